This design comes from an exercise in tuning for small area on the open sky130 flow, not from production work. At most, simulation tests tie the RTL to the original design; equivalence was not proved. Order is by start time. A run may have started before the one above it ended, and the first run may already hold edits. Not every run is shown, and edits may drop behaviour that the tests do not exercise. The RTL of runs 1, 4 and 5 was laid out without a check of its function. The clock port is modelled as an ideal driver; clocking choices that lean on that would not hold on a real chip. No activity file was given, so power comes from the tool's default toggle rates.

## design.v

```verilog
module alu(
    input clk,
    input [2:0] aluControl,
    input [17:0] a,
    input [17:0] b,
    output reg [17:0] result,
    output zero,
    output negative,
    output reg carry_out,
    output reg cf_out,
    output reg zf_out
);
    localparam ALU_ADD  = 3'b000;
    localparam ALU_AND  = 3'b001;
    localparam ALU_NAND = 3'b010;
    localparam ALU_NOR  = 3'b011;
    localparam ALU_SUB  = 3'b100;  
    localparam ALU_ADDI = 3'b101;
    localparam ALU_ANDI = 3'b110;
    always @(*) begin
        zf_out = a == b ? 1'b1 : 1'b0;
        cf_out = b > a ? 1'b1 : 1'b0;
        case (aluControl)
            ALU_ADD: {carry_out, result} = a + b;  
	    ALU_ADDI: {carry_out, result} = a + b;  
            ALU_AND: begin
                result = a & b;  
                carry_out = 0;
            end
	    ALU_ANDI: begin
                result = a & b;  
                carry_out = 0;
            end
            ALU_NAND: begin
                result = ~(a & b);  
                carry_out = 0;
            end
            ALU_NOR: begin
                result = ~(a | b);  
                carry_out = 0;
            end
            default: begin
                result = 0;
                carry_out = 0;
            end
        endcase
    end
    assign zero = (result == 0);
    assign negative = result[17];
endmodule
module control_unit(
    input clk,
    input reset,
    input [17:14] opcode,  
    input ZF,  
    input CF,  
    output reg branch,  
    output reg pc_write,  
    output reg mem_read,  
    output reg mem_to_reg,  
    output reg mem_write,  
    output reg alu_src,  
    output reg reg_write,  
    output reg [2:0] alu_op,  
    output reg is_cmp_op  
);
    parameter ADD  = 4'b0001;
    parameter AND  = 4'b0011;
    parameter NAND = 4'b0101;
    parameter NOR  = 4'b0110;
    parameter ADDI = 4'b0010;
    parameter ANDI = 4'b0100;
    parameter LD   = 4'b1000;
    parameter ST   = 4'b1001;
    parameter CMP  = 4'b1010;
    parameter JUMP = 4'b0111;
    parameter JE   = 4'b1011;
    parameter JA   = 4'b1100;
    parameter JB   = 4'b1101;
    parameter JAE  = 4'b1110;
    parameter JBE  = 4'b1111;
    parameter ALU_ADD  = 3'b000;
    parameter ALU_AND  = 3'b001;
    parameter ALU_NAND = 3'b010;
    parameter ALU_NOR  = 3'b011;
    parameter ALU_SUB  = 3'b100;  
    parameter ALU_ADDI = 3'b101;
    parameter ALU_ANDI = 3'b110;
    always @(*) begin
        pc_write = 0;
        mem_read = 0;
        mem_to_reg = 0;
        mem_write = 0;
        alu_src = 0;
        reg_write = 0;
        alu_op = ALU_ADD;
        branch = 0;  
        case (opcode)
            ADD: begin
                alu_op = ALU_ADD;
                reg_write = 1;
            end
            AND: begin
                alu_op = ALU_AND;
                reg_write = 1;
            end
            NAND: begin
                alu_op = ALU_NAND;
                reg_write = 1;
            end
            NOR: begin
                alu_op = ALU_NOR;
                reg_write = 1;
            end
            ADDI: begin
                alu_op = ALU_ADDI;
                alu_src = 1;
                reg_write = 1;
            end
            ANDI: begin
                alu_op = ALU_ANDI;
                alu_src = 1;
                reg_write = 1;
            end
            LD: begin
                mem_read = 1;
                mem_to_reg = 1;
                reg_write = 1;
            end
            ST: begin
                mem_write = 1;
            end
            CMP: begin
                alu_op = ALU_SUB;  
            end
            JUMP: begin
                pc_write = 1;
            end
            JE: begin
                if (ZF) begin
                    pc_write = 1;  
                    branch = 1;  
                end
            end
            JA: begin
                if (!ZF && !CF) begin
                    pc_write = 1;
                    branch = 1;
                end
            end
	    JB: begin
                if (!ZF && CF) begin
                    pc_write = 1;
                    branch = 1;
                end
            end
	    JAE: begin
                if (!CF) begin
                    pc_write = 1;
                    branch = 1;
                end
            end
	    JBE: begin
                if (ZF || CF) begin
                    pc_write = 1;
                    branch = 1;
                end
            end
            default: begin
            end
        endcase
    end
endmodule
module register_file(
    input clk,
    input reset,
    input reg_write_en,
    input [3:0] read_sel1,
    input [3:0] read_sel2,
    input [3:0] read_sel3,
    input [3:0] write_sel,
    input [17:0] write_data,
    output [17:0] read_data1,
    output [17:0] read_data2,
    output [17:0] read_data3
);
    reg [17:0] registers[15:0];
    integer i;
    always @(posedge clk or posedge reset) begin
        if (reset) begin
            for (i = 0; i < 16; i = i + 1)
                registers[i] <= 18'd0;
        end else if (reg_write_en) begin
            registers[write_sel] <= write_data;
        end
    end
    assign read_data1 = registers[read_sel1];
    assign read_data2 = registers[read_sel2];
    assign read_data3 = registers[read_sel3];
endmodule
module cpu(
    input clk,
    input reset,
    output wire [9:0] imem_addr,
    input wire [17:0] imem_data,
    output wire [9:0] dmem_addr,
    output wire dmem_we,
    output wire [17:0] dmem_wdata,
    input wire [17:0] dmem_rdata,
    output wire [3:0] debug_opcode,  
    output wire debug_pc_write,  
    output wire debug_branch  
);
    parameter ALU_SUB  = 3'b100;  
    reg [9:0] program_counter;
    reg CF_bit, ZF_bit;
    wire [2:0] alu_op;
    wire alu_src, reg_write, mem_read, mem_to_reg, mem_write, pc_write, branch, CF_in, ZF_in;
    wire [17:0] write_data, alu_operand2, read_data1, read_data2, data_mem_in;
    wire [17:0] current_instr;
    wire [3:0] opcode;   
    wire [3:0] reg_dst, reg_src1, reg_src2;
    wire [5:0] imm;
    wire [9:0] addr;
    wire [17:0] alu_result;
    wire alu_zero, alu_carry, alu_negative;
    wire [17:0] data_mem_out;
    alu my_alu(
        .clk(clk),
        .aluControl(alu_op),
        .a(read_data1),
        .b(alu_operand2),
        .result(alu_result),
        .zero(alu_zero),
        .negative(alu_negative),
        .carry_out(alu_carry),
	.cf_out(CF_in),
	.zf_out(ZF_in)
    );
    control_unit my_cu(
	.clk(clk),
	.reset(reset),
	.ZF(ZF_bit),
	.CF(CF_bit),
        .opcode(opcode),
        .pc_write(pc_write),
        .mem_read(mem_read),
        .mem_to_reg(mem_to_reg),
        .mem_write(mem_write),
        .alu_src(alu_src),
        .reg_write(reg_write),
        .alu_op(alu_op),
        .branch(branch)
    );
    register_file my_reg_file(
        .clk(clk),
        .reset(reset),
        .reg_write_en(reg_write),
        .read_sel1(reg_src1),
        .read_sel2(reg_src2),
        .read_sel3(reg_dst),
        .write_sel(reg_dst),
        .write_data(write_data),
        .read_data1(read_data1),
        .read_data2(read_data2),
        .read_data3(data_mem_in)
    );
    assign dmem_addr = addr;
    assign dmem_we = mem_write;
    assign dmem_wdata = data_mem_in;
    assign data_mem_out = dmem_rdata;
    assign imem_addr = program_counter;
    assign current_instr = imem_data;
    assign opcode = current_instr[17:14]; 
    assign reg_dst = current_instr[13:10];
    assign reg_src1 = alu_op == ALU_SUB ? current_instr[13:10] : current_instr[9:6];
    assign reg_src2 = current_instr[3:0];
    assign addr = current_instr[9:0];
    assign imm = current_instr[5:0];  
assign debug_opcode = opcode;
assign debug_pc_write = pc_write;
assign debug_branch = branch;
    assign alu_operand2 = alu_src ? {imm[5:5] ? 12'hFFF : 12'h000, imm} : read_data2;  
    assign write_data = mem_to_reg ? data_mem_out : alu_result;
always @(posedge clk or posedge reset) begin
    	if (reset) begin
	    program_counter <= 1023;
	    ZF_bit <= 1'b0;
	    CF_bit <= 1'b0;
        end else begin
	ZF_bit <= alu_op == ALU_SUB ? ZF_in : ZF_bit;
    	CF_bit <= alu_op == ALU_SUB ? CF_in : CF_bit;
	if (pc_write) begin
	program_counter <= program_counter + addr;
	end
	else begin
        program_counter <= program_counter + 1;
	end
	end
end
endmodule
```

## run.sh

```bash
#!/bin/bash
# synth_recipe.tcl (not shown) runs the flow's synth.tcl, then flattens the netlist and writes it again
# the make line also repeats each setting of config.mk as NAME=value (left out here)
make -C /OpenROAD-flow-scripts/flow DESIGN_CONFIG=/design/flow/config.mk WORK_HOME=/design/flow/orfs CLKGATE_MAP_FILE= SYNTH_SCRIPT=/design/flow/synth_recipe.tcl finish
```

## config.mk

```make
export PLATFORM = sky130hd
export DESIGN_NAME = cpu
export DESIGN_NICKNAME = cpu
export VERILOG_FILES = /design/flow/design.v
export SDC_FILE = /design/flow/constraint.sdc
export NUM_CORES = 4
export LEC_CHECK = 0
export CAP_MARGIN = 20
export CORE_MARGIN = 2
export CORE_UTILIZATION = 30
export SLEW_MARGIN = 20
```

## constraint.sdc

```tcl
create_clock -name core_clock -period 7.0 [get_ports {clk}]
set_input_delay 1.4000 -clock core_clock [delete_from_list [all_inputs] [get_ports {clk}]]
set_output_delay 1.4000 -clock core_clock [all_outputs]
set_load 0.01 [all_outputs]
```

==> impl_metrics.tcl, run 1 <==
set metrics [dict create \
    outcome "finished clean" \
    p_seq_share_pct 39.7 \
    overflow 0 \
    whs_path_depth 2 \
    clock_path_buffers 3 \
    yosys.area.top_type "dfrtp_1" \
    hold_violations 0 \
    dieArea_sq_mm 0.0730 \
    ant_nets 0 \
    pwr-share-comb_pct 37.4 \
    start_util_pct 30.3 \
    crit_start "imem_data[15]" \
    clock_sinks 300 \
    grt_max_degree 154 \
    routed-via-count 23100 \
    synthFlopType "dfrtp_1" \
    r2r-end "my_reg_file.registers[7][15]" \
    min_to "my_reg_file.registers[1][7]" \
    core-area_sq_mm 0.0701 \
    synth_fa_ha_area_share_pct 3.95 \
    hp-class "flop to flop" \
    period_needed_ns 6.07 \
    rows 97 \
    post_drt_wl_per_cell_um 33.8 \
    rrSetupSlack_ns 2.43 \
    vias_per_cell 6.57 \
    maxCapViolCount 0 \
    synth.distinct_cells 93 \
    io_pins 83 \
    final_common_cell "nand2_1" \
    antenna_found_initial 7 \
    track_usage_pct 31.6 \
    rr_worst_depth 14 \
    synth_mux_area_share_pct 4.90 \
    final_cells 3520 \
    finClkSkew_ns 0.0255 \
    firstDrtPassIters 10 \
    worstPathRequired_ns 7.39 \
    hold_buffers 0 \
    postSynthAreaPerCell_sq_um 8.52 \
    finalWorstSetupSlack_ns 0.933 \
    worst_slew_pin_slew_ns 1.17 \
    postCtsSetupRepairBufs 0 \
    synth_top_area_share_pct 34.1 \
    finish.instance_area_sq_mm 0.0250 \
    timing.rr.start "my_reg_file.registers[1][4]" \
    gp_congestion 1.07 \
    drv_slew 0 \
    ctsResizeCount 0 \
    worst_ir_drop_vdd_mv 0.211 \
    dp_slack_ns 0.414 \
    dp_hpwl_um 83300 \
    wirelength_um 119000 \
    dieHeight_um 270 \
    synth_xor_xnor_area_share_pct 0.535 \
    fin_crit_sh_pct 86.7 \
    drive_above_1_share_pct 13.2 \
    pwr_density_cell_mw_per_mm2 363 \
    switchingPower_mw 4.02 \
    p_int_mw 5.07 \
    crit_arrival_ns 6.45 \
    synth_top_family_by_area "compound AO/OA/AOI/OAI gates" \
    ys_warn_count 5 \
    area_delta_synth_final_pct 17.6 \
    holdWs_ns 0.542 \
    total_power_mw 9.09 \
    syn_area_sq_mm 0.0213 \
    synth_compound_area_share_pct 32.6 \
    synth_edf_count 0 \
    ys_seq_area_share_pct 35.4 \
    netlist_instances 2495 \
    leakage_nw 10.1 \
    multi_input_area_sq_mm 0.0127 \
    setup_tns_ns 0 \
    grt_pass1_vias 22400 \
    regArea_sq_mm 0.00752 \
    route.detailed.drc 0 \
    insertion_delay_ns 0.58 \
    synth_seq_cells 300 \
    synth_area_leaders "dfrtp_1, a22oi_1, o21ai_0" \
    hold_start "my_reg_file.registers[1][7]" \
    setup_viol 0 \
    cp_max_fo 37 \
    grt_pass1_wl_um 168000 \
    rsz0062_at_grt "false" \
    placed_area_sq_mm 0.0237 \
    cp-end-kind "flop" \
    drt_iter0_drc 4126 \
    async_flop_share_pct 100 \
    cp-start-kind "primary input" \
    max_freq_mhz 165 \
    port_buffers 82 \
    fill_cells 7323 \
    path_class "primary input to flop" \
    final_core_util_pct 35.7 \
    p_sw_share_pct 44.2 \
    cts_tree "yes" \
    nets 2654 \
    htree_num_levels 2 \
    numCtsBuffers 37 \
    clock_tree.root_cell "clkbuf_16" \
    pwr-share-clk_pct 22.9 \
    clk_pin_slew_ns 0.06 \
    fp.dieW_um 270 \
    relSlewSlack_pct 22.0 \
    synthSimpleGateAreaFrac_pct 16.9 \
    most-common-layout-cells "nand2_1, dfrtp_1, o21ai_0" \
    place_inst 3450 \
]
[synthesized netlist by cell type, types with 7 or more instances]
cell type and number:
o32ai_1 18, nor3_1 16, buf_4 19, nand3_1 50, nand4_1 30, o32a_1 16, and2_1 23, o221ai_1 11
ha_1 64, o22ai_1 15, nand2_1 349, o22a_1 20, xnor2_1 11, a211oi_1 7, o31a_1 8, inv_1 36
a32oi_1 23, o31ai_1 9, a31oi_1 57, and3_1 9, nand2b_1 27, dfstp_2 10, a221oi_1 30, a21oi_1 83
buf_2 65, buf_1 16, a22o_1 20, nor2_1 166, o21ai_0 288, nand3b_1 7, nor4_1 9, o21a_1 12
a22oi_1 230, mux2i_1 67, clkbuf_1 126, a21o_1 8, nor2b_1 39, dfrtp_1 290, mux2_2 28, a222oi_1 31
[routing by layer]
| metal | track usage [%] | part of all wire (%) | vias up |
|---|---|---|---|
| li1 | - | - | 9554 |
| met4 | 21.3 | 8.7 | 12 |
| met1 | 39.0 | 38 | 11000 |
| met5 | 1.38 | 0.24 | - |
| met2 | 44.9 | 40 | 1820 |
| met3 | 12.9 | 14 | 685 |
[critical path: stages]
cell	delay, ns
clkdlybuf4s50_1	0.51
and4bb_2	0.47
buf_12	0.29
nor2_1	0.15
a21o_1	0.35
buf_4	0.32
a21oi_1	0.15
nand4_1	0.13
o32a_1	0.48
ha_1	0.52
nand2_1	0.13
nor2_1	0.15
and3_1	0.18
a21o_1	0.19
a311o_1	0.77
a31oi_1	0.18
[sequential cells by signal, summed over array words and instances, names as in the netlist]
signal and cells:
program_counter 10, my_reg_file.registers 288, CF_bit 1, ZF_bit 1
[kinds of logic (layout without fill, tap and decap cells)]
kind of cell / Yosys count / after routing
DFF: 300 / 300
AOI/OAI and AO/OA: 975 / 975
buffers and inverters: 271 / 354
other: 0 / 2
muxes: 98 / 98
and+or+nand+nor: 772 / 772
adders and majority gates: 66 / 66
xor gates and xnor gates: 13 / 13
[layout make-up]
class,count,area share [%]
clock buffer,51,4.28
multi-input combinational,1924,50.8
sequential,300,30.1
clock inverter,16,0.845
timing repair buffer,250,8.71
tap,940,4.70
antenna,2,0.0200
inverter,37,0.570
[worst max-delay path by stage]
stage,end,slack [ns],cells after the start
2_1_floorplan,my_reg_file.registers[11][12],1.55,21
3_3_place_gp,my_reg_file.registers[3][9],0.47,16
3_5_place_dp,my_reg_file.registers[9][9],0.41,17
4_1_cts,my_reg_file.registers[6][9],1.05,17
5_1_grt,CF_bit,0.81,16
6_report,my_reg_file.registers[7][15],0.93,16
[power groups by stage]
stage	logic [mW]	registers, mW	clock network, mW
floorplan	2.10	3.04	0
global placement	3.27	3.58	0
detailed placement	3.31	3.55	0
CTS	3.32	3.53	2.10
global route	3.69	3.63	2.16
finish	3.40	3.61	2.08
==> run 2: changes to the inputs <==
==> design.v (replaced) <==
module alu(
    input [3:0] op,
    input [17:0] a,
    input [17:0] b,
    output reg [17:0] result,
    output zf,
    output cf
);
    wire sub = op[3];
    wire [18:0] sum = {1'b0, a} + {1'b0, b ^ {18{sub}}} + {18'd0, sub};
    assign zf = sum[17:0] == 18'd0;
    assign cf = ~sum[18];
    always @(*) begin
        case (op[2:0])
            3'd3, 3'd4: result = a & b;
            3'd5: result = ~(a & b);
            3'd6: result = ~(a | b);
            default: result = sum[17:0];
        endcase
    end
endmodule
module control_unit(
    input [3:0] opcode,
    input ZF,
    input CF,
    output reg branch,
    output pc_write
);
    always @(*) begin
        case (opcode)
            4'd11: branch = ZF;
            4'd12: branch = !ZF && !CF;
            4'd13: branch = !ZF && CF;
            4'd14: branch = !CF;
            4'd15: branch = ZF || CF;
            default: branch = 1'b0;
        endcase
    end
    assign pc_write = branch | (opcode == 4'd7);
endmodule
module rf_aoi222(input a0, input b0, input a1, input b1, input a2, input b2, output y);
    assign y = ~((a0 & b0) | (a1 & b1) | (a2 & b2));
endmodule
module rf_nand2(input a, input b, output y);
    assign y = ~(a & b);
endmodule
module rf_nand6(input [5:0] g, output y);
    assign y = ~&g;
endmodule
module rf_read_bit(input [15:0] sel, input [15:0] d, output y);
    wire [5:0] g;
    rf_aoi222 u0(.a0(sel[0]),  .b0(d[0]),  .a1(sel[1]),  .b1(d[1]),  .a2(sel[2]),  .b2(d[2]),  .y(g[0]));
    rf_aoi222 u1(.a0(sel[3]),  .b0(d[3]),  .a1(sel[4]),  .b1(d[4]),  .a2(sel[5]),  .b2(d[5]),  .y(g[1]));
    rf_aoi222 u2(.a0(sel[6]),  .b0(d[6]),  .a1(sel[7]),  .b1(d[7]),  .a2(sel[8]),  .b2(d[8]),  .y(g[2]));
    rf_aoi222 u3(.a0(sel[9]),  .b0(d[9]),  .a1(sel[10]), .b1(d[10]), .a2(sel[11]), .b2(d[11]), .y(g[3]));
    rf_aoi222 u4(.a0(sel[12]), .b0(d[12]), .a1(sel[13]), .b1(d[13]), .a2(sel[14]), .b2(d[14]), .y(g[4]));
    rf_nand2  u5(.a(sel[15]), .b(d[15]), .y(g[5]));
    rf_nand6  u6(.g(g), .y(y));
endmodule
module register_file(input [15:0] sel, input [287:0] regs, output [17:0] rdata);
    genvar b, i;
    generate
        for (b = 0; b < 18; b = b + 1) begin : bits
            wire [15:0] d;
            for (i = 0; i < 16; i = i + 1) begin : regs_i
                assign d[i] = regs[18*i + b];
            end
            rf_read_bit u(.sel(sel), .d(d), .y(rdata[b]));
        end
    endgenerate
endmodule
module cpu(
    input clk,
    input reset,
    output wire [9:0] imem_addr,
    input wire [17:0] imem_data,
    output wire [9:0] dmem_addr,
    output wire dmem_we,
    output wire [17:0] dmem_wdata,
    input wire [17:0] dmem_rdata,
    output wire [3:0] debug_opcode,
    output wire debug_pc_write,
    output wire debug_branch
);
    reg [9:0] program_counter;
    reg ZF_bit, CF_bit;
    reg [17:0] regs [0:15];
    reg [15:0] valid;
    wire [3:0] opcode = imem_data[17:14];
    wire [3:0] rd  = imem_data[13:10];
    wire [3:0] rs1 = imem_data[9:6];
    wire [3:0] rs2 = imem_data[3:0];
    wire [9:0] addr = imem_data[9:0];
    wire [17:0] simm = {{12{imem_data[5]}}, imem_data[5:0]};
    wire is_st  = opcode == 4'd9;
    wire is_cmp = opcode == 4'd10;
    wire is_ld  = opcode == 4'd8;
    wire reg_write = (opcode != 4'd0) && (opcode[3] == 1'b0 ? opcode != 4'd7 : is_ld);
    wire [3:0] sel_a = (is_cmp | is_st) ? rd : rs1;
    wire [15:0] oh_a = (16'd1 << sel_a) & valid;
    wire [15:0] oh_b = (16'd1 << rs2) & valid;
    wire [287:0] regs_flat;
    genvar gi;
    generate
        for (gi = 0; gi < 16; gi = gi + 1) begin : flat
            assign regs_flat[18*gi +: 18] = regs[gi];
        end
    endgenerate
    wire [17:0] rdata_a, rdata_b;
    register_file port_a(.sel(oh_a), .regs(regs_flat), .rdata(rdata_a));
    register_file port_b(.sel(oh_b), .regs(regs_flat), .rdata(rdata_b));
    wire use_imm = (opcode == 4'd2) | (opcode == 4'd4);
    wire [17:0] opb = use_imm ? simm : rdata_b;
    wire [17:0] alu_result;
    wire zf_in, cf_in;
    alu my_alu(.op(opcode), .a(rdata_a), .b(opb), .result(alu_result), .zf(zf_in), .cf(cf_in));
    wire [17:0] write_data = is_ld ? dmem_rdata : alu_result;
    wire branch, pc_write;
    control_unit cu(.opcode(opcode), .ZF(ZF_bit), .CF(CF_bit), .branch(branch), .pc_write(pc_write));
    always @(posedge clk) begin
        if (reg_write) regs[rd] <= write_data;
    end
    always @(posedge clk or posedge reset) begin
        if (reset) begin
            valid <= 16'd0;
            program_counter <= 10'd1023;
            ZF_bit <= 1'b0;
            CF_bit <= 1'b0;
        end else begin
            if (reg_write) valid[rd] <= 1'b1;
            if (is_cmp) begin
                ZF_bit <= zf_in;
                CF_bit <= cf_in;
            end
            program_counter <= program_counter + (pc_write ? addr : 10'd1);
        end
    end
    assign imem_addr = program_counter;
    assign dmem_addr = addr;
    assign dmem_we = is_st;
    assign dmem_wdata = rdata_a;
    assign debug_opcode = opcode;
    assign debug_pc_write = pc_write;
    assign debug_branch = branch;
endmodule
--- a/config.mk
+++ b/config.mk
@@ -11 +11,3 @@
 export SLEW_MARGIN = 20
+export SYNTH_HIERARCHICAL = 1
+export SYNTH_MINIMUM_KEEP_SIZE = 0
==> impl_metrics.tcl, run 2 <==
set metrics [dict create \
    critical_path.slowest_cell "clkdlybuf4s50_1" \
    path_class "primary input to flop" \
    hold_buffers 0 \
    syn_area_sq_mm 0.0157 \
    track_usage_pct 18.6 \
    netlist_instances 1164 \
    cp-start-kind "primary input" \
    clock_path_buffers 3 \
    synth.most_common_cell "edfxtp_1" \
    gp_congestion 0.931 \
    relSlewSlack_pct 37.3 \
    top_register "regs" \
    grt_pass1_vias 12200 \
    synth_seq_cells 316 \
    most-common-layout-cells "edfxtp_1, a222oi_1, buf_4" \
    firstDrtPassIters 11 \
    route.detailed.drc 0 \
    overflow 0 \
    whs_path_depth 1 \
    dieHeight_um 233 \
    postSynthAreaPerCell_sq_um 13.5 \
    grtUsageMet2_pct 31.8 \
    drt_iter0_drc 1990 \
    cp_max_fo 16 \
    postCtsSetupRepairBufs 0 \
    async_flop_share_pct 8.86 \
    io_pins 83 \
    worst_ir_drop_vdd_mv 0.157 \
    cp-end-kind "flop" \
    clk_pin_slew_ns 0.06 \
    dieArea_sq_mm 0.0541 \
    ys_top_cells_by_count "edfxtp_1, a222oi_1, nand2_1" \
    synth_top_area_share_pct 55.1 \
    post_drt_wl_per_cell_um 25.0 \
    total_power_mw 5.60 \
    largestRegisters "regs x288, valid x16, program_counter x10" \
    pwr-share-comb_pct 29.1 \
    slowest_delay_ns 0.55 \
    start_util_pct 30.5 \
    core-area_sq_mm 0.0515 \
    drv_slew 0 \
    period_needed_ns 6.47 \
    finish.instance_area_sq_mm 0.0191 \
    port_buffers 82 \
    placed_area_sq_mm 0.0181 \
    nets 1423 \
    p_sw_share_pct 30.6 \
    crit_chain "clkdlybuf4s50_1 > nand2b_4 > nand2b_1 > buf_12 > nand3b_1 > o31ai_2 > and3_1 > buf_4 > a222oi_1 > and4_1 > nand3_1 > ha_1 > o21a_1 > o31a_1 > o311ai_1 > nor3b_2 > o21bai_1 > a21oi_1 > xor2_1 > a2111oi_0 > or3_1 > mux2_2" \
    antenna_cells 0 \
    synth_area_leaders "edfxtp_1, a222oi_1, dfrtp_1" \
    vias_per_cell 6.02 \
    wirelength_um 51400 \
    synth_edf_count 288 \
    fp.dieW_um 233 \
    synth.distinct_cells 72 \
    fin_crit_sh_pct 92.5 \
    p_seq_share_pct 43.3 \
    finClkSkew_ns 0.0270 \
    rr_worst_depth 17 \
    synthFlopType "edfxtp_1" \
    largest_register_ffs 288 \
    maxCapViolCount 0 \
    grt_max_degree 49 \
    setup_viol 0 \
    grt_pass1_wl_um 76300 \
    crit_arrival_ns 6.73 \
    busiest_layer "met2" \
    rows 83 \
    clock_tree.root_cell "clkbuf_16" \
    worst_slew_pin_slew_ns 0.941 \
    final_common_cell "edfxtp_1" \
    cts_tree "yes" \
    pwr_density_cell_mw_per_mm2 294 \
    rsz0062_at_grt "false" \
    fill_cells 4917 \
    outcome "finished clean" \
    numCtsBuffers 28 \
    globalRouteMet1Util_pct 23.8 \
    worstPathRequired_ns 7.26 \
    htree_num_levels 1 \
    hp-class "flop to flop" \
    holdWs_ns 0.475 \
    area_delta_synth_final_pct 21.5 \
    hold_violations 0 \
    routed-via-count 12400 \
    drive_above_1_share_pct 16.1 \
    yosys.area.top_type "edfxtp_1" \
    insertion_delay_ns 0.57 \
    dp_hpwl_um 35200 \
    ys_seq_area_share_pct 59.7 \
    use_met3_pct 2.90 \
    p_int_mw 3.89 \
    antenna_found_initial 0 \
    setup_tns_ns 0 \
    ctsResizeCount 0 \
    switchingPower_mw 1.71 \
    pwr-share-clk_pct 27.6 \
    leakage_nw 6.54 \
    clock_sinks 316 \
    ys_warn_count 9 \
    max_freq_mhz 154 \
    ant_nets 0 \
]
## run 2: changes by cell type after synthesis, moves of 64 or more
| cell | delta |
|---|---|
| o21ai_0 | -259 |
| a22oi_1 | -227 |
| edfxtp_1 | +288 |
| a222oi_1 | +149 |
| nand2_1 | -268 |
| mux2i_1 | -64 |
| clkbuf_1 | -114 |
| dfrtp_1 | -272 |
| nor2_1 | -112 |
| buf_2 | -64 |
## run 2: kinds of logic after synthesis
group	count (synthesis)	synth area share [%]
mux	28	1.99
buf+inv	56	2.04
compound gates	348	19.1
fa+ha+maj	34	2.81
flops	316	59.7
simple gates	338	11.9
xor+xnor	44	2.46
## run 2: final timing paths
| kind | startpoint | end | slack, ns |
|---|---|---|---|
| min | valid[12] | valid[12] | 0.47 |
| max reg2reg | valid[9] | regs[14][16] | 1.85 |
| min in group asynchronous | reset | valid[5] | 1.20 |
| max in group asynchronous | reset | program_counter[2] | 5.49 |
| min reg2reg | valid[12] | valid[12] | 0.47 |
| max | imem_data[17] | regs[7][14] | 0.53 |
## run 2: cell type report
| cell class | count | area, sq um | area share (%) |
|---|---|---|---|
| Clock inverter | 16 | 158 | 0.827 |
| Clock buffer | 35 | 748 | 3.93 |
| Sequential cell | 316 | 9360 | 49.1 |
| Tap cell | 680 | 851 | 4.46 |
| Timing Repair Buffer | 194 | 1810 | 9.47 |
| Multi-Input combinational cell | 792 | 6060 | 31.8 |
| Inverter | 19 | 71.3 | 0.374 |
## run 2: worst max-delay path, delay by kind of cell
| kind | cells | cell delay, ns |
|---|---|---|
| AND/OR/NAND/NOR | 8 | 1.81 |
| AO/OA/AOI/OAI | 8 | 1.49 |
| buffers and inverters | 3 | 0.94 |
| adder cells (fa/ha/maj) | 1 | 0.40 |
| multiplexers | 1 | 0.40 |
| XOR/XNOR | 1 | 0.26 |
## run 2: stage by stage
stage	setup slack, ns	utilization [%]	instances
floorplan	0.873	-	1164
global placement	0.0325	35.2	1999
detailed placement	0.0574	35.2	1999
CTS	0.621	37.0	2050
global route	0.201	37.0	2052
finish	0.525	37.0	2052
## run 2: modules after synthesis, one instance, submodules excluded, excerpt
module	cells	cell area, sq um	flip-flops and latches
rf_nand6	2	13.8	0
alu	285	1840	0
rf_aoi222	1	10.0	0
control_unit	14	93.8	0
cpu	577	11300	316
rf_nand2	1	3.75	0
## run 2: power by group through the flow
| stage | logic, mW | registers (mW) | clock network (mW) |
|---|---|---|---|
| finish | 1.63 | 2.42 | 1.54 |
| global route | 1.77 | 2.43 | 1.64 |
| CTS | 1.61 | 2.42 | 1.57 |
| detailed placement | 1.60 | 2.46 | 0 |
| global placement | 1.57 | 2.46 | 0 |
| floorplan | 0.931 | 2.45 | 0 |
## run 2: layer usage
metal / vias up / wire length [um]
met5: - / 0
li1: 5384 / -
met1: 6083 / 19800
met3: 109 / 5310
met4: 0 / 1430
met2: 780 / 24800
==> run 3: changes to the inputs <==
==> flow/run.sh (new file) <==
#!/bin/bash
set -euo pipefail
export BUFFER_PORTS_ARGS="-buffer_cell sky130_fd_sc_hd__buf_1"
bash standard.sh > flow.log 2>&1
==> standard.sh (new file) <==
#!/bin/bash
# synth_recipe.tcl (not shown) runs the flow's synth.tcl, then flattens the netlist and writes it again
# the make line also repeats each setting of config.mk as NAME=value (left out here)
make -C /OpenROAD-flow-scripts/flow DESIGN_CONFIG=/design/flow/config.mk WORK_HOME=/design/flow/orfs CLKGATE_MAP_FILE= SYNTH_SCRIPT=/design/flow/synth_recipe.tcl "${@:-finish}"
--- a/config.mk
+++ b/config.mk
@@ -9,3 +9,6 @@
 export CORE_MARGIN = 2
-export CORE_UTILIZATION = 30
+export CORE_UTILIZATION = 50
+export CTS_BUF_LIST = sky130_fd_sc_hd__clkbuf_8
+export CTS_CLUSTER_DIAMETER = 50
+export CTS_CLUSTER_SIZE = 15
 export SLEW_MARGIN = 20
removed: run.sh
==> impl_metrics.tcl, run 3 <==
set metrics [dict create \
    clock_path_buffers 3 \
    max_freq_mhz 157 \
    pwr-share-clk_pct 22.9 \
    pwr_density_cell_mw_per_mm2 286 \
    worst_ir_drop_vdd_mv 0.147 \
    pwr-share-comb_pct 28.8 \
    worstPathRequired_ns 7.32 \
    grt_pass1_wl_um 75100 \
    fill_cells 2549 \
    dieArea_sq_mm 0.0328 \
    crit_arrival_ns 6.68 \
    routed-via-count 12300 \
    overflow 0 \
    dp_hpwl_um 34100 \
    gp_congestion 0.931 \
    hold_buffers 0 \
    largestRegisters "regs x288, valid x16, program_counter x10" \
    ys_seq_area_share_pct 59.7 \
    firstDrtPassIters 9 \
    setup_viol 0 \
    syn_area_sq_mm 0.0157 \
    hold_start "valid[11]" \
    placed_area_sq_mm 0.0169 \
    finish.instance_area_sq_mm 0.0175 \
    antenna_found_initial 0 \
    netlist_instances 1164 \
    synth_edf_count 288 \
    clock_sinks 316 \
    htree_num_levels 1 \
    synth.distinct_cells 72 \
    synthFlopType "edfxtp_1" \
    hold_violations 0 \
    final_common_cell "edfxtp_1" \
    crit_start "imem_data[1]" \
    worst_slew_pin_slew_ns 1.06 \
    antenna_cells 0 \
    clk_pin_slew_ns 0.09 \
    cts_tree "yes" \
    ys_top_cells_by_count "edfxtp_1, a222oi_1, nand2_1" \
    start_util_pct 51.0 \
    period_needed_ns 6.36 \
    most-common-layout-cells "edfxtp_1, a222oi_1, nand2_1" \
    ant_nets 0 \
    fp.dieW_um 181 \
    top_register "regs" \
    maxCapViolCount 0 \
    area_delta_synth_final_pct 11.8 \
    total_power_mw 5.02 \
    drt_iter0_drc 2348 \
    vias_per_cell 7.11 \
    grt_max_degree 49 \
    outcome "finished clean" \
    cp-start-kind "primary input" \
    final_core_util_pct 57.0 \
    dieHeight_um 181 \
    cp-end-kind "flop" \
    place_inst 1679 \
    insertion_delay_ns 0.63 \
    path_class "primary input to flop" \
    largest_register_ffs 288 \
    numCtsBuffers 31 \
    nets 1389 \
    postCtsSetupRepairBufs 0 \
    p_sw_share_pct 33.9 \
    rsz0062_at_grt "false" \
    hp-class "flop to flop" \
    clock_tree.root_cell "clkbuf_8" \
    drive_above_1_share_pct 14.2 \
    relSlewSlack_pct 29.1 \
    track_usage_pct 30.6 \
    fin_crit_sh_pct 90.9 \
    cp_max_fo 16 \
    synth.most_common_cell "edfxtp_1" \
    drv_slew 0 \
    final_cells 1731 \
    wirelength_um 51200 \
    core-area_sq_mm 0.0307 \
    synth_seq_cells 316 \
    ys_warn_count 9 \
    finClkSkew_ns 0.0315 \
    p_int_mw 3.32 \
    leakage_nw 6.01 \
    timing.rr.start "valid[12]" \
    async_flop_share_pct 8.86 \
    grt_pass1_vias 11700 \
    io_pins 83 \
    route.detailed.drc 0 \
    postSynthAreaPerCell_sq_um 13.5 \
    p_seq_share_pct 48.2 \
    switchingPower_mw 1.70 \
    port_buffers 82 \
    synth_area_leaders "edfxtp_1, a222oi_1, dfrtp_1" \
    yosys.area.top_type "edfxtp_1" \
    setup_tns_ns 0 \
    ctsResizeCount 0 \
    post_drt_wl_per_cell_um 29.6 \
    rows 64 \
    synth_top_area_share_pct 55.1 \
]
## run 3: metal layers
layer / wire length [um] / GRT usage [%]
met2: 23200 / 48.3
met4: 1230 / 8.78
met3: 6040 / 6.25
met1: 20700 / 43.3
met5: 0 / 0
## run 3: stage by stage
step                      worst slack [ns]  hold slack [ns]
after floorplan                      0.873            0.433
after CTS                            0.735            0.493
final                                0.637            0.494
after global placement               0.141            0.471
after global routing                 0.400            0.520
after detailed placement             0.101            0.472
## run 3: power groups by stage
stage          registers, mW  clock network (mW)  logic [mW]
3_3_place_gp            2.46                   0        1.39
4_1_cts                 2.42                1.17        1.41
2_1_floorplan           2.45                   0       0.931
5_1_grt                 2.43                1.24        1.56
6_report                2.42                1.15        1.45
3_5_place_dp            2.46                   0        1.41
## run 3: worst paths after layout
| path | to | slack [ns] | depth (start not counted) |
|---|---|---|---|
| max | regs[4][14] | 0.64 | 20 |
| min | valid[11] | 0.49 | 1 |
| max in group asynchronous | program_counter[9] | 5.77 | 3 |
| min reg2reg | valid[11] | 0.49 | 1 |
| min in group asynchronous | CF_bit | 0.62 | 2 |
| max reg2reg | regs[4][14] | 1.64 | 18 |
## run 3: layout make-up
type,count,area [sq um],area share [%]
repair buffers,157,956,5.45
inverters,19,71.3,0.407
clock buffers,31,427,2.43
clock inverters,20,178,1.01
well taps,396,495,2.83
flip-flops and latches,316,9360,53.4
multi-input cells,792,6050,34.5
## run 3: kinds of logic (layout without fill, tap and decap cells)
logic type	Yosys count	count (layout)	share of synthesized area [%]
AOI/OAI and AO/OA	348	348	19.1
muxes	28	28	1.99
buffers and inverters	56	227	2.04
DFF	316	316	59.7
and+or+nand+nor	338	338	11.9
adders and majority gates	34	34	2.81
xor gates and xnor gates	44	44	2.46
## run 3: critical path, stage by stage
cell,delay (ns)
buf_1,0.36
nor2_1,0.20
and3_1,0.29
buf_4,0.25
a222oi_1,0.42
and4_1,0.35
nand3_1,0.09
mux2_2,0.33
xor2_1,0.17
ha_1,0.35
nor2b_1,0.16
o31a_1,0.29
o311ai_1,0.26
nor3b_2,0.31
o21bai_1,0.09
a21oi_1,0.19
xor2_1,0.27
a2111oi_0,0.14
or3_1,0.37
mux2_2,0.39
## run 3: Yosys stat by module (local to each module, per instance), a selection
| module | cells inside | cell area (sq um) |
|---|---|---|
| rf_nand6 | 2 | 13.8 |
| rf_nand2 | 1 | 3.75 |
| rf_aoi222 | 1 | 10.0 |
| cpu | 577 | 11300 |
| control_unit | 14 | 93.8 |
| alu | 285 | 1840 |
==> run 4: changes to the inputs <==
--- a/design.v
+++ b/design.v
@@ -1,6 +1,8 @@
 module alu(
-    input [3:0] op,
     input [17:0] a,
     input [17:0] b,
-    output reg [17:0] result,
+    input [17:0] m,
+    input sub,
+    input k_ld, input k_add, input k_and, input k_nand, input k_nor,
+    output [17:0] wd,
     output zf,
@@ -8,14 +10,220 @@
 );
-    wire sub = op[3];
-    wire [18:0] sum = {1'b0, a} + {1'b0, b ^ {18{sub}}} + {18'd0, sub};
-    assign zf = sum[17:0] == 18'd0;
-    assign cf = ~sum[18];
-    always @(*) begin
-        case (op[2:0])
-            3'd3, 3'd4: result = a & b;
-            3'd5: result = ~(a & b);
-            3'd6: result = ~(a | b);
-            default: result = sum[17:0];
-        endcase
-    end
+    wire [17:0] bx, gn, pn, s;
+    wire g0_1;
+    wire g_10;
+    wire g_12;
+    wire g_14;
+    wire g_16;
+    wire g_18;
+    wire g_20;
+    wire g_21;
+    wire g_23;
+    wire g_25;
+    wire g_27;
+    wire g_28;
+    wire g_3;
+    wire g_30;
+    wire g_32;
+    wire g_34;
+    wire g_35;
+    wire g_36;
+    wire g_38;
+    wire g_4;
+    wire g_40;
+    wire g_41;
+    wire g_42;
+    wire g_43;
+    wire g_44;
+    wire g_46;
+    wire g_47;
+    wire g_48;
+    wire g_6;
+    wire g_8;
+    wire i_2;
+    wire i_31;
+    wire i_33;
+    wire i_37;
+    wire i_39;
+    wire i_45;
+    wire p_11;
+    wire p_13;
+    wire p_15;
+    wire p_17;
+    wire p_19;
+    wire p_22;
+    wire p_24;
+    wire p_26;
+    wire p_29;
+    wire p_5;
+    wire p_7;
+    wire p_9;
+    alu_xor2 u0(.a(b[0]), .b(sub), .y(bx[0]));
+    alu_nand2 u1(.a(a[0]), .b(bx[0]), .y(gn[0]));
+    alu_xnor2 u2(.a(a[0]), .b(bx[0]), .y(pn[0]));
+    alu_xor2 u3(.a(b[1]), .b(sub), .y(bx[1]));
+    alu_nand2 u4(.a(a[1]), .b(bx[1]), .y(gn[1]));
+    alu_xnor2 u5(.a(a[1]), .b(bx[1]), .y(pn[1]));
+    alu_xor2 u6(.a(b[2]), .b(sub), .y(bx[2]));
+    alu_nand2 u7(.a(a[2]), .b(bx[2]), .y(gn[2]));
+    alu_xnor2 u8(.a(a[2]), .b(bx[2]), .y(pn[2]));
+    alu_xor2 u9(.a(b[3]), .b(sub), .y(bx[3]));
+    alu_nand2 u10(.a(a[3]), .b(bx[3]), .y(gn[3]));
+    alu_xnor2 u11(.a(a[3]), .b(bx[3]), .y(pn[3]));
+    alu_xor2 u12(.a(b[4]), .b(sub), .y(bx[4]));
+    alu_nand2 u13(.a(a[4]), .b(bx[4]), .y(gn[4]));
+    alu_xnor2 u14(.a(a[4]), .b(bx[4]), .y(pn[4]));
+    alu_xor2 u15(.a(b[5]), .b(sub), .y(bx[5]));
+    alu_nand2 u16(.a(a[5]), .b(bx[5]), .y(gn[5]));
+    alu_xnor2 u17(.a(a[5]), .b(bx[5]), .y(pn[5]));
+    alu_xor2 u18(.a(b[6]), .b(sub), .y(bx[6]));
+    alu_nand2 u19(.a(a[6]), .b(bx[6]), .y(gn[6]));
+    alu_xnor2 u20(.a(a[6]), .b(bx[6]), .y(pn[6]));
+    alu_xor2 u21(.a(b[7]), .b(sub), .y(bx[7]));
+    alu_nand2 u22(.a(a[7]), .b(bx[7]), .y(gn[7]));
+    alu_xnor2 u23(.a(a[7]), .b(bx[7]), .y(pn[7]));
+    alu_xor2 u24(.a(b[8]), .b(sub), .y(bx[8]));
+    alu_nand2 u25(.a(a[8]), .b(bx[8]), .y(gn[8]));
+    alu_xnor2 u26(.a(a[8]), .b(bx[8]), .y(pn[8]));
+    alu_xor2 u27(.a(b[9]), .b(sub), .y(bx[9]));
+    alu_nand2 u28(.a(a[9]), .b(bx[9]), .y(gn[9]));
+    alu_xnor2 u29(.a(a[9]), .b(bx[9]), .y(pn[9]));
+    alu_xor2 u30(.a(b[10]), .b(sub), .y(bx[10]));
+    alu_nand2 u31(.a(a[10]), .b(bx[10]), .y(gn[10]));
+    alu_xnor2 u32(.a(a[10]), .b(bx[10]), .y(pn[10]));
+    alu_xor2 u33(.a(b[11]), .b(sub), .y(bx[11]));
+    alu_nand2 u34(.a(a[11]), .b(bx[11]), .y(gn[11]));
+    alu_xnor2 u35(.a(a[11]), .b(bx[11]), .y(pn[11]));
+    alu_xor2 u36(.a(b[12]), .b(sub), .y(bx[12]));
+    alu_nand2 u37(.a(a[12]), .b(bx[12]), .y(gn[12]));
+    alu_xnor2 u38(.a(a[12]), .b(bx[12]), .y(pn[12]));
+    alu_xor2 u39(.a(b[13]), .b(sub), .y(bx[13]));
+    alu_nand2 u40(.a(a[13]), .b(bx[13]), .y(gn[13]));
+    alu_xnor2 u41(.a(a[13]), .b(bx[13]), .y(pn[13]));
+    alu_xor2 u42(.a(b[14]), .b(sub), .y(bx[14]));
+    alu_nand2 u43(.a(a[14]), .b(bx[14]), .y(gn[14]));
+    alu_xnor2 u44(.a(a[14]), .b(bx[14]), .y(pn[14]));
+    alu_xor2 u45(.a(b[15]), .b(sub), .y(bx[15]));
+    alu_nand2 u46(.a(a[15]), .b(bx[15]), .y(gn[15]));
+    alu_xnor2 u47(.a(a[15]), .b(bx[15]), .y(pn[15]));
+    alu_xor2 u48(.a(b[16]), .b(sub), .y(bx[16]));
+    alu_nand2 u49(.a(a[16]), .b(bx[16]), .y(gn[16]));
+    alu_xnor2 u50(.a(a[16]), .b(bx[16]), .y(pn[16]));
+    alu_xor2 u51(.a(b[17]), .b(sub), .y(bx[17]));
+    alu_nand2 u52(.a(a[17]), .b(bx[17]), .y(gn[17]));
+    alu_xnor2 u53(.a(a[17]), .b(bx[17]), .y(pn[17]));
+    alu_maj3 u54(.a(a[0]), .b(bx[0]), .c(sub), .y(g0_1));
+    alu_inv u55(.a(g0_1), .y(i_2));
+    alu_o21ai u56(.a1(pn[1]), .a2(i_2), .b1(gn[1]), .y(g_3));
+    alu_o21ai u57(.a1(pn[3]), .a2(gn[2]), .b1(gn[3]), .y(g_4));
+    alu_nor2 u58(.a(pn[3]), .b(pn[2]), .y(p_5));
+    alu_o21ai u59(.a1(pn[5]), .a2(gn[4]), .b1(gn[5]), .y(g_6));
+    alu_nor2 u60(.a(pn[5]), .b(pn[4]), .y(p_7));
+    alu_o21ai u61(.a1(pn[7]), .a2(gn[6]), .b1(gn[7]), .y(g_8));
+    alu_nor2 u62(.a(pn[7]), .b(pn[6]), .y(p_9));
+    alu_o21ai u63(.a1(pn[9]), .a2(gn[8]), .b1(gn[9]), .y(g_10));
+    alu_nor2 u64(.a(pn[9]), .b(pn[8]), .y(p_11));
+    alu_o21ai u65(.a1(pn[11]), .a2(gn[10]), .b1(gn[11]), .y(g_12));
+    alu_nor2 u66(.a(pn[11]), .b(pn[10]), .y(p_13));
+    alu_o21ai u67(.a1(pn[13]), .a2(gn[12]), .b1(gn[13]), .y(g_14));
+    alu_nor2 u68(.a(pn[13]), .b(pn[12]), .y(p_15));
+    alu_o21ai u69(.a1(pn[15]), .a2(gn[14]), .b1(gn[15]), .y(g_16));
+    alu_nor2 u70(.a(pn[15]), .b(pn[14]), .y(p_17));
+    alu_o21ai u71(.a1(pn[17]), .a2(gn[16]), .b1(gn[17]), .y(g_18));
+    alu_nor2 u72(.a(pn[17]), .b(pn[16]), .y(p_19));
+    alu_a21oi u73(.a1(p_5), .a2(g_3), .b1(g_4), .y(g_20));
+    alu_a21oi u74(.a1(p_9), .a2(g_6), .b1(g_8), .y(g_21));
+    alu_nand2 u75(.a(p_9), .b(p_7), .y(p_22));
+    alu_a21oi u76(.a1(p_13), .a2(g_10), .b1(g_12), .y(g_23));
+    alu_nand2 u77(.a(p_13), .b(p_11), .y(p_24));
+    alu_a21oi u78(.a1(p_17), .a2(g_14), .b1(g_16), .y(g_25));
+    alu_nand2 u79(.a(p_17), .b(p_15), .y(p_26));
+    alu_o21ai u80(.a1(p_22), .a2(g_20), .b1(g_21), .y(g_27));
+    alu_o21ai u81(.a1(p_26), .a2(g_23), .b1(g_25), .y(g_28));
+    alu_nor2 u82(.a(p_26), .b(p_24), .y(p_29));
+    alu_a21oi u83(.a1(p_29), .a2(g_27), .b1(g_28), .y(g_30));
+    alu_inv u84(.a(g_27), .y(i_31));
+    alu_o21ai u85(.a1(p_24), .a2(i_31), .b1(g_23), .y(g_32));
+    alu_inv u86(.a(g_20), .y(i_33));
+    alu_a21oi u87(.a1(p_7), .a2(i_33), .b1(g_6), .y(g_34));
+    alu_a21oi u88(.a1(p_11), .a2(g_27), .b1(g_10), .y(g_35));
+    alu_a21oi u89(.a1(p_15), .a2(g_32), .b1(g_14), .y(g_36));
+    alu_inv u90(.a(g_30), .y(i_37));
+    alu_a21oi u91(.a1(p_19), .a2(i_37), .b1(g_18), .y(g_38));
+    alu_inv u92(.a(g_3), .y(i_39));
+    alu_o21ai u93(.a1(pn[2]), .a2(i_39), .b1(gn[2]), .y(g_40));
+    alu_o21ai u94(.a1(pn[4]), .a2(g_20), .b1(gn[4]), .y(g_41));
+    alu_o21ai u95(.a1(pn[6]), .a2(g_34), .b1(gn[6]), .y(g_42));
+    alu_o21ai u96(.a1(pn[8]), .a2(i_31), .b1(gn[8]), .y(g_43));
+    alu_o21ai u97(.a1(pn[10]), .a2(g_35), .b1(gn[10]), .y(g_44));
+    alu_inv u98(.a(g_32), .y(i_45));
+    alu_o21ai u99(.a1(pn[12]), .a2(i_45), .b1(gn[12]), .y(g_46));
+    alu_o21ai u100(.a1(pn[14]), .a2(g_36), .b1(gn[14]), .y(g_47));
+    alu_o21ai u101(.a1(pn[16]), .a2(g_30), .b1(gn[16]), .y(g_48));
+    alu_xnor2 u102(.a(pn[0]), .b(sub), .y(s[0]));
+    alu_xnor2 u103(.a(pn[1]), .b(g0_1), .y(s[1]));
+    alu_xnor2 u104(.a(pn[2]), .b(g_3), .y(s[2]));
+    alu_xnor2 u105(.a(pn[3]), .b(g_40), .y(s[3]));
+    alu_xor2 u106(.a(pn[4]), .b(g_20), .y(s[4]));
+    alu_xnor2 u107(.a(pn[5]), .b(g_41), .y(s[5]));
+    alu_xor2 u108(.a(pn[6]), .b(g_34), .y(s[6]));
+    alu_xnor2 u109(.a(pn[7]), .b(g_42), .y(s[7]));
+    alu_xnor2 u110(.a(pn[8]), .b(g_27), .y(s[8]));
+    alu_xnor2 u111(.a(pn[9]), .b(g_43), .y(s[9]));
+    alu_xor2 u112(.a(pn[10]), .b(g_35), .y(s[10]));
+    alu_xnor2 u113(.a(pn[11]), .b(g_44), .y(s[11]));
+    alu_xnor2 u114(.a(pn[12]), .b(g_32), .y(s[12]));
+    alu_xnor2 u115(.a(pn[13]), .b(g_46), .y(s[13]));
+    alu_xor2 u116(.a(pn[14]), .b(g_36), .y(s[14]));
+    alu_xnor2 u117(.a(pn[15]), .b(g_47), .y(s[15]));
+    alu_xor2 u118(.a(pn[16]), .b(g_30), .y(s[16]));
+    alu_xnor2 u119(.a(pn[17]), .b(g_48), .y(s[17]));
+    alu_rbit u120(.s(s[0]), .m(m[0]), .gn(gn[0]), .pn(pn[0]), .k_ld(k_ld), .k_add(k_add), .k_and(k_and), .k_nand(k_nand), .k_nor(k_nor), .y(wd[0]));
+    alu_rbit u121(.s(s[1]), .m(m[1]), .gn(gn[1]), .pn(pn[1]), .k_ld(k_ld), .k_add(k_add), .k_and(k_and), .k_nand(k_nand), .k_nor(k_nor), .y(wd[1]));
+    alu_rbit u122(.s(s[2]), .m(m[2]), .gn(gn[2]), .pn(pn[2]), .k_ld(k_ld), .k_add(k_add), .k_and(k_and), .k_nand(k_nand), .k_nor(k_nor), .y(wd[2]));
+    alu_rbit u123(.s(s[3]), .m(m[3]), .gn(gn[3]), .pn(pn[3]), .k_ld(k_ld), .k_add(k_add), .k_and(k_and), .k_nand(k_nand), .k_nor(k_nor), .y(wd[3]));
+    alu_rbit u124(.s(s[4]), .m(m[4]), .gn(gn[4]), .pn(pn[4]), .k_ld(k_ld), .k_add(k_add), .k_and(k_and), .k_nand(k_nand), .k_nor(k_nor), .y(wd[4]));
+    alu_rbit u125(.s(s[5]), .m(m[5]), .gn(gn[5]), .pn(pn[5]), .k_ld(k_ld), .k_add(k_add), .k_and(k_and), .k_nand(k_nand), .k_nor(k_nor), .y(wd[5]));
+    alu_rbit u126(.s(s[6]), .m(m[6]), .gn(gn[6]), .pn(pn[6]), .k_ld(k_ld), .k_add(k_add), .k_and(k_and), .k_nand(k_nand), .k_nor(k_nor), .y(wd[6]));
+    alu_rbit u127(.s(s[7]), .m(m[7]), .gn(gn[7]), .pn(pn[7]), .k_ld(k_ld), .k_add(k_add), .k_and(k_and), .k_nand(k_nand), .k_nor(k_nor), .y(wd[7]));
+    alu_rbit u128(.s(s[8]), .m(m[8]), .gn(gn[8]), .pn(pn[8]), .k_ld(k_ld), .k_add(k_add), .k_and(k_and), .k_nand(k_nand), .k_nor(k_nor), .y(wd[8]));
+    alu_rbit u129(.s(s[9]), .m(m[9]), .gn(gn[9]), .pn(pn[9]), .k_ld(k_ld), .k_add(k_add), .k_and(k_and), .k_nand(k_nand), .k_nor(k_nor), .y(wd[9]));
+    alu_rbit u130(.s(s[10]), .m(m[10]), .gn(gn[10]), .pn(pn[10]), .k_ld(k_ld), .k_add(k_add), .k_and(k_and), .k_nand(k_nand), .k_nor(k_nor), .y(wd[10]));
+    alu_rbit u131(.s(s[11]), .m(m[11]), .gn(gn[11]), .pn(pn[11]), .k_ld(k_ld), .k_add(k_add), .k_and(k_and), .k_nand(k_nand), .k_nor(k_nor), .y(wd[11]));
+    alu_rbit u132(.s(s[12]), .m(m[12]), .gn(gn[12]), .pn(pn[12]), .k_ld(k_ld), .k_add(k_add), .k_and(k_and), .k_nand(k_nand), .k_nor(k_nor), .y(wd[12]));
+    alu_rbit u133(.s(s[13]), .m(m[13]), .gn(gn[13]), .pn(pn[13]), .k_ld(k_ld), .k_add(k_add), .k_and(k_and), .k_nand(k_nand), .k_nor(k_nor), .y(wd[13]));
+    alu_rbit u134(.s(s[14]), .m(m[14]), .gn(gn[14]), .pn(pn[14]), .k_ld(k_ld), .k_add(k_add), .k_and(k_and), .k_nand(k_nand), .k_nor(k_nor), .y(wd[14]));
+    alu_rbit u135(.s(s[15]), .m(m[15]), .gn(gn[15]), .pn(pn[15]), .k_ld(k_ld), .k_add(k_add), .k_and(k_and), .k_nand(k_nand), .k_nor(k_nor), .y(wd[15]));
+    alu_rbit u136(.s(s[16]), .m(m[16]), .gn(gn[16]), .pn(pn[16]), .k_ld(k_ld), .k_add(k_add), .k_and(k_and), .k_nand(k_nand), .k_nor(k_nor), .y(wd[16]));
+    alu_rbit u137(.s(s[17]), .m(m[17]), .gn(gn[17]), .pn(pn[17]), .k_ld(k_ld), .k_add(k_add), .k_and(k_and), .k_nand(k_nand), .k_nor(k_nor), .y(wd[17]));
+    assign cf = g_38;
+    assign zf = ~|pn;
+endmodule
+module alu_xor2(input a, input b, output y);
+    assign y = a ^ b;
+endmodule
+module alu_xnor2(input a, input b, output y);
+    assign y = ~(a ^ b);
+endmodule
+module alu_nand2(input a, input b, output y);
+    assign y = ~(a & b);
+endmodule
+module alu_nor2(input a, input b, output y);
+    assign y = ~(a | b);
+endmodule
+module alu_inv(input a, output y);
+    assign y = ~a;
+endmodule
+module alu_maj3(input a, input b, input c, output y);
+    assign y = (a & b) | (a & c) | (b & c);
+endmodule
+module alu_o21ai(input a1, input a2, input b1, output y);
+    assign y = ~((a1 | a2) & b1);
+endmodule
+module alu_a21oi(input a1, input a2, input b1, output y);
+    assign y = ~((a1 & a2) | b1);
+endmodule
+module alu_rbit(input s, input m, input gn, input pn,
+                input k_ld, input k_add, input k_and, input k_nand, input k_nor,
+                output y);
+    assign y = (k_ld & m) | (k_add & s) | (k_and & ~gn) | (k_nand & gn) | (k_nor & gn & pn);
 endmodule
@@ -43,4 +251,4 @@
 endmodule
-module rf_nand2(input a, input b, output y);
-    assign y = ~(a & b);
+module rf_aoi22(input a0, input b0, input a1, input b1, output y);
+    assign y = ~((a0 & b0) | (a1 & b1));
 endmodule
@@ -49,3 +257,3 @@
 endmodule
-module rf_read_bit(input [15:0] sel, input [15:0] d, output y);
+module rf_read_bit(input [15:0] sel, input [15:0] d, input xs, input x, output y);
     wire [5:0] g;
@@ -56,6 +264,6 @@
     rf_aoi222 u4(.a0(sel[12]), .b0(d[12]), .a1(sel[13]), .b1(d[13]), .a2(sel[14]), .b2(d[14]), .y(g[4]));
-    rf_nand2  u5(.a(sel[15]), .b(d[15]), .y(g[5]));
+    rf_aoi22  u5(.a0(sel[15]), .b0(d[15]), .a1(xs), .b1(x), .y(g[5]));
     rf_nand6  u6(.g(g), .y(y));
 endmodule
-module register_file(input [15:0] sel, input [287:0] regs, output [17:0] rdata);
+module register_file(input [15:0] sel, input [287:0] regs, input xs, input [17:0] x, output [17:0] rdata);
     genvar b, i;
@@ -67,3 +275,3 @@
             end
-            rf_read_bit u(.sel(sel), .d(d), .y(rdata[b]));
+            rf_read_bit u(.sel(sel), .d(d), .xs(xs), .x(x[b]), .y(rdata[b]));
         end
@@ -98,5 +306,9 @@
     wire reg_write = (opcode != 4'd0) && (opcode[3] == 1'b0 ? opcode != 4'd7 : is_ld);
-    wire [3:0] sel_a = (is_cmp | is_st) ? rd : rs1;
-    wire [15:0] oh_a = (16'd1 << sel_a) & valid;
-    wire [15:0] oh_b = (16'd1 << rs2) & valid;
+    wire use_rd = is_cmp | is_st;
+    wire use_imm = (opcode == 4'd2) | (opcode == 4'd4);
+    wire [15:0] rd_oh  = 16'd1 << rd;
+    wire [15:0] rs1_oh = 16'd1 << rs1;
+    wire [15:0] rs2_oh = 16'd1 << rs2;
+    wire [15:0] oh_a = (use_rd ? rd_oh : rs1_oh) & valid;
+    wire [15:0] oh_b = use_imm ? 16'd0 : rs2_oh & valid;
     wire [287:0] regs_flat;
@@ -108,11 +320,14 @@
     endgenerate
-    wire [17:0] rdata_a, rdata_b;
-    register_file port_a(.sel(oh_a), .regs(regs_flat), .rdata(rdata_a));
-    register_file port_b(.sel(oh_b), .regs(regs_flat), .rdata(rdata_b));
-    wire use_imm = (opcode == 4'd2) | (opcode == 4'd4);
-    wire [17:0] opb = use_imm ? simm : rdata_b;
-    wire [17:0] alu_result;
+    wire [17:0] rdata_a, opb;
+    register_file port_a(.sel(oh_a), .regs(regs_flat), .xs(1'b0), .x(18'd0), .rdata(rdata_a));
+    register_file port_b(.sel(oh_b), .regs(regs_flat), .xs(use_imm), .x(simm), .rdata(opb));
+    wire [17:0] write_data;
     wire zf_in, cf_in;
-    alu my_alu(.op(opcode), .a(rdata_a), .b(opb), .result(alu_result), .zf(zf_in), .cf(cf_in));
-    wire [17:0] write_data = is_ld ? dmem_rdata : alu_result;
+    wire k_add = (opcode == 4'd1) | (opcode == 4'd2);
+    wire k_and = (opcode == 4'd3) | (opcode == 4'd4);
+    wire k_nand = opcode == 4'd5;
+    wire k_nor = opcode == 4'd6;
+    alu my_alu(.a(rdata_a), .b(opb), .m(dmem_rdata), .sub(is_cmp),
+               .k_ld(is_ld), .k_add(k_add), .k_and(k_and), .k_nand(k_nand), .k_nor(k_nor),
+               .wd(write_data), .zf(zf_in), .cf(cf_in));
     wire branch, pc_write;
==> flow/run.sh (replaced) <==
#!/bin/bash
set -euo pipefail
export BUFFER_PORTS_ARGS="-buffer_cell sky130_fd_sc_hd__buf_1"
export CTS_ARGS="-sink_clustering_enable -repair_clock_nets -dont_use_dummy_load -buf_list sky130_fd_sc_hd__clkbuf_4 -sink_clustering_size 8 -sink_clustering_max_diameter 40"
bash standard.sh > flow.log 2>&1
--- a/config.mk
+++ b/config.mk
@@ -10,5 +10,2 @@
 export CORE_UTILIZATION = 50
-export CTS_BUF_LIST = sky130_fd_sc_hd__clkbuf_8
-export CTS_CLUSTER_DIAMETER = 50
-export CTS_CLUSTER_SIZE = 15
 export SLEW_MARGIN = 20
==> impl_metrics.tcl, run 4 <==
set metrics [dict create \
    outcome "finished clean" \
    ys_top_cells_by_count "edfxtp_1, a222oi_1, nor2_1" \
    track_usage_pct 32.2 \
    grt_max_degree 29 \
    firstDrtPassIters 9 \
    rr_worst_depth 15 \
    async_flop_share_pct 8.86 \
    place_inst 1602 \
    setup_viol 0 \
    cp_max_fo 16 \
    antenna_found_initial 1 \
    ant_nets 0 \
    max_freq_mhz 156 \
    grt_pass1_vias 11400 \
    synth_edf_count 288 \
    numCtsBuffers 52 \
    finish.instance_area_sq_mm 0.0168 \
    syn_area_sq_mm 0.0151 \
    synth.distinct_cells 56 \
    leakage_nw 5.56 \
    rows 63 \
    clock_sinks 316 \
    overflow 0 \
    worst_slew_pin_slew_ns 0.952 \
    cp-end-kind "flop" \
    fin_crit_sh_pct 91.4 \
    top_register "regs" \
    dieHeight_um 178 \
    fp.dieW_um 178 \
    ctsResizeCount 0 \
    synth_area_leaders "edfxtp_1, a222oi_1, a22oi_2" \
    finalWorstSetupSlack_ns 0.604 \
    yosys.area.top_type "edfxtp_1" \
    maxCapViolCount 0 \
    final_cells 1656 \
    cp-start-kind "primary input" \
    synth_seq_cells 316 \
    clock_tree.root_cell "clkbuf_4" \
    final_core_util_pct 56.8 \
    relSlewSlack_pct 36.6 \
    io_pins 83 \
    post_drt_wl_per_cell_um 30.5 \
    most-common-layout-cells "edfxtp_1, a222oi_1, buf_1" \
    wirelength_um 50400 \
    critical_path.slowest_cell "a221o_1" \
    vias_per_cell 7.13 \
    dieArea_sq_mm 0.0315 \
    area_delta_synth_final_pct 11.6 \
    dp_slack_ns 0.161 \
    insertion_delay_ns 0.72 \
    rsz0062_at_grt "false" \
    cts_tree "yes" \
    start_util_pct 50.9 \
    total_power_mw 4.39 \
    postSynthAreaPerCell_sq_um 14.4 \
    worstPathRequired_ns 7.33 \
    netlist_instances 1049 \
    ys_seq_area_share_pct 62.1 \
    placed_area_sq_mm 0.0164 \
    period_needed_ns 6.40 \
    postCtsSetupRepairBufs 0 \
    clk_pin_slew_ns 0.06 \
    routed-via-count 11800 \
    slowest_delay_ns 0.65 \
    hold_violations 0 \
    path_class "primary input to flop" \
    core-area_sq_mm 0.0296 \
    nets 1319 \
    pwr_density_cell_mw_per_mm2 261 \
    dp_hpwl_um 34100 \
    finClkSkew_ns 0.0918 \
    hp-class "flop to flop" \
    largestRegisters "regs x288, valid x16, program_counter x10" \
    htree_num_levels 2 \
    grt_pass1_wl_um 73700 \
    largest_register_ffs 288 \
    port_buffers 82 \
    synth.most_common_cell "edfxtp_1" \
    holdWs_ns 0.509 \
    whs_path_depth 1 \
    synthFlopType "edfxtp_1" \
    drt_iter0_drc 2540 \
    crit_chain "buf_1 > xor2_1 > nand2b_1 > nand3b_1 > o31ai_2 > and3_1 > buf_4 > a222oi_1 > and4_1 > nand3_1 > xnor2_1 > nor2_1 > a21oi_2 > o21ai_1 > buf_4 > a21oi_2 > o21ai_1 > xnor2_1 > a221o_1" \
    worst_ir_drop_vdd_mv 0.119 \
    ys_warn_count 8 \
    setup_tns_ns 0 \
    clock_path_buffers 3 \
    route.detailed.drc 0 \
    drive_above_1_share_pct 16.6 \
    final_common_cell "edfxtp_1" \
    drv_slew 0 \
    crit_arrival_ns 6.73 \
    synth_top_area_share_pct 57.4 \
    hold_buffers 0 \
    gp_congestion 0.943 \
]
run 4: cell count changes after synthesis, moves of 9 or more:
cell,delta
nand2_1,-42
a22oi_2,+36
a21o_1,-31
o21ai_0,-26
xnor2_1,+26
mux2_2,-23
o21ai_1,+20
a221o_1,+18
ha_1,-18
a21oi_2,+10
clkbuf_1,-10
o21bai_1,+10
nand3_1,-9
run 4: final cells by class:
cell class                 count  area [sq um]
clock buffer                  52           390
antenna                        2          5.00
sequential                   316          9360
inverter                      16          60.1
timing repair buffer         152           833
multi-input combinational    728          5680
tap                          390           488
fill                        2515         12800
run 4: final timing paths:
path	from	endpoint	slack [ns]
hold / removal	valid[2]	valid[2]	0.51
min in group asynchronous	reset	CF_bit	0.74
hold reg to reg	valid[2]	valid[2]	0.51
setup / recovery	imem_data[15]	regs[9][11]	0.60
setup reg to reg	valid[12]	regs[9][11]	2.29
max in group asynchronous	reset	program_counter[1]	5.90
run 4: kinds of logic (layout without fill, tap and decap cells):
family | Yosys count | in the layout | synth area share (%)
AOI/OAI and AO/OA | 346 | 346 | 20.9
DFF | 316 | 316 | 62.1
and+or+nand+nor | 261 | 261 | 9.90
xor gates and xnor gates | 66 | 66 | 3.84
buffers and inverters | 40 | 220 | 1.63
adders and majority gates | 16 | 16 | 1.37
muxes | 3 | 3 | 0.216
other | 1 | 38 | 0.0249
run 4: worst max-delay path: cells and delay by family:
kind | cells | cell delay (ns)
AND/OR/NAND/NOR | 6 | 1.83
AO/OA/AOI/OAI | 7 | 1.83
XOR/XNOR | 3 | 0.82
buffers and inverters | 3 | 0.80
run 4: layer usage:
metal  global-route usage, %  vias up  wire (um)
li1                        -     5030          -
met1                    44.9     5763      19700
met2                    49.5      888      22500
met3                    7.82      129       6700
met4                    10.9        0       1510
met5                       0        -          0
run 4: report_power, final:
group,switching (mW),internal [mW],total [mW]
Clock,0.601,0.338,0.938
Combinational,0.733,0.366,1.10
Sequential,0.0602,2.29,2.35
Total,1.39,3.00,4.39
run 4: modules after synthesis (local to each module, per instance), excerpt:
module,flops+latches,times used
alu_xnor2,0,31
control_unit,0,1
cpu,316,1
alu_o21ai,0,20
alu_maj3,0,1
alu_rbit,0,18
rf_aoi222,0,180
alu_a21oi,0,9
alu_xor2,0,23
rf_nand6,0,36
==> run 5: changes to the inputs <==
--- a/design.v
+++ b/design.v
@@ -251,4 +251,4 @@
 endmodule
-module rf_aoi22(input a0, input b0, input a1, input b1, output y);
-    assign y = ~((a0 & b0) | (a1 & b1));
+module rf_nand2(input a, input b, output y);
+    assign y = ~(a & b);
 endmodule
@@ -257,4 +257,6 @@
 endmodule
-module rf_read_bit(input [15:0] sel, input [15:0] d, input xs, input x, output y);
-    wire [5:0] g;
+module rf_nand6_or(input [5:0] g, input xs, input x, output y);
+    assign y = ~&g | (xs & x);
+endmodule
+module rf_groups(input [15:0] sel, input [15:0] d, output [5:0] g);
     rf_aoi222 u0(.a0(sel[0]),  .b0(d[0]),  .a1(sel[1]),  .b1(d[1]),  .a2(sel[2]),  .b2(d[2]),  .y(g[0]));
@@ -264,6 +266,19 @@
     rf_aoi222 u4(.a0(sel[12]), .b0(d[12]), .a1(sel[13]), .b1(d[13]), .a2(sel[14]), .b2(d[14]), .y(g[4]));
-    rf_aoi22  u5(.a0(sel[15]), .b0(d[15]), .a1(xs), .b1(x), .y(g[5]));
-    rf_nand6  u6(.g(g), .y(y));
+    rf_nand2  u5(.a(sel[15]), .b(d[15]), .y(g[5]));
+endmodule
+module register_file(input [15:0] sel, input [287:0] regs, output [17:0] rdata);
+    genvar b, i;
+    generate
+        for (b = 0; b < 18; b = b + 1) begin : bits
+            wire [15:0] d;
+            wire [5:0] g;
+            for (i = 0; i < 16; i = i + 1) begin : regs_i
+                assign d[i] = regs[18*i + b];
+            end
+            rf_groups u(.sel(sel), .d(d), .g(g));
+            rf_nand6 o(.g(g), .y(rdata[b]));
+        end
+    endgenerate
 endmodule
-module register_file(input [15:0] sel, input [287:0] regs, input xs, input [17:0] x, output [17:0] rdata);
+module register_file_x(input [15:0] sel, input [287:0] regs, input xs, input [17:0] x, output [17:0] rdata);
     genvar b, i;
@@ -272,2 +287,3 @@
             wire [15:0] d;
+            wire [5:0] g;
             for (i = 0; i < 16; i = i + 1) begin : regs_i
@@ -275,3 +291,4 @@
             end
-            rf_read_bit u(.sel(sel), .d(d), .xs(xs), .x(x[b]), .y(rdata[b]));
+            rf_groups u(.sel(sel), .d(d), .g(g));
+            rf_nand6_or o(.g(g), .xs(xs), .x(x[b]), .y(rdata[b]));
         end
@@ -321,4 +338,4 @@
     wire [17:0] rdata_a, opb;
-    register_file port_a(.sel(oh_a), .regs(regs_flat), .xs(1'b0), .x(18'd0), .rdata(rdata_a));
-    register_file port_b(.sel(oh_b), .regs(regs_flat), .xs(use_imm), .x(simm), .rdata(opb));
+    register_file port_a(.sel(oh_a), .regs(regs_flat), .rdata(rdata_a));
+    register_file_x port_b(.sel(oh_b), .regs(regs_flat), .xs(use_imm), .x(simm), .rdata(opb));
     wire [17:0] write_data;
--- a/flow/run.sh
+++ b/flow/run.sh
@@ -4,2 +4,7 @@
 export CTS_ARGS="-sink_clustering_enable -repair_clock_nets -dont_use_dummy_load -buf_list sky130_fd_sc_hd__clkbuf_4 -sink_clustering_size 8 -sink_clustering_max_diameter 40"
+bash standard.sh cts > flow_cts.log 2>&1
+R=orfs/results/sky130hd/cpu/base
+DS_IN=$R/4_cts.odb DS_OUT=$R/4_cts_ds.odb DS_SDC=$R/4_cts.sdc DS_MARGIN=0.35 \
+  openroad -no_init -exit flow/downsize.tcl > downsize.log 2>&1
+mv -f $R/4_cts_ds.odb $R/4_cts.odb
 bash standard.sh > flow.log 2>&1
==> flow/downsize.tcl (new file) <==
# Post-CTS area recovery: each combinational cell is tried at the smaller
# drive strengths of its own family (same function and pins), smallest first;
# a change is kept only if the worst setup slack stays at least DS_MARGIN ns
# and the worst hold slack non-negative (placement-estimated parasitics).
# Flip-flops and clock cells are left alone. Then the usual design and timing
# repair, and detailed placement to legalize.
# Environment: DS_IN, DS_OUT (odb), DS_SDC, DS_MARGIN (ns), FLOW_HOME.
set platform $::env(FLOW_HOME)/platforms/sky130hd
read_liberty $platform/lib/sky130_fd_sc_hd__tt_025C_1v80.lib
read_db $::env(DS_IN)
read_sdc $::env(DS_SDC)
source $platform/setRC.tcl
estimate_parasitics -placement
set margin [expr {$::env(DS_MARGIN) * 1e-9}]
set block [ord::get_db_block]
set db [ord::get_db]

proc core_area {} {
  set a 0
  foreach inst [[ord::get_db_block] getInsts] {
    set m [$inst getMaster]
    if {[$m getType] eq "CORE"} { set a [expr {$a + [$m getWidth] * [$m getHeight]}] }
  }
  return [expr {$a / 1e6}]
}
puts "start area [format %.1f [core_area]] wns [sta::worst_slack_cmd max]"

# cell families: sky130_fd_sc_hd__<function>_<drive>
array set fam {}
foreach lib [$db getLibs] {
  foreach m [$lib getMasters] {
    set n [$m getName]
    if {[regexp {^(sky130_fd_sc_hd__[a-z0-9]+)_([0-9]+)$} $n -> base drv]} {
      lappend fam($base) [list [$m getWidth] $n]
    }
  }
}
set tried 0
set kept 0
foreach inst [$block getInsts] {
  set m [$inst getMaster]
  if {[$m getType] ne "CORE"} continue
  set n [$m getName]
  if {![regexp {^(sky130_fd_sc_hd__[a-z0-9]+)_([0-9]+)$} $n -> base drv]} continue
  if {[string match "*df*" $base] || [string match "*clk*" $base] || [string match "*dl*" $base]} continue
  set w [$m getWidth]
  foreach c [lsort -integer -index 0 $fam($base)] {
    set cw [lindex $c 0]
    set cn [lindex $c 1]
    if {$cw >= $w} break
    incr tried
    set iname [$inst getName]
    replace_cell [get_cells $iname] [get_lib_cells */$cn]
    estimate_parasitics -placement
    if {[sta::worst_slack_cmd max] < $margin || [sta::worst_slack_cmd min] < 0} {
      replace_cell [get_cells $iname] [get_lib_cells */$n]
      estimate_parasitics -placement
    } else {
      incr kept
      break
    }
  }
}
puts "tried $tried kept $kept"
estimate_parasitics -placement
repair_design
repair_timing -setup_margin [expr {$::env(DS_MARGIN) / 2.0}]
detailed_placement
check_placement
estimate_parasitics -placement
puts "end area [format %.1f [core_area]] wns [sta::worst_slack_cmd max] whs [sta::worst_slack_cmd min]"
write_db $::env(DS_OUT)
==> impl_metrics.tcl, run 5 <==
set metrics [dict create \
    async_flop_share_pct 8.86 \
    grt_max_degree 29 \
    insertion_delay_ns 0.74 \
    final_core_util_pct 54.6 \
    wirelength_um 48700 \
    maxCapViolCount 0 \
    syn_area_sq_mm 0.0148 \
    route.detailed.drc 0 \
    cp_max_fo 17 \
    finClkSkew_ns 0.0923 \
    fin_crit_sh_pct 94.6 \
    drive_above_1_share_pct 7.11 \
    synth_edf_count 288 \
    ys_seq_area_share_pct 63.1 \
    dieHeight_um 176 \
    clock_path_buffers 3 \
    vias_per_cell 7.15 \
    port_buffers 82 \
    holdWs_ns 0.519 \
    slowest_delay_ns 0.83 \
    relSlewSlack_pct 21.5 \
    largest_register_ffs 288 \
    dieArea_sq_mm 0.0311 \
    worst_slew_pin_slew_ns 1.18 \
    synth_top_area_share_pct 58.3 \
    pwr_density_cell_mw_per_mm2 266 \
    dp_hpwl_um 33100 \
    postCtsSetupRepairBufs 0 \
    largestRegisters "regs x288, valid x16, program_counter x10" \
    synth.distinct_cells 54 \
    hold_violations 0 \
    track_usage_pct 30.6 \
    crit_chain "buf_1 > buf_1 > xnor2_1 > nor3_2 > nor3b_1 > and3_1 > buf_1 > a222oi_1 > and4_1 > nand4_1 > xor2_1 > xnor2_1 > o21ai_1 > a21oi_1 > o21ai_1 > inv_1 > o21ai_1 > a21oi_1 > o21ai_1 > xnor2_1 > a221o_1" \
    grt_pass1_vias 10800 \
    path_class "primary input to flop" \
    gp_congestion 0.938 \
    nets 1307 \
    postSynthAreaPerCell_sq_um 13.9 \
    dp_slack_ns 0.199 \
    most-common-layout-cells "edfxtp_1, a222oi_1, buf_1" \
    worstPathRequired_ns 7.35 \
    drt_iter0_drc 2695 \
    rsz0062_at_grt "false" \
    cts_tree "yes" \
    post_drt_wl_per_cell_um 29.6 \
    crit_arrival_ns 6.98 \
    top_register "regs" \
    yosys.area.top_type "edfxtp_1" \
    leakage_nw 5.14 \
    critical_path.slowest_cell "buf_1" \
    clock_tree.root_cell "clkbuf_4" \
    synth_area_leaders "edfxtp_1, a222oi_1, dfrtp_1" \
    outcome "finished clean" \
    ant_nets 0 \
    firstDrtPassIters 14 \
    hold_start "valid[3]" \
    hold_buffers 0 \
    routed-via-count 11800 \
    period_needed_ns 6.63 \
    start_util_pct 50.5 \
    rows 63 \
    finalWorstSetupSlack_ns 0.375 \
    clock_sinks 316 \
    setup_tns_ns 0 \
    overflow 0 \
    area_delta_synth_final_pct 8.18 \
    numCtsBuffers 50 \
    grt_pass1_wl_um 70100 \
    cp_common_cell "o21ai_1" \
    io_pins 83 \
    hp-class "flop to flop" \
    core-area_sq_mm 0.0294 \
    synth.most_common_cell "edfxtp_1" \
    final_common_cell "edfxtp_1" \
    total_power_mw 4.28 \
    crit_start "imem_data[15]" \
    rr_worst_depth 16 \
    antenna_found_initial 2 \
    setup_viol 0 \
    cp-start-kind "primary input" \
    fp.dieW_um 176 \
    ys_warn_count 8 \
    worst_ir_drop_vdd_mv 0.132 \
    max_freq_mhz 151 \
    synthFlopType "edfxtp_1" \
    synth_seq_cells 316 \
    clk_pin_slew_ns 0.08 \
    timing.rr.start "valid[9]" \
    cp-end-kind "flop" \
    whs_path_depth 1 \
    ys_top_cells_by_count "edfxtp_1, a222oi_1, nand2_1" \
    drv_slew 0 \
    netlist_instances 1066 \
    htree_num_levels 2 \
]
[run 5: area by class of cell]
class	count	area, sq um
diodes	2	5.00
well taps	390	488
inverters	16	60.1
multi-input cells	710	5140
clock buffers	50	375
flip-flops and latches	316	9360
fillers	2544	13300
repair buffers	160	629
[run 5: per-stage QoR]
stage | cell area (sq um) | cells
after floorplan | 14800 | 1066
after global placement | 16100 | 1592
after detailed placement | 16100 | 1592
after CTS | 16500 | 1642
after global routing | 16100 | 1643
final | 16100 | 1644
[run 5: timing repair]
item | 4_1_cts | 5_1_grt
endpoints found under the setup margin | 0 | 16
endpoints found under the hold margin | 0 | 0
gates resized for setup | 0 | 6
[run 5: worst max-delay path, delay by kind of cell]
| family | cells | cell delay (ns) |
|---|---|---|
| AOI/OAI and AO/OA | 8 | 2.16 |
| and+or+nand+nor | 5 | 1.44 |
| buffers and inverters | 4 | 1.34 |
| xor gates and xnor gates | 4 | 0.62 |
[run 5: final timing paths]
path | slack [ns] | end
min in group asynchronous | 0.90 | ZF_bit
hold reg to reg | 0.52 | valid[3]
setup reg to reg | 1.88 | regs[7][15]
hold / removal | 0.52 | valid[3]
max in group asynchronous | 5.61 | CF_bit
setup / recovery | 0.37 | regs[7][15]
[run 5: per-layer routing]
layer / global-route usage [%] / vias up / share of wire [%]
met5: 0 / - / 0
met4: 7.13 / 0 / 1.7
met2: 45.2 / 940 / 43
met1: 44.6 / 5731 / 40
li1: - / 5000 / -
met3: 9.45 / 89 / 15
[run 5: kinds of logic (layout without fill, tap and decap cells)]
family	after synthesis	count (layout)	synth area share [%]
flip-flops	316	316	63.1
AND/OR/NAND/NOR	315	315	11.6
AO/OA/AOI/OAI	310	310	18.2
XOR/XNOR	66	66	3.89
buffers and inverters	40	226	1.65
adder cells (fa/ha/maj)	16	16	1.39
multiplexers	3	3	0.219
other	0	2	0
[run 5: power breakdown]
group | internal, mW | switching (mW)
sequential | 2.28 | 0.0606
combinational | 0.332 | 0.682
clock | 0.325 | 0.599
[run 5: modules after synthesis, one instance, submodules excluded, a selection]
| module | flops+latches | cells inside | area, sq um | copies in the design |
|---|---|---|---|---|
| rf_nand6 | 0 | 2 | 13.8 | 18 |
| cpu | 316 | 548 | 11000 | 1 |
| alu_o21ai | 0 | 1 | 5.00 | 20 |
| alu_xor2 | 0 | 1 | 8.76 | 23 |
| rf_nand2 | 0 | 1 | 3.75 | 36 |
| control_unit | 0 | 14 | 93.8 | 1 |
| alu_rbit | 0 | 4 | 23.8 | 18 |
| alu_inv | 0 | 1 | 3.75 | 6 |
==> run 6: changes to the inputs <==
--- a/design.v
+++ b/design.v
@@ -248,2 +248,39 @@
 endmodule
+module pc_fa(input a, input b, input c, output s, output co);
+    assign s = a ^ b ^ c;
+    assign co = (a & b) | (a & c) | (b & c);
+endmodule
+module pc_ha(input a, input b, output s, output co);
+    assign s = a ^ b;
+    assign co = a & b;
+endmodule
+module pc_xor2(input a, input b, output y);
+    assign y = a ^ b;
+endmodule
+module pc_and2(input a, input b, output y);
+    assign y = a & b;
+endmodule
+module pc_or2b(input a, input bn, output y);
+    assign y = a | ~bn;
+endmodule
+module pc_adder(input [9:0] pc, input pcw, input [9:0] addr, output [9:0] nxt);
+    wire [9:0] b;
+    wire [9:0] c;
+    wire t9;
+    pc_or2b b0(.a(addr[0]), .bn(pcw), .y(b[0]));
+    genvar i;
+    generate
+        for (i = 1; i < 10; i = i + 1) begin : bsel
+            pc_and2 u(.a(addr[i]), .b(pcw), .y(b[i]));
+        end
+    endgenerate
+    pc_ha h0(.a(pc[0]), .b(b[0]), .s(nxt[0]), .co(c[1]));
+    generate
+        for (i = 1; i < 9; i = i + 1) begin : add
+            pc_fa u(.a(pc[i]), .b(b[i]), .c(c[i]), .s(nxt[i]), .co(c[i+1]));
+        end
+    endgenerate
+    pc_xor2 x9a(.a(pc[9]), .b(b[9]), .y(t9));
+    pc_xor2 x9b(.a(t9), .b(c[9]), .y(nxt[9]));
+endmodule
 module rf_aoi222(input a0, input b0, input a1, input b1, input a2, input b2, output y);
@@ -351,2 +388,4 @@
     control_unit cu(.opcode(opcode), .ZF(ZF_bit), .CF(CF_bit), .branch(branch), .pc_write(pc_write));
+    wire [9:0] pc_next;
+    pc_adder pc_add(.pc(program_counter), .pcw(pc_write), .addr(addr), .nxt(pc_next));
     always @(posedge clk) begin
@@ -366,3 +405,3 @@
             end
-            program_counter <= program_counter + (pc_write ? addr : 10'd1);
+            program_counter <= pc_next;
         end
==> impl_metrics.tcl, run 6 <==
set metrics [dict create \
    crit_cells 19 \
    crit_arrival_ns 7.17 \
    ant_nets 0 \
    insertion_delay_ns 0.71 \
    fin_crit_sh_pct 97.1 \
    overflow 0 \
    worst_ir_drop_vdd_mv 0.130 \
    crit_buf_inv 3 \
    path_class "primary input to flop" \
    dieHeight_um 176 \
    clock_path_buffers 3 \
    post_drt_wl_per_cell_um 28.0 \
    drt_iter0_drc 2333 \
    setup_tns_ns 0 \
    cts_tree "yes" \
    clk_pin_slew_ns 0.08 \
    crit_start "imem_data[16]" \
    final_common_cell "edfxtp_1" \
    cp-end-kind "flop" \
    yosys.area.top_type "edfxtp_1" \
    regArea_sq_mm 0.00936 \
    ys_warn_count 8 \
    outcome "finished clean" \
    grt_pass1_wl_um 67200 \
    r2r-end "regs[12][17]" \
    synth_area_leaders "edfxtp_1, a222oi_1, dfrtp_1" \
    crit_chain "buf_1 > buf_1 > xnor2_1 > nor3_1 > nor3_1 > and3_1 > buf_1 > a222oi_1 > and4_1 > nand4_1 > xor2_1 > xnor2_1 > o21ai_1 > a21oi_1 > o21ai_1 > a21oi_1 > o21ai_1 > xnor2_1 > a221o_1" \
    maxCapViolCount 0 \
    syn_area_sq_mm 0.0147 \
    worst_slew_pin_slew_ns 1.13 \
    route.detailed.drc 0 \
    nets 1284 \
    async_flop_share_pct 8.86 \
    antenna_found_initial 3 \
    pwr_density_cell_mw_per_mm2 262 \
    fp.dieW_um 176 \
    area_delta_synth_final_pct 8.57 \
    ys_seq_area_share_pct 63.6 \
    largestRegisters "regs x288, valid x16, program_counter x10" \
    netlist_instances 1041 \
    dp_slack_ns 0.164 \
    clock_sinks 316 \
    hold_start "valid[9]" \
    leakage_nw 5.00 \
    rows 62 \
    finalWorstSetupSlack_ns 0.205 \
    largest_register_ffs 288 \
    core-area_sq_mm 0.0289 \
    dieArea_sq_mm 0.0308 \
    max_freq_mhz 147 \
    relSlewSlack_pct 24.6 \
    rr_worst_depth 14 \
    routed-via-count 11400 \
    hp-class "flop to flop" \
    rrSetupSlack_ns 1.96 \
    synth.most_common_cell "edfxtp_1" \
    final_core_util_pct 55.4 \
    htree_num_levels 2 \
    synthFlopType "edfxtp_1" \
    cpLargestDelayFamily "compound AO/OA/AOI/OAI gates" \
    start_util_pct 51.0 \
    rsz0062_at_grt "false" \
    place_inst 1565 \
    io_pins 83 \
    finish.instance_area_sq_mm 0.0160 \
    cp-start-kind "primary input" \
    timing.rr.start "valid[2]" \
    period_needed_ns 6.80 \
    most-common-layout-cells "edfxtp_1, a222oi_1, buf_1" \
    slowest_delay_ns 0.64 \
    firstDrtPassIters 13 \
    worstPathRequired_ns 7.37 \
    critical_path.slowest_cell "a222oi_1" \
    setup_viol 0 \
    dp_hpwl_um 33000 \
    port_buffers 82 \
    fill_cells 2480 \
    ys_top_cells_by_count "edfxtp_1, a222oi_1, nand2_1" \
    finClkSkew_ns 0.102 \
    vias_per_cell 7.08 \
    wirelength_um 45300 \
    drive_above_1_share_pct 6.82 \
    grt_pass1_vias 10700 \
    grt_max_degree 29 \
    multi_input_area_sq_mm 0.00507 \
    synth_edf_count 288 \
    synth_seq_cells 316 \
    gp_congestion 0.946 \
    top_register "regs" \
    endpoint "regs[14][17]" \
    postSynthAreaPerCell_sq_um 14.1 \
    placed_area_sq_mm 0.0161 \
    synth.distinct_cells 57 \
    hold_violations 0 \
    numCtsBuffers 50 \
    track_usage_pct 29.0 \
    final_cells 1616 \
    drv_slew 0 \
    cp_max_fo 16 \
    synth_top_area_share_pct 58.8 \
    clock_tree.root_cell "clkbuf_4" \
]
==> run 6: changes by cell type after synthesis, moves of 4 or more <==
cell      before  now
nand3_1       25   32
and3_1        34   16
a21boi_0       0    6
nand3b_1       7    2
nand2_1       93   87
xnor2_1       42   34
ha_1          14    5
nand4_1       19   23
fa_1           1    8
a31o_1         4    0
nor4bb_1       0    4
==> run 6: stage by stage <==
step                      power (mW)  hold WS [ns]
after floorplan                 2.97         0.440
after global placement          3.33         0.483
after detailed placement        3.35         0.482
after CTS                       4.25         0.507
after global routing            4.38         0.521
final                           4.18         0.506
==> run 6: how the worst min path moves through the flow <==
| stage | slack (ns) | cells past startpoint | end |
|---|---|---|---|
| detailed placement | 0.48 | 2 | valid[0] |
| global placement | 0.48 | 2 | valid[0] |
| floorplan | 0.44 | 2 | valid[0] |
| CTS | 0.51 | 2 | valid[0] |
| finish | 0.51 | 1 | valid[9] |
| global route | 0.52 | 1 | valid[13] |
==> run 6: power breakdown <==
group	internal, mW	total [mW]	switching (mW)
logic	0.299	0.931	0.632
clock network	0.326	0.909	0.583
registers	2.28	2.34	0.0616
total	2.91	4.18	1.28
==> run 6: cell type report <==
| type | count | share of cell area, % |
|---|---|---|
| sequential | 316 | 58.6 |
| multi-input combinational | 688 | 31.7 |
| timing repair buffer | 164 | 3.99 |
| tap | 384 | 3.01 |
| clock buffer | 50 | 2.35 |
| inverter | 13 | 0.305 |
| antenna | 1 | 0.0157 |
==> run 6: cell families (layout without fill, tap and decap cells) <==
kind of cell | after synthesis | in the layout | synth area share, %
xor gates and xnor gates | 60 | 60 | 3.57
adders and majority gates | 14 | 14 | 1.59
muxes | 7 | 7 | 0.595
buffers and inverters | 37 | 227 | 1.47
other | 0 | 1 | 0
AOI/OAI and AO/OA | 299 | 299 | 17.8
and+or+nand+nor | 308 | 308 | 11.4
DFF | 316 | 316 | 63.6
==> run 6: what timing repair did <==
| action | 4_1_cts | 5_1_grt |
|---|---|---|
| hold buffers | 0 | 0 |
| setup endpoints to repair | 0 | 50 |
| buffers inserted | 0 | 0 |
| gates resized for setup | 0 | 3 |
==> run 6: per-layer routing <==
metal,part of all wire [%],GRT usage (%),vias to the layer above
met5,0,0,-
met4,1.4,5.85,0
met3,14,8.44,59
met2,43,42.2,808
met1,42,43.7,5659
li1,-,-,4909
==> run 6: modules after synthesis, one instance, submodules excluded, a selection <==
module | cells inside | flip-flops and latches | cell area (sq um)
alu_a21oi | 1 | 0 | 8.76
alu_xnor2 | 1 | 0 | 8.76
alu_inv | 1 | 0 | 3.75
rf_nand2 | 1 | 0 | 3.75
pc_fa | 1 | 0 | 20.0
alu_nand2 | 1 | 0 | 3.75
pc_and2 | 1 | 0 | 6.26
alu_xor2 | 1 | 0 | 8.76
alu | 6 | 0 | 43.8
rf_nand6_or | 3 | 0 | 18.8
alu_maj3 | 1 | 0 | 11.3
control_unit | 14 | 0 | 93.8
==> run 7: changes to the inputs <==
--- a/design.v
+++ b/design.v
@@ -291,4 +291,7 @@
 endmodule
-module rf_nand6(input [5:0] g, output y);
-    assign y = ~&g;
+module rf_nand5_or(input [4:0] g, input a, input b, output y);
+    assign y = ~&g | (a & b);
+endmodule
+module rf_nand7(input [5:0] g, input t, output y);
+    assign y = ~(&g & t);
 endmodule
@@ -297,3 +300,3 @@
 endmodule
-module rf_groups(input [15:0] sel, input [15:0] d, output [5:0] g);
+module rf_groups(input [14:0] sel, input [14:0] d, output [4:0] g);
     rf_aoi222 u0(.a0(sel[0]),  .b0(d[0]),  .a1(sel[1]),  .b1(d[1]),  .a2(sel[2]),  .b2(d[2]),  .y(g[0]));
@@ -303,3 +306,2 @@
     rf_aoi222 u4(.a0(sel[12]), .b0(d[12]), .a1(sel[13]), .b1(d[13]), .a2(sel[14]), .b2(d[14]), .y(g[4]));
-    rf_nand2  u5(.a(sel[15]), .b(d[15]), .y(g[5]));
 endmodule
@@ -310,3 +312,3 @@
             wire [15:0] d;
-            wire [5:0] g;
+            wire [4:0] g;
             for (i = 0; i < 16; i = i + 1) begin : regs_i
@@ -314,4 +316,4 @@
             end
-            rf_groups u(.sel(sel), .d(d), .g(g));
-            rf_nand6 o(.g(g), .y(rdata[b]));
+            rf_groups u(.sel(sel[14:0]), .d(d[14:0]), .g(g));
+            rf_nand5_or o(.g(g), .a(sel[15]), .b(d[15]), .y(rdata[b]));
         end
@@ -319,3 +321,5 @@
 endmodule
-module register_file_x(input [15:0] sel, input [287:0] regs, input xs, input [17:0] x, output [17:0] rdata);
+module register_file_x(input [15:0] sel, input [287:0] regs, input xs, input [5:0] imm, output [17:0] rdata);
+    wire sign_n;
+    rf_nand2 sg(.a(xs), .b(imm[5]), .y(sign_n));
     genvar b, i;
@@ -328,4 +332,9 @@
             end
-            rf_groups u(.sel(sel), .d(d), .g(g));
-            rf_nand6_or o(.g(g), .xs(xs), .x(x[b]), .y(rdata[b]));
+            rf_groups u(.sel(sel[14:0]), .d(d[14:0]), .g(g[4:0]));
+            rf_nand2 u15(.a(sel[15]), .b(d[15]), .y(g[5]));
+            if (b < 6) begin : low
+                rf_nand6_or o(.g(g), .xs(xs), .x(imm[b]), .y(rdata[b]));
+            end else begin : high
+                rf_nand7 o(.g(g), .t(sign_n), .y(rdata[b]));
+            end
         end
@@ -355,3 +364,2 @@
     wire [9:0] addr = imem_data[9:0];
-    wire [17:0] simm = {{12{imem_data[5]}}, imem_data[5:0]};
     wire is_st  = opcode == 4'd9;
@@ -376,3 +384,3 @@
     register_file port_a(.sel(oh_a), .regs(regs_flat), .rdata(rdata_a));
-    register_file_x port_b(.sel(oh_b), .regs(regs_flat), .xs(use_imm), .x(simm), .rdata(opb));
+    register_file_x port_b(.sel(oh_b), .regs(regs_flat), .xs(use_imm), .imm(imem_data[5:0]), .rdata(opb));
     wire [17:0] write_data;
--- a/flow/run.sh
+++ b/flow/run.sh
@@ -6,3 +6,3 @@
 R=orfs/results/sky130hd/cpu/base
-DS_IN=$R/4_cts.odb DS_OUT=$R/4_cts_ds.odb DS_SDC=$R/4_cts.sdc DS_MARGIN=0.35 \
+DS_IN=$R/4_cts.odb DS_OUT=$R/4_cts_ds.odb DS_SDC=$R/4_cts.sdc DS_MARGIN=0.7 \
   openroad -no_init -exit flow/downsize.tcl > downsize.log 2>&1
==> impl_metrics.tcl, run 7 <==
set metrics [dict create \
    start_util_pct 50.9 \
    postSynthAreaPerCell_sq_um 14.2 \
    vias_per_cell 7.05 \
    worstPathRequired_ns 7.32 \
    overflow 0 \
    synth_area_leaders "edfxtp_1, a222oi_1, dfrtp_1" \
    antenna_found_initial 1 \
    crit_chain "buf_1 > xnor2_1 > or2_1 > buf_1 > nand4_1 > a21boi_1 > buf_1 > a222oi_1 > and3_1 > nand4_1 > xnor2_1 > nor2_1 > a21oi_1 > o21ai_1 > inv_1 > o21ai_1 > a21oi_1 > o21ai_1 > xnor2_1 > a221o_1" \
    top_register "regs" \
    port_buffers 82 \
    drv_slew 0 \
    numCtsBuffers 51 \
    dieArea_sq_mm 0.0307 \
    async_flop_share_pct 8.86 \
    busiest_layer "met1" \
    netlist_instances 1030 \
    fin_crit_sh_pct 92.3 \
    cp-start-kind "primary input" \
    yosys.area.top_type "edfxtp_1" \
    hp-class "flop to flop" \
    final_common_cell "edfxtp_1" \
    track_usage_pct 27.7 \
    htree_num_levels 2 \
    routed-via-count 11200 \
    synth_seq_cells 316 \
    synth_mux_area_share_pct 0.598 \
    crit_buf_inv 4 \
    synth_fa_ha_area_share_pct 1.60 \
    ys_top_cells_by_count "edfxtp_1, a222oi_1, nand2_1" \
    route.detailed.drc 0 \
    synth_xor_xnor_area_share_pct 3.59 \
    hold_buffers 0 \
    firstDrtPassIters 10 \
    cp-end-kind "flop" \
    grt_max_degree 29 \
    ys_seq_area_share_pct 63.9 \
    rrSetupSlack_ns 1.99 \
    fp.dieW_um 175 \
    worst_slew_pin_slew_ns 1.19 \
    area_delta_synth_final_pct 8.79 \
    synth_edf_count 288 \
    postCtsSetupRepairBufs 0 \
    io_pins 83 \
    gp_congestion 0.919 \
    clock_sinks 316 \
    post_drt_wl_per_cell_um 27.1 \
    cpLargestDelayFamily "compound AO/OA/AOI/OAI gates" \
    synthSimpleGateAreaFrac_pct 11.0 \
    syn_area_sq_mm 0.0147 \
    grtUsageMet2_pct 37.7 \
    finClkSkew_ns 0.0920 \
    synth.distinct_cells 57 \
    clock_tree.root_cell "clkbuf_4" \
    clock_path_buffers 3 \
    largest_register_ffs 288 \
    drt_iter0_drc 2097 \
    insertion_delay_ns 0.70 \
    rows 62 \
    cts_tree "yes" \
    globalRouteMet1Util_pct 45.2 \
    hold_violations 0 \
    crit_arrival_ns 6.78 \
    clk_pin_slew_ns 0.06 \
    wirelength_um 43100 \
    core-area_sq_mm 0.0288 \
    slowest_delay_ns 0.67 \
    cp_max_fo 16 \
    holdWs_ns 0.495 \
    total_power_mw 4.19 \
    worst_ir_drop_vdd_mv 0.0950 \
    path_class "primary input to flop" \
    largestRegisters "regs x288, valid x16, program_counter x10" \
    period_needed_ns 6.46 \
    leakage_nw 5.03 \
    ant_nets 0 \
    setup_tns_ns 0 \
    ctsResizeCount 0 \
    grt_pass1_vias 10500 \
    critical_path.slowest_cell "buf_1" \
    synthFlopType "edfxtp_1" \
    dp_hpwl_um 30900 \
    dieHeight_um 175 \
    maxCapViolCount 0 \
    ys_warn_count 8 \
    drive_above_1_share_pct 7.79 \
    synth_top_area_share_pct 59.0 \
    outcome "finished clean" \
    synth.most_common_cell "edfxtp_1" \
    max_freq_mhz 155 \
    pwr_density_cell_mw_per_mm2 263 \
    grt_pass1_wl_um 64900 \
    synth_top_family_by_area "compound AO/OA/AOI/OAI gates" \
    nets 1259 \
    use_met3_pct 5.68 \
    rsz0062_at_grt "false" \
    synth_compound_area_share_pct 17.9 \
    most-common-layout-cells "edfxtp_1, a222oi_1, buf_1" \
    relSlewSlack_pct 19.9 \
    setup_viol 0 \
    fill_cells 2507 \
]
-- run 7: cell types whose count changed after synthesis, sizes merged --
cell / previous run / this run
nand3: 32 / 14
and4: 36 / 18
and3: 16 / 34
nand2: 87 / 76
nand4: 23 / 41
-- run 7: layout make-up --
type	instances	area [sq um]	area share, %
multi-input cells	677	5040	31.6
repair buffers	149	629	3.95
flip-flops and latches	316	9360	58.7
diodes	1	2.50	0.0157
well taps	384	480	3.01
clock buffers	51	383	2.40
inverters	13	48.8	0.306
-- run 7: kinds of logic (layout without fill, tap and decap cells) --
logic type,count (synthesis),after routing
AOI/OAI and AO/OA,299,299
xor gates and xnor gates,60,60
adders and majority gates,14,14
buffers and inverters,37,213
DFF,316,316
muxes,7,7
other,0,1
and+or+nand+nor,297,297
-- run 7: per-module statistics from Yosys (local to each module, per instance), excerpt --
module,copies in the design,cells,flip-flops and latches
cpu,1,502,316
control_unit,1,14,0
alu,1,6,0
rf_nand5_or,18,3,0
rf_nand7,12,2,0
alu_maj3,1,1,0
alu_xnor2,31,1,0
alu_nand2,21,1,0
rf_nand2,19,1,0
-- run 7: metrics by stage --
step                      util [%]  setup WS [ns]  cells  instance area [sq um]
after global routing          55.4         0.0737   1591                  15900
after CTS                     56.4          0.880   1585                  16200
final                         55.4          0.537   1591                  15900
after global placement        55.0          0.354   1534                  15800
after floorplan                  -          0.291   1030                  14700
after detailed placement      55.1          0.229   1534                  15900
-- run 7: routing by layer --
layer | wire [um] | vias up
li1 | - | 4849
met1 | 19100 | 5511
met2 | 17600 | 810
met3 | 5630 | 50
met4 | 732 | 0
met5 | 0 | -
-- run 7: worst min-delay path: stages (launching register included) --
cell and delay (ns):
dfrtp_1 0.35, inv_1 0.06, o31ai_1 0.06
-- run 7: where the power goes --
part	total [mW]	internal [mW]	leakage (nW)	switching [mW]
clock network	0.929	0.332	0.235	0.597
registers	2.34	2.28	2.94	0.0626
logic	0.912	0.297	1.86	0.616
-- run 7: worst paths after layout --
kind / startpoint / endpoint / depth (start not counted)
max: imem_data[15] / regs[3][15] / 20
min: valid[0] / valid[0] / 2
max reg2reg: ZF_bit / program_counter[9] / 14
min reg2reg: valid[0] / valid[0] / 2
max in group asynchronous: reset / valid[7] / 3
min in group asynchronous: reset / valid[8] / 3
==> run 8: changes to the inputs <==
--- a/design.v
+++ b/design.v
@@ -288,2 +288,8 @@
 endmodule
+module rf_hold(input we, input we_n, input d, input q, output y);
+    assign y = (we & d) | (we_n & q);
+endmodule
+module rf_and2(input a, input b, output y);
+    assign y = a & b;
+endmodule
 module rf_nand2(input a, input b, output y);
@@ -357,3 +363,3 @@
     reg ZF_bit, CF_bit;
-    reg [17:0] regs [0:15];
+    reg [287:0] regs;
     reg [15:0] valid;
@@ -375,9 +381,3 @@
     wire [15:0] oh_b = use_imm ? 16'd0 : rs2_oh & valid;
-    wire [287:0] regs_flat;
-    genvar gi;
-    generate
-        for (gi = 0; gi < 16; gi = gi + 1) begin : flat
-            assign regs_flat[18*gi +: 18] = regs[gi];
-        end
-    endgenerate
+    wire [287:0] regs_flat = regs;
     wire [17:0] rdata_a, opb;
@@ -398,4 +398,24 @@
     pc_adder pc_add(.pc(program_counter), .pcw(pc_write), .addr(addr), .nxt(pc_next));
+    wire [3:0] rd_lo = 4'd1 << rd[1:0];
+    wire [3:0] rd_hi = reg_write ? (4'd1 << rd[3:2]) : 4'd0;
+    wire [15:0] we_oh, we_n;
+    genvar gw;
+    generate
+        for (gw = 0; gw < 16; gw = gw + 1) begin : wdec
+            rf_and2  a(.a(rd_hi[gw / 4]), .b(rd_lo[gw % 4]), .y(we_oh[gw]));
+            rf_nand2 n(.a(rd_hi[gw / 4]), .b(rd_lo[gw % 4]), .y(we_n[gw]));
+        end
+    endgenerate
+    wire [287:0] regs_next;
+    genvar gi, gb;
+    generate
+        for (gi = 0; gi < 16; gi = gi + 1) begin : wr
+            for (gb = 0; gb < 18; gb = gb + 1) begin : b
+                rf_hold h(.we(we_oh[gi]), .we_n(we_n[gi]), .d(write_data[gb]),
+                          .q(regs[18*gi + gb]), .y(regs_next[18*gi + gb]));
+            end
+        end
+    endgenerate
     always @(posedge clk) begin
-        if (reg_write) regs[rd] <= write_data;
+        regs <= regs_next;
     end
@@ -408,3 +428,3 @@
         end else begin
-            if (reg_write) valid[rd] <= 1'b1;
+            valid <= valid | we_oh;
             if (is_cmp) begin
==> impl_metrics.tcl, run 8 <==
set metrics [dict create \
    vias_per_cell 7.46 \
    synth_edf_count 0 \
    synth_fa_ha_area_share_pct 1.28 \
    maxCapViolCount 0 \
    synth_xor_xnor_area_share_pct 3.77 \
    synth_compound_area_share_pct 34.7 \
    gp_congestion 0.898 \
    pwr-share-clk_pct 22.4 \
    outcome "finished clean" \
    most-common-layout-cells "a22o_1, dfxtp_1, a222oi_1" \
    dp_hpwl_um 36600 \
    drive_above_1_share_pct 6.77 \
    slowest_delay_ns 0.72 \
    grt_pass1_wl_um 81300 \
    rr_worst_depth 17 \
    synthSimpleGateAreaFrac_pct 13.3 \
    route.detailed.drc 0 \
    rsz0062_at_grt "false" \
    setup_viol 0 \
    crit_cells 21 \
    cpLargestDelayFamily "compound AO/OA/AOI/OAI gates" \
    grt_pass1_vias 12800 \
    insertion_delay_ns 0.75 \
    switchingPower_mw 1.44 \
    crit_arrival_ns 7.02 \
    dieHeight_um 174 \
    finalWorstSetupSlack_ns 0.559 \
    ant_nets 0 \
    nets 1555 \
    fp.dieW_um 174 \
    pwr-share-comb_pct 21.2 \
    area_delta_synth_final_pct 8.10 \
    critical_path.slowest_cell "nor2_1" \
    ys_warn_count 8 \
    p_seq_share_pct 56.5 \
    overflow 0 \
    rows 62 \
    cts_tree "yes" \
    whs_path_depth 1 \
    placed_area_sq_mm 0.0155 \
    p_int_mw 2.90 \
    finClkSkew_ns 0.106 \
    antenna_found_initial 3 \
    netlist_instances 1341 \
    hold_violations 0 \
    io_pins 83 \
    synth_top_family_by_area "compound AO/OA/AOI/OAI gates" \
    start_util_pct 50.5 \
    clk_pin_slew_ns 0.08 \
    clock_sinks 316 \
    dieArea_sq_mm 0.0302 \
    htree_num_levels 2 \
    yosys.area.top_type "dfxtp_1" \
    dp_slack_ns 0.637 \
    grt_max_degree 29 \
    pwr_density_cell_mw_per_mm2 279 \
    cp-end-kind "flop" \
    drt_iter0_drc 3040 \
    top_register "regs" \
    p_sw_share_pct 33.2 \
    crit_buf_inv 6 \
    postSynthAreaPerCell_sq_um 10.7 \
    finish.instance_area_sq_mm 0.0156 \
    crit_chain "buf_1 > buf_2 > nand2b_1 > nor2_1 > buf_2 > o21ai_1 > buf_2 > a222oi_1 > and3_1 > nand4_1 > maj3_1 > inv_1 > o21ai_1 > a21oi_1 > o21ai_1 > buf_1 > a21oi_1 > o21ai_1 > xnor2_1 > a221o_1 > a22o_1" \
    synth_top_area_share_pct 40.0 \
    leakage_nw 5.61 \
    routed-via-count 14100 \
    clock_tree.root_cell "clkbuf_4" \
    ys_top_cells_by_count "a22o_1, dfxtp_1, a222oi_1" \
    clock_path_buffers 3 \
    drv_slew 0 \
    max_freq_mhz 155 \
    core-area_sq_mm 0.0285 \
    worstPathRequired_ns 7.57 \
    firstDrtPassIters 11 \
    worst_slew_pin_slew_ns 1.29 \
    post_drt_wl_per_cell_um 28.9 \
    postCtsSetupRepairBufs 0 \
    syn_area_sq_mm 0.0144 \
    final_core_util_pct 54.6 \
    synth.distinct_cells 54 \
    worst_ir_drop_vdd_mv 0.166 \
    cp-start-kind "primary input" \
    cp_common_cell "o21ai_1" \
    synthFlopType "dfxtp_1" \
    largest_register_ffs 288 \
    largestRegisters "regs x288, valid x16, program_counter x10" \
    path_class "primary input to flop" \
    hold_buffers 0 \
    synth_area_leaders "dfxtp_1, a22o_1, a222oi_1" \
    ys_seq_area_share_pct 45.0 \
    period_needed_ns 6.44 \
    synth_mux_area_share_pct 0.573 \
    numCtsBuffers 52 \
    relSlewSlack_pct 13.7 \
    wirelength_um 54600 \
    port_buffers 82 \
    cp_max_fo 18 \
    setup_tns_ns 0 \
    hp-class "flop to flop" \
    async_flop_share_pct 8.86 \
    synth_seq_cells 316 \
    ctsResizeCount 0 \
    fin_crit_sh_pct 92.0 \
    track_usage_pct 34.8 \
]
run 8: cell count changes in the layout (fill, tap and decap cells not counted), sizes merged, moves of 8 or more:
| cell | change |
|---|---|
| o21ai | +10 |
| dfxtp | +288 |
| nand4 | +17 |
| nor2 | -13 |
| and2 | +18 |
| a22o | +288 |
| edfxtp | -288 |
| o21bai | -14 |
| clkbuf | -14 |
| or2 | +15 |
| and3 | -8 |
run 8: kinds of logic (layout without fill, tap and decap cells):
kind of cell	Yosys count	count (layout)
xor gates and xnor gates	59	59
AOI/OAI and AO/OA	571	571
and+or+nand+nor	341	341
adders and majority gates	10	10
DFF	316	316
buffers and inverters	36	201
other	0	1
muxes	8	8
run 8: final timing paths:
path / end / slack (ns) / start
min: regs[192] / 0.50 / regs[192]
max in group asynchronous: valid[6] / 5.55 / reset
max: regs[143] / 0.56 / imem_data[17]
min in group asynchronous: valid[12] / 0.88 / reset
max reg2reg: regs[143] / 1.82 / valid[10]
min reg2reg: regs[192] / 0.50 / regs[192]
run 8: per-module statistics from Yosys, one instance, submodules excluded, excerpt:
module     cells inside  area [sq um]
rf_hold               1          8.76
alu_xnor2             1          8.76
pc_ha                 1          12.5
cpu                 493          7650
alu_rbit              4          23.8
rf_aoi222             1          10.0
run 8: metal layers:
metal  track usage, %  wire [um]
met1             51.0      22900
met2             49.9      22900
met3             8.82       7180
met4             11.1       1670
met5                0          0
run 8: power groups by stage:
stage,combinational (mW),sequential (mW),clock [mW]
detailed placement,0.926,2.47,0
global placement,0.901,2.47,0
CTS,0.928,2.44,0.984
finish,0.918,2.45,0.971
global route,0.995,2.49,1.05
floorplan,0.633,2.41,0
run 8: layout make-up:
cell class	instances	area, sq um
Fill cell	2698	13000
Multi-Input combinational cell	989	7640
Sequential cell	316	6480
Timing Repair Buffer	139	549
Tap cell	384	480
Clock buffer	52	390
Inverter	10	37.5
Antenna cell	1	2.50
run 8: stage by stage:
step	power (mW)	hold WS, ns	instances
after floorplan	3.05	0.460	1341
after detailed placement	3.40	0.475	1838
final	4.34	0.501	1891
after CTS	4.35	0.498	1890
after global placement	3.37	0.472	1838
after global routing	4.54	0.519	1891
run 8: worst reg2reg max path: stages, from the launching register on:
cell      delay [ns]
dfrtp_1         0.41
nand3_1         0.10
nor3_2          0.71
buf_1           0.54
a222oi_1        0.15
and4_1          0.36
nand4_1         0.15
xor2_1          0.11
xnor2_1         0.37
o21ai_1         0.11
a21oi_1         0.21
o21ai_1         0.16
buf_1           0.16
a21oi_1         0.34
o21ai_1         0.14
xnor2_1         0.14
a221o_1         0.57
a22o_1          0.31
==> run 9: changes to the inputs <==
--- a/design.v
+++ b/design.v
@@ -291,2 +291,5 @@
 endmodule
+module rf_and3(input a, input b, input c, output y);
+    assign y = a & b & c;
+endmodule
 module rf_and2(input a, input b, output y);
@@ -376,7 +379,15 @@
     wire use_imm = (opcode == 4'd2) | (opcode == 4'd4);
-    wire [15:0] rd_oh  = 16'd1 << rd;
-    wire [15:0] rs1_oh = 16'd1 << rs1;
-    wire [15:0] rs2_oh = 16'd1 << rs2;
-    wire [15:0] oh_a = (use_rd ? rd_oh : rs1_oh) & valid;
-    wire [15:0] oh_b = use_imm ? 16'd0 : rs2_oh & valid;
+    wire [3:0] sel_a = use_rd ? rd : rs1;
+    wire [3:0] a_lo = 4'd1 << sel_a[1:0];
+    wire [3:0] a_hi = 4'd1 << sel_a[3:2];
+    wire [3:0] b_lo = 4'd1 << rs2[1:0];
+    wire [3:0] b_hi = use_imm ? 4'd0 : (4'd1 << rs2[3:2]);
+    wire [15:0] oh_a, oh_b;
+    genvar gs;
+    generate
+        for (gs = 0; gs < 16; gs = gs + 1) begin : rsel
+            rf_and3 a(.a(valid[gs]), .b(a_hi[gs / 4]), .c(a_lo[gs % 4]), .y(oh_a[gs]));
+            rf_and3 b(.a(valid[gs]), .b(b_hi[gs / 4]), .c(b_lo[gs % 4]), .y(oh_b[gs]));
+        end
+    endgenerate
     wire [287:0] regs_flat = regs;
==> impl_metrics.tcl, run 9 <==
set metrics [dict create \
    dieArea_sq_mm 0.0296 \
    timing.rr.start "valid[9]" \
    outcome "finished clean" \
    min_to "valid[8]" \
    fp.dieW_um 172 \
    globalRouteMet1Util_pct 49.6 \
    relSlewSlack_pct 23.2 \
    io_pins 83 \
    hold_buffers 0 \
    grt_pass1_wl_um 78800 \
    hold_violations 0 \
    regArea_sq_mm 0.00648 \
    clock_path_buffers 3 \
    synth.distinct_cells 47 \
    drt_iter0_drc 2493 \
    clock_sinks 316 \
    hold_start "valid[8]" \
    drv_slew 0 \
    synth_xor_xnor_area_share_pct 3.60 \
    setup_viol 0 \
    use_met3_pct 10.3 \
    synth_top_area_share_pct 40.9 \
    postCtsSetupRepairBufs 0 \
    cts_tree "yes" \
    yosys.area.top_type "dfxtp_1" \
    synth_mux_area_share_pct 0.869 \
    ant_nets 0 \
    rrSetupSlack_ns 1.98 \
    clock_tree.root_cell "clkbuf_4" \
    start_util_pct 50.8 \
    max_freq_mhz 153 \
    postSynthAreaPerCell_sq_um 10.9 \
    synth_seq_cells 316 \
    synth_edf_count 0 \
    post_drt_wl_per_cell_um 28.9 \
    hp-class "flop to flop" \
    top_register "regs" \
    setup_tns_ns 0 \
    finalWorstSetupSlack_ns 0.482 \
    largest_register_ffs 288 \
    busiest_layer "met2" \
    largestRegisters "regs x288, valid x16, program_counter x10" \
    grt_pass1_vias 12400 \
    dp_hpwl_um 36400 \
    worst_ir_drop_vdd_mv 0.164 \
    htree_num_levels 2 \
    worstPathRequired_ns 7.54 \
    route.detailed.drc 0 \
    synthSimpleGateAreaFrac_pct 12.2 \
    ctsResizeCount 0 \
    port_buffers 82 \
    fin_crit_sh_pct 93.1 \
    insertion_delay_ns 0.74 \
    cp_max_fo 16 \
    synthFlopType "dfxtp_1" \
    netlist_instances 1292 \
    synth_compound_area_share_pct 34.8 \
    ys_top_cells_by_count "a22o_1, dfxtp_1, a222oi_1" \
    fill_cells 2620 \
    syn_area_sq_mm 0.0141 \
    dieHeight_um 172 \
    pwr_density_cell_mw_per_mm2 287 \
    nets 1521 \
    slowest_delay_ns 0.68 \
    overflow 0 \
    crit_arrival_ns 7.06 \
    rsz0062_at_grt "false" \
    critical_path.slowest_cell "a222oi_1" \
    crit_chain "buf_1 > buf_2 > xnor2_1 > nor3_1 > buf_2 > nor3_1 > and3_1 > buf_1 > a222oi_1 > nand4_1 > xor2_1 > xnor2_1 > nor2_1 > a21oi_1 > o21ai_1 > buf_1 > a21oi_1 > o21ai_1 > xnor2_1 > a221o_1 > a22o_1" \
    numCtsBuffers 51 \
    firstDrtPassIters 10 \
    grt_max_degree 29 \
    synth_fa_ha_area_share_pct 1.30 \
    ys_seq_area_share_pct 45.9 \
    r2r-end "regs[107]" \
    whs_path_depth 1 \
    vias_per_cell 7.33 \
    synth_top_family_by_area "compound AO/OA/AOI/OAI gates" \
    worst_slew_pin_slew_ns 1.15 \
    wirelength_um 53600 \
    cp-end-kind "flop" \
    track_usage_pct 35.3 \
    rr_worst_depth 16 \
    path_class "primary input to flop" \
    most-common-layout-cells "a22o_1, dfxtp_1, a222oi_1" \
    finClkSkew_ns 0.108 \
    rows 61 \
    multi_input_area_sq_mm 0.00737 \
    async_flop_share_pct 8.86 \
    cp-start-kind "primary input" \
    routed-via-count 13600 \
    grtUsageMet2_pct 52.1 \
    synth_area_leaders "dfxtp_1, a22o_1, a222oi_1" \
    crit_buf_inv 5 \
    cpLargestDelayFamily "compound AO/OA/AOI/OAI gates" \
    ys_warn_count 8 \
    area_delta_synth_final_pct 8.51 \
    leakage_nw 5.67 \
    maxCapViolCount 0 \
    gp_congestion 0.926 \
    period_needed_ns 6.52 \
    antenna_found_initial 2 \
    holdWs_ns 0.488 \
    drive_above_1_share_pct 6.05 \
    clk_pin_slew_ns 0.08 \
    dp_slack_ns 0.319 \
    core-area_sq_mm 0.0278 \
]
==> run 9: worst max path at each step <==
stage	start	endpoint	slack, ns	cells past startpoint
2_1_floorplan	imem_data[15]	regs[15]	1.11	21
3_3_place_gp	imem_data[16]	regs[49]	0.38	20
3_5_place_dp	imem_data[16]	regs[15]	0.32	20
4_1_cts	imem_data[16]	regs[285]	1.01	20
5_1_grt	imem_data[16]	regs[285]	0.34	23
6_report	imem_data[16]	regs[107]	0.48	21
==> run 9: kinds of logic after synthesis <==
family | count (synthesis)
simple gates | 311
buf+inv | 29
fa+ha+maj | 10
compound gates | 558
xor+xnor | 58
mux | 10
flops | 316
==> run 9: metal layers <==
layer | vias up | wire (um)
met3 | 128 | 6490
met2 | 901 | 22800
met5 | - | 10
met4 | 2 | 1580
met1 | 6625 | 22700
li1 | 5912 | -
==> run 9: per-module statistics from Yosys (local to each module, per instance), excerpt <==
module        cells  copies in the design  area (sq um)
alu_maj3          1                     1          11.3
alu_nand2         1                    21          3.75
pc_xor2           1                     2          8.76
control_unit     14                     1          93.8
pc_fa             1                     8          20.0
pc_ha             1                     1          12.5
alu               6                     1          43.8
alu_rbit          4                    18          23.8
rf_hold           1                   288          8.76
rf_aoi222         1                   180          10.0
alu_a21oi         1                     9          8.76
rf_nand6_or       3                     6          18.8
alu_inv           1                     6          3.75
cpu             412                     1          7160
==> run 9: per-stage QoR <==
| step | std cells | utilization, % | power, mW | instance area [sq um] |
|---|---|---|---|---|
| 3_3_place_gp | 1799 | 55.0 | 3.44 | 15300 |
| 2_1_floorplan | 1292 | - | 3.09 | 14100 |
| 4_1_cts | 1850 | 56.3 | 4.40 | 15700 |
| 6_report | 1851 | 55.1 | 4.40 | 15300 |
| 3_5_place_dp | 1799 | 55.0 | 3.46 | 15300 |
| 5_1_grt | 1851 | 55.1 | 4.60 | 15300 |
==> run 9: area by class of cell <==
cell class	instances	area share, %
clock buffers	51	2.50
flip-flops and latches	316	42.3
diodes	1	0.0163
well taps	378	3.09
multi-input cells	947	48.1
inverters	10	0.245
repair buffers	148	3.72
==> run 9: worst register-to-register path, delay by kind of cell, from the launching register on <==
family	cells	cell delay, ns
XOR/XNOR	3	0.81
AND/OR/NAND/NOR	4	0.96
flip-flops	1	0.40
buffers and inverters	2	0.50
AO/OA/AOI/OAI	7	2.18
==> run 9: where the power goes <==
group          switching (mW)  leakage [nW]  internal [mW]
Clock                   0.632         0.235          0.332
Combinational           0.558          2.77          0.414
Sequential              0.285          2.66           2.17
Total                    1.48          5.67           2.92
==> run 10: changes to the inputs <==
--- a/flow/run.sh
+++ b/flow/run.sh
@@ -8,3 +8,5 @@
   openroad -no_init -exit flow/downsize.tcl > downsize.log 2>&1
-mv -f $R/4_cts_ds.odb $R/4_cts.odb
+UB_IN=$R/4_cts_ds.odb UB_OUT=$R/4_cts_ub.odb UB_SDC=$R/4_cts.sdc UB_MARGIN=0.6 \
+  openroad -no_init -exit flow/unbuf.tcl > unbuf.log 2>&1
+mv -f $R/4_cts_ub.odb $R/4_cts.odb
 bash standard.sh > flow.log 2>&1
==> flow/unbuf.tcl (new file) <==
# Greedy buffer removal: each buffer that drives no port, is driven by no
# port and is not in the clock network is removed (its loads moved to its
# input net); the removal is kept only if the worst setup slack stays at
# least UB_MARGIN ns, hold slack non-negative and no max slew/capacitance
# violation appears; otherwise the buffer is put back as it was.
# Environment: UB_IN, UB_OUT (odb), UB_SDC, UB_MARGIN (ns), FLOW_HOME.
set platform $::env(FLOW_HOME)/platforms/sky130hd
read_liberty $platform/lib/sky130_fd_sc_hd__tt_025C_1v80.lib
read_db $::env(UB_IN)
read_sdc $::env(UB_SDC)
source $platform/setRC.tcl
estimate_parasitics -placement
set margin [expr {$::env(UB_MARGIN) * 1e-9}]
set block [ord::get_db_block]
set db [ord::get_db]
proc core_area {} {
  set a 0
  foreach inst [[ord::get_db_block] getInsts] {
    set m [$inst getMaster]
    if {[$m getType] eq "CORE"} { set a [expr {$a + [$m getWidth] * [$m getHeight]}] }
  }
  return [expr {$a / 1e6}]
}
puts "start area [format %.1f [core_area]] wns [sta::worst_slack_cmd max]"
set nslew [sta::max_slew_violation_count]
set ncap [sta::max_capacitance_violation_count]
set cands {}
foreach inst [$block getInsts] {
  set n [[$inst getMaster] getName]
  if {![regexp {^sky130_fd_sc_hd__(buf|clkbuf)_[0-9]+$} $n]} continue
  set ok 1
  foreach it [$inst getITerms] {
    if {![$it isInputSignal] && ![$it isOutputSignal]} continue
    set net [$it getNet]
    if {$net eq "NULL" || [llength [$net getBTerms]] > 0 || [$net getSigType] eq "CLOCK"} { set ok 0; break }
  }
  if {$ok} { lappend cands [$inst getName] }
}
puts "candidates [llength $cands]"
set removed 0
foreach name $cands {
  set inst [$block findInst $name]
  set master [$inst getMaster]
  set loc [$inst getLocation]
  set orient [$inst getOrient]
  set in_net NULL; set out_net NULL; set in_term ""; set out_term ""
  foreach it [$inst getITerms] {
    if {[$it isInputSignal]} { set in_net [$it getNet]; set in_term [[$it getMTerm] getName] } elseif {[$it isOutputSignal]} { set out_net [$it getNet]; set out_term [[$it getMTerm] getName] }
  }
  set out_name [$out_net getName]
  set loads {}
  foreach it [$out_net getITerms] {
    if {[$it getInst] eq $inst} continue
    lappend loads [list [[$it getInst] getName] [[$it getMTerm] getName]]
  }
  # remove
  foreach l $loads {
    set it [[$block findInst [lindex $l 0]] findITerm [lindex $l 1]]
    $it disconnect
    $it connect $in_net
  }
  foreach it [$inst getITerms] { if {[$it isInputSignal] || [$it isOutputSignal]} { $it disconnect } }
  odb::dbInst_destroy $inst
  odb::dbNet_destroy $out_net
  estimate_parasitics -placement
  if {[sta::worst_slack_cmd max] < $margin || [sta::worst_slack_cmd min] < 0
      || [sta::max_slew_violation_count] > $nslew || [sta::max_capacitance_violation_count] > $ncap} {
    # put it back
    set inst [odb::dbInst_create $block $master $name]
    $inst setOrient $orient
    $inst setLocation [lindex $loc 0] [lindex $loc 1]
    $inst setPlacementStatus PLACED
    set out_net [odb::dbNet_create $block $out_name]
    [$inst findITerm $in_term] connect $in_net
    [$inst findITerm $out_term] connect $out_net
    foreach l $loads {
      set it [[$block findInst [lindex $l 0]] findITerm [lindex $l 1]]
      $it disconnect
      $it connect $out_net
    }
    estimate_parasitics -placement
  } else {
    incr removed
  }
}
puts "removed $removed"
detailed_placement
check_placement
estimate_parasitics -placement
puts "end area [format %.1f [core_area]] wns [sta::worst_slack_cmd max] whs [sta::worst_slack_cmd min]"
write_db $::env(UB_OUT)
==> impl_metrics.tcl, run 10 <==
set metrics [dict create \
    outcome "finished clean" \
    routed-via-count 13400 \
    placed_area_sq_mm 0.0153 \
    synth_area_leaders "dfxtp_1, a22o_1, a222oi_1" \
    netlist_instances 1292 \
    finClkSkew_ns 0.107 \
    ys_warn_count 8 \
    clock_sinks 316 \
    max_freq_mhz 150 \
    vias_per_cell 7.41 \
    synth_seq_cells 316 \
    clock_tree.root_cell "clkbuf_4" \
    route.detailed.drc 0 \
    worst_slew_pin_slew_ns 1.20 \
    ys_seq_area_share_pct 45.9 \
    most-common-layout-cells "a22o_1, dfxtp_1, a222oi_1" \
    cp_max_fo 18 \
    crit_arrival_ns 7.22 \
    synth.distinct_cells 47 \
    hp-class "flop to flop" \
    grt_pass1_vias 12200 \
    ys_top_cells_by_count "a22o_1, dfxtp_1, a222oi_1" \
    synth_top_area_share_pct 40.9 \
    wirelength_um 53200 \
    whs_path_depth 1 \
    nets 1479 \
    top_register "regs" \
    overflow 0 \
    ctsResizeCount 0 \
    setup_viol 0 \
    firstDrtPassIters 11 \
    port_buffers 82 \
    grt_max_degree 29 \
    finish.instance_area_sq_mm 0.0152 \
    hold_buffers 0 \
    drive_above_1_share_pct 6.22 \
    gp_congestion 0.926 \
    async_flop_share_pct 8.86 \
    postCtsSetupRepairBufs 0 \
    cp-start-kind "primary input" \
    dieArea_sq_mm 0.0296 \
    fill_cells 2597 \
    grt_pass1_wl_um 78000 \
    largestRegisters "regs x288, valid x16, program_counter x10" \
    worst_ir_drop_vdd_mv 0.164 \
    io_pins 83 \
    clock_path_buffers 3 \
    maxCapViolCount 0 \
    path_class "primary input to flop" \
    post_drt_wl_per_cell_um 29.4 \
    synthFlopType "dfxtp_1" \
    syn_area_sq_mm 0.0141 \
    final_core_util_pct 54.6 \
    yosys.area.top_type "dfxtp_1" \
    dieHeight_um 172 \
    clk_pin_slew_ns 0.09 \
    rows 61 \
    rr_worst_depth 15 \
    period_needed_ns 6.67 \
    rsz0062_at_grt "false" \
    track_usage_pct 35.0 \
    dp_hpwl_um 36400 \
    setup_tns_ns 0 \
    final_cells 1809 \
    numCtsBuffers 51 \
    place_inst 1799 \
    start_util_pct 50.8 \
    cp-end-kind "flop" \
    fp.dieW_um 172 \
    htree_num_levels 2 \
    worstPathRequired_ns 7.55 \
    cts_tree "yes" \
    leakage_nw 5.61 \
    drv_slew 0 \
    drt_iter0_drc 2415 \
    largest_register_ffs 288 \
    postSynthAreaPerCell_sq_um 10.9 \
    core-area_sq_mm 0.0278 \
    ant_nets 0 \
    synth_edf_count 0 \
    pwr_density_cell_mw_per_mm2 289 \
    relSlewSlack_pct 20.1 \
    area_delta_synth_final_pct 7.38 \
    fin_crit_sh_pct 95.3 \
    antenna_found_initial 2 \
    insertion_delay_ns 0.73 \
    hold_violations 0 \
]
## run 10: cell counts after synthesis
No cell type changed its count.
## run 10: cells by family after synthesis
| group | synth area share (%) |
|---|---|
| AOI/OAI and AO/OA | 34.8 |
| xor gates and xnor gates | 3.60 |
| adders and majority gates | 1.30 |
| buffers and inverters | 1.32 |
| DFF | 45.9 |
| muxes | 0.869 |
| and+or+nand+nor | 12.2 |
## run 10: critical path: stages
cell and delay [ns]:
buf_1 0.11, buf_2 0.29, nor3_1 0.18, nor3b_1 0.56
and3_1 0.96, a222oi_1 0.27, and4_1 0.34, nand4_1 0.15
xor2_1 0.10, xnor2_1 0.42, o21ai_1 0.20, a21oi_1 0.38
o21ai_1 0.20, buf_1 0.17, a21oi_1 0.30, o21ai_1 0.13
xnor2_1 0.14, a221o_1 0.58, a22o_1 0.31
## run 10: area by class of cell
type	instances	area, sq um	share of cell area (%)
clock buffers	51	383	2.53
well taps	378	473	3.12
flip-flops and latches	316	6480	42.7
multi-input cells	947	7370	48.6
inverters	10	37.5	0.248
diodes	1	2.50	0.0165
plain buffers	24	101	0.669
repair buffers	82	308	2.03
## run 10: metrics by stage
step	hold WS, ns	setup slack, ns	total power, mW
after floorplan	0.444	1.11	3.09
after global placement	0.465	0.381	3.44
after detailed placement	0.470	0.319	3.46
after CTS	0.487	1.01	4.40
after global routing	0.519	0.154	4.59
final	0.488	0.326	4.38
## run 10: routing by layer
| metal | vias up | GRT usage, % | share of wire [%] |
|---|---|---|---|
| met2 | 918 | 51.8 | 42 |
| met3 | 117 | 9.54 | 12 |
| met1 | 6540 | 49.4 | 43 |
| met5 | - | 0 | 0 |
| met4 | 0 | 11.5 | 3.0 |
| li1 | 5822 | - | - |
## run 10: worst paths after layout
kind / start / endpoint / slack, ns
worst max register to register: valid[9] / regs[125] / 1.79
worst min register to register: valid[8] / valid[8] / 0.49
worst max-delay path: imem_data[14] / regs[125] / 0.33
worst min-delay path: valid[8] / valid[8] / 0.49
min in group asynchronous: reset / valid[14] / 0.77
max in group asynchronous: reset / ZF_bit / 5.71
## run 10: power by group
group / switching [mW] / internal [mW]
Sequential: 0.285 / 2.17
Combinational: 0.552 / 0.406
Clock: 0.630 / 0.332
Total: 1.47 / 2.91
## run 10: modules after synthesis (local to each module, per instance), excerpt
module	cells inside	flip-flops and latches
alu	6	0
rf_and2	1	0
rf_nand2	1	0
pc_and2	1	0
pc_fa	1	0
cpu	412	316
pc_xor2	1	0
alu_nor2	1	0
control_unit	14	0
alu_inv	1	0
rf_hold	1	0
alu_maj3	1	0
pc_or2b	1	0
rf_aoi222	1	0
alu_nand2	1	0
==> run 11: changes to the inputs <==
--- a/design.v
+++ b/design.v
@@ -288,4 +288,7 @@
 endmodule
-module rf_hold(input we, input we_n, input d, input q, output y);
-    assign y = (we & d) | (we_n & q);
+module rf_hold(input we, input keep, input d, input q, output y);
+    assign y = (we & d) | (keep & q);
+endmodule
+module rf_a21oi(input a1, input a2, input b1, output y);
+    assign y = ~((a1 & a2) | b1);
 endmodule
@@ -367,3 +370,3 @@
     reg [287:0] regs;
-    reg [15:0] valid;
+    reg valid;
     wire [3:0] opcode = imem_data[17:14];
@@ -381,5 +384,5 @@
     wire [3:0] a_lo = 4'd1 << sel_a[1:0];
-    wire [3:0] a_hi = 4'd1 << sel_a[3:2];
+    wire [3:0] a_hi = valid ? (4'd1 << sel_a[3:2]) : 4'd0;
     wire [3:0] b_lo = 4'd1 << rs2[1:0];
-    wire [3:0] b_hi = use_imm ? 4'd0 : (4'd1 << rs2[3:2]);
+    wire [3:0] b_hi = (valid & ~use_imm) ? (4'd1 << rs2[3:2]) : 4'd0;
     wire [15:0] oh_a, oh_b;
@@ -388,4 +391,4 @@
         for (gs = 0; gs < 16; gs = gs + 1) begin : rsel
-            rf_and3 a(.a(valid[gs]), .b(a_hi[gs / 4]), .c(a_lo[gs % 4]), .y(oh_a[gs]));
-            rf_and3 b(.a(valid[gs]), .b(b_hi[gs / 4]), .c(b_lo[gs % 4]), .y(oh_b[gs]));
+            rf_and2 a(.a(a_hi[gs / 4]), .b(a_lo[gs % 4]), .y(oh_a[gs]));
+            rf_and2 b(.a(b_hi[gs / 4]), .b(b_lo[gs % 4]), .y(oh_b[gs]));
         end
@@ -411,3 +414,4 @@
     wire [3:0] rd_hi = reg_write ? (4'd1 << rd[3:2]) : 4'd0;
-    wire [15:0] we_oh, we_n;
+    wire valid_n = ~valid;
+    wire [15:0] we_oh, keep;
     genvar gw;
@@ -416,3 +420,3 @@
             rf_and2  a(.a(rd_hi[gw / 4]), .b(rd_lo[gw % 4]), .y(we_oh[gw]));
-            rf_nand2 n(.a(rd_hi[gw / 4]), .b(rd_lo[gw % 4]), .y(we_n[gw]));
+            rf_a21oi k(.a1(rd_hi[gw / 4]), .a2(rd_lo[gw % 4]), .b1(valid_n), .y(keep[gw]));
         end
@@ -424,3 +428,3 @@
             for (gb = 0; gb < 18; gb = gb + 1) begin : b
-                rf_hold h(.we(we_oh[gi]), .we_n(we_n[gi]), .d(write_data[gb]),
+                rf_hold h(.we(we_oh[gi]), .keep(keep[gi]), .d(write_data[gb]),
                           .q(regs[18*gi + gb]), .y(regs_next[18*gi + gb]));
@@ -434,3 +438,3 @@
         if (reset) begin
-            valid <= 16'd0;
+            valid <= 1'b0;
             program_counter <= 10'd1023;
@@ -439,3 +443,3 @@
         end else begin
-            valid <= valid | we_oh;
+            valid <= 1'b1;
             if (is_cmp) begin
==> impl_metrics.tcl, run 11 <==
set metrics [dict create \
    outcome "aborted with a tool error" \
    flow.stopped_at "6_report" \
    tool.error "[ERROR PSM-0069] Check connectivity failed on VDD." \
    grt_max_degree 21 \
    netlist_instances 1268 \
    antenna_found_initial 1 \
    dieHeight_um 170 \
    synth_top_family_by_area "compound AO/OA/AOI/OAI gates" \
    synth.distinct_cells 52 \
    clock_tree.root_cell "clkbuf_4" \
    hold_buffers 0 \
    port_buffers 82 \
    htree_num_levels 2 \
    yosys.area.top_type "dfxtp_1" \
    clock_sinks 301 \
    synth_area_leaders "dfxtp_1, a22o_1, a222oi_1" \
    ant_nets 0 \
    grt_pass1_vias 12200 \
    synth_compound_area_share_pct 37.3 \
    gp_congestion 0.916 \
    routed-via-count 13400 \
    synth_mux_area_share_pct 0.237 \
    synth_edf_count 0 \
    firstDrtPassIters 52 \
    synth_top_area_share_pct 42.0 \
    wirelength_um 52200 \
    ys_seq_area_share_pct 44.4 \
    ys_warn_count 8 \
    track_usage_pct 35.3 \
    rows 60 \
    synthSimpleGateAreaFrac_pct 11.6 \
    fp.dieW_um 170 \
    async_flop_share_pct 4.32 \
    drt_iter0_drc 3020 \
    ctsResizeCount 0 \
    synth_xor_xnor_area_share_pct 3.82 \
    postSynthAreaPerCell_sq_um 10.8 \
    synth_seq_cells 301 \
    postCtsSetupRepairBufs 0 \
    clock_path_buffers 3 \
    dp_hpwl_um 35700 \
    overflow 0 \
    io_pins 83 \
    syn_area_sq_mm 0.0137 \
    synth_fa_ha_area_share_pct 1.34 \
    ys_top_cells_by_count "a22o_1, dfxtp_1, a222oi_1" \
    start_util_pct 51.0 \
    synthFlopType "dfxtp_1" \
    grt_pass1_wl_um 77700 \
    numCtsBuffers 48 \
]
==> run 11: cell types whose count changed after synthesis, sizes merged, moves of 4 or more <==
cell	previous run	this run
and3	50	20
mux2	6	2
a21oi	47	63
or2	16	0
dfrtp	18	3
nand2	87	70
nand3	2	6
and2	26	59
==> run 11: power groups by stage <==
stage	Combinational, mW	Sequential (mW)	Clock [mW]
floorplan	0.210	1.87	0
global placement	0.367	1.86	0
detailed placement	0.378	1.86	0
CTS	0.379	1.82	0.922
global route	0.404	1.83	0.996
==> run 11: kinds of logic after synthesis <==
group | Yosys count
AO/OA/AOI/OAI | 583
flip-flops | 301
AND/OR/NAND/NOR | 282
XOR/XNOR | 59
buffers and inverters | 29
adder cells (fa/ha/maj) | 10
multiplexers | 3
other | 1
==> run 11: per-stage QoR <==
stage          instance area, sq um  hold slack (ns)  instances  total power [mW]  setup WS [ns]
3_5_place_dp                  14700            0.478       1716              2.24          0.264
3_3_place_gp                  14700            0.473       1716              2.23          0.374
5_1_grt                       14800            0.519       1748              3.23         0.0507
4_1_cts                       15000            0.499       1764              3.12          0.968
2_1_floorplan                 13700            0.460       1268              2.08           1.17
==> run 11: modules after synthesis (local to each module, per instance), excerpt <==
module | times used | area, sq um
rf_and2 | 48 | 6.26
cpu | 1 | 6700
alu_rbit | 18 | 23.8
pc_or2b | 1 | 6.26
rf_nand6_or | 6 | 18.8
alu_maj3 | 1 | 11.3
alu_xnor2 | 31 | 8.76
alu_xor2 | 23 | 8.76
alu_a21oi | 9 | 8.76
alu | 1 | 43.8
alu_nand2 | 21 | 3.75
pc_fa | 8 | 20.0
==> run 11: worst max path at each step <==
stage                       start   endpoint  depth (start not counted)
floorplan           imem_data[16]  regs[159]                         20
global route        imem_data[15]  regs[267]                         21
detailed placement  imem_data[15]   regs[69]                         21
CTS                 imem_data[15]  regs[141]                         21
global placement    imem_data[15]   regs[32]                         20
==> run 11: metal layers <==
layer  up-vias  GRT usage, %  share of wire, %
met4         1          9.61               2.6
met5         -             0             0.048
met1      6542          52.7                43
met3       127          8.08                13
li1       5748             -                 -
met2       968          50.8                41
==> run 12: changes to the inputs <==
--- a/flow/downsize.tcl
+++ b/flow/downsize.tcl
@@ -9,2 +9,4 @@
 read_liberty $platform/lib/sky130_fd_sc_hd__tt_025C_1v80.lib
+# the platform's don't-use cells (probe and low-power cells), as in ORFS
+set_dont_use [get_lib_cells {*/sky130_fd_sc_hd__probe* */sky130_fd_sc_hd__lpflow_*}]
 read_db $::env(DS_IN)
--- a/flow/unbuf.tcl
+++ b/flow/unbuf.tcl
@@ -8,2 +8,4 @@
 read_liberty $platform/lib/sky130_fd_sc_hd__tt_025C_1v80.lib
+# the platform's don't-use cells (probe and low-power cells), as in ORFS
+set_dont_use [get_lib_cells {*/sky130_fd_sc_hd__probe* */sky130_fd_sc_hd__lpflow_*}]
 read_db $::env(UB_IN)
==> impl_metrics.tcl, run 12 <==
set metrics [dict create \
    cp_common_cell "buf_1" \
    vias_per_cell 7.70 \
    grt_pass1_vias 12200 \
    async_flop_share_pct 4.32 \
    switchingPower_mw 0.899 \
    cp-start-kind "primary input" \
    endpoint "regs[287]" \
    start_util_pct 51.0 \
    firstDrtPassIters 10 \
    grt_pass1_wl_um 77700 \
    ctsResizeCount 0 \
    top_register "regs" \
    hp-class "flop to flop" \
    io_pins 83 \
    most-common-layout-cells "a22o_1, dfxtp_1, a222oi_1" \
    leakage_nw 5.04 \
    dieArea_sq_mm 0.0288 \
    maxCapViolCount 0 \
    clock_sinks 301 \
    routed-via-count 13400 \
    final_core_util_pct 54.5 \
    wirelength_um 52000 \
    finClkSkew_ns 0.0888 \
    rsz0062_at_grt "false" \
    route.detailed.drc 0 \
    crit_buf_inv 3 \
    postCtsSetupRepairBufs 0 \
    cp_max_fo 18 \
    crit_cells 19 \
    insertion_delay_ns 0.71 \
    path_class "primary input to flop" \
    p_sw_share_pct 29.0 \
    ys_seq_area_share_pct 44.4 \
    crit_chain "buf_1 > buf_1 > xor2_1 > nand3_1 > o21ai_0 > and2_1 > a222oi_1 > and3_1 > nand4_1 > xnor2_1 > nor2_1 > a21oi_1 > o21ai_1 > buf_1 > a21oi_1 > o21ai_1 > xnor2_1 > a221o_1 > a22o_1" \
    pwr-share-clk_pct 29.3 \
    p_int_mw 2.20 \
    p_seq_share_pct 58.8 \
    relSlewSlack_pct 18.2 \
    setup_tns_ns 0 \
    area_delta_synth_final_pct 7.01 \
    worstPathRequired_ns 7.52 \
    r2r-end "regs[195]" \
    pwr-share-comb_pct 12.0 \
    rrSetupSlack_ns 0.65 \
    fill_cells 2527 \
    clock_path_buffers 3 \
    numCtsBuffers 48 \
    drive_above_1_share_pct 5.56 \
    synth_top_area_share_pct 42.0 \
    period_needed_ns 6.67 \
    outcome "finished clean" \
    nets 1451 \
    dp_hpwl_um 35700 \
    ant_nets 0 \
    synthFlopType "dfxtp_1" \
    cts_tree "yes" \
    worst_slew_pin_slew_ns 1.23 \
    holdWs_ns 0.503 \
    yosys.area.top_type "dfxtp_1" \
    worst_ir_drop_vdd_mv 0.151 \
    crit_arrival_ns 7.20 \
    post_drt_wl_per_cell_um 29.8 \
    clk_pin_slew_ns 0.07 \
    port_buffers 82 \
    antenna_found_initial 1 \
    setup_viol 0 \
    hold_violations 0 \
    crit_start "imem_data[15]" \
    synth_area_leaders "dfxtp_1, a22o_1, a222oi_1" \
    largestRegisters "regs x288, program_counter x10" \
    grt_max_degree 21 \
    synth_edf_count 0 \
    synth.distinct_cells 52 \
    core-area_sq_mm 0.0270 \
    largest_register_ffs 288 \
    cp-end-kind "flop" \
    clock_tree.root_cell "clkbuf_4" \
    timing.rr.start "valid" \
    pwr_density_cell_mw_per_mm2 211 \
    htree_num_levels 2 \
    track_usage_pct 35.2 \
    max_freq_mhz 150 \
    slowest_delay_ns 0.91 \
    critical_path.slowest_cell "and2_1" \
    rr_worst_depth 20 \
    netlist_instances 1268 \
    syn_area_sq_mm 0.0137 \
    fin_crit_sh_pct 95.3 \
    drt_iter0_drc 3057 \
    ys_top_cells_by_count "a22o_1, dfxtp_1, a222oi_1" \
    postSynthAreaPerCell_sq_um 10.8 \
    synth_seq_cells 301 \
    drv_slew 0 \
    gp_congestion 0.916 \
    overflow 0 \
    cpLargestDelayFamily "compound AO/OA/AOI/OAI gates" \
    dieHeight_um 170 \
    hold_buffers 0 \
    fp.dieW_um 170 \
    rows 60 \
    ys_warn_count 8 \
]
==> run 12: cell counts after synthesis <==
No cell type changed its count.
==> run 12: power groups by stage <==
stage	Clock (mW)	Combinational, mW	Sequential [mW]
3_5_place_dp	0	0.378	1.86
3_3_place_gp	0	0.367	1.86
6_report	0.907	0.370	1.82
4_1_cts	0.922	0.379	1.82
2_1_floorplan	0	0.210	1.87
5_1_grt	0.996	0.399	1.83
==> run 12: how the worst min path moves through the flow <==
stage	cells past startpoint	slack [ns]	endpoint	startpoint
detailed placement	1	0.48	regs[62]	regs[62]
global route	1	0.52	regs[0]	regs[0]
CTS	1	0.50	regs[62]	regs[62]
floorplan	1	0.46	regs[0]	regs[0]
finish	1	0.50	regs[109]	regs[109]
global placement	1	0.47	regs[9]	regs[9]
==> run 12: area by class of cell <==
type / instances / area [sq um] / share of cell area, %
repair buffers: 82 / 308 / 2.09
clock buffers: 48 / 360 / 2.45
inverters: 11 / 41.3 / 0.281
multi-input cells: 938 / 7360 / 50.1
diodes: 1 / 2.50 / 0.0170
plain buffers: 22 / 91.3 / 0.621
flip-flops and latches: 301 / 6100 / 41.5
well taps: 341 / 427 / 2.90
==> run 12: modules after synthesis (local to each module, per instance), excerpt <==
module	cell area [sq um]	flip-flops and latches
alu	43.8	0
alu_inv	3.75	0
alu_maj3	11.3	0
alu_xnor2	8.76	0
pc_ha	12.5	0
rf_aoi222	10.0	0
==> run 12: cell families after synthesis <==
logic type / share of synthesized area [%]
AND/OR/NAND/NOR: 11.6
AO/OA/AOI/OAI: 37.3
flip-flops: 44.4
adder cells (fa/ha/maj): 1.34
XOR/XNOR: 3.82
multiplexers: 0.237
other: 0.0273
buffers and inverters: 1.28
==> run 12: metrics by stage <==
stage | instances | instance area (sq um) | power (mW) | worst slack (ns)
global placement | 1716 | 14700 | 2.23 | 0.374
finish | 1744 | 14700 | 3.10 | 0.328
detailed placement | 1716 | 14700 | 2.24 | 0.264
CTS | 1764 | 15000 | 3.12 | 0.968
global route | 1744 | 14700 | 3.22 | 0.0429
floorplan | 1268 | 13700 | 2.08 | 1.17
==> run 12: metal layers <==
layer	share of wire, %	wire, um	global-route usage (%)
met1	43	22600	52.8
met3	12	6490	7.86
met5	0	0	0
met4	2.5	1320	9.36
met2	42	21600	50.7
==> run 12: worst reg2reg max path, cell delays in order (launching register included) <==
cell and delay, ns:
dfrtp_1 0.52, inv_1 0.46, a2111oi_0 0.48, buf_1 0.24, and2_1 0.85, a222oi_1 0.30, and4_1 0.25, nand4_1 0.11
xor2_1 0.26, maj3_1 0.28, inv_1 0.05, o21ai_1 0.27, a21oi_1 0.21, o21ai_1 0.29, inv_1 0.09, o21ai_1 0.29
a21oi_1 0.15, o21ai_1 0.19, xnor2_1 0.10, a221o_1 0.57, a22o_1 0.32
==> run 13: changes to the inputs <==
--- a/flow/run.sh
+++ b/flow/run.sh
@@ -8,5 +8,3 @@
   openroad -no_init -exit flow/downsize.tcl > downsize.log 2>&1
-UB_IN=$R/4_cts_ds.odb UB_OUT=$R/4_cts_ub.odb UB_SDC=$R/4_cts.sdc UB_MARGIN=0.6 \
-  openroad -no_init -exit flow/unbuf.tcl > unbuf.log 2>&1
-mv -f $R/4_cts_ub.odb $R/4_cts.odb
+mv -f $R/4_cts_ds.odb $R/4_cts.odb
 bash standard.sh > flow.log 2>&1
removed: flow/unbuf.tcl
==> impl_metrics.tcl, run 13 <==
set metrics [dict create \
    synthFlopType "dfxtp_1" \
    drive_above_1_share_pct 6.01 \
    syn_area_sq_mm 0.0137 \
    route.detailed.drc 0 \
    grt_pass1_vias 12300 \
    place_inst 1716 \
    drt_iter0_drc 2928 \
    ys_warn_count 8 \
    finClkSkew_ns 0.0675 \
    rsz0062_at_grt "false" \
    crit_chain "buf_1 > buf_1 > xor2_1 > nand3_1 > o21ai_0 > and2_1 > a222oi_1 > and3_1 > nand4_1 > maj3_1 > inv_1 > o21ai_1 > a21oi_1 > o21ai_1 > inv_1 > o21ai_1 > a21oi_1 > o21ai_1 > xnor2_1 > a221o_1 > a22o_1" \
    crit_buf_inv 4 \
    wirelength_um 52300 \
    clock_path_buffers 3 \
    holdWs_ns 0.499 \
    dp_slack_ns 0.264 \
    dieHeight_um 170 \
    pwr_density_cell_mw_per_mm2 209 \
    most-common-layout-cells "a22o_1, dfxtp_1, a222oi_1" \
    grtUsageMet2_pct 51.4 \
    fin_crit_sh_pct 92.9 \
    final_cells 1773 \
    r2r-end "regs[33]" \
    synth_seq_cells 301 \
    leakage_nw 5.12 \
    area_delta_synth_final_pct 8.43 \
    yosys.area.top_type "dfxtp_1" \
    outcome "finished clean" \
    grt_max_degree 21 \
    maxCapViolCount 0 \
    setup_tns_ns 0 \
    numCtsBuffers 48 \
    largestRegisters "regs x288, program_counter x10" \
    track_usage_pct 35.4 \
    postSynthAreaPerCell_sq_um 10.8 \
    globalRouteMet1Util_pct 53.1 \
    critical_path.slowest_cell "and2_1" \
    port_buffers 82 \
    finalWorstSetupSlack_ns 0.494 \
    postCtsSetupRepairBufs 0 \
    cp_max_fo 18 \
    vias_per_cell 7.61 \
    nets 1480 \
    ctsResizeCount 0 \
    rrSetupSlack_ns 0.86 \
    clk_pin_slew_ns 0.09 \
    htree_num_levels 2 \
    cp-end-kind "flop" \
    rows 60 \
    netlist_instances 1268 \
    use_met3_pct 7.70 \
    cts_tree "yes" \
    cp_common_cell "o21ai_1" \
    synth_top_area_share_pct 42.0 \
    synth_area_leaders "dfxtp_1, a22o_1, a222oi_1" \
    worst_slew_pin_slew_ns 1.23 \
    hold_violations 0 \
    ys_seq_area_share_pct 44.4 \
    antenna_found_initial 1 \
    cpLargestDelayFamily "compound AO/OA/AOI/OAI gates" \
    dieArea_sq_mm 0.0288 \
    async_flop_share_pct 4.32 \
    slowest_delay_ns 0.79 \
    worstPathRequired_ns 7.57 \
    min_to "regs[62]" \
    clock_sinks 301 \
    overflow 0 \
    clock_tree.root_cell "clkbuf_4" \
    fp.dieW_um 170 \
    hp-class "flop to flop" \
    io_pins 83 \
    crit_start "imem_data[15]" \
    busiest_layer "met1" \
    ant_nets 0 \
    insertion_delay_ns 0.71 \
    final_core_util_pct 55.3 \
    setup_viol 0 \
    gp_congestion 0.916 \
    synth.distinct_cells 52 \
    whs_path_depth 1 \
    dp_hpwl_um 35700 \
    period_needed_ns 6.51 \
    grt_pass1_wl_um 78200 \
    post_drt_wl_per_cell_um 29.5 \
    worst_ir_drop_vdd_mv 0.153 \
    drv_slew 0 \
    hold_buffers 0 \
    relSlewSlack_pct 17.9 \
    cp-start-kind "primary input" \
    max_freq_mhz 154 \
    start_util_pct 51.0 \
    routed-via-count 13500 \
    core-area_sq_mm 0.0270 \
    top_register "regs" \
    ys_top_cells_by_count "a22o_1, dfxtp_1, a222oi_1" \
    hold_start "regs[62]" \
    rr_worst_depth 20 \
    timing.rr.start "valid" \
    crit_arrival_ns 7.08 \
    largest_register_ffs 288 \
    path_class "primary input to flop" \
    synth_edf_count 0 \
    firstDrtPassIters 11 \
]
[run 13: cell counts after synthesis]
Identical to the previous run, type by type.
[run 13: cells by family after synthesis]
| kind of cell | share of synthesized area [%] |
|---|---|
| buffers and inverters | 1.28 |
| other | 0.0273 |
| adder cells (fa/ha/maj) | 1.34 |
| multiplexers | 0.237 |
| flip-flops | 44.4 |
| XOR/XNOR | 3.82 |
| AO/OA/AOI/OAI | 37.3 |
| AND/OR/NAND/NOR | 11.6 |
[run 13: how the worst max path moves through the flow]
| stage | endpoint | slack, ns | depth (start not counted) |
|---|---|---|---|
| 6_report | regs[33] | 0.49 | 21 |
| 5_1_grt | regs[267] | 0.16 | 21 |
| 4_1_cts | regs[141] | 0.97 | 21 |
| 3_5_place_dp | regs[69] | 0.26 | 21 |
| 3_3_place_gp | regs[32] | 0.37 | 20 |
| 2_1_floorplan | regs[159] | 1.17 | 20 |
[run 13: power breakdown]
group / internal, mW / switching [mW]
logic: 0.111 / 0.270
registers: 1.78 / 0.0390
clock network: 0.313 / 0.594
total: 2.21 / 0.903
[run 13: per-stage QoR]
step                      power (mW)  area [sq um]
after floorplan                 2.08         13700
after global placement          2.23         14700
after detailed placement        2.24         14700
after CTS                       3.12         15000
after global routing            3.23         14900
final                           3.11         14900
[run 13: final cells by class]
cell class              instances  area [sq um]
fillers                      2531         12100
diodes                          1          2.50
multi-input cells             938          7360
inverters                      11          41.3
flip-flops and latches        301          6100
well taps                     341           427
repair buffers                133           594
clock buffers                  48           360
[run 13: per-layer routing]
layer,up-vias,routed length (um)
li1,5805,-
met4,0,1310
met1,6605,22800
met3,113,6190
met5,-,0
met2,974,21900
[run 13: per-module statistics from Yosys, one instance, submodules excluded, a selection]
module       flip-flops and latches  cells inside
alu_o21ai                         0             1
pc_fa                             0             1
rf_nand2                          0             1
rf_a21oi                          0             1
cpu                             301           388
rf_nand5_or                       0             3
alu_nand2                         0             1
alu_maj3                          0             1
alu                               0             6
[run 13: worst reg2reg max path, stage by stage, from the launching register on]
cell and delay (ns):
dfrtp_1 0.51, inv_1 0.45, a2111oi_0 0.46, buf_1 0.25
and2_1 0.67, a222oi_1 0.29, and4_1 0.25, nand4_1 0.11
xor2_1 0.27, maj3_1 0.29, inv_1 0.05, o21ai_1 0.27
a21oi_1 0.21, o21ai_1 0.28, inv_1 0.09, o21ai_1 0.29
a21oi_1 0.15, o21ai_1 0.19, xnor2_1 0.10, a221o_1 0.58
a22o_1 0.31

re-timing with driven ports:
How much do the figures lean on ideal ports? The routed layouts below were timed once more, with nothing changed but the port constraints.
Step 1 (the two cells are an assumption about what drives the block):
set clk [get_ports {clk}]
set_driving_cell -lib_cell sky130_fd_sc_hd__clkbuf_16 $clk
set_driving_cell -lib_cell sky130_fd_sc_hd__buf_2 [delete_from_list [all_inputs] $clk]
Step 2 adds t to the input delays and takes it off the output delays; t is the mean of the earliest and latest rising clock arrival at the registers after step 1. Input paths then give back, and output paths get back, about the clock's delay inside the block.
Slacks: no drivers / after step 1 / after step 2; pairs: no drivers / after step 1.
| run | t (ns) | setup WS [ns] | slew at the worst register clock pin (ns) | worst slew at a driven data input, ns | cell pins on the clock port's net |
|---|---|---|---|---|---|
| run 1 | 0.626 | 0.933 / 0.960 / 0.334 | 0.07 / 0.07 | 0.07 | 1 |
| run 2 | 0.621 | 0.525 / 0.546 / -0.075 | 0.07 / 0.07 | 0.04 | 1 |
| run 3 | 0.659 | 0.637 / 0.660 / 0.001 | 0.10 / 0.10 | 0.05 | 1 |
| run 4 | 0.715 | 0.604 / 0.622 / -0.093 | 0.10 / 0.10 | 0.04 | 1 |
| run 5 | 0.745 | 0.375 / 0.400 / -0.345 | 0.10 / 0.10 | 0.05 | 1 |
| run 6 | 0.709 | 0.205 / 0.228 / -0.481 | 0.10 / 0.10 | 0.05 | 1 |
| run 7 | 0.698 | 0.537 / 0.554 / -0.144 | 0.09 / 0.09 | 0.03 | 1 |
| run 8 | 0.742 | 0.559 / 0.579 / -0.163 | 0.10 / 0.10 | 0.03 | 1 |
| run 9 | 0.725 | 0.482 / 0.498 / -0.227 | 0.10 / 0.10 | 0.03 | 1 |
| run 10 | 0.719 | 0.326 / 0.343 / -0.376 | 0.10 / 0.10 | 0.03 | 1 |
| run 12 | 0.695 | 0.328 / 0.340 / -0.354 | 0.10 / 0.10 | 0.03 | 1 |
| run 13 | 0.703 | 0.494 / 0.508 / -0.195 | 0.10 / 0.10 | 0.03 | 1 |
With both steps, setup timing fails in 10 of these runs, where it was met with ideal ports. The setup slack of run 8, which loses most, moves by +0.020 ns with the drivers and by -0.722 ns with both steps.
